This is an optimization exercise on Yosys and OpenROAD, whose aim is small area, not a production implementation. RTL that was checked went through simulation tests only; none was proved equivalent to the original. The runs stand in the order in which they began. Some may have run side by side, so a run need not build on the results above it, and the first need not be the original design. Some runs may be left out. An edit can pass the tests and still lose a function that they never use. Function not checked in run 2: the RTL went through the layout flow alone. The flow treats the clock pin as an ideal source, which a real chip does not have. Power figures rest on the tool's default switching activity, not on a simulated workload.

`flow/run.sh`:
```
#!/bin/bash
# synth_recipe.tcl (not shown) runs the flow's synth.tcl, then flattens the netlist and writes it again
# the make line also repeats each setting of config.mk as NAME=value (left out here)
make -C /OpenROAD-flow-scripts/flow DESIGN_CONFIG=/design/flow/config.mk WORK_HOME=/design/flow/orfs CLKGATE_MAP_FILE= SYNTH_SCRIPT=/design/flow/synth_recipe.tcl finish
```
`flow/config.mk`:
```
export PLATFORM = sky130hd
export DESIGN_NAME = system
export DESIGN_NICKNAME = system
export VERILOG_FILES = /design/flow/design.v
export SDC_FILE = /design/flow/constraint.sdc
export NUM_CORES = 4
export LEC_CHECK = 0
export CAP_MARGIN = 20
export CORE_MARGIN = 2
export CORE_UTILIZATION = 40
export SLEW_MARGIN = 20
```
`flow/constraint.sdc`:
```
create_clock -name core_clock -period 100.0 [get_ports {CLOCK_50}]
set_input_delay 20.0000 -clock core_clock [delete_from_list [all_inputs] [get_ports {CLOCK_50}]]
set_output_delay 20.0000 -clock core_clock [all_outputs]
set_load 0.01 [all_outputs]
```
`flow/design.v`:
```
module debouncer (
 input CLOCK_50,
 input rst,
 input in,
 output reg out
 );
 reg [9:0] count;
 always @(posedge CLOCK_50)
 if (rst)
 count <= 10'd0;
 else
 count <= count + 1'b1;
 always @(posedge CLOCK_50)
 if (rst)
 out <= 1'b0;
 else if (count == 10'h1ff)
 out <= in;
endmodule
module incrementer(
    input CLOCK_50,
    input rst,
    input [1:0] SW,
    input DB,
    output reg [7:0] BPM
    );
	reg DB_q;
	always @(posedge CLOCK_50)
		if (rst)
			DB_q <= 1'b0;
		else
			DB_q <= DB;
	always @(posedge CLOCK_50) begin 
		if (rst)
			BPM <= 8'd121;
		else if (DB & ~DB_q) begin
		if(SW[1])
			BPM <= 8'd120;
		else if(BPM == 1 & SW[0] == 0)
			BPM <= 8'd255;
		else if(BPM == 255 & SW[0] == 1)
			BPM <= 8'd1;
		else if(SW[0])
			BPM <= BPM + 1;
		else
			BPM <= BPM - 1;
		end
	end
endmodule
module bin_to_dec (
	input [7:0] binary,
	output reg [3:0] huns,
	output reg [3:0] tens,
	output reg [3:0] ones
	);
	integer count;
	always @(binary)	
		begin
			huns = 4'd0;
			tens = 4'd0;
			ones = 4'd0;
		for ( count = 7; count >=0; count = count-1)
			begin	 
				if (huns >= 5)
					huns = huns + 3;
				if (tens >= 5)
					tens = tens + 3;
				if (ones >= 5)
					ones = ones + 3;
				huns = huns << 1;
				huns[0] = tens[3];
				tens = tens << 1;
				tens[0] = ones[3];
				ones = ones << 1;
				ones[0] = binary[count];
			end
		end
endmodule		
module clk_det(
   input [7:0]BPM,
   input    CLOCK_50,
   input    rst,
   output reg BEEP
	);
	reg [31:0] goal;
	reg [31:0] counter;
	reg [31:0] lightcount;
	always@ (posedge(CLOCK_50)) begin
		if (rst) begin
			goal <= 0;
			counter <= 0;
			lightcount <= 0;
			BEEP <= 0;
		end
		else begin
		goal <= 50000 * 60 / BPM;
		counter <= counter + 1;
		lightcount <= lightcount + 1;
		if(counter >= goal) begin
			BEEP <= 1;
			counter <= 0;
			lightcount <= 0;
		end
		else if(lightcount > 1000)	
			BEEP <= 0;
		end
	end
endmodule
module disp(
	input [3:0]in,
	output reg [6:0]out);
	always @(in) begin
		case (in)
			4'h0: out = 7'b1000000;
			4'h1: out = 7'b1111001;
			4'h2: out = 7'b0100100;
			4'h3: out = 7'b0110000;
			4'h4: out = 7'b0011001;
			4'h5: out = 7'b0010010;
			4'h6: out = 7'b0000010;
			4'h7: out = 7'b1111000;
			4'h8: out = 7'b0000000;
			4'h9: out = 7'b0010000;
			4'ha: out = 7'b0001000;
			4'hb: out = 7'b0000011;
			4'hc: out = 7'b1000110;
			4'hd: out = 7'b0100001;
			4'he: out = 7'b0000110;
			4'hf: out = 7'b0001110;
		endcase
	end
endmodule
module system(
	input [1:0] SW,
	input KEY,
	input CLOCK_50,
	input rst,
	output LEDG,
	output [6:0] HEX0,
	output [6:0] HEX1,
	output [6:0] HEX2);
	wire debouncer_to_inc;
	wire debouncer_to_res;
	wire [7:0]inc_to_clk_det;
	wire [3:0]inc_to_disp100;
	wire [3:0]inc_to_disp10;
	wire [3:0]inc_to_disp1;
	debouncer d(
		.CLOCK_50		(CLOCK_50),
		.rst				(rst),
		.in				(KEY),
		.out				(debouncer_to_inc)
	);
	incrementer inc(
		.CLOCK_50		(CLOCK_50),
		.rst				(rst),
		.SW				(SW),
		.DB				(debouncer_to_inc),
		.BPM				(inc_to_clk_det)
	);
	bin_to_dec conv(
		.binary			(inc_to_clk_det),
		.huns				(inc_to_disp100),
		.tens				(inc_to_disp10),
		.ones				(inc_to_disp1)
	);
	clk_det	clk_det(
		.BPM				(inc_to_clk_det),
		.CLOCK_50		(CLOCK_50),
		.rst				(rst),
		.BEEP				(LEDG)
	);
	disp disp100(
		.in				(inc_to_disp100),
		.out				(HEX2)
	);
	disp disp10(
		.in		(inc_to_disp10),
		.out		(HEX1)		
	);
	disp disp1(
		.in		(inc_to_disp1),
		.out		(HEX0)		
	);	
endmodule
```
==> results.json, run 1 <==
{
  "path_clk_slew_ns": 0.06,
  "ant_nets": 0,
  "nets": 4157,
  "ys.flop_type": "dfxtp_1",
  "grt_pass1_vias": 26600,
  "slew_violations": 0,
  "syn_area_mm2": 0.0278,
  "die_w_um": 268,
  "cts_setup_buffers": 0,
  "avgSynthCellArea_um2": 7.05,
  "fp.dieArea_mm2": 0.0717,
  "synth_top_area_share_pct": 11.8,
  "holdPathStages": 1,
  "drv_cap": 0,
  "r2r-start": "inc.BPM[0]$_SDFFE_PP1P_",
  "max_freq_ghz": 0.0117,
  "root_buffer": "clkbuf_16",
  "outcome": "finished clean",
  "synth_common_cells": "nor2_1, nand2_1, a21oi_1",
  "drt-initial-drc-count": 2219,
  "initial_core_util_pct": 40.5,
  "rsz0062_at_grt": "false",
  "setup_viol": 0,
  "start_kind": "register",
  "finClkSkew_ns": 0.0127,
  "vias": 28900,
  "clock_sink_count": 117,
  "grt_usage_pct": 22.0,
  "cp_slowest_stage_delay_ns": 0.84,
  "cts_max_path_buffers": 2,
  "syn2layout_area_growth_pct": 5.76,
  "reg2regPathDepth": 361,
  "synth_area_leader_cell": "ha_1",
  "grt_first_pass_wirelength_mm": 134,
  "slew_headroom_pct": 31.7,
  "via_per_inst": 5.98,
  "r2r_slack_ns": 14.38,
  "hold_buffers": 0,
  "grt_max_degree": 55,
  "overflow": 0,
  "min_to": "d.count[0]$_SDFF_PP0_",
  "timing.final.crit_period_ns": 85.62,
  "worst_slew_pin_slew_ns": 1.01,
  "cp_common_cell": "o21a_1",
  "path_class": "register to register",
  "slowest_stage": "a41oi_1",
  "cts_tree": "built",
  "cp.required_ns": 100.27,
  "wirelength_mm": 80.9,
  "antenna_found_initial": 1,
  "async_reset_ff_share_pct": 0,
  "post_cts_resized": 0,
  "yosysMostFrequentCell": "nor2_1",
  "synth_area_leaders": "ha_1, dfxtp_1, nor2_1",
  "worstPathArrival_ns": 85.89,
  "ys_seq_area_share_pct": 8.42,
  "hpwlAfterDp_mm": 62.6,
  "first_pass_iters": 6,
  "io_buffers": 25,
  "wire_per_inst_um": 16.7,
  "drc": 0,
  "rr_endpoint": "clk_det.goal[0]$_SDFF_PP0_",
  "min-delay-start": "d.count[0]$_SDFF_PP0_",
  "syn_nets": 4218,
  "drive_gt1_share_pct": 6.36,
  "ys_warn_count": 5,
  "min_path_type": "register to register",
  "synth_cell_types": 135,
  "layout_worst_path_cycle_share_pct": 85.6,
  "ys_ff_latch": 117,
  "coreArea_mm2": 0.0687,
  "io_pins": 27,
  "htreeDepth": 4,
  "syn_inst": 3950,
  "end_kind": "register",
  "cp_max_fo": 36,
  "synth-edff-count": 0,
  "report.final.hold_viol_count": 0,
  "die_height_um": 268,
  "fin_tns_setup_ns": 0,
  "cts_buffers": 17,
  "clk_latency_ns": 0.43,
  "finalWeightedCongestion": 0.917,
  "num_rows": 96
}
how the worst max path moves through the flow:
stage                                       to                    start  depth (start not counted)
finish              clk_det.goal[0]$_SDFF_PP0_  inc.BPM[0]$_SDFFE_PP1P_                        361
CTS                 clk_det.goal[0]$_SDFF_PP0_  inc.BPM[0]$_SDFFE_PP1P_                        361
floorplan           clk_det.goal[0]$_SDFF_PP0_  inc.BPM[0]$_SDFFE_PP1P_                        399
global placement    clk_det.goal[0]$_SDFF_PP0_  inc.BPM[0]$_SDFFE_PP1P_                        362
global route        clk_det.goal[0]$_SDFF_PP0_  inc.BPM[0]$_SDFFE_PP1P_                        365
detailed placement  clk_det.goal[0]$_SDFF_PP0_  inc.BPM[0]$_SDFFE_PP1P_                        362
final cells by class:
class                   count  area [um^2]
well taps                 931         1160
flip-flops and latches    117         2340
clock buffers              19          433
fillers                  7157        39300
repair buffers             52          448
diodes                      1         2.50
multi-input cells        3580        24400
clock inverters            13          170
inverters                 121          454
critical path, delay by kind of cell (launching register included):
family	cells	cell delay, ns
AOI/OAI and AO/OA	184	39.36
adders and majority gates	31	9.58
buffers and inverters	6	1.07
DFF	1	0.80
muxes	3	0.76
and+or+nand+nor	137	33.75
sequential cells by signal (all words and copies together), names as in the netlist:
signal	count
d.out	1
d.count	10
inc.BPM	8
inc.DB_q	1
clk_det.goal	32
clk_det.lightcount	32
clk_det.BEEP	1
clk_det.counter	32
layer usage:
metal	track usage, %	share of wire [%]
met4	4.05	1.3
met5	0	0
met3	1.70	4.2
met2	37.1	45
met1	30.9	49
per-stage QoR:
stage          area [um^2]  hold slack, ns  util [%]  setup WS [ns]  std cells
2_1_floorplan        27800           0.418         -          24.49       3950
3_3_place_gp         28800           0.433      42.0          17.58       4801
3_5_place_dp         28800           0.440      42.0          15.49       4801
4_1_cts              29400           0.453      42.8          15.08       4833
5_1_grt              29400           0.497      42.8           5.22       4834
6_report             29400           0.450      42.8          14.38       4834
cell usage in the layout (no fill, tap or decap), drive strengths merged, types with 19 or more instances in the layout:
cell           Yosys  layout
a211oi            57      57
a21boi            24      24
a21o             123     123
a21oi            298     298
a31oi             47      47
and2              60      60
and3              54      54
buf               60      28
clkbuf            72      19
clkdlybuf4s50      0      24
dfxtp            117     117
ha               263     263
inv              121     124
mux2              62      62
mux2i             57      57
nand2            304     304
nand2b            97      97
nand3            142     142
nand4             59      59
nor2             468     468
nor2b             70      70
nor3             142     142
nor4              56      56
o211ai            49      49
o21a              99      99
o21ai            223     223
o22ai             20      20
o31ai             56      56
or2               34      34
or3               54      54
xnor2            166     166
xor2             136     136
cell families (layout without fill, tap and decap cells):
family | Yosys count | in the layout | share of synthesized area (%)
flip-flops | 117 | 117 | 8.42
AND/OR/NAND/NOR | 1643 | 1643 | 30.6
multiplexers | 120 | 120 | 4.68
other | 1 | 2 | 0.0135
XOR/XNOR | 304 | 304 | 9.70
AO/OA/AOI/OAI | 1249 | 1249 | 30.9
adder cells (fa/ha/maj) | 263 | 263 | 11.8
buffers and inverters | 253 | 205 | 3.87
Power of run 1 is not shown: the default activity estimate is doubtful for this run.
==> run 2: changes to the inputs <==
==> flow/design.v (replaced) <==
module debouncer (
	input CLOCK_50,
	input rst,
	input in,
	output reg out,
	output reg [9:0] count
	);
	always @(posedge CLOCK_50)
		if (rst)
			count <= 10'd0;
		else
			count <= count + 1'b1;
	always @(posedge CLOCK_50)
		if (rst)
			out <= 1'b0;
		else if (count == 10'h1ff)
			out <= in;
endmodule
module incrementer(
	input CLOCK_50,
	input rst,
	input [1:0] SW,
	input DB,
	output reg [7:0] BPM,
	output press
	);
	reg DB_q;
	always @(posedge CLOCK_50)
		if (rst)
			DB_q <= 1'b0;
		else
			DB_q <= DB;
	assign press = DB & ~DB_q;
	always @(posedge CLOCK_50)
		if (rst)
			BPM <= 8'd121;
		else if (press) begin
			if (SW[1])
				BPM <= 8'd120;
			else if (SW[0])
				BPM <= (BPM == 8'd255) ? 8'd1 : BPM + 8'd1;
			else
				BPM <= (BPM == 8'd1) ? 8'd255 : BPM - 8'd1;
		end
endmodule
module bin_to_dec (
	input [7:0] binary,
	output reg [3:0] huns,
	output reg [3:0] tens,
	output reg [3:0] ones
	);
	integer count;
	always @(binary)	
		begin
			huns = 4'd0;
			tens = 4'd0;
			ones = 4'd0;
		for ( count = 7; count >=0; count = count-1)
			begin	 
				if (huns >= 5)
					huns = huns + 3;
				if (tens >= 5)
					tens = tens + 3;
				if (ones >= 5)
					ones = ones + 3;
				huns = huns << 1;
				huns[0] = tens[3];
				tens = tens << 1;
				tens[0] = ones[3];
				ones = ones << 1;
				ones[0] = binary[count];
			end
		end
endmodule		
module clk_det(
	input  [7:0] BPM,
	input        CLOCK_50,
	input        rst,
	input  [1:0] SW,
	input        press,
	input  [9:0] P,
	output reg   BEEP
	);
	localparam [21:0] N = 22'd3000000;
	reg [21:0] G, GU, C;
	reg  [7:0] rem;
	reg  [1:0] mode;           
	wire p512  = (P == 10'd512);
	wire p513  = (P == 10'd513);
	wire win   = (P[9:5] == 5'b10000);
	wire step  = win & (P[4:0] >= 5'd10);           
	wire hold  = win & (P[4:0] >= 5'd2);            
	wire top   = (BPM == 8'd255);
	wire up    = (mode == 2'b01);
	wire down  = (mode == 2'b10);
	wire div   = (up | down) & ~top;
	wire [4:0] idx  = 5'd31 - P[4:0];
	wire       nbit = N[idx];
	wire [8:0] rs   = {rem, nbit};
	wire [9:0] diff = {1'b0, rs} - {2'b0, BPM} - {9'b0, up};
	wire       q    = ~diff[9];
	wire beat = (C >= G) & ~(down & ~top & hold);
	always @(posedge CLOCK_50) begin
		if (p512)
			mode <= {press & (SW[1] | ~SW[0]), press & (SW[1] | SW[0])};
		if (div & step)
			rem <= q ? diff[7:0] : rs[7:0];
		else
			rem <= 8'd0;
		if (rst) begin
			G  <= 22'd24793;
			GU <= 22'd24590;
		end
		else if (p513) begin
			case (mode)
			2'b01: begin G <= GU; if (top) GU <= 22'd3000000; end
			2'b10: begin GU <= G; if (top) G <= 22'd11764; end
			2'b11: begin G <= 22'd25000; GU <= 22'd24793; end
			default: ;
			endcase
		end
		else if (div & step) begin
			if (up) GU <= {GU[20:0], q};
			else    G  <= {G[20:0], q};
		end
		if (rst) begin
			C    <= 22'h3fffff;
			BEEP <= 1'b0;
		end
		else if (beat) begin
			C    <= 22'd0;
			BEEP <= 1'b1;
		end
		else begin
			C <= C + 22'd1;
			if (C > 22'd1000)
				BEEP <= 1'b0;
		end
	end
endmodule
module disp(
	input [3:0]in,
	output reg [6:0]out);
	always @(in) begin
		case (in)
			4'h0: out = 7'b1000000;
			4'h1: out = 7'b1111001;
			4'h2: out = 7'b0100100;
			4'h3: out = 7'b0110000;
			4'h4: out = 7'b0011001;
			4'h5: out = 7'b0010010;
			4'h6: out = 7'b0000010;
			4'h7: out = 7'b1111000;
			4'h8: out = 7'b0000000;
			4'h9: out = 7'b0010000;
			4'ha: out = 7'b0001000;
			4'hb: out = 7'b0000011;
			4'hc: out = 7'b1000110;
			4'hd: out = 7'b0100001;
			4'he: out = 7'b0000110;
			4'hf: out = 7'b0001110;
		endcase
	end
endmodule
module system(
	input [1:0] SW,
	input KEY,
	input CLOCK_50,
	input rst,
	output LEDG,
	output [6:0] HEX0,
	output [6:0] HEX1,
	output [6:0] HEX2);
	wire       db;
	wire [9:0] P;
	wire [7:0] bpm;
	wire       press;
	wire [3:0] d100, d10, d1;
	debouncer d(
		.CLOCK_50 (CLOCK_50),
		.rst      (rst),
		.in       (KEY),
		.out      (db),
		.count    (P)
	);
	incrementer inc(
		.CLOCK_50 (CLOCK_50),
		.rst      (rst),
		.SW       (SW),
		.DB       (db),
		.BPM      (bpm),
		.press    (press)
	);
	bin_to_dec conv(
		.binary (bpm),
		.huns   (d100),
		.tens   (d10),
		.ones   (d1)
	);
	clk_det clk_det(
		.BPM      (bpm),
		.CLOCK_50 (CLOCK_50),
		.rst      (rst),
		.SW       (SW),
		.press    (press),
		.P        (P),
		.BEEP     (LEDG)
	);
	disp disp100(.in(d100), .out(HEX2));
	disp disp10 (.in(d10),  .out(HEX1));
	disp disp1  (.in(d1),   .out(HEX0));
endmodule
==> run 2 against run 1 <==
  * Still clean
  * Routed wire length is 79% lower
  * Cell count is 76% lower
  * Final area is 72% lower
  * Non-clock buffer count is 22 lower
  * Global-route usage is 4.5 points lower
  * Register-to-register slack better by 81 ns
  * Sequential cell count is 20 lower
  * Core utilization is 0.98 points higher
  * Largest cell class unchanged
==> results.json, run 2 <==
{
  "ys.flop_type": "dfxtp_1",
  "initial_core_util_pct": 40.4,
  "avgSynthCellArea_um2": 8.03,
  "nets": 995,
  "cp_common_cell": "ha_1",
  "final_common_cell": "dfxtp_1",
  "multi_input_area_mm2": 0.00503,
  "start_kind": "register",
  "r2r-start": "d.count[0]$_SDFF_PP0_",
  "finClkSkew_ns": 0.00889,
  "wire_per_inst_um": 14.7,
  "worst-path-stages": 29,
  "drive_gt1_share_pct": 5.33,
  "hold_buffers": 0,
  "num_rows": 50,
  "cp.required_ns": 80.00,
  "fin_tns_setup_ns": 0,
  "wirelength_mm": 16.9,
  "diodes": 0,
  "r2r_slack_ns": 95.70,
  "path_buf_inv": 6,
  "syn_inst": 935,
  "outcome": "finished clean",
  "ys_warn_count": 5,
  "synth-edff-count": 2,
  "synth_cell_types": 90,
  "hpwlAfterDp_mm": 12.0,
  "ant_nets": 0,
  "fp.dieArea_mm2": 0.0199,
  "n_fill_cell": 1881,
  "overflow": 0,
  "max_freq_ghz": 0.0358,
  "rr_endpoint": "clk_det.G[0]$_SDFFE_PP1P_",
  "timing.final.crit_period_ns": 27.93,
  "setup_viol": 0,
  "grt_usage_pct": 17.5,
  "root_buffer": "clkbuf_16",
  "async_reset_ff_share_pct": 0,
  "coreArea_mm2": 0.0186,
  "path_clk_slew_ns": 0.06,
  "crit_end": "HEX1[2]",
  "via_per_inst": 5.55,
  "leakage_nw": 3.12,
  "ys_seq_area_share_pct": 26.1,
  "slew_headroom_pct": 33.2,
  "final_cell_mix": "dfxtp_1, nor2_1, inv_1",
  "yosysMostFrequentCell": "dfxtp_1",
  "path_class": "register to output pin",
  "die_height_um": 141,
  "fin_util_pct": 43.8,
  "slew_violations": 0,
  "cts_buffers": 9,
  "grt_max_degree": 88,
  "end_kind": "output pin",
  "antenna_found_initial": 0,
  "finalWeightedCongestion": 0.803,
  "die_w_um": 141,
  "grt_first_pass_wirelength_mm": 29.2,
  "power_density_mw_per_mm2": 10.3,
  "min_path_type": "register to register",
  "vias": 6399,
  "placed_cells": 1141,
  "htreeDepth": 3,
  "cts_setup_buffers": 0,
  "synth_area_leader_cell": "dfxtp_1",
  "grt_pass1_vias": 6009,
  "worst_slew_pin_slew_ns": 1.00,
  "drt-initial-drc-count": 440,
  "synth_top_area_share_pct": 25.3,
  "layout_worst_path_cycle_share_pct": 27.9,
  "drv_cap": 0,
  "ys_ff_latch": 97,
  "reg_top3": "clk_det.C (22), clk_det.GU (22), clk_det.G (22)",
  "drc": 0,
  "io_pins": 27,
  "syn_nets": 1012,
  "ir_drop_uv": 8.82,
  "reg2regPathDepth": 17,
  "rsz0062_at_grt": "false",
  "worstPathArrival_ns": 7.93,
  "critPathLaunch": "inc.BPM[6]$_SDFFE_PP1P_",
  "cts_max_path_buffers": 2,
  "clock_sink_count": 97,
  "cp_max_fo": 11,
  "synth_area_leaders": "dfxtp_1, ha_1, a211oi_1",
  "first_pass_iters": 5,
  "holdPathStages": 2,
  "report.final.hold_viol_count": 0,
  "cp_slowest_stage_delay_ns": 0.55,
  "synth_common_cells": "dfxtp_1, nor2_1, inv_1",
  "syn2layout_area_growth_pct": 8.38,
  "syn_area_mm2": 0.00751,
  "cts_tree": "built",
  "post_cts_resized": 0,
  "clk_latency_ns": 0.35,
  "path_delay_family": "simple AND/OR/NAND/NOR gates",
  "final_cells": 1154,
  "slowest_stage": "or4_4",
  "seqCellArea_mm2": 0.00196,
  "io_buffers": 25
}
-- run 2: cell count changes in the layout (fill, tap and decap cells not counted), sizes merged, moves of 113 or more --
cell   before  now
o21ai     223   31
nor2      468   82
ha        263   70
xnor2     166   21
nor3      142   29
a21oi     298   50
nand2     304   52
xor2      136   18
-- run 2: routing by layer --
layer	vias to the layer above	GRT usage (%)	share of wire, %	routed length (um)
li1	3351	-	-	-
met4	0	4.37	1.4	244
met5	-	0	0	0
met3	15	3.50	2.8	478
met1	2949	23.2	49	8330
met2	84	29.4	47	7880
-- run 2: how the worst min path moves through the flow --
| stage | start | endpoint | slack, ns |
|---|---|---|---|
| after floorplan | d.count[0]$_SDFF_PP0_ | d.count[0]$_SDFF_PP0_ | 0.44 |
| after global placement | clk_det.GU[4]$_SDFFE_PP0P_ | clk_det.GU[4]$_SDFFE_PP0P_ | 0.46 |
| after detailed placement | clk_det.GU[0]$_SDFFE_PP0P_ | clk_det.GU[0]$_SDFFE_PP0P_ | 0.47 |
| after CTS | clk_det.GU[0]$_SDFFE_PP0P_ | clk_det.GU[0]$_SDFFE_PP0P_ | 0.48 |
| after global routing | d.count[0]$_SDFF_PP0_ | d.count[0]$_SDFF_PP0_ | 0.52 |
| final | clk_det.GU[4]$_SDFFE_PP0P_ | clk_det.GU[4]$_SDFFE_PP0P_ | 0.48 |
-- run 2: layout make-up --
type	instances	share of cell area [%]
Timing Repair Buffer	30	3.47
Clock buffer	11	3.12
Multi-Input combinational cell	705	61.8
Tap cell	234	3.60
Inverter	75	3.46
Sequential cell	97	24.1
Clock inverter	2	0.476
-- run 2: cells by family (layout without fill, tap and decap cells) --
family | after synthesis | in the layout | synth area share, %
mux | 25 | 25 | 3.48
simple gates | 301 | 301 | 20.5
compound gates | 267 | 267 | 25.8
buf+inv | 133 | 118 | 7.11
flops | 97 | 97 | 26.1
fa+ha+maj | 72 | 72 | 12.2
other cells | 1 | 1 | 0.0499
xor+xnor | 39 | 39 | 4.75
-- run 2: through the flow --
step | power (mW) | area, um^2 | setup slack (ns) | hold WS (ns)
after global placement | 0.0491 | 7850 | 72.66 | 0.464
after global routing | 0.0877 | 8140 | 71.39 | 0.516
final | 0.0835 | 8140 | 72.07 | 0.479
after floorplan | 0.0473 | 7510 | 73.62 | 0.445
after CTS | 0.0849 | 8140 | 72.11 | 0.483
after detailed placement | 0.0492 | 7850 | 72.52 | 0.472
-- run 2: tightest hold or removal path: stages (launching register included) --
cell and delay, ns:
dfxtp_1 0.32, nand2_1 0.06, a21oi_1 0.05
-- run 2: power breakdown --
group	switching, mW	internal, mW
Combinational	0.00357	0.00312
Clock	0.0147	0.0206
Sequential	0.00169	0.0399
==> run 3: changes to the inputs <==
--- a/flow/design.v
+++ b/flow/design.v
@@ -32,4 +32,15 @@
 			DB_q <= DB;
 	assign press = DB & ~DB_q;
+	wire       dn = ~SW[0];
+	wire [7:0] a  = BPM ^ {8{dn}};
+	wire [7:0] t;
+	assign t[0] = 1'b1;
+	genvar i;
+	generate for (i = 1; i < 8; i = i + 1) begin : g
+		assign t[i] = t[i-1] & a[i-1];
+	end endgenerate
+	wire [7:0] pm  = BPM ^ t;
+	wire       top = &BPM;                      
+	wire       bot = (BPM[7:1] == 7'd0);        
 	always @(posedge CLOCK_50)
 		if (rst)
@@ -38,8 +49,10 @@
 			if (SW[1])
 				BPM <= 8'd120;
-			else if (SW[0])
-				BPM <= (BPM == 8'd255) ? 8'd1 : BPM + 8'd1;
+			else if (~dn & top)
+				BPM <= 8'd1;
+			else if (dn & bot)
+				BPM <= 8'd255;
 			else
-				BPM <= (BPM == 8'd1) ? 8'd255 : BPM - 8'd1;
+				BPM <= pm;
 		end
 endmodule
@@ -86,42 +99,60 @@
 	reg  [7:0] rem;
 	reg  [1:0] mode;           
+	reg        init;
 	wire p512  = (P == 10'd512);
 	wire p513  = (P == 10'd513);
-	wire win   = (P[9:5] == 5'b10000);
-	wire step  = win & (P[4:0] >= 5'd10);           
-	wire hold  = win & (P[4:0] >= 5'd2);            
-	wire top   = (BPM == 8'd255);
+	wire step  = (P[8:5] == 4'b0000) & (P[4:0] >= 5'd10);   
+	wire w1    = step & P[9];
+	wire w2    = step & ~P[9];
+	wire hold  = (P[9:5] == 5'b10000) & (P[4:1] != 4'd0);   
+	wire top   = &BPM;
 	wire up    = (mode == 2'b01);
 	wire down  = (mode == 2'b10);
-	wire div   = (up | down) & ~top;
-	wire [4:0] idx  = 5'd31 - P[4:0];
-	wire       nbit = N[idx];
+	wire gdiv  = (down & ~top) | init;
+	wire       nbit = N[5'd31 - P[4:0]];
 	wire [8:0] rs   = {rem, nbit};
-	wire [9:0] diff = {1'b0, rs} - {2'b0, BPM} - {9'b0, up};
-	wire       q    = ~diff[9];
-	wire beat = (C >= G) & ~(down & ~top & hold);
+	wire [8:0] d    = {1'b0, BPM & {8{~(w2 & top)}}};
+	wire       cin  = w2;             
+	wire [9:0] b;                     
+	wire [8:0] df;
+	assign b[0] = cin;
+	genvar i;
+	generate for (i = 0; i < 9; i = i + 1) begin : sub
+		assign df[i]  = rs[i] ^ d[i] ^ b[i];
+		assign b[i+1] = (~rs[i] & (d[i] | b[i])) | (d[i] & b[i]);
+	end endgenerate
+	wire q = ~b[9];
+	wire [22:0] c;
+	assign c[0] = 1'b1;
+	generate for (i = 0; i < 22; i = i + 1) begin : cmp
+		assign c[i+1] = (C[i] & ~G[i]) | ((C[i] | ~G[i]) & c[i]);
+	end endgenerate
+	wire ge = c[22];
+	wire beat = ge & ~(hold & gdiv);
+	wire [22:0] cc;
+	assign cc[0] = 1'b1;
+	generate for (i = 0; i < 22; i = i + 1) begin : inc
+		assign cc[i+1] = cc[i] & C[i];
+	end endgenerate
+	wire [21:0] cn = C ^ cc[21:0];
 	always @(posedge CLOCK_50) begin
 		if (p512)
 			mode <= {press & (SW[1] | ~SW[0]), press & (SW[1] | SW[0])};
-		if (div & step)
-			rem <= q ? diff[7:0] : rs[7:0];
+		if (rst)
+			init <= 1'b1;
+		else if (P[9:5] == 5'b10001)
+			init <= 1'b0;
+		if (step)
+			rem <= q ? df[7:0] : rs[7:0];
 		else
 			rem <= 8'd0;
-		if (rst) begin
-			G  <= 22'd24793;
-			GU <= 22'd24590;
-		end
-		else if (p513) begin
-			case (mode)
-			2'b01: begin G <= GU; if (top) GU <= 22'd3000000; end
-			2'b10: begin GU <= G; if (top) G <= 22'd11764; end
-			2'b11: begin G <= 22'd25000; GU <= 22'd24793; end
-			default: ;
-			endcase
-		end
-		else if (div & step) begin
-			if (up) GU <= {GU[20:0], q};
-			else    G  <= {G[20:0], q};
-		end
+		if (w2)
+			GU <= {GU[20:0], q};
+		if (rst)
+			G[13] <= 1'b1;
+		else if (p513 & (mode != 2'b00) & ~(down & ~top))
+			G <= up ? GU : mode[0] ? 22'd25000 : 22'd11764;
+		else if (w1 & gdiv)
+			G <= {G[20:0], q};
 		if (rst) begin
 			C    <= 22'h3fffff;
@@ -133,6 +164,6 @@
 		end
 		else begin
-			C <= C + 22'd1;
-			if (C > 22'd1000)
+			C <= cn;
+			if ({C[9:5], C[3], C[0]} == 7'b1111111)
 				BEEP <= 1'b0;
 		end
--- a/flow/config.mk
+++ b/flow/config.mk
@@ -6,4 +6,5 @@
 export NUM_CORES = 4
 export LEC_CHECK = 0
+export ABC_AREA = 1
 export CAP_MARGIN = 20
 export CORE_MARGIN = 2
==> run 3 against run 2 <==
  * Critical endpoint unchanged
  * Clock power shrank 4%
  * Sequential cell count is 1 higher
  * Total power decreased by 2.2%
  * First-iteration DRC count is 55% lower
  * Largest power group unchanged
  * Cell count decreased by 12%
  * Maximum frequency is 4.0% higher
==> results.json, run 3 <==
{
  "via_per_inst": 4.86,
  "cts_buffers": 9,
  "ys_ff_latch": 98,
  "cts_max_path_buffers": 2,
  "syn_inst": 801,
  "ir_drop_uv": 8.52,
  "grt_first_pass_wirelength_mm": 20.5,
  "grt_pass1_vias": 4559,
  "fp.dieArea_mm2": 0.0164,
  "drt-initial-drc-count": 199,
  "finClkSkew_ns": 0.00835,
  "clk_latency_ns": 0.35,
  "critPathLaunch": "inc.BPM[5]$_SDFFE_PP1P_",
  "outcome": "finished clean",
  "nets": 885,
  "vias": 4918,
  "final_common_cell": "nand2_1",
  "diodes": 0,
  "power_density_mw_per_mm2": 11.9,
  "drive_gt1_share_pct": 6.68,
  "hpwlAfterDp_mm": 8.55,
  "coreArea_mm2": 0.0151,
  "ant_nets": 0,
  "reg2regPathDepth": 22,
  "ys_warn_count": 5,
  "fin_tns_setup_ns": 0,
  "hold_buffers": 0,
  "num_rows": 45,
  "cts_tree": "built",
  "synth-edff-count": 45,
  "grt_max_degree": 32,
  "end_kind": "output pin",
  "path_clk_slew_ns": 0.07,
  "wire_per_inst_um": 11.8,
  "leakage_nw": 3.22,
  "synth_area_leaders": "edfxtp_1, dfxtp_1, nand2_1",
  "wirelength_mm": 11.9,
  "layout_worst_path_cycle_share_pct": 26.9,
  "async_reset_ff_share_pct": 0,
  "worstPathArrival_ns": 6.86,
  "reg_top3": "clk_det.C (22), clk_det.GU (22), clk_det.G (22)",
  "synth_common_cells": "nand2_1, inv_1, ha_1",
  "path_class": "register to output pin",
  "final_cell_mix": "nand2_1, inv_1, ha_1",
  "timing.final.crit_period_ns": 26.86,
  "clock_sink_count": 98,
  "slew_violations": 0,
  "die_height_um": 128,
  "syn_area_mm2": 0.00616,
  "min_path_type": "register to register",
  "synth_area_leader_cell": "edfxtp_1",
  "initial_core_util_pct": 40.6,
  "io_buffers": 25,
  "setup_viol": 0,
  "htreeDepth": 3,
  "r2r-start": "d.count[1]$_SDFF_PP0_",
  "worst_slew_pin_slew_ns": 0.849,
  "grt_usage_pct": 15.3,
  "ys.flop_type": "dfxtp_1",
  "r2r_slack_ns": 93.87,
  "overflow": 0,
  "io_pins": 27,
  "slowest_stage": "clkdlybuf4s50_1",
  "root_buffer": "clkbuf_16",
  "ys_seq_area_share_pct": 39.2,
  "crit_end": "HEX1[2]",
  "rr_endpoint": "clk_det.rem[5]$_SDFF_PN0_",
  "cp_slowest_stage_delay_ns": 0.56,
  "synth_top_area_share_pct": 22.0,
  "cp_common_cell": "inv_1",
  "synth_cell_types": 42,
  "report.final.hold_viol_count": 0,
  "syn2layout_area_growth_pct": 11.6,
  "syn_nets": 868,
  "yosysMostFrequentCell": "nand2_1",
  "rsz0062_at_grt": "false",
  "avgSynthCellArea_um2": 7.69,
  "cp.required_ns": 80.00,
  "post_cts_resized": 0,
  "max_freq_ghz": 0.0372,
  "n_fill_cell": 1498,
  "cts_setup_buffers": 0,
  "finalWeightedCongestion": 0.803,
  "drc": 0,
  "cp_max_fo": 9,
  "antenna_found_initial": 0,
  "drv_cap": 0,
  "first_pass_iters": 4,
  "die_w_um": 128,
  "whs_ns": 0.453,
  "slew_headroom_pct": 43.2,
  "start_kind": "register"
}
==> run 3: kinds of logic (layout without fill, tap and decap cells) <==
family | Yosys count | count (layout) | synth area share [%]
and+or+nand+nor | 327 | 327 | 22.1
adders and majority gates | 62 | 62 | 13.6
DFF | 98 | 98 | 39.2
xor gates and xnor gates | 12 | 12 | 1.95
buffers and inverters | 169 | 191 | 10.5
AOI/OAI and AO/OA | 132 | 132 | 12.6
other | 1 | 1 | 0.0609
==> run 3: how the worst min path moves through the flow <==
stage                              start                         to  cells past startpoint
5_1_grt         clk_det.GU[11]$_DFFE_PP_   clk_det.GU[12]$_DFFE_PP_                      0
6_report        clk_det.GU[14]$_DFFE_PP_   clk_det.GU[15]$_DFFE_PP_                      0
4_1_cts         clk_det.GU[11]$_DFFE_PP_   clk_det.GU[12]$_DFFE_PP_                      0
3_5_place_dp    clk_det.GU[11]$_DFFE_PP_   clk_det.GU[12]$_DFFE_PP_                      0
3_3_place_gp    clk_det.GU[11]$_DFFE_PP_   clk_det.GU[12]$_DFFE_PP_                      0
2_1_floorplan  clk_det.init$_SDFFE_PP1N_  clk_det.init$_SDFFE_PP1N_                      2
==> run 3: area by class of cell <==
type	instances	area, um^2	area share, %
Clock buffer	10	239	3.48
Clock inverter	6	48.8	0.711
Inverter	148	558	8.13
Multi-Input combinational cell	534	3110	45.3
Sequential cell	98	2410	35.1
Tap cell	188	235	3.43
Timing Repair Buffer	27	265	3.86
==> run 3: through the flow <==
stage	instances	total power, mW	utilization (%)	worst slack [ns]	instance area, um^2
detailed placement	995	0.0490	43.4	73.57	6580
CTS	1011	0.0828	45.3	73.14	6860
finish	1011	0.0817	45.3	73.14	6870
floorplan	801	0.0478	-	74.52	6160
global placement	995	0.0489	43.4	73.73	6580
global route	1011	0.0852	45.3	72.51	6870
==> run 3: layer usage <==
| metal | vias to the layer above | global-route usage (%) | wire length, um |
|---|---|---|---|
| met2 | 64 | 25.9 | 5600 |
| li1 | 2593 | - | - |
| met5 | - | 0 | 0 |
| met1 | 2257 | 19.4 | 5820 |
| met4 | 0 | 4.14 | 78 |
| met3 | 4 | 3.96 | 400 |
==> run 3: worst max-delay path: cells and delay by family (launching register included) <==
| kind | cells | cell delay (ns) |
|---|---|---|
| simple gates | 9 | 0.98 |
| xor+xnor | 4 | 1.15 |
| buf+inv | 11 | 1.54 |
| compound gates | 4 | 0.77 |
| flops | 1 | 0.49 |
| fa+ha+maj | 8 | 1.54 |
==> run 3: power breakdown <==
part | internal, mW | switching (mW)
Combinational | 0.00180 | 0.00271
Sequential | 0.0426 | 0.000936
Clock | 0.0178 | 0.0159
Total | 0.0622 | 0.0195
==> run 4: changes to the inputs <==
==> flow/flow/run.sh (new file) <==
#!/bin/bash
# Own flow: the standard synthesis, then its combinational logic re-mapped
# for area by ABC (flip-flops untouched), then the standard layout with
# small port buffers and a lighter clock tree.
set -euo pipefail
W=$(pwd)
F=$W/flow
R=$W/orfs/results/$FLOW_PLATFORM/system/base
LIB=$FLOW_HOME/platforms/$FLOW_PLATFORM/lib/sky130_fd_sc_hd__tt_025C_1v80.lib
YOSYS=$(command -v yosys || echo "$FLOW_HOME/../tools/install/yosys/bin/yosys")

bash standard.sh synth > $W/log_1_standard_synth.txt 2>&1

cp $R/1_2_yosys.v $W/std_synth.v
FFS=$(grep -oE '^\s*sky130_fd_sc_hd__[a-z0-9_]+' $W/std_synth.v | tr -d ' ' | sort -u | grep -E '__(s?e?df|dl[xr]|dlclkp|sdlclkp)' | tr '\n' ' ')
REOPT_LIB=$LIB REOPT_FFS="$FFS" REOPT_DONT_USE="$(cat $F/dont_use.txt | tr '\n' ' ')" \
REOPT_IN=$W/std_synth.v REOPT_OUT=$W/reopt.v REOPT_STAT=$W/reopt_stat.txt REOPT_SCRIPT=$F/abc_area.script \
  $YOSYS -c $F/reopt.tcl > $W/log_2_reopt.txt 2>&1

ffs() { grep -E '^\s*sky130_fd_sc_hd__(s?e?df|dl[xr]|dlclkp|sdlclkp)' "$1" | awk '{print $1, $2}' | sort; }
if [[ "$(ffs $W/std_synth.v)" == "$(ffs $W/reopt.v)" ]] && [[ -s $W/reopt.v ]]; then
  cp $W/reopt.v $R/1_2_yosys.v
  echo "re-mapped netlist used" > $W/log_3_choice.txt
else
  echo "flip-flops differ; standard netlist kept" > $W/log_3_choice.txt
fi
touch $R/1_2_yosys.v

export BUFFER_PORTS_ARGS="-buffer_cell sky130_fd_sc_hd__buf_1"
export CTS_ARGS="-sink_clustering_enable -repair_clock_nets -dont_use_dummy_load -buf_list sky130_fd_sc_hd__clkbuf_8"
bash standard.sh > $W/log_4_standard_layout.txt 2>&1
==> flow/flow/abc_area.script (new file) <==
strash
dch
map -a
strash
dch
map -a
==> flow/flow/dont_use.txt (new file) <==
sky130_fd_sc_hd__probe_p_8
sky130_fd_sc_hd__probec_p_8
sky130_fd_sc_hd__lpflow_bleeder_1
sky130_fd_sc_hd__lpflow_clkbufkapwr_1
sky130_fd_sc_hd__lpflow_clkbufkapwr_16
sky130_fd_sc_hd__lpflow_clkbufkapwr_2
sky130_fd_sc_hd__lpflow_clkbufkapwr_4
sky130_fd_sc_hd__lpflow_clkbufkapwr_8
sky130_fd_sc_hd__lpflow_clkinvkapwr_1
sky130_fd_sc_hd__lpflow_clkinvkapwr_16
sky130_fd_sc_hd__lpflow_clkinvkapwr_2
sky130_fd_sc_hd__lpflow_clkinvkapwr_4
sky130_fd_sc_hd__lpflow_clkinvkapwr_8
sky130_fd_sc_hd__lpflow_decapkapwr_12
sky130_fd_sc_hd__lpflow_decapkapwr_3
sky130_fd_sc_hd__lpflow_decapkapwr_4
sky130_fd_sc_hd__lpflow_decapkapwr_6
sky130_fd_sc_hd__lpflow_decapkapwr_8
sky130_fd_sc_hd__lpflow_inputiso0n_1
sky130_fd_sc_hd__lpflow_inputiso0p_1
sky130_fd_sc_hd__lpflow_inputiso1n_1
sky130_fd_sc_hd__lpflow_inputiso1p_1
sky130_fd_sc_hd__lpflow_inputisolatch_1
sky130_fd_sc_hd__lpflow_isobufsrc_1
sky130_fd_sc_hd__lpflow_isobufsrc_16
sky130_fd_sc_hd__lpflow_isobufsrc_2
sky130_fd_sc_hd__lpflow_isobufsrc_4
sky130_fd_sc_hd__lpflow_isobufsrc_8
sky130_fd_sc_hd__lpflow_isobufsrckapwr_16
sky130_fd_sc_hd__lpflow_lsbuf_lh_hl_isowell_tap_1
sky130_fd_sc_hd__lpflow_lsbuf_lh_hl_isowell_tap_2
sky130_fd_sc_hd__lpflow_lsbuf_lh_hl_isowell_tap_4
sky130_fd_sc_hd__lpflow_lsbuf_lh_isowell_4
sky130_fd_sc_hd__lpflow_lsbuf_lh_isowell_tap_1
sky130_fd_sc_hd__lpflow_lsbuf_lh_isowell_tap_2
sky130_fd_sc_hd__lpflow_lsbuf_lh_isowell_tap_4
sky130_fd_sc_hd__fill_1
sky130_fd_sc_hd__fill_2
sky130_fd_sc_hd__fill_4
sky130_fd_sc_hd__fill_8
==> flow/flow/reopt.tcl (new file) <==
# Re-map the combinational logic of the standard synthesis for area.
# The flip-flops are kept as they are (same instances, names and cells).
yosys -import
set lib   $::env(REOPT_LIB)
set ffs   $::env(REOPT_FFS)
set du    {}
foreach c [split [string trim $::env(REOPT_DONT_USE)]] { lappend du -dont_use $c }
read_liberty -ignore_miss_func $lib
read_verilog $::env(REOPT_IN)
hierarchy -top $::env(FLOW_TOP)
foreach f $ffs { setattr -mod -set keep_hierarchy 1 $f }
flatten
foreach f $ffs { blackbox $f }
hierarchy -top $::env(FLOW_TOP)
opt -purge
abc -liberty $lib {*}$du -script $::env(REOPT_SCRIPT)
opt_clean -purge
splitnets
opt_clean -purge
hilomap -singleton -hicell sky130_fd_sc_hd__conb_1 HI -locell sky130_fd_sc_hd__conb_1 LO
insbuf -buf sky130_fd_sc_hd__buf_4 A X
check
tee -o $::env(REOPT_STAT) stat -liberty $lib
write_verilog -noattr -nohex -nodec $::env(REOPT_OUT)
==> flow/standard.sh (new file) <==
#!/bin/bash
# synth_recipe.tcl (not shown) runs the flow's synth.tcl, then flattens the netlist and writes it again
# the make line also repeats each setting of config.mk as NAME=value (left out here)
make -C /OpenROAD-flow-scripts/flow DESIGN_CONFIG=/design/flow/config.mk WORK_HOME=/design/flow/orfs CLKGATE_MAP_FILE= SYNTH_SCRIPT=/design/flow/synth_recipe.tcl "${@:-finish}"
--- a/flow/config.mk
+++ b/flow/config.mk
@@ -9,4 +9,4 @@
 export CAP_MARGIN = 20
 export CORE_MARGIN = 2
-export CORE_UTILIZATION = 40
+export CORE_UTILIZATION = 70
 export SLEW_MARGIN = 20
removed: flow/run.sh
==> run 4 against run 3 <==
  * Count of clock-buffer cells in the layout fell by 1
  * Synthesized area down 22%
  * Routed wire length decreased by 14%
  * Still clean
==> results.json, run 4 <==
{
  "fp.dieArea_mm2": 0.00757,
  "holdPathStages": 0,
  "syn_nets": 630,
  "root_buffer": "clkbuf_8",
  "cts_tree": "built",
  "sw_frac_of_total_pct": 23.0,
  "cp_max_fo": 6,
  "leakage_nw": 1.90,
  "syn_area_mm2": 0.00482,
  "grt_first_pass_wirelength_mm": 16.9,
  "initial_core_util_pct": 71.8,
  "clk_latency_ns": 0.37,
  "slowest_stage": "dfxtp_1",
  "ir_drop_uv": 7.83,
  "path_class": "register to output pin",
  "final_common_cell": "nor2_1",
  "setup_viol": 0,
  "cts_setup_buffers": 0,
  "r2r-start": "inc.BPM[7]$_SDFFE_PP0P_",
  "hold_buffers": 0,
  "timing.final.crit_period_ns": 25.23,
  "path_delay_family": "simple AND/OR/NAND/NOR gates",
  "crit_end": "HEX0[3]",
  "pwr-share-seq_pct": 64.3,
  "drt-initial-drc-count": 218,
  "slew_violations": 0,
  "path_buf_inv": 11,
  "finalWeightedCongestion": 0.958,
  "overflow": 0,
  "finClkSkew_ns": 0.0317,
  "hpwlAfterDp_mm": 7.56,
  "num_rows": 30,
  "vias": 4262,
  "htreeDepth": 3,
  "syn_inst": 625,
  "nets": 666,
  "drive_gt1_share_pct": 3.19,
  "io_pins": 27,
  "p_sw_mw": 0.0155,
  "grt_max_degree": 34,
  "end_kind": "output pin",
  "r2r_slack_ns": 93.98,
  "drv_cap": 0,
  "worst_slew_pin_slew_ns": 0.908,
  "worst-path-stages": 36,
  "ant_nets": 0,
  "reg_top3": "clk_det.C (22), clk_det.GU (22), clk_det.G (22)",
  "cp_common_cell": "nor2_1",
  "grt_pass1_vias": 3881,
  "fin_util_pct": 76.6,
  "report.final.hold_viol_count": 0,
  "layout_worst_path_cycle_share_pct": 25.2,
  "antenna_found_initial": 0,
  "path_clk_slew_ns": 0.10,
  "cts_max_path_buffers": 2,
  "n_fill_cell": 499,
  "io_buffers": 25,
  "cts_buffers": 9,
  "avgSynthCellArea_um2": 7.72,
  "max_freq_ghz": 0.0396,
  "final_cell_mix": "nor2_1, clkinv_1, nand2_1",
  "cp.required_ns": 80.00,
  "worstPathArrival_ns": 5.23,
  "outcome": "finished clean",
  "clock_sink_count": 98,
  "diodes": 0,
  "grt_usage_pct": 28.5,
  "slew_headroom_pct": 38.9,
  "power_density_mw_per_mm2": 13.1,
  "p_int_mw": 0.0520,
  "via_per_inst": 5.77,
  "first_pass_iters": 5,
  "wire_per_inst_um": 13.8,
  "rsz0062_at_grt": "false",
  "p_comb_share_pct": 5.9,
  "drc": 0,
  "ys_warn_count": 5,
  "min_path_type": "register to register",
  "post_cts_resized": 0,
  "cp_slowest_stage_delay_ns": 0.34,
  "die_height_um": 87,
  "coreArea_mm2": 0.00672,
  "clkPwrFrac_pct": 29.9,
  "power_mw": 0.0675,
  "reg2regPathDepth": 42,
  "syn2layout_area_growth_pct": 6.72,
  "start_kind": "register",
  "die_w_um": 87,
  "critPathLaunch": "inc.BPM[7]$_SDFFE_PP0P_",
  "rr_endpoint": "clk_det.rem[4]$_SDFF_PN0_",
  "wirelength_mm": 10.2,
  "fin_tns_setup_ns": 0
}
==> run 4: through the flow <==
step | setup WS [ns] | instances | instance area, um^2 | hold slack, ns
after global placement | 75.58 | 730 | 5020 | 0.424
final | 74.77 | 739 | 5150 | 0.431
after detailed placement | 75.20 | 730 | 5020 | 0.430
after CTS | 74.81 | 739 | 5150 | 0.425
after floorplan | 75.91 | 625 | 4820 | 0.413
after global routing | 74.06 | 739 | 5150 | 0.431
==> run 4: routing by layer <==
metal	routed length (um)	vias up	global-route usage (%)
met5	0	-	0
met4	308	0	11.6
met3	466	27	4.74
met2	4920	111	48.8
met1	4510	1947	35.8
li1	-	2177	-
==> run 4: power groups by stage <==
stage                     sequential, mW  clock, mW  combinational [mW]
after floorplan                   0.0441          0             0.00289
after global placement            0.0442          0             0.00369
after detailed placement          0.0443          0             0.00392
after CTS                         0.0433     0.0200             0.00393
after global routing              0.0435     0.0216             0.00456
final                             0.0434     0.0202             0.00396
==> run 4: final cells by class <==
| class | count | area [um^2] | area share [%] |
|---|---|---|---|
| sequential | 98 | 2410 | 46.9 |
| multi-input combinational | 420 | 2000 | 38.9 |
| timing repair buffer | 28 | 116 | 2.26 |
| tap | 80 | 100 | 1.95 |
| inverter | 104 | 390 | 7.59 |
| clock buffer | 9 | 124 | 2.41 |
==> run 4: worst min-delay path by stage <==
stage,from,to,slack [ns]
2_1_floorplan,d.out$_SDFFE_PP0N_,inc.DB_q$_SDFF_PP0_,0.41
3_3_place_gp,d.out$_SDFFE_PP0N_,inc.DB_q$_SDFF_PP0_,0.42
3_5_place_dp,d.out$_SDFFE_PP0N_,inc.DB_q$_SDFF_PP0_,0.43
4_1_cts,clk_det.GU[5]$_DFFE_PP_,clk_det.GU[6]$_DFFE_PP_,0.43
5_1_grt,clk_det.GU[5]$_DFFE_PP_,clk_det.GU[6]$_DFFE_PP_,0.43
6_report,clk_det.GU[5]$_DFFE_PP_,clk_det.GU[6]$_DFFE_PP_,0.43
==> run 4: worst reg2reg max path: cells and delay by family (launching register included) <==
| family | cells | cell delay, ns |
|---|---|---|
| flops | 1 | 0.34 |
| compound gates | 11 | 1.15 |
| buf+inv | 8 | 0.94 |
| simple gates | 23 | 3.52 |
==> run 5: changes to the inputs <==
--- a/flow/config.mk
+++ b/flow/config.mk
@@ -9,4 +9,4 @@
 export CAP_MARGIN = 20
 export CORE_MARGIN = 2
-export CORE_UTILIZATION = 70
+export CORE_UTILIZATION = 40
 export SLEW_MARGIN = 20
==> run 5 against run 4 <==
  * Worst setup slack worse by 0.035 ns
  * Via count is 2.3% lower
  * Routed wire length grew 2.1%
  * Synthesized cell count did not move
  * Register-to-register slack barely moved
  * Critical path type unchanged
  * Highest routed layer unchanged
==> results.json, run 5 <==
{
  "io_buffers": 25,
  "htreeDepth": 3,
  "min_path_type": "register to register",
  "drive_gt1_share_pct": 3.04,
  "ir_drop_uv": 7.31,
  "min-delay-start": "clk_det.rem[1]$_SDFF_PN0_",
  "cts_setup_buffers": 0,
  "end_kind": "output pin",
  "wire_per_inst_um": 12.9,
  "die_height_um": 114,
  "post_cts_resized": 0,
  "start_kind": "register",
  "r2r_slack_ns": 93.98,
  "placed_cells": 796,
  "fin_tns_setup_ns": 0,
  "rr_endpoint": "clk_det.rem[1]$_SDFF_PN0_",
  "grt_max_degree": 34,
  "io_pins": 27,
  "clk_latency_ns": 0.37,
  "wirelength_mm": 10.4,
  "final_cell_mix": "nor2_1, clkinv_1, nand2_1",
  "antenna_found_initial": 0,
  "power_density_mw_per_mm2": 12.9,
  "syn2layout_area_growth_pct": 8.30,
  "layout_worst_path_cycle_share_pct": 25.3,
  "timing.final.crit_period_ns": 25.26,
  "p_sw_mw": 0.0155,
  "holdPathStages": 1,
  "initial_core_util_pct": 40.5,
  "diodes": 0,
  "hold_buffers": 0,
  "final_area_mm2": 0.00522,
  "cp_common_cell": "nor2_1",
  "ys_warn_count": 5,
  "overflow": 0,
  "max_freq_ghz": 0.0396,
  "power_mw": 0.0675,
  "finalWeightedCongestion": 0.828,
  "nets": 665,
  "cp_max_fo": 6,
  "final_cells": 805,
  "avgSynthCellArea_um2": 7.72,
  "reg2regPathDepth": 42,
  "reg_top3": "clk_det.C (22), clk_det.GU (22), clk_det.G (22)",
  "pwr-share-seq_pct": 64.3,
  "syn_nets": 630,
  "clkPwrFrac_pct": 30.1,
  "first_pass_iters": 4,
  "report.final.hold_viol_count": 0,
  "slowest_stage": "dfxtp_1",
  "leakage_nw": 1.89,
  "min_to": "clk_det.rem[2]$_SDFF_PN0_",
  "path_clk_slew_ns": 0.09,
  "syn_inst": 625,
  "grt_usage_pct": 17.0,
  "cp_slowest_stage_delay_ns": 0.34,
  "cts_max_path_buffers": 2,
  "p_comb_share_pct": 5.7,
  "hpwlAfterDp_mm": 7.73,
  "cts_tree": "built",
  "sw_frac_of_total_pct": 23.0,
  "rsz0062_at_grt": "false",
  "outcome": "finished clean",
  "slew_violations": 0,
  "drc": 0,
  "coreArea_mm2": 0.0119,
  "syn_area_mm2": 0.00482,
  "final_common_cell": "nor2_1",
  "place_area_mm2": 0.00510,
  "vias": 4166,
  "grt_pass1_vias": 3839,
  "setup_viol": 0,
  "drt-initial-drc-count": 164,
  "root_buffer": "clkbuf_8",
  "drv_cap": 0,
  "cp.required_ns": 80.00,
  "ant_nets": 0,
  "worst_slew_pin_slew_ns": 1.03,
  "grt_first_pass_wirelength_mm": 17.5,
  "worstPathArrival_ns": 5.26,
  "fp.dieArea_mm2": 0.0129,
  "via_per_inst": 5.18,
  "r2r-start": "inc.BPM[7]$_SDFFE_PP0P_",
  "die_w_um": 114,
  "finClkSkew_ns": 0.0313,
  "clock_sink_count": 98,
  "path_class": "register to output pin",
  "p_int_mw": 0.0519,
  "num_rows": 40,
  "slew_headroom_pct": 30.8,
  "cts_buffers": 9
}
## run 5: changes by cell type in the layout (fill, tap and decap cells not counted)
cell,previous run,this run
buf_4,3,2
## run 5: worst max path at each step
stage	start	slack, ns	to	depth (start not counted)
final	inc.BPM[7]$_SDFFE_PP0P_	74.74	HEX0[3]	36
after global routing	inc.BPM[7]$_SDFFE_PP0P_	74.01	HEX0[3]	36
after CTS	inc.BPM[7]$_SDFFE_PP0P_	74.80	HEX0[3]	36
after detailed placement	inc.BPM[7]$_SDFFE_PP0P_	75.23	HEX0[3]	36
after global placement	inc.BPM[7]$_SDFFE_PP0P_	75.54	HEX0[3]	36
after floorplan	inc.BPM[7]$_SDFFE_PP0P_	75.91	HEX0[3]	35
## run 5: critical path, delay by kind of cell, from the launching register on
| kind | cells | cell delay (ns) |
|---|---|---|
| AND/OR/NAND/NOR | 22 | 2.88 |
| flip-flops | 1 | 0.34 |
| buffers and inverters | 11 | 1.15 |
| AO/OA/AOI/OAI | 3 | 0.56 |
## run 5: layout make-up
class / instances / area [um^2]
flip-flops and latches: 98 / 2410
clock buffers: 9 / 124
fillers: 1222 / 6690
multi-input cells: 420 / 2000
well taps: 147 / 184
repair buffers: 27 / 109
inverters: 104 / 390
## run 5: power groups by stage
stage | logic [mW] | clock network [mW] | registers [mW]
3_5_place_dp | 0.00384 | 0 | 0.0442
3_3_place_gp | 0.00373 | 0 | 0.0442
4_1_cts | 0.00385 | 0.0212 | 0.0433
6_report | 0.00381 | 0.0203 | 0.0433
2_1_floorplan | 0.00289 | 0 | 0.0441
5_1_grt | 0.00452 | 0.0226 | 0.0435
## run 5: per-layer routing
metal	share of wire [%]	global-route usage [%]
met1	49	21.7
met2	47	28.9
met3	4.0	4.14
met4	0.65	4.55
met5	0	0
## run 5: metrics by stage
stage	setup slack (ns)	hold WS, ns	util [%]
3_3_place_gp	75.54	0.429	42.8
3_5_place_dp	75.23	0.436	42.8
2_1_floorplan	75.91	0.413	-
4_1_cts	74.80	0.416	43.8
5_1_grt	74.01	0.427	43.8
6_report	74.74	0.416	43.8
==> run 6: changes to the inputs <==
--- a/flow/flow/run.sh
+++ b/flow/flow/run.sh
@@ -28,4 +28,4 @@
 
 export BUFFER_PORTS_ARGS="-buffer_cell sky130_fd_sc_hd__buf_1"
-export CTS_ARGS="-sink_clustering_enable -repair_clock_nets -dont_use_dummy_load -buf_list sky130_fd_sc_hd__clkbuf_8"
+export CTS_ARGS="-sink_clustering_enable -repair_clock_nets -dont_use_dummy_load -buf_list sky130_fd_sc_hd__clkbuf_8 -sink_clustering_size 35 -sink_clustering_max_diameter 120"
 bash standard.sh > $W/log_4_standard_layout.txt 2>&1
==> run 6 against run 5 <==
  * Still clean on timing, DRC and antenna
  * Maximum frequency stayed put
  * Sequential cell count did not move
  * Critical path depth did not move
  * Non-clock buffer count unchanged
  * Global-route usage unchanged
  * Core utilization is the same
  * First-iteration DRC count did not move
  * Clock skew unchanged
  * Hold slack unchanged
  * Critical path type unchanged
==> results.json, run 6 <==
{
  "ys_warn_count": 5,
  "syn_area_mm2": 0.00482,
  "syn_nets": 630,
  "ant_nets": 0,
  "r2r_slack_ns": 93.98,
  "rr_endpoint": "clk_det.rem[1]$_SDFF_PN0_",
  "wire_per_inst_um": 12.9,
  "overflow": 0,
  "power_density_mw_per_mm2": 12.9,
  "via_per_inst": 5.18,
  "min_path_type": "register to register",
  "clk_latency_ns": 0.37,
  "cp_common_cell": "nor2_1",
  "avgSynthCellArea_um2": 7.72,
  "rsz0062_at_grt": "false",
  "slew_headroom_pct": 30.8,
  "vias": 4166,
  "pwr-share-seq_pct": 64.3,
  "grt_pass1_vias": 3839,
  "cp_max_fo": 6,
  "grt_max_degree": 34,
  "final_common_cell": "nor2_1",
  "r2r-start": "inc.BPM[7]$_SDFFE_PP0P_",
  "cts_max_path_buffers": 2,
  "fin_tns_setup_ns": 0,
  "n_fill_cell": 1222,
  "syn2layout_area_growth_pct": 8.30,
  "finalWeightedCongestion": 0.828,
  "reg_top3": "clk_det.C (22), clk_det.GU (22), clk_det.G (22)",
  "initial_core_util_pct": 40.5,
  "seqCellArea_mm2": 0.00241,
  "setup_viol": 0,
  "max_freq_ghz": 0.0396,
  "nets": 665,
  "antenna_found_initial": 0,
  "cts_setup_buffers": 0,
  "critPathLaunch": "inc.BPM[7]$_SDFFE_PP0P_",
  "drv_cap": 0,
  "cts_tree": "built",
  "root_buffer": "clkbuf_8",
  "reg2regPathDepth": 42,
  "cp_slowest_stage_delay_ns": 0.34,
  "multi_input_area_mm2": 0.00200,
  "diodes": 0,
  "io_pins": 27,
  "p_sw_mw": 0.0155,
  "timing.final.crit_period_ns": 25.26,
  "htreeDepth": 3,
  "p_comb_share_pct": 5.7,
  "io_buffers": 25,
  "end_kind": "output pin",
  "clkPwrFrac_pct": 30.1,
  "die_w_um": 114,
  "grt_first_pass_wirelength_mm": 17.5,
  "outcome": "finished clean",
  "grt_usage_pct": 17.0,
  "num_rows": 40,
  "die_height_um": 114,
  "worstPathArrival_ns": 5.26,
  "fin_util_pct": 43.8,
  "start_kind": "register",
  "drt-initial-drc-count": 164,
  "syn_inst": 625,
  "first_pass_iters": 4,
  "drc": 0,
  "report.final.hold_viol_count": 0,
  "slew_violations": 0,
  "path_clk_slew_ns": 0.09,
  "finClkSkew_ns": 0.0313,
  "clock_sink_count": 98,
  "slowest_stage": "dfxtp_1",
  "drive_gt1_share_pct": 3.04,
  "hpwlAfterDp_mm": 7.73,
  "final_cell_mix": "nor2_1, clkinv_1, nand2_1",
  "cts_buffers": 9,
  "cp.required_ns": 80.00,
  "fp.dieArea_mm2": 0.0129,
  "ir_drop_uv": 7.31,
  "power_mw": 0.0675,
  "leakage_nw": 1.89,
  "post_cts_resized": 0,
  "p_int_mw": 0.0519,
  "layout_worst_path_cycle_share_pct": 25.3,
  "crit_end": "HEX0[3]",
  "sw_frac_of_total_pct": 23.0,
  "path_class": "register to output pin",
  "hold_buffers": 0,
  "worst_slew_pin_slew_ns": 1.03,
  "coreArea_mm2": 0.0119,
  "wirelength_mm": 10.4
}
-- run 6: critical path: cells and delay by family (launching register included) --
kind | cells | cell delay (ns)
buf+inv | 11 | 1.15
flops | 1 | 0.34
compound gates | 3 | 0.56
simple gates | 22 | 2.88
-- run 6: power by group through the flow --
stage,Sequential [mW],Clock [mW],Combinational (mW)
final,0.0433,0.0203,0.00381
after detailed placement,0.0442,0,0.00384
after global routing,0.0435,0.0226,0.00452
after global placement,0.0442,0,0.00373
after floorplan,0.0441,0,0.00289
after CTS,0.0433,0.0212,0.00385
-- run 6: worst min-delay path by stage --
stage / from / cells after the start / slack (ns) / endpoint
after floorplan: d.out$_SDFFE_PP0N_ / 2 / 0.41 / inc.DB_q$_SDFF_PP0_
after CTS: clk_det.rem[4]$_SDFF_PN0_ / 1 / 0.42 / clk_det.rem[5]$_SDFF_PN0_
after global routing: clk_det.rem[4]$_SDFF_PN0_ / 1 / 0.43 / clk_det.rem[5]$_SDFF_PN0_
after detailed placement: clk_det.GU[0]$_DFFE_PP_ / 0 / 0.44 / clk_det.GU[1]$_DFFE_PP_
after global placement: d.out$_SDFFE_PP0N_ / 2 / 0.43 / inc.DB_q$_SDFF_PP0_
final: clk_det.rem[1]$_SDFF_PN0_ / 1 / 0.42 / clk_det.rem[2]$_SDFF_PN0_
-- run 6: area by class of cell --
type,count,area share (%)
clock buffer,9,2.37
tap,147,3.52
sequential,98,46.2
inverter,104,7.47
timing repair buffer,27,2.08
multi-input combinational,420,38.4
-- run 6: stage by stage --
step           instances  hold slack [ns]  worst slack (ns)  instance area (um^2)
2_1_floorplan        625            0.413             75.91                  4820
6_report             805            0.416             74.74                  5220
3_3_place_gp         796            0.429             75.54                  5100
5_1_grt              805            0.427             74.01                  5220
3_5_place_dp         796            0.436             75.23                  5100
4_1_cts              805            0.416             74.80                  5220
-- run 6: per-layer routing --
| layer | up-vias | share of wire, % | track usage, % |
|---|---|---|---|
| li1 | 2176 | - | - |
| met3 | 4 | 4.0 | 4.14 |
| met2 | 81 | 47 | 28.9 |
| met5 | - | 0 | 0 |
| met4 | 0 | 0.65 | 4.55 |
| met1 | 1905 | 49 | 21.7 |
==> run 7: changes to the inputs <==
--- a/flow/flow/run.sh
+++ b/flow/flow/run.sh
@@ -28,4 +28,4 @@
 
 export BUFFER_PORTS_ARGS="-buffer_cell sky130_fd_sc_hd__buf_1"
-export CTS_ARGS="-sink_clustering_enable -repair_clock_nets -dont_use_dummy_load -buf_list sky130_fd_sc_hd__clkbuf_8 -sink_clustering_size 35 -sink_clustering_max_diameter 120"
+export CTS_ARGS="-sink_clustering_enable -repair_clock_nets -dont_use_dummy_load -buf_list sky130_fd_sc_hd__clkbuf_16 -sink_clustering_size 50 -sink_clustering_max_diameter 200"
 bash standard.sh > $W/log_4_standard_layout.txt 2>&1
==> run 7 against run 6 <==
  * Worst setup slack better by 0.069 ns
  * Clock power up 44%
  * Synthesized cell count unchanged
  * Largest cell class unchanged
  * Die area unchanged
  * Core utilization up 0.85 points
  * Still clean on timing, DRC and antenna
  * Final area up 1.9%
  * Critical path depth unchanged
  * Sequential cell count unchanged
  * Largest power group unchanged
  * Sequential share of layout area down 0.88 points
  * Hold slack better by 0.016 ns
  * Sequential power about the same
==> results.json, run 7 <==
{
  "slew_violations": 0,
  "clock_sink_count": 98,
  "io_buffers": 25,
  "clk_latency_ns": 0.34,
  "final_area_mm2": 0.00532,
  "reg_top3": "clk_det.C (22), clk_det.GU (22), clk_det.G (22)",
  "outcome": "finished clean",
  "timing.final.crit_period_ns": 25.19,
  "path_buf_inv": 11,
  "worst-path-stages": 36,
  "avgSynthCellArea_um2": 7.72,
  "max_freq_ghz": 0.0397,
  "cp_max_fo": 6,
  "hold_buffers": 0,
  "cts_buffers": 9,
  "num_rows": 40,
  "worst_slew_pin_slew_ns": 1.02,
  "drt-met1-wl_mm": 5.06,
  "fin_tns_setup_ns": 0,
  "root_buffer": "clkbuf_16",
  "grt_pass1_vias": 3865,
  "hpwlAfterDp_mm": 7.73,
  "slew_headroom_pct": 31.9,
  "syn_nets": 630,
  "final_cell_mix": "nor2_1, clkinv_1, nand2_1",
  "drt-initial-drc-count": 163,
  "cts_tree": "built",
  "slowest_stage": "dfxtp_1",
  "ir_drop_uv": 11.6,
  "path_clk_slew_ns": 0.07,
  "grt_max_degree": 34,
  "report.final.hold_viol_count": 0,
  "leakage_nw": 1.94,
  "drive_gt1_share_pct": 3.04,
  "htreeDepth": 3,
  "wirelength_mm": 10.5,
  "worstPathArrival_ns": 5.19,
  "drv_cap": 0,
  "syn_inst": 625,
  "ant_nets": 0,
  "start_kind": "register",
  "post_cts_resized": 0,
  "first_pass_iters": 4,
  "ys_warn_count": 5,
  "grt_first_pass_wirelength_mm": 17.6,
  "syn2layout_area_growth_pct": 10.4,
  "rsz0062_at_grt": "false",
  "routed.top_layer": "met4",
  "setup_viol": 0,
  "nets": 665,
  "final_common_cell": "nor2_1",
  "finClkSkew_ns": 0.0177,
  "cts_max_path_buffers": 2,
  "wire_per_inst_um": 13.0,
  "syn_area_mm2": 0.00482,
  "layout_worst_path_cycle_share_pct": 25.2,
  "end_kind": "output pin",
  "initial_core_util_pct": 40.5,
  "grt_usage_pct": 17.1,
  "via_per_inst": 5.20,
  "met3_length_um": 410,
  "die_height_um": 114,
  "min_path_type": "register to register",
  "coreArea_mm2": 0.0119,
  "cts_setup_buffers": 0,
  "cp.required_ns": 80.00,
  "drc": 0,
  "diodes": 0,
  "cp_common_cell": "nor2_1",
  "io_pins": 27,
  "finalWeightedCongestion": 0.828,
  "wl_met2_mm": 4.84,
  "vias": 4182,
  "fp.dieArea_mm2": 0.0129,
  "overflow": 0,
  "power_density_mw_per_mm2": 14.4,
  "cp_slowest_stage_delay_ns": 0.33,
  "holdPathStages": 1,
  "place_area_mm2": 0.00510,
  "antenna_found_initial": 0,
  "die_w_um": 114,
  "path_delay_family": "simple AND/OR/NAND/NOR gates",
  "reg2regPathDepth": 42,
  "path_class": "register to output pin"
}
run 7: final timing paths:
kind,from,endpoint,slack (ns)
max,inc.BPM[7]$_SDFFE_PP0P_,HEX0[3],74.81
min,clk_det.rem[1]$_SDFF_PN0_,clk_det.rem[2]$_SDFF_PN0_,0.43
max reg2reg,inc.BPM[7]$_SDFFE_PP0P_,clk_det.rem[1]$_SDFF_PN0_,94.01
min reg2reg,clk_det.rem[1]$_SDFF_PN0_,clk_det.rem[2]$_SDFF_PN0_,0.43
run 7: layout make-up:
type,count,area (um^2)
repair buffers,27,109
inverters,104,390
fillers,1202,6590
multi-input cells,420,2000
flip-flops and latches,98,2410
well taps,147,184
clock buffers,9,225
run 7: metal layers:
metal | track usage, % | vias up
li1 | - | 2174
met1 | 21.7 | 1917
met2 | 29.2 | 77
met3 | 4.46 | 14
met4 | 4.72 | 0
met5 | 0 | -
run 7: report_power, final:
part | total, mW | internal, mW | switching (mW)
Combinational | 0.00381 | 0.00133 | 0.00248
Sequential | 0.0434 | 0.0426 | 0.000828
Clock | 0.0292 | 0.0159 | 0.0133
Total | 0.0764 | 0.0598 | 0.0166
run 7: through the flow:
step / power, mW / cells / setup slack, ns / hold slack, ns / util (%)
after floorplan: 0.0469 / 625 / 75.91 / 0.413 / -
after global placement: 0.0480 / 796 / 75.54 / 0.429 / 42.8
after detailed placement: 0.0481 / 796 / 75.23 / 0.436 / 42.8
after CTS: 0.0773 / 805 / 74.84 / 0.430 / 44.7
after global routing: 0.0797 / 805 / 74.05 / 0.444 / 44.7
final: 0.0764 / 805 / 74.81 / 0.433 / 44.7
==> run 8: changes to the inputs <==
--- a/flow/design.v
+++ b/flow/design.v
@@ -21,15 +21,21 @@
 	input rst,
 	input [1:0] SW,
+	input KEY,
 	input DB,
+	input [9:0] P,
 	output reg [7:0] BPM,
-	output press
-	);
-	reg DB_q;
-	always @(posedge CLOCK_50)
-		if (rst)
-			DB_q <= 1'b0;
-		else
-			DB_q <= DB;
-	assign press = DB & ~DB_q;
+	output reg [1:0] mode
+	);
+	wire p511  = (P == 10'd511);
+	wire p512  = (P == 10'd512);
+	wire press = p512 & mode[0];
+	always @(posedge CLOCK_50) begin
+		if (p511)
+			mode[0] <= KEY & ~DB;
+		else if (p512)
+			mode[0] <= mode[0] & (SW[1] | SW[0]);
+		if (p512)
+			mode[1] <= mode[0] & (SW[1] | ~SW[0]);
+	end
 	wire       dn = ~SW[0];
 	wire [7:0] a  = BPM ^ {8{dn}};
@@ -90,7 +96,6 @@
 	input        CLOCK_50,
 	input        rst,
-	input  [1:0] SW,
-	input        press,
 	input  [9:0] P,
+	input  [1:0] mode,
 	output reg   BEEP
 	);
@@ -98,23 +103,21 @@
 	reg [21:0] G, GU, C;
 	reg  [7:0] rem;
-	reg  [1:0] mode;           
 	reg        init;
-	wire p512  = (P == 10'd512);
-	wire p513  = (P == 10'd513);
-	wire step  = (P[8:5] == 4'b0000) & (P[4:0] >= 5'd10);   
-	wire w1    = step & P[9];
-	wire w2    = step & ~P[9];
-	wire hold  = (P[9:5] == 5'b10000) & (P[4:1] != 4'd0);   
-	wire top   = &BPM;
-	wire up    = (mode == 2'b01);
-	wire down  = (mode == 2'b10);
-	wire gdiv  = (down & ~top) | init;
-	wire       nbit = N[5'd31 - P[4:0]];
+	wire e1   = (P == 10'd513);
+	wire cp   = (P == 10'd541);
+	wire step = (P[8:5] == 4'b0000) & (P[4:0] >= 5'd7) & (P[4:0] <= 5'd28);
+	wire w1   = step & P[9];                                  
+	wire w2   = step & ~P[9];                                 
+	wire hold = (P[9:5] == 5'b10000) & (P[4:0] >= 5'd2) & (P[4:0] <= 5'd29);
+	wire top  = &BPM;
+	wire up   = (mode == 2'b01);
+	wire down = (mode == 2'b10);
+	wire gdiv = (down & ~top) | init;
+	wire       nbit = N[5'd28 - P[4:0]];
 	wire [8:0] rs   = {rem, nbit};
 	wire [8:0] d    = {1'b0, BPM & {8{~(w2 & top)}}};
-	wire       cin  = w2;             
 	wire [9:0] b;                     
 	wire [8:0] df;
-	assign b[0] = cin;
+	assign b[0] = w2;
 	genvar i;
 	generate for (i = 0; i < 9; i = i + 1) begin : sub
@@ -128,6 +131,5 @@
 		assign c[i+1] = (C[i] & ~G[i]) | ((C[i] | ~G[i]) & c[i]);
 	end endgenerate
-	wire ge = c[22];
-	wire beat = ge & ~(hold & gdiv);
+	wire beat = c[22] & ~(hold & gdiv);
 	wire [22:0] cc;
 	assign cc[0] = 1'b1;
@@ -136,10 +138,10 @@
 	end endgenerate
 	wire [21:0] cn = C ^ cc[21:0];
+	wire gload = (e1 & (mode[0] | (mode[1] & top))) | (cp & gdiv);
+	wire [21:0] gx = (e1 & ~up) ? (mode[0] ? 22'd25000 : 22'd11764) : GU;
 	always @(posedge CLOCK_50) begin
-		if (p512)
-			mode <= {press & (SW[1] | ~SW[0]), press & (SW[1] | SW[0])};
 		if (rst)
 			init <= 1'b1;
-		else if (P[9:5] == 5'b10001)
+		else if (cp)
 			init <= 1'b0;
 		if (step)
@@ -147,12 +149,9 @@
 		else
 			rem <= 8'd0;
-		if (w2)
-			GU <= {GU[20:0], q};
+		GU <= {GU[20:0], (w2 | (w1 & gdiv)) ? q : GU[21]};
 		if (rst)
 			G[13] <= 1'b1;
-		else if (p513 & (mode != 2'b00) & ~(down & ~top))
-			G <= up ? GU : mode[0] ? 22'd25000 : 22'd11764;
-		else if (w1 & gdiv)
-			G <= {G[20:0], q};
+		else if (gload)
+			G <= gx;
 		if (rst) begin
 			C    <= 22'h3fffff;
@@ -206,5 +205,5 @@
 	wire [9:0] P;
 	wire [7:0] bpm;
-	wire       press;
+	wire [1:0] mode;
 	wire [3:0] d100, d10, d1;
 	debouncer d(
@@ -219,7 +218,9 @@
 		.rst      (rst),
 		.SW       (SW),
+		.KEY      (KEY),
 		.DB       (db),
+		.P        (P),
 		.BPM      (bpm),
-		.press    (press)
+		.mode     (mode)
 	);
 	bin_to_dec conv(
@@ -233,7 +234,6 @@
 		.CLOCK_50 (CLOCK_50),
 		.rst      (rst),
-		.SW       (SW),
-		.press    (press),
 		.P        (P),
+		.mode     (mode),
 		.BEEP     (LEDG)
 	);
==> flow/flow/run.sh (replaced) <==
#!/bin/bash
# Own flow: the standard synthesis; then its combinational logic re-mapped
# for area by ABC with a few scripts (flip-flops untouched), each result
# checked to be fully mapped, to keep the standard flip-flops and to be
# equivalent to the standard netlist, and the smallest kept; then the
# standard layout with small port buffers and a lighter clock tree.
set -uo pipefail
W=$(pwd)
F=$W/flow
R=$W/orfs/results/$FLOW_PLATFORM/system/base
LIB=$FLOW_HOME/platforms/$FLOW_PLATFORM/lib/sky130_fd_sc_hd__tt_025C_1v80.lib
YOSYS=$(command -v yosys || echo "$FLOW_HOME/../tools/install/yosys/bin/yosys")

bash standard.sh synth > $W/log_1_standard_synth.txt 2>&1 || exit 1
cp $R/1_2_yosys.v $W/std_synth.v

FFRE='__(s?e?df|dl[xr]|dlclkp|sdlclkp)'
FFS=$(grep -oE '^\s*sky130_fd_sc_hd__[a-z0-9_]+' $W/std_synth.v | tr -d ' ' | sort -u | grep -E "$FFRE" | tr '\n' ' ')
ffs() { grep -E "^\s*sky130_fd_sc_hd__(s?e?df|dl[xr]|dlclkp|sdlclkp)" "$1" | awk '{print $1, $2}' | sort; }

remap() {  # remap NAME
  local n=$1
  REOPT_LIB=$LIB REOPT_FFS="$FFS" REOPT_DONT_USE="$(tr '\n' ' ' < $F/dont_use.txt)" \
  REOPT_IN=$W/std_synth.v REOPT_OUT=$W/reopt_$n.v REOPT_STAT=$W/reopt_$n.stat REOPT_SCRIPT=$F/abc_$n.script \
    timeout 1200 $YOSYS -c $F/reopt.tcl > $W/log_2_reopt_$n.txt 2>&1 || return 1
  [[ "$(ffs $W/std_synth.v)" == "$(ffs $W/reopt_$n.v)" ]] || { echo "flip-flops differ" >> $W/log_2_reopt_$n.txt; return 1; }
  EQ_LIB=$LIB EQ_GOLD=$W/std_synth.v EQ_GATE=$W/reopt_$n.v \
    timeout 1200 $YOSYS -c $F/eqv.tcl > $W/log_3_equiv_$n.txt 2>&1 || return 1
  grep 'Chip area' $W/reopt_$n.stat | awk '{print $NF}' > $W/reopt_$n.area
}
for n in a b c; do remap $n & done
wait

best=""; barea=""
for n in a b c; do
  [[ -s $W/reopt_$n.area ]] || continue
  a=$(cat $W/reopt_$n.area)
  if [[ -z "$best" ]] || awk -v x="$a" -v y="$barea" 'BEGIN{exit !(x<y)}'; then best=$n; barea=$a; fi
done
if [[ -n "$best" ]]; then
  cp $W/reopt_$best.v $R/1_2_yosys.v
  echo "re-mapped netlist $best used, area $barea" > $W/log_4_choice.txt
else
  echo "no re-mapped netlist passed; standard netlist kept" > $W/log_4_choice.txt
fi
touch $R/1_2_yosys.v

export BUFFER_PORTS_ARGS="-buffer_cell sky130_fd_sc_hd__buf_1"
export CTS_ARGS="-sink_clustering_enable -repair_clock_nets -dont_use_dummy_load -buf_list sky130_fd_sc_hd__clkbuf_8"
bash standard.sh > $W/log_5_standard_layout.txt 2>&1
==> flow/flow/abc_a.script (new file) <==
strash
dch -f
amap
mfs
strash
dch -f
amap
mfs
strash
dch -f
amap
==> flow/flow/abc_b.script (new file) <==
strash
&get -n
&deepsyn -T 60
&put
dch -f
amap
mfs
strash
dch -f
amap
==> flow/flow/abc_c.script (new file) <==
strash
dch
map -a
strash
dch
map -a
==> flow/flow/eqv.tcl (new file) <==
yosys -import
set lib $::env(EQ_LIB)
read_liberty -ignore_miss_func $lib
read_verilog $::env(EQ_GOLD)
yosys rename $::env(FLOW_TOP) gold
read_verilog $::env(EQ_GATE)
yosys rename $::env(FLOW_TOP) gate
hierarchy -check
flatten gold gate
opt_clean
yosys rename -hide gold/w:_* gate/w:_*
async2sync
check -assert gate
setundef -undriven -zero gate
equiv_make gold gate equiv
hierarchy -top equiv
equiv_simple -seq 2
equiv_induct
equiv_status -assert
--- a/flow/flow/reopt.tcl
+++ b/flow/flow/reopt.tcl
@@ -21,4 +21,5 @@
 insbuf -buf sky130_fd_sc_hd__buf_4 A X
 check
+select -assert-none t:$*
 tee -o $::env(REOPT_STAT) stat -liberty $lib
 write_verilog -noattr -nohex -nodec $::env(REOPT_OUT)
removed: flow/flow/abc_area.script
==> run 8 against run 7 <==
  * Total power shrank 13%
  * Cell count shrank 8.3%
  * Die area is 7.7% lower
  * Synthesized cell count shrank 9.9%
  * Core utilization about the same
  * Critical path type unchanged
  * Largest cell class unchanged
==> results.json, run 8 <==
{
  "outcome": "finished clean",
  "die_height_um": 109,
  "drv_cap": 0,
  "clock_sink_count": 97,
  "clk_latency_ns": 0.36,
  "layout_worst_path_cycle_share_pct": 23.5,
  "initial_core_util_pct": 40.9,
  "min_path_type": "register to register",
  "worst_slew_pin_slew_ns": 0.907,
  "n_fill_cell": 1124,
  "via_per_inst": 5.14,
  "cp_max_fo": 7,
  "slew_violations": 0,
  "avgSynthCellArea_um2": 7.88,
  "drive_gt1_share_pct": 2.17,
  "ys_warn_count": 5,
  "grt_max_degree": 26,
  "nets": 605,
  "end_kind": "output pin",
  "rr_endpoint": "clk_det.rem[0]$_SDFF_PN0_",
  "drc": 0,
  "io_buffers": 25,
  "syn_inst": 563,
  "grt_usage_pct": 16.2,
  "grt_first_pass_wirelength_mm": 15.6,
  "num_rows": 38,
  "min-delay-start": "clk_det.GU[17]$_DFF_P_",
  "report.final.hold_viol_count": 0,
  "wirelength_mm": 8.98,
  "vias": 3794,
  "cts_tree": "built",
  "htreeDepth": 3,
  "power_mw": 0.0666,
  "drt-initial-drc-count": 156,
  "ant_nets": 0,
  "r2r_slack_ns": 93.59,
  "syn_nets": 568,
  "reg_top3": "clk_det.C (22), clk_det.GU (22), clk_det.G (22)",
  "overflow": 0,
  "first_pass_iters": 5,
  "syn_area_mm2": 0.00444,
  "start_kind": "register",
  "io_pins": 27,
  "max_freq_ghz": 0.0426,
  "rsz0062_at_grt": "false",
  "min_to": "clk_det.GU[18]$_DFF_P_",
  "grt_pass1_vias": 3517,
  "antenna_found_initial": 0,
  "setup_slack_ns": 76.54,
  "timing.final.crit_period_ns": 23.46,
  "diodes": 0,
  "fp.dieArea_mm2": 0.0120,
  "cp.required_ns": 80.00,
  "whs_ns": 0.324,
  "hold_buffers": 0,
  "slew_headroom_pct": 38.7,
  "leakage_nw": 1.69,
  "syn2layout_area_growth_pct": 9.11,
  "hpwlAfterDp_mm": 6.76,
  "cts_buffers": 9,
  "final_cell_mix": "nor2_1, clkinv_1, o21ai_0",
  "holdPathStages": 0,
  "fin_tns_setup_ns": 0,
  "wire_per_inst_um": 12.2,
  "reg2regPathDepth": 32,
  "post_cts_resized": 0,
  "finClkSkew_ns": 0.0262,
  "path_class": "register to output pin",
  "final_common_cell": "nor2_1",
  "power_density_mw_per_mm2": 13.8,
  "finalWeightedCongestion": 0.865,
  "cts_setup_buffers": 0,
  "worstPathArrival_ns": 3.46,
  "root_buffer": "clkbuf_8",
  "die_w_um": 109,
  "path_clk_slew_ns": 0.09,
  "cts_max_path_buffers": 2,
  "ir_drop_uv": 5.90,
  "dpl_worst_slack_ns": 77.05,
  "setup_viol": 0,
  "coreArea_mm2": 0.0108,
  "fin_util_pct": 44.7,
  "r2r-start": "inc.BPM[5]$_SDFFE_PP1P_"
}
==> run 8: worst max-delay path, stage by stage, from the launching register on <==
cell      delay (ns)
dfxtp_1         0.46
clkinv_1        0.21
nor2_1          0.21
clkinv_1        0.11
nor2_1          0.26
nor2b_1         0.12
a21oi_1         0.24
nand2_1         0.13
nor2_1          0.26
clkinv_1        0.19
nor4_1          0.31
o31ai_1         0.15
o21ai_0         0.25
clkinv_1        0.10
buf_1           0.13
==> run 8: worst max path at each step <==
stage	cells after the start	from	slack [ns]	end
2_1_floorplan	14	inc.BPM[5]$_SDFFE_PP1P_	77.37	HEX1[1]
3_3_place_gp	15	inc.BPM[5]$_SDFFE_PP1P_	77.20	HEX0[3]
3_5_place_dp	14	inc.BPM[4]$_SDFFE_PP1P_	77.05	HEX0[3]
4_1_cts	14	inc.BPM[5]$_SDFFE_PP1P_	76.65	HEX0[3]
5_1_grt	14	inc.BPM[5]$_SDFFE_PP1P_	76.28	HEX0[3]
6_report	14	inc.BPM[5]$_SDFFE_PP1P_	76.54	HEX0[3]
==> run 8: final cells by class <==
class / instances / area [um^2] / area share [%]
flip-flops and latches: 97 / 2170 / 44.9
multi-input cells: 376 / 1920 / 39.6
inverters: 87 / 327 / 6.75
well taps: 140 / 175 / 3.62
clock buffers: 9 / 124 / 2.56
repair buffers: 29 / 124 / 2.56
==> run 8: report_power, final <==
group / switching, mW / total, mW / internal (mW)
combinational: 0.00275 / 0.00450 / 0.00175
clock: 0.0118 / 0.0199 / 0.00810
sequential: 0.000823 / 0.0423 / 0.0414
==> run 8: per-layer routing <==
| layer | vias to the layer above | share of wire (%) | wire (um) | global-route usage [%] |
|---|---|---|---|---|
| li1 | 2006 | - | - | - |
| met1 | 1708 | 49 | 4360 | 21.0 |
| met2 | 65 | 47 | 4230 | 27.6 |
| met3 | 15 | 2.8 | 252 | 2.73 |
| met4 | 0 | 1.4 | 128 | 5.24 |
| met5 | - | 0 | 0 | 0 |
==> run 8: through the flow <==
stage / area [um^2] / std cells
2_1_floorplan: 4440 / 563
3_3_place_gp: 4720 / 729
3_5_place_dp: 4720 / 729
4_1_cts: 4840 / 738
5_1_grt: 4840 / 738
6_report: 4840 / 738
==> run 9: changes to the inputs <==
--- a/flow/flow/run.sh
+++ b/flow/flow/run.sh
@@ -47,4 +47,4 @@
 
 export BUFFER_PORTS_ARGS="-buffer_cell sky130_fd_sc_hd__buf_1"
-export CTS_ARGS="-sink_clustering_enable -repair_clock_nets -dont_use_dummy_load -buf_list sky130_fd_sc_hd__clkbuf_8"
+export CTS_ARGS="-sink_clustering_enable -repair_clock_nets -dont_use_dummy_load -buf_list sky130_fd_sc_hd__clkbuf_8 -sink_clustering_size 30 -sink_clustering_max_diameter 80 -sink_clustering_levels 1"
 bash standard.sh > $W/log_5_standard_layout.txt 2>&1
==> run 9 against run 8 <==
  * Cell count unchanged
  * Worst setup slack is the same
  * Global-route usage did not move
  * Synthesized cell count did not move
  * Sequential power is essentially flat
  * Non-clock buffer count stayed put
  * Clock power barely moved
  * Synthesized area stayed put
  * Die area is the same
  * Critical path type unchanged
==> results.json, run 9 <==
{
  "fin_tns_setup_ns": 0,
  "finClkSkew_ns": 0.0262,
  "grt_use_met3_pct": 2.73,
  "ys_warn_count": 5,
  "wire_per_inst_um": 12.2,
  "initial_core_util_pct": 40.9,
  "cp_slowest_stage_delay_ns": 0.46,
  "cts_tree": "built",
  "worst_slew_pin_slew_ns": 0.907,
  "fp.dieArea_mm2": 0.0120,
  "pwr-share-seq_pct": 63.4,
  "path_class": "register to output pin",
  "cp.required_ns": 80.00,
  "post_cts_resized": 0,
  "slew_headroom_pct": 38.7,
  "power_density_mw_per_mm2": 13.8,
  "wirelength_mm": 8.98,
  "layout_worst_path_cycle_share_pct": 23.5,
  "die_height_um": 109,
  "num_rows": 38,
  "cp_common_cell": "clkinv_1",
  "min_path_type": "register to register",
  "grt_max_degree": 26,
  "r2r-start": "inc.BPM[5]$_SDFFE_PP1P_",
  "path_delay_family": "simple AND/OR/NAND/NOR gates",
  "overflow": 0,
  "holdPathStages": 0,
  "setup_viol": 0,
  "clk_latency_ns": 0.36,
  "leakage_nw": 1.69,
  "finalWeightedCongestion": 0.865,
  "antenna_found_initial": 0,
  "timing.final.crit_period_ns": 23.46,
  "path_clk_slew_ns": 0.09,
  "drc": 0,
  "placed_cells": 729,
  "cp_cell_sequence": "clkinv_1, nor2_1, clkinv_1, nor2_1, nor2b_1, a21oi_1, nand2_1, nor2_1, clkinv_1, nor4_1, o31ai_1, o21ai_0, clkinv_1, buf_1",
  "cts_setup_buffers": 0,
  "min_to": "clk_det.GU[18]$_DFF_P_",
  "grt_util_met1_pct": 21.0,
  "rsz0062_at_grt": "false",
  "hpwlAfterDp_mm": 6.76,
  "drt-initial-drc-count": 156,
  "n_fill_cell": 1124,
  "slowest_stage": "dfxtp_1",
  "cp_max_fo": 7,
  "rr_endpoint": "clk_det.rem[0]$_SDFF_PN0_",
  "grt_pass1_vias": 3517,
  "hold_buffers": 0,
  "cts_max_path_buffers": 2,
  "place_area_mm2": 0.00472,
  "first_pass_iters": 5,
  "max_freq_ghz": 0.0426,
  "slew_violations": 0,
  "syn2layout_area_growth_pct": 9.11,
  "final_cell_mix": "nor2_1, clkinv_1, o21ai_0",
  "ir_drop_uv": 5.90,
  "clkPwrFrac_pct": 29.8,
  "htreeDepth": 3,
  "via_per_inst": 5.14,
  "drive_gt1_share_pct": 2.17,
  "p_comb_share_pct": 6.7,
  "coreArea_mm2": 0.0108,
  "grt_first_pass_wirelength_mm": 15.6,
  "grt_usage_pct": 16.2,
  "reg_top3": "clk_det.C (22), clk_det.GU (22), clk_det.G (22)",
  "cts_buffers": 9,
  "syn_area_mm2": 0.00444,
  "start_kind": "register",
  "reg2regPathDepth": 32,
  "root_buffer": "clkbuf_8",
  "r2r_slack_ns": 93.59,
  "worstPathArrival_ns": 3.46,
  "report.final.hold_viol_count": 0,
  "nets": 605,
  "final_area_mm2": 0.00484,
  "avgSynthCellArea_um2": 7.88,
  "p_int_mw": 0.0513,
  "diodes": 0,
  "min-delay-start": "clk_det.GU[17]$_DFF_P_",
  "io_buffers": 25,
  "syn_inst": 563,
  "io_pins": 27,
  "path_buf_inv": 5,
  "clock_sink_count": 97,
  "final_common_cell": "nor2_1",
  "final_cells": 738,
  "grtUsageMet2_pct": 27.6,
  "end_kind": "output pin",
  "grt-busiest-layer": "met2",
  "p_sw_mw": 0.0153,
  "die_w_um": 109,
  "vias": 3794,
  "drv_cap": 0,
  "outcome": "finished clean",
  "sw_frac_of_total_pct": 23.0,
  "ant_nets": 0,
  "syn_nets": 568
}
-- run 9: layout make-up --
type	instances	area, um^2	area share, %
sequential	97	2170	44.9
tap	140	175	3.62
clock buffer	9	124	2.56
multi-input combinational	376	1920	39.6
inverter	87	327	6.75
timing repair buffer	29	124	2.56
-- run 9: worst max-delay path by stage --
stage | startpoint | to | slack [ns] | cells after the start
5_1_grt | inc.BPM[5]$_SDFFE_PP1P_ | HEX0[3] | 76.28 | 14
3_3_place_gp | inc.BPM[5]$_SDFFE_PP1P_ | HEX0[3] | 77.20 | 15
4_1_cts | inc.BPM[5]$_SDFFE_PP1P_ | HEX0[3] | 76.65 | 14
2_1_floorplan | inc.BPM[5]$_SDFFE_PP1P_ | HEX1[1] | 77.37 | 14
3_5_place_dp | inc.BPM[4]$_SDFFE_PP1P_ | HEX0[3] | 77.05 | 14
6_report | inc.BPM[5]$_SDFFE_PP1P_ | HEX0[3] | 76.54 | 14
-- run 9: metal layers --
metal	share of wire (%)	vias to the layer above
met3	2.8	15
li1	-	2006
met4	1.4	0
met1	49	1708
met5	0	-
met2	47	65
-- run 9: power by group through the flow --
stage	Sequential [mW]	Combinational, mW	Clock (mW)
6_report	0.0423	0.00450	0.0199
4_1_cts	0.0423	0.00457	0.0207
5_1_grt	0.0425	0.00530	0.0219
3_5_place_dp	0.0432	0.00455	0
3_3_place_gp	0.0431	0.00440	0
2_1_floorplan	0.0430	0.00338	0
-- run 9: through the flow --
stage	total power, mW	setup slack [ns]	hold WS, ns	util [%]
after floorplan	0.0463	77.37	0.324	-
after global routing	0.0696	76.28	0.325	44.7
final	0.0666	76.54	0.324	44.7
after detailed placement	0.0477	77.05	0.333	43.5
after global placement	0.0475	77.20	0.331	43.5
after CTS	0.0675	76.65	0.319	44.7
==> run 10: changes to the inputs <==
--- a/flow/flow/run.sh
+++ b/flow/flow/run.sh
@@ -47,4 +47,4 @@
 
 export BUFFER_PORTS_ARGS="-buffer_cell sky130_fd_sc_hd__buf_1"
-export CTS_ARGS="-sink_clustering_enable -repair_clock_nets -dont_use_dummy_load -buf_list sky130_fd_sc_hd__clkbuf_8 -sink_clustering_size 30 -sink_clustering_max_diameter 80 -sink_clustering_levels 1"
+export CTS_ARGS="-sink_clustering_enable -repair_clock_nets -dont_use_dummy_load -buf_list \"sky130_fd_sc_hd__clkbuf_4 sky130_fd_sc_hd__clkbuf_8\""
 bash standard.sh > $W/log_5_standard_layout.txt 2>&1
==> run 10 against run 9 <==
  * Maximum frequency did not move
  * Sequential cell count did not move
  * Synthesized area did not move
  * Die area did not move
  * Hold slack did not move
  * Global-route usage did not move
  * Critical endpoint unchanged
  * Largest cell class unchanged
==> results.json, run 10 <==
{
  "io_buffers": 25,
  "multi_input_area_mm2": 0.00192,
  "cts_buffers": 9,
  "rsz0062_at_grt": "false",
  "grt_pass1_vias": 3517,
  "cp_max_fo": 7,
  "hpwlAfterDp_mm": 6.76,
  "worstPathArrival_ns": 3.46,
  "report.final.hold_viol_count": 0,
  "die_w_um": 109,
  "min_path_type": "register to register",
  "ir_drop_uv": 5.90,
  "worst_slew_pin_slew_ns": 0.907,
  "avgSynthCellArea_um2": 7.88,
  "overflow": 0,
  "cts_setup_buffers": 0,
  "start_kind": "register",
  "max_freq_ghz": 0.0426,
  "syn_nets": 568,
  "path_clk_slew_ns": 0.09,
  "power_density_mw_per_mm2": 13.8,
  "finClkSkew_ns": 0.0262,
  "fin_tns_setup_ns": 0,
  "syn_area_mm2": 0.00444,
  "ant_nets": 0,
  "slew_headroom_pct": 38.7,
  "clk_latency_ns": 0.36,
  "vias": 3794,
  "reg_top3": "clk_det.C (22), clk_det.GU (22), clk_det.G (22)",
  "wirelength_mm": 8.98,
  "hold_buffers": 0,
  "drv_cap": 0,
  "antenna_found_initial": 0,
  "grt_first_pass_wirelength_mm": 15.6,
  "cts_tree": "built",
  "outcome": "finished clean",
  "power_mw": 0.0666,
  "final_cell_mix": "nor2_1, clkinv_1, o21ai_0",
  "path_class": "register to output pin",
  "grt_usage_pct": 16.2,
  "r2r_slack_ns": 93.59,
  "post_cts_resized": 0,
  "htreeDepth": 3,
  "grt_max_degree": 26,
  "via_per_inst": 5.14,
  "cts_max_path_buffers": 2,
  "num_rows": 38,
  "final_common_cell": "nor2_1",
  "initial_core_util_pct": 40.9,
  "die_height_um": 109,
  "fp.dieArea_mm2": 0.0120,
  "layout_worst_path_cycle_share_pct": 23.5,
  "wire_per_inst_um": 12.2,
  "nets": 605,
  "seqCellArea_mm2": 0.00217,
  "coreArea_mm2": 0.0108,
  "root_buffer": "clkbuf_8",
  "diodes": 0,
  "syn2layout_area_growth_pct": 9.11,
  "drt-initial-drc-count": 156,
  "clock_sink_count": 97,
  "drc": 0,
  "finalWeightedCongestion": 0.865,
  "io_pins": 27,
  "end_kind": "output pin",
  "cp.required_ns": 80.00,
  "drive_gt1_share_pct": 2.17,
  "first_pass_iters": 5,
  "slew_violations": 0,
  "ys_warn_count": 5,
  "leakage_nw": 1.69,
  "n_fill_cell": 1124,
  "timing.final.crit_period_ns": 23.46,
  "setup_viol": 0,
  "syn_inst": 563
}
[run 10: per-layer routing]
metal	routed length (um)	up-vias	track usage, %
li1	-	2006	-
met1	4360	1708	21.0
met2	4230	65	27.6
met3	252	15	2.73
met4	128	0	5.24
met5	0	-	0
[run 10: power by group]
group | total, mW | leakage, nW | switching, mW | internal, mW
Sequential | 0.0423 | 0.819 | 0.000823 | 0.0414
Combinational | 0.00450 | 0.809 | 0.00275 | 0.00175
Clock | 0.0199 | 0.0647 | 0.0118 | 0.00810
[run 10: through the flow]
step / cell area (um^2) / utilization (%) / std cells / hold WS (ns) / setup WS, ns
final: 4840 / 44.7 / 738 / 0.324 / 76.54
after global routing: 4840 / 44.7 / 738 / 0.325 / 76.28
after CTS: 4840 / 44.7 / 738 / 0.319 / 76.65
after detailed placement: 4720 / 43.5 / 729 / 0.333 / 77.05
after global placement: 4720 / 43.5 / 729 / 0.331 / 77.20
after floorplan: 4440 / - / 563 / 0.324 / 77.37
[run 10: final timing paths]
check | from | end | cells after the start
setup / recovery | inc.BPM[5]$_SDFFE_PP1P_ | HEX0[3] | 14
setup reg to reg | inc.BPM[5]$_SDFFE_PP1P_ | clk_det.rem[0]$_SDFF_PN0_ | 32
hold / removal | clk_det.GU[17]$_DFF_P_ | clk_det.GU[18]$_DFF_P_ | 0
hold reg to reg | clk_det.GU[17]$_DFF_P_ | clk_det.GU[18]$_DFF_P_ | 0
[run 10: final cells by class]
type                       instances  area share [%]
multi-input combinational        376            39.6
tap                              140            3.62
sequential                        97            44.9
clock buffer                       9            2.56
inverter                          87            6.75
timing repair buffer              29            2.56
[run 10: worst max-delay path, cell delays in order (launching register included)]
cell and delay, ns:
dfxtp_1 0.46, clkinv_1 0.21, nor2_1 0.21, clkinv_1 0.11, nor2_1 0.26, nor2b_1 0.12
a21oi_1 0.24, nand2_1 0.13, nor2_1 0.26, clkinv_1 0.19, nor4_1 0.31, o31ai_1 0.15
o21ai_0 0.25, clkinv_1 0.10, buf_1 0.13
==> run 11: changes to the inputs <==
--- a/flow/flow/run.sh
+++ b/flow/flow/run.sh
@@ -47,4 +47,4 @@
 
 export BUFFER_PORTS_ARGS="-buffer_cell sky130_fd_sc_hd__buf_1"
-export CTS_ARGS="-sink_clustering_enable -repair_clock_nets -dont_use_dummy_load -buf_list \"sky130_fd_sc_hd__clkbuf_4 sky130_fd_sc_hd__clkbuf_8\""
+export CTS_ARGS="-sink_clustering_enable -repair_clock_nets -dont_use_dummy_load -root_buf sky130_fd_sc_hd__clkbuf_8 -buf_list sky130_fd_sc_hd__clkbuf_4"
 bash standard.sh > $W/log_5_standard_layout.txt 2>&1
==> run 11 against run 10 <==
  * Still clean
  * Hold slack unchanged
  * Final area unchanged
  * Sequential cell count did not move
  * Combinational power about the same
  * Synthesized cell count did not move
  * First-iteration DRC count unchanged
  * Sequential power is essentially flat
  * Total power unchanged
  * Routed wire length is the same
  * Maximum frequency did not move
  * Register-to-register slack is essentially flat
  * Core utilization unchanged
  * Critical endpoint unchanged
  * Highest routed layer unchanged
==> results.json, run 11 <==
{
  "final_cell_mix": "nor2_1, clkinv_1, o21ai_0",
  "reg_top3": "clk_det.C (22), clk_det.GU (22), clk_det.G (22)",
  "final_common_cell": "nor2_1",
  "cp.required_ns": 80.00,
  "overflow": 0,
  "drv_cap": 0,
  "ys_warn_count": 5,
  "antenna_found_initial": 0,
  "cts_max_path_buffers": 2,
  "io_pins": 27,
  "path_clk_slew_ns": 0.09,
  "end_kind": "output pin",
  "clock_sink_count": 97,
  "slew_violations": 0,
  "whs_ns": 0.324,
  "die_w_um": 109,
  "place_area_mm2": 0.00472,
  "diodes": 0,
  "htreeDepth": 3,
  "timing.final.crit_period_ns": 23.46,
  "rsz0062_at_grt": "false",
  "post_cts_resized": 0,
  "die_height_um": 109,
  "max_freq_ghz": 0.0426,
  "outcome": "finished clean",
  "syn2layout_area_growth_pct": 9.11,
  "min_path_type": "register to register",
  "grt_usage_pct": 16.2,
  "slew_headroom_pct": 38.7,
  "grt_max_degree": 26,
  "grt_pass1_vias": 3517,
  "vias": 3794,
  "cts_buffers": 9,
  "grt_first_pass_wirelength_mm": 15.6,
  "ant_nets": 0,
  "ir_drop_uv": 5.90,
  "syn_inst": 563,
  "fp.dieArea_mm2": 0.0120,
  "drt-initial-drc-count": 156,
  "wire_per_inst_um": 12.2,
  "hpwlAfterDp_mm": 6.76,
  "first_pass_iters": 5,
  "initial_core_util_pct": 40.9,
  "report.final.hold_viol_count": 0,
  "drive_gt1_share_pct": 2.17,
  "final_cells": 738,
  "dpl_worst_slack_ns": 77.05,
  "placed_cells": 729,
  "cts_tree": "built",
  "io_buffers": 25,
  "fin_util_pct": 44.7,
  "wirelength_mm": 8.98,
  "final_area_mm2": 0.00484,
  "setup_viol": 0,
  "hold_buffers": 0,
  "drc": 0,
  "via_per_inst": 5.14,
  "coreArea_mm2": 0.0108,
  "layout_worst_path_cycle_share_pct": 23.5,
  "power_density_mw_per_mm2": 13.8,
  "leakage_nw": 1.69,
  "start_kind": "register",
  "worst_slew_pin_slew_ns": 0.907,
  "cp_max_fo": 7,
  "power_mw": 0.0666,
  "syn_area_mm2": 0.00444,
  "fin_tns_setup_ns": 0,
  "worstPathArrival_ns": 3.46,
  "cts_setup_buffers": 0,
  "finClkSkew_ns": 0.0262,
  "finalWeightedCongestion": 0.865,
  "num_rows": 38,
  "clk_latency_ns": 0.36,
  "root_buffer": "clkbuf_8",
  "path_class": "register to output pin",
  "setup_slack_ns": 76.54,
  "nets": 605,
  "avgSynthCellArea_um2": 7.88,
  "syn_nets": 568
}
==> run 11: metal layers <==
layer	global-route usage (%)	vias to the layer above	share of wire, %	wire [um]
met5	0	-	0	0
met4	5.24	0	1.4	128
met3	2.73	15	2.8	252
met2	27.6	65	47	4230
met1	21.0	1708	49	4360
li1	-	2006	-	-
==> run 11: area by class of cell <==
class                   count  area [um^2]
fillers                  1124         6000
flip-flops and latches     97         2170
multi-input cells         376         1920
inverters                  87          327
well taps                 140          175
clock buffers               9          124
repair buffers             29          124
==> run 11: worst max-delay path: stages (launching register included) <==
cell,delay [ns]
dfxtp_1,0.46
clkinv_1,0.21
nor2_1,0.21
clkinv_1,0.11
nor2_1,0.26
nor2b_1,0.12
a21oi_1,0.24
nand2_1,0.13
nor2_1,0.26
clkinv_1,0.19
nor4_1,0.31
o31ai_1,0.15
o21ai_0,0.25
clkinv_1,0.10
buf_1,0.13
==> run 11: power breakdown <==
part           total, mW  switching, mW  internal [mW]  leakage [nW]
combinational    0.00450        0.00275        0.00175         0.809
clock             0.0199         0.0118        0.00810        0.0647
sequential        0.0423       0.000823         0.0414         0.819
==> run 11: worst paths after layout <==
check / to / from / slack, ns / cells after the start
worst max register to register: clk_det.rem[0]$_SDFF_PN0_ / inc.BPM[5]$_SDFFE_PP1P_ / 93.59 / 32
worst min-delay path: clk_det.GU[18]$_DFF_P_ / clk_det.GU[17]$_DFF_P_ / 0.32 / 0
worst min register to register: clk_det.GU[18]$_DFF_P_ / clk_det.GU[17]$_DFF_P_ / 0.32 / 0
worst max-delay path: HEX0[3] / inc.BPM[5]$_SDFFE_PP1P_ / 76.54 / 14
==> run 12: changes to the inputs <==
--- a/flow/design.v
+++ b/flow/design.v
@@ -103,5 +103,4 @@
 	reg [21:0] G, GU, C;
 	reg  [7:0] rem;
-	reg        init;
 	wire e1   = (P == 10'd513);
 	wire cp   = (P == 10'd541);
@@ -109,9 +108,8 @@
 	wire w1   = step & P[9];                                  
 	wire w2   = step & ~P[9];                                 
-	wire hold = (P[9:5] == 5'b10000) & (P[4:0] >= 5'd2) & (P[4:0] <= 5'd29);
+	wire hold = (P[9:5] == 5'b10000) & (P[4:1] != 4'd0);           
 	wire top  = &BPM;
 	wire up   = (mode == 2'b01);
 	wire down = (mode == 2'b10);
-	wire gdiv = (down & ~top) | init;
 	wire       nbit = N[5'd28 - P[4:0]];
 	wire [8:0] rs   = {rem, nbit};
@@ -131,5 +129,5 @@
 		assign c[i+1] = (C[i] & ~G[i]) | ((C[i] | ~G[i]) & c[i]);
 	end endgenerate
-	wire beat = c[22] & ~(hold & gdiv);
+	wire beat = c[22] & ~(hold & down & ~top);
 	wire [22:0] cc;
 	assign cc[0] = 1'b1;
@@ -138,16 +136,12 @@
 	end endgenerate
 	wire [21:0] cn = C ^ cc[21:0];
-	wire gload = (e1 & (mode[0] | (mode[1] & top))) | (cp & gdiv);
+	wire gload = (e1 & (mode[0] | (mode[1] & top))) | cp;
 	wire [21:0] gx = (e1 & ~up) ? (mode[0] ? 22'd25000 : 22'd11764) : GU;
 	always @(posedge CLOCK_50) begin
-		if (rst)
-			init <= 1'b1;
-		else if (cp)
-			init <= 1'b0;
 		if (step)
 			rem <= q ? df[7:0] : rs[7:0];
 		else
 			rem <= 8'd0;
-		GU <= {GU[20:0], (w2 | (w1 & gdiv)) ? q : GU[21]};
+		GU <= {GU[20:0], step ? q : GU[21]};
 		if (rst)
 			G[13] <= 1'b1;
--- a/flow/flow/run.sh
+++ b/flow/flow/run.sh
@@ -29,9 +29,9 @@
   grep 'Chip area' $W/reopt_$n.stat | awk '{print $NF}' > $W/reopt_$n.area
 }
-for n in a b c; do remap $n & done
+for n in a c d1 d2 d3 d4 d5 d6; do remap $n & done
 wait
 
 best=""; barea=""
-for n in a b c; do
+for n in a c d1 d2 d3 d4 d5 d6; do
   [[ -s $W/reopt_$n.area ]] || continue
   a=$(cat $W/reopt_$n.area)
@@ -47,4 +47,4 @@
 
 export BUFFER_PORTS_ARGS="-buffer_cell sky130_fd_sc_hd__buf_1"
-export CTS_ARGS="-sink_clustering_enable -repair_clock_nets -dont_use_dummy_load -root_buf sky130_fd_sc_hd__clkbuf_8 -buf_list sky130_fd_sc_hd__clkbuf_4"
+export CTS_ARGS="-sink_clustering_enable -repair_clock_nets -dont_use_dummy_load -buf_list sky130_fd_sc_hd__clkbuf_8"
 bash standard.sh > $W/log_5_standard_layout.txt 2>&1
==> flow/flow/abc_d1.script (new file) <==
strash
&get -n
&deepsyn -T 60 -S 1
&put
dch -f
amap
mfs
strash
dch -f
amap
==> flow/flow/abc_d2.script (new file) <==
strash
&get -n
&deepsyn -T 60 -S 2
&put
dch -f
amap
mfs
strash
dch -f
amap
==> flow/flow/abc_d3.script (new file) <==
strash
&get -n
&deepsyn -T 60 -S 3
&put
dch -f
amap
mfs
strash
dch -f
amap
==> flow/flow/abc_d4.script (new file) <==
strash
&get -n
&deepsyn -T 60 -S 4
&put
dch -f
amap
mfs
strash
dch -f
amap
==> flow/flow/abc_d5.script (new file) <==
strash
&get -n
&deepsyn -T 60 -S 5
&put
dch -f
amap
mfs
strash
dch -f
amap
==> flow/flow/abc_d6.script (new file) <==
strash
&get -n
&deepsyn -T 60 -S 6
&put
dch -f
amap
mfs
strash
dch -f
amap
removed: flow/flow/abc_b.script
==> run 12 against run 11 <==
  * Synthesized cell count shrank 6.4%
  * Sequential share of layout area increased by 1.1 points
  * Non-clock buffer count shrank 2
  * Final area shrank 3.4%
  * Total power fell by 5.3%
  * Critical path depth increased by 3
  * Critical endpoint is now HEX1[6]
  * Highest routed layer unchanged
==> results.json, run 12 <==
{
  "clk_latency_ns": 0.36,
  "setup_viol": 0,
  "antenna_found_initial": 0,
  "drc": 0,
  "cts_setup_buffers": 0,
  "cts_buffers": 9,
  "min-delay-start": "clk_det.GU[12]$_DFF_P_",
  "reg_top3": "clk_det.C (22), clk_det.GU (22), clk_det.G (22)",
  "die_height_um": 107,
  "hpwlAfterDp_mm": 6.37,
  "clock_sink_count": 96,
  "diodes": 0,
  "path_class": "register to output pin",
  "finClkSkew_ns": 0.0263,
  "grt_usage_pct": 16.1,
  "cts_max_path_buffers": 2,
  "final_cells": 696,
  "fp.dieArea_mm2": 0.0115,
  "r2r_slack_ns": 93.23,
  "slew_violations": 0,
  "root_buffer": "clkbuf_8",
  "num_rows": 37,
  "outcome": "finished clean",
  "die_w_um": 107,
  "grt_pass1_vias": 3317,
  "io_pins": 27,
  "wire_per_inst_um": 12.5,
  "leakage_nw": 1.83,
  "final_area_mm2": 0.00468,
  "drt-initial-drc-count": 191,
  "io_buffers": 25,
  "worst_slew_pin_slew_ns": 1.00,
  "ys_warn_count": 5,
  "ir_drop_uv": 6.27,
  "drive_gt1_share_pct": 2.32,
  "end_kind": "output pin",
  "nets": 567,
  "timing.final.crit_period_ns": 23.82,
  "final_common_cell": "nor2_1",
  "start_kind": "register",
  "cp_max_fo": 5,
  "cp.required_ns": 80.00,
  "post_cts_resized": 0,
  "syn_inst": 527,
  "finalWeightedCongestion": 0.841,
  "placed_cells": 687,
  "reg2regPathDepth": 33,
  "overflow": 0,
  "min_path_type": "register to register",
  "slew_headroom_pct": 32.8,
  "syn_nets": 532,
  "syn2layout_area_growth_pct": 9.23,
  "holdPathStages": 0,
  "place_area_mm2": 0.00455,
  "ant_nets": 0,
  "layout_worst_path_cycle_share_pct": 23.8,
  "power_mw": 0.0631,
  "min_to": "clk_det.GU[13]$_DFF_P_",
  "hold_buffers": 0,
  "via_per_inst": 5.15,
  "drv_cap": 0,
  "coreArea_mm2": 0.0104,
  "rsz0062_at_grt": "false",
  "initial_core_util_pct": 41.3,
  "n_fill_cell": 1055,
  "grt_first_pass_wirelength_mm": 14.9,
  "wirelength_mm": 8.69,
  "max_freq_ghz": 0.0420,
  "first_pass_iters": 4,
  "syn_area_mm2": 0.00428,
  "htreeDepth": 3,
  "fin_tns_setup_ns": 0,
  "avgSynthCellArea_um2": 8.12,
  "worstPathArrival_ns": 3.82,
  "vias": 3587,
  "report.final.hold_viol_count": 0,
  "path_clk_slew_ns": 0.09,
  "final_cell_mix": "nor2_1, dfxtp_1, clkinv_1",
  "r2r-start": "inc.BPM[5]$_SDFFE_PP1P_",
  "rr_endpoint": "clk_det.rem[1]$_SDFF_PN0_",
  "cts_tree": "built",
  "power_density_mw_per_mm2": 13.5,
  "grt_max_degree": 27
}
==> run 12: final cells by class <==
cell class / instances / area [um^2] / share of cell area, %
Clock buffer: 9 / 124 / 2.65
Inverter: 61 / 229 / 4.90
Multi-Input combinational cell: 367 / 1890 / 40.5
Sequential cell: 96 / 2150 / 46.0
Tap cell: 136 / 170 / 3.64
Timing Repair Buffer: 27 / 109 / 2.33
==> run 12: routing by layer <==
metal | vias up | routed length, um | track usage [%]
li1 | 1887 | - | -
met1 | 1596 | 4230 | 21.2
met2 | 84 | 3950 | 26.0
met3 | 20 | 299 | 2.30
met4 | 0 | 214 | 7.97
met5 | - | 0 | 0
==> run 12: how the worst max path moves through the flow <==
| stage | to | slack, ns | start |
|---|---|---|---|
| 2_1_floorplan | HEX1[6] | 76.91 | inc.BPM[5]$_SDFFE_PP1P_ |
| 3_3_place_gp | HEX1[6] | 76.81 | inc.BPM[5]$_SDFFE_PP1P_ |
| 3_5_place_dp | HEX1[6] | 76.60 | inc.BPM[5]$_SDFFE_PP1P_ |
| 4_1_cts | HEX1[6] | 76.19 | inc.BPM[5]$_SDFFE_PP1P_ |
| 5_1_grt | HEX1[6] | 75.76 | inc.BPM[5]$_SDFFE_PP1P_ |
| 6_report | HEX1[6] | 76.18 | inc.BPM[5]$_SDFFE_PP1P_ |
==> run 12: metrics by stage <==
stage,util [%],hold slack [ns],setup slack (ns)
global route,45.1,0.356,75.76
floorplan,-,0.324,76.91
detailed placement,43.9,0.331,76.60
global placement,43.9,0.331,76.81
CTS,45.1,0.353,76.19
finish,45.1,0.347,76.18
==> run 12: critical path, cell delays in order, from the launching register on <==
cell and delay (ns):
dfxtp_1 0.37, clkinv_1 0.15, nor2_1 0.22, nand2_1 0.13, and3_1 0.19, or2_0 0.24, a31oi_1 0.30, nor2_1 0.11
nor2_1 0.21, nor2_1 0.11, o32ai_1 0.32, clkinv_1 0.16, o21ai_0 0.12, o21ai_0 0.20, o211ai_1 0.17, clkinv_1 0.14
nor2_1 0.16, buf_1 0.17
==> run 12: where the power goes <==
part	switching, mW	leakage, nW	internal (mW)	total, mW
Sequential	0.000406	0.853	0.0401	0.0405
Combinational	0.00173	0.909	0.000909	0.00264
Clock	0.0118	0.0647	0.00809	0.0199
Total	0.0139	1.83	0.0491	0.0631
==> run 13: changes to the inputs <==
--- a/flow/flow/run.sh
+++ b/flow/flow/run.sh
@@ -19,8 +19,8 @@
 ffs() { grep -E "^\s*sky130_fd_sc_hd__(s?e?df|dl[xr]|dlclkp|sdlclkp)" "$1" | awk '{print $1, $2}' | sort; }
 
-remap() {  # remap NAME
+remap() {  # remap NAME SCRIPT INPUT
   local n=$1
   REOPT_LIB=$LIB REOPT_FFS="$FFS" REOPT_DONT_USE="$(tr '\n' ' ' < $F/dont_use.txt)" \
-  REOPT_IN=$W/std_synth.v REOPT_OUT=$W/reopt_$n.v REOPT_STAT=$W/reopt_$n.stat REOPT_SCRIPT=$F/abc_$n.script \
+  REOPT_IN=$3 REOPT_OUT=$W/reopt_$n.v REOPT_STAT=$W/reopt_$n.stat REOPT_SCRIPT=$F/abc_$2.script \
     timeout 1200 $YOSYS -c $F/reopt.tcl > $W/log_2_reopt_$n.txt 2>&1 || return 1
   [[ "$(ffs $W/std_synth.v)" == "$(ffs $W/reopt_$n.v)" ]] || { echo "flip-flops differ" >> $W/log_2_reopt_$n.txt; return 1; }
@@ -29,13 +29,22 @@
   grep 'Chip area' $W/reopt_$n.stat | awk '{print $NF}' > $W/reopt_$n.area
 }
-for n in a c d1 d2 d3 d4 d5 d6; do remap $n & done
+pick() {  # pick NAMES... -> sets best/barea
+  for n in "$@"; do
+    [[ -s $W/reopt_$n.area ]] || continue
+    a=$(cat $W/reopt_$n.area)
+    if [[ -z "$best" ]] || awk -v x="$a" -v y="$barea" 'BEGIN{exit !(x<y)}'; then best=$n; barea=$a; fi
+  done
+}
+best=""; barea=""
+# round 1 from the standard netlist, round 2 from round 1's smallest
+for s in a c d1 d2 d3 d4 d5 d6; do remap 1$s $s $W/std_synth.v & done
 wait
-
-best=""; barea=""
-for n in a c d1 d2 d3 d4 d5 d6; do
-  [[ -s $W/reopt_$n.area ]] || continue
-  a=$(cat $W/reopt_$n.area)
-  if [[ -z "$best" ]] || awk -v x="$a" -v y="$barea" 'BEGIN{exit !(x<y)}'; then best=$n; barea=$a; fi
-done
+pick 1a 1c 1d1 1d2 1d3 1d4 1d5 1d6
+if [[ -n "$best" ]]; then
+  first=$best
+  for s in a d1 d2 d3 d4 d5 d6 d7; do remap 2$s $s $W/reopt_$first.v & done
+  wait
+  pick 2a 2d1 2d2 2d3 2d4 2d5 2d6 2d7
+fi
 if [[ -n "$best" ]]; then
   cp $W/reopt_$best.v $R/1_2_yosys.v
==> flow/flow/abc_d7.script (new file) <==
strash
&get -n
&deepsyn -T 60 -S 7
&put
dch -f
amap
mfs
strash
dch -f
amap
--- a/flow/flow/reopt.tcl
+++ b/flow/flow/reopt.tcl
@@ -19,5 +19,5 @@
 opt_clean -purge
 hilomap -singleton -hicell sky130_fd_sc_hd__conb_1 HI -locell sky130_fd_sc_hd__conb_1 LO
-insbuf -buf sky130_fd_sc_hd__buf_4 A X
+insbuf -buf sky130_fd_sc_hd__buf_1 A X
 check
 select -assert-none t:$*
==> run 13 against run 12 <==
  * Combinational power is 64% higher
  * Total power grew 4.2%
  * Critical path depth shrank 1
  * Largest power group unchanged
  * Routed wire length up 0.60%
  * Hold slack lost 0.014 ns
  * Largest cell class unchanged
  * Sequential power up 3%
  * Synthesized cell count is 0.38% higher
  * Sequential share of layout area rose by 0.36 points
==> results.json, run 13 <==
{
  "outcome": "finished clean",
  "avgSynthCellArea_um2": 8.03,
  "fin_util_pct": 45.0,
  "setup_slack_ns": 76.04,
  "final_common_cell": "nor2_1",
  "die_height_um": 107,
  "drv_cap": 0,
  "cts_tree": "built",
  "syn_area_mm2": 0.00425,
  "cp_max_fo": 9,
  "worstPathArrival_ns": 3.96,
  "power_mw": 0.0657,
  "max_freq_ghz": 0.0417,
  "min_to": "clk_det.GU[13]$_DFF_P_",
  "final_cell_mix": "nor2_1, dfxtp_1, clkinv_1",
  "ir_drop_uv": 6.12,
  "syn_inst": 529,
  "ys_warn_count": 5,
  "via_per_inst": 5.21,
  "drc": 0,
  "holdPathStages": 0,
  "nets": 569,
  "fp.dieArea_mm2": 0.0115,
  "clock_sink_count": 96,
  "cts_setup_buffers": 0,
  "coreArea_mm2": 0.0103,
  "min-delay-start": "clk_det.GU[12]$_DFF_P_",
  "cts_max_path_buffers": 2,
  "num_rows": 37,
  "antenna_found_initial": 0,
  "wire_per_inst_um": 12.5,
  "min_path_type": "register to register",
  "timing.final.crit_period_ns": 23.96,
  "grt_pass1_vias": 3450,
  "grt_max_degree": 27,
  "rr_endpoint": "clk_det.rem[1]$_SDFF_PN0_",
  "finClkSkew_ns": 0.0247,
  "cp_cell_sequence": "clkinv_1, o22ai_1, a21oi_1, o22ai_1, clkinv_1, nor2_1, clkinv_1, a32oi_1, o21ai_0, o32ai_1, clkinv_1, o21ai_0, clkinv_1, nor2b_1, nor2_1, buf_1",
  "path_class": "register to output pin",
  "setup_viol": 0,
  "cts_buffers": 9,
  "io_pins": 27,
  "n_fill_cell": 1014,
  "slew_headroom_pct": 33.1,
  "diodes": 0,
  "layout_worst_path_cycle_share_pct": 24.0,
  "syn_nets": 534,
  "hold_buffers": 0,
  "report.final.hold_viol_count": 0,
  "rsz0062_at_grt": "false",
  "r2r-start": "inc.BPM[6]$_SDFFE_PP1P_",
  "cp_slowest_stage_delay_ns": 0.50,
  "r2r_slack_ns": 93.34,
  "wirelength_mm": 8.75,
  "slowest_stage": "dfxtp_1",
  "path_clk_slew_ns": 0.09,
  "power_density_mw_per_mm2": 14.2,
  "end_kind": "output pin",
  "start_kind": "register",
  "root_buffer": "clkbuf_8",
  "initial_core_util_pct": 41.1,
  "whs_ns": 0.333,
  "worst_slew_pin_slew_ns": 0.997,
  "dpl_worst_slack_ns": 76.53,
  "io_buffers": 25,
  "cp_common_cell": "clkinv_1",
  "hpwlAfterDp_mm": 6.28,
  "ant_nets": 0,
  "grt_first_pass_wirelength_mm": 15.3,
  "fin_tns_setup_ns": 0,
  "overflow": 0,
  "cp.required_ns": 80.00,
  "reg2regPathDepth": 30,
  "htreeDepth": 3,
  "first_pass_iters": 6,
  "slew_violations": 0,
  "clk_latency_ns": 0.35,
  "reg_top3": "clk_det.C (22), clk_det.GU (22), clk_det.G (22)",
  "grt_usage_pct": 16.4,
  "finalWeightedCongestion": 0.827,
  "drive_gt1_share_pct": 2.14,
  "syn2layout_area_growth_pct": 9.31,
  "post_cts_resized": 0,
  "vias": 3639,
  "leakage_nw": 1.63,
  "die_w_um": 107,
  "drt-initial-drc-count": 122
}
run 13: how the worst max path moves through the flow:
stage	startpoint	to	slack, ns	cells after the start
finish	inc.BPM[6]$_SDFFE_PP1P_	HEX1[6]	76.04	16
global placement	inc.BPM[5]$_SDFFE_PP1P_	HEX1[6]	76.70	16
floorplan	inc.BPM[6]$_SDFFE_PP1P_	HEX1[6]	76.90	15
CTS	inc.BPM[6]$_SDFFE_PP1P_	HEX1[6]	76.13	16
detailed placement	inc.BPM[6]$_SDFFE_PP1P_	HEX1[6]	76.53	16
global route	inc.BPM[6]$_SDFFE_PP1P_	HEX1[6]	75.52	16
run 13: power breakdown:
part | switching [mW] | internal [mW]
logic | 0.00268 | 0.00166
clock network | 0.0115 | 0.00810
registers | 0.000806 | 0.0410
run 13: critical path, delay by kind of cell (launching register included):
family	cells	cell delay [ns]
AOI/OAI and AO/OA	7	1.68
buffers and inverters	6	0.95
DFF	1	0.50
and+or+nand+nor	3	0.50
run 13: cell type report:
type | instances | area, um^2 | share of cell area, %
timing repair buffer | 27 | 109 | 2.35
tap | 136 | 170 | 3.67
clock buffer | 9 | 124 | 2.67
multi-input combinational | 358 | 1820 | 39.1
inverter | 72 | 270 | 5.82
sequential | 96 | 2150 | 46.4
run 13: per-stage QoR:
stage	area, um^2	std cells
after global routing	4640	698
final	4640	698
after floorplan	4250	529
after detailed placement	4520	689
after CTS	4640	698
after global placement	4520	689
run 13: routing by layer:
metal / share of wire [%] / vias to the layer above / global-route usage (%)
met1: 48 / 1625 / 20.7
met2: 46 / 99 / 27.7
met3: 4.1 / 15 / 3.40
met4: 1.6 / 0 / 5.47
met5: 0 / - / 0
li1: - / 1900 / -
==> run 14: changes to the inputs <==
--- a/flow/design.v
+++ b/flow/design.v
@@ -101,9 +101,10 @@
 	);
 	localparam [21:0] N = 22'd3000000;
-	reg [21:0] G, GU, C;
+	reg [21:0] Gn, C;          
+	reg [20:0] GUn;            
 	reg  [7:0] rem;
 	wire e1   = (P == 10'd513);
-	wire cp   = (P == 10'd541);
-	wire step = (P[8:5] == 4'b0000) & (P[4:0] >= 5'd7) & (P[4:0] <= 5'd28);
+	wire cp   = (P == 10'd542);
+	wire step = (P[8:5] == 4'b0000) & (P[4:0] >= 5'd8) & (P[4:0] <= 5'd29);
 	wire w1   = step & P[9];                                  
 	wire w2   = step & ~P[9];                                 
@@ -112,5 +113,5 @@
 	wire up   = (mode == 2'b01);
 	wire down = (mode == 2'b10);
-	wire       nbit = N[5'd28 - P[4:0]];
+	wire       nbit = N[5'd29 - P[4:0]];
 	wire [8:0] rs   = {rem, nbit};
 	wire [8:0] d    = {1'b0, BPM & {8{~(w2 & top)}}};
@@ -127,5 +128,5 @@
 	assign c[0] = 1'b1;
 	generate for (i = 0; i < 22; i = i + 1) begin : cmp
-		assign c[i+1] = (C[i] & ~G[i]) | ((C[i] | ~G[i]) & c[i]);
+		assign c[i+1] = (C[i] & Gn[i]) | ((C[i] | Gn[i]) & c[i]);
 	end endgenerate
 	wire beat = c[22] & ~(hold & down & ~top);
@@ -137,5 +138,6 @@
 	wire [21:0] cn = C ^ cc[21:0];
 	wire gload = (e1 & (mode[0] | (mode[1] & top))) | cp;
-	wire [21:0] gx = (e1 & ~up) ? (mode[0] ? 22'd25000 : 22'd11764) : GU;
+	wire [20:0] gx = (e1 & ~up) ? (mode[0] ? ~21'd25000 : ~21'd11764) : GUn;
+	wire        bot = (BPM == 8'd1);
 	always @(posedge CLOCK_50) begin
 		if (step)
@@ -143,9 +145,9 @@
 		else
 			rem <= 8'd0;
-		GU <= {GU[20:0], step ? q : GU[21]};
-		if (rst)
-			G[13] <= 1'b1;
+		GUn <= {GUn[19:0], step ? ~q : GUn[20]};
+		if (rst)
+			Gn[13] <= 1'b0;
 		else if (gload)
-			G <= gx;
+			Gn <= {~bot, gx};
 		if (rst) begin
 			C    <= 22'h3fffff;
==> run 14 against run 13 <==
  * Still clean
  * Sequential power is 1% lower
  * First-iteration DRC count rose by 70%
  * Final area decreased by 0.62%
  * Worst setup slack better by 0.19 ns
  * Die area is 1.2% lower
  * Hold slack improved by 0.0016 ns
  * Via count is 1.5% lower
  * Largest cell class unchanged
==> results.json, run 14 <==
{
  "rsz0062_at_grt": "false",
  "first_pass_iters": 4,
  "syn_inst": 516,
  "drive_gt1_share_pct": 2.71,
  "path_clk_slew_ns": 0.09,
  "final_common_cell": "nor2_1",
  "worstPathArrival_ns": 3.77,
  "drt-initial-drc-count": 208,
  "ir_drop_uv": 6.65,
  "coreArea_mm2": 0.0102,
  "n_fill_cell": 1022,
  "die_height_um": 106,
  "grt_max_degree": 27,
  "nets": 560,
  "cp_common_cell": "clkinv_1",
  "final_cell_mix": "nor2_1, dfxtp_1, o21ai_0",
  "io_buffers": 25,
  "via_per_inst": 5.20,
  "cts_setup_buffers": 0,
  "hpwlAfterDp_mm": 6.11,
  "place_area_mm2": 0.00449,
  "htreeDepth": 3,
  "fin_tns_setup_ns": 0,
  "fin_util_pct": 45.1,
  "cp_cell_sequence": "clkinv_1, nor2_1, clkinv_1, nand2_1, o22ai_1, nor2_1, clkinv_1, o22ai_1, o21ai_0, o21ai_0, o221ai_1, clkinv_1, o32ai_1, nand2_1, o21ai_0, o22ai_1, nor2b_1, nor2_1, buf_1",
  "vias": 3584,
  "timing.final.crit_period_ns": 23.77,
  "start_kind": "register",
  "cp.required_ns": 80.00,
  "grt_usage_pct": 16.3,
  "leakage_nw": 1.74,
  "power_density_mw_per_mm2": 14.0,
  "fp.dieArea_mm2": 0.0113,
  "root_buffer": "clkbuf_8",
  "whs_ns": 0.334,
  "dpl_worst_slack_ns": 76.70,
  "cp_max_fo": 9,
  "cts_buffers": 9,
  "setup_slack_ns": 76.23,
  "finalWeightedCongestion": 0.833,
  "overflow": 0,
  "max_freq_ghz": 0.0421,
  "diodes": 0,
  "worst_slew_pin_slew_ns": 0.640,
  "min_path_type": "register to register",
  "cts_max_path_buffers": 2,
  "grt_pass1_vias": 3338,
  "slew_violations": 0,
  "cp_slowest_stage_delay_ns": 0.40,
  "io_pins": 27,
  "path_delay_family": "compound AO/OA/AOI/OAI gates",
  "slowest_stage": "dfxtp_1",
  "layout_worst_path_cycle_share_pct": 23.8,
  "syn2layout_area_growth_pct": 10.1,
  "ys_warn_count": 5,
  "path_class": "register to output pin",
  "finClkSkew_ns": 0.0242,
  "outcome": "finished clean",
  "setup_viol": 0,
  "clk_latency_ns": 0.36,
  "cts_tree": "built",
  "drc": 0,
  "syn_area_mm2": 0.00419,
  "clock_sink_count": 95,
  "grt_first_pass_wirelength_mm": 15.0,
  "die_w_um": 106,
  "syn_nets": 521,
  "reg_top3": "clk_det.C (22), clk_det.Gn (22), clk_det.GUn (21)",
  "initial_core_util_pct": 41.0,
  "final_area_mm2": 0.00461,
  "num_rows": 37,
  "avgSynthCellArea_um2": 8.12,
  "report.final.hold_viol_count": 0,
  "post_cts_resized": 0,
  "hold_buffers": 0,
  "slew_headroom_pct": 56.2,
  "r2r_slack_ns": 93.85,
  "antenna_found_initial": 0,
  "path_buf_inv": 5,
  "drv_cap": 0,
  "ant_nets": 0,
  "wire_per_inst_um": 12.3,
  "end_kind": "output pin",
  "wirelength_mm": 8.48
}
-- run 14: cell count changes in the layout (fill, tap and decap cells not counted), sizes merged, moves of 4 or more --
cell,delta
clkinv,-19
buf,+4
nand3,-5
o21ai,-8
a21oi,+6
nor2b,-10
a21boi,+4
or3,+14
nand2,+9
-- run 14: worst register-to-register path: cells and delay by family, from the launching register on --
family          cells  cell delay, ns
buf+inv             3            0.63
compound gates     11            1.97
simple gates       17            3.07
flops               1            0.40
-- run 14: layout make-up --
| cell class | instances | area, um^2 | area share, % |
|---|---|---|---|
| well taps | 136 | 170 | 3.69 |
| flip-flops and latches | 95 | 2130 | 46.2 |
| repair buffers | 31 | 139 | 3.01 |
| inverters | 53 | 199 | 4.31 |
| clock buffers | 9 | 124 | 2.69 |
| multi-input cells | 365 | 1850 | 40.1 |
-- run 14: path summary, 6_finish.rpt --
| kind | from | endpoint | cells after the start |
|---|---|---|---|
| setup / recovery | inc.BPM[5]$_SDFFE_PP1P_ | HEX1[6] | 19 |
| hold / removal | clk_det.GUn[3]$_DFF_P_ | clk_det.GUn[4]$_DFF_P_ | 0 |
| setup reg to reg | inc.BPM[5]$_SDFFE_PP1P_ | clk_det.rem[0]$_SDFF_PN0_ | 31 |
| hold reg to reg | clk_det.GUn[3]$_DFF_P_ | clk_det.GUn[4]$_DFF_P_ | 0 |
-- run 14: stage by stage --
step | std cells | power, mW
after floorplan | 516 | 0.0446
after global placement | 680 | 0.0456
after detailed placement | 680 | 0.0457
after CTS | 689 | 0.0654
after global routing | 689 | 0.0675
final | 689 | 0.0645
-- run 14: report_power, final --
part / internal [mW] / switching (mW) / total, mW
sequential: 0.0403 / 0.000973 / 0.0413
combinational: 0.00151 / 0.00201 / 0.00353
clock: 0.00808 / 0.0116 / 0.0196
total: 0.0499 / 0.0145 / 0.0645
-- run 14: per-layer routing --
metal	track usage, %	share of wire, %	up-vias	wire length (um)
met2	26.1	45	57	3790
li1	-	-	1902	-
met5	0	0	-	0
met4	5.36	1.3	0	106
met1	21.3	50	1618	4250
met3	4.54	4.0	7	335
==> run 15: changes to the inputs <==
--- a/flow/config.mk
+++ b/flow/config.mk
@@ -10,3 +10,4 @@
 export CORE_MARGIN = 2
 export CORE_UTILIZATION = 40
+export GPL_TIMING_DRIVEN = 0
 export SLEW_MARGIN = 20
==> run 15 against run 14 <==
  * Clock power about the same
  * Combinational power is 2% higher
  * Clock skew decreased by 0.00068 ns
  * Via count grew 2.1%
  * Critical path depth unchanged
  * Maximum frequency shrank 0.15%
  * Largest cell class unchanged
==> results.json, run 15 <==
{
  "outcome": "finished clean",
  "start_kind": "register",
  "slew_violations": 0,
  "initial_core_util_pct": 41.0,
  "syn_inst": 516,
  "ir_drop_uv": 5.68,
  "fin_tns_setup_ns": 0,
  "htreeDepth": 3,
  "end_kind": "output pin",
  "io_pins": 27,
  "ant_nets": 0,
  "path_clk_slew_ns": 0.08,
  "whs_ns": 0.340,
  "hpwlAfterDp_mm": 6.20,
  "layout_worst_path_cycle_share_pct": 23.8,
  "die_height_um": 106,
  "p_comb_share_pct": 5.6,
  "final_common_cell": "nor2_1",
  "cp_slowest_stage_delay_ns": 0.47,
  "cp_cell_sequence": "clkinv_1, nor2_1, o21a_1, a21oi_1, o21a_1, nor2_1, clkinv_1, o22ai_1, o21ai_0, o21ai_0, o221ai_1, clkinv_1, o32ai_1, nand2_1, o21ai_0, o22ai_1, nor2b_1, nor2_1, buf_1",
  "path_class": "register to output pin",
  "diodes": 0,
  "power_density_mw_per_mm2": 14.0,
  "hold_buffers": 0,
  "first_pass_iters": 4,
  "antenna_found_initial": 0,
  "clk_latency_ns": 0.37,
  "setup_slack_ns": 76.19,
  "dpl_worst_slack_ns": 76.67,
  "coreArea_mm2": 0.0102,
  "p_sw_mw": 0.0149,
  "vias": 3658,
  "cts_setup_buffers": 0,
  "grt_max_degree": 27,
  "worst_slew_pin_slew_ns": 1.07,
  "max_freq_ghz": 0.0420,
  "ys_warn_count": 5,
  "min_path_type": "register to register",
  "worstPathArrival_ns": 3.81,
  "fp.dieArea_mm2": 0.0113,
  "report.final.hold_viol_count": 0,
  "clock_sink_count": 95,
  "die_w_um": 106,
  "cp_max_fo": 8,
  "p_int_mw": 0.0499,
  "avgSynthCellArea_um2": 8.12,
  "timing.final.crit_period_ns": 23.81,
  "clkPwrFrac_pct": 30.7,
  "post_cts_resized": 0,
  "finClkSkew_ns": 0.0235,
  "reg_top3": "clk_det.C (22), clk_det.Gn (22), clk_det.GUn (21)",
  "grt_usage_pct": 16.7,
  "final_cell_mix": "nor2_1, dfxtp_1, o21ai_0",
  "syn_area_mm2": 0.00419,
  "drc": 0,
  "cts_max_path_buffers": 2,
  "nets": 559,
  "via_per_inst": 5.32,
  "slowest_stage": "dfxtp_1",
  "grt_first_pass_wirelength_mm": 15.1,
  "drt-initial-drc-count": 148,
  "overflow": 0,
  "io_buffers": 25,
  "drive_gt1_share_pct": 2.54,
  "leakage_nw": 1.72,
  "slew_headroom_pct": 28.5,
  "syn2layout_area_growth_pct": 10.2,
  "grt_pass1_vias": 3384,
  "r2r_slack_ns": 93.79,
  "root_buffer": "clkbuf_8",
  "syn_nets": 521,
  "sw_frac_of_total_pct": 23.0,
  "wire_per_inst_um": 12.7,
  "rsz0062_at_grt": "false",
  "cts_buffers": 9,
  "num_rows": 37,
  "cp.required_ns": 80.00,
  "setup_viol": 0,
  "pwr-share-seq_pct": 63.7,
  "finalWeightedCongestion": 0.856,
  "wirelength_mm": 8.75,
  "cts_tree": "built",
  "drv_cap": 0
}
-- run 15: critical path, delay by kind of cell, from the launching register on --
family                 cells  cell delay [ns]
AOI/OAI and AO/OA         10             1.55
and+or+nand+nor            5             0.81
buffers and inverters      4             0.63
DFF                        1             0.47
-- run 15: path summary, 6_finish.rpt --
| kind | start | endpoint | cells past startpoint |
|---|---|---|---|
| worst min register to register | clk_det.GUn[19]$_DFF_P_ | clk_det.GUn[20]$_DFF_P_ | 0 |
| worst max-delay path | inc.BPM[2]$_SDFFE_PP0P_ | HEX1[6] | 19 |
| worst max register to register | inc.BPM[2]$_SDFFE_PP0P_ | clk_det.rem[0]$_SDFF_PN0_ | 31 |
| worst min-delay path | clk_det.GUn[19]$_DFF_P_ | clk_det.GUn[20]$_DFF_P_ | 0 |
-- run 15: final cells by class --
class / instances / area [um^2]
inverter: 53 / 199
timing repair buffer: 27 / 120
sequential: 95 / 2130
clock buffer: 9 / 124
multi-input combinational: 365 / 1860
tap: 136 / 170
buffer: 3 / 11.3
fill: 1031 / 5610
-- run 15: routing by layer --
metal  vias up  routed length, um  GRT usage (%)
li1       1886                  -              -
met1      1679               4230           20.7
met2        77               3980           27.2
met3        16                334           3.99
met4         0                204           7.99
met5         -                  0              0
-- run 15: metrics by stage --
step	total power, mW	cell area (um^2)	cells	utilization, %
CTS	0.0655	4620	688	45.1
floorplan	0.0446	4190	516	-
global placement	0.0455	4450	677	43.5
global route	0.0681	4620	688	45.1
detailed placement	0.0458	4490	679	43.9
finish	0.0649	4620	688	45.1
-- run 15: power by group through the flow --
stage	combinational (mW)	sequential [mW]	clock [mW]
floorplan	0.00266	0.0420	0
global placement	0.00338	0.0422	0
global route	0.00421	0.0415	0.0224
CTS	0.00363	0.0413	0.0205
detailed placement	0.00361	0.0422	0
finish	0.00361	0.0413	0.0199
==> run 16: changes to the inputs <==
--- a/flow/config.mk
+++ b/flow/config.mk
@@ -7,7 +7,6 @@
 export LEC_CHECK = 0
 export ABC_AREA = 1
-export CAP_MARGIN = 20
+export CAP_MARGIN = 0
 export CORE_MARGIN = 2
 export CORE_UTILIZATION = 40
-export GPL_TIMING_DRIVEN = 0
-export SLEW_MARGIN = 20
+export SLEW_MARGIN = 0
==> run 16 against run 15 <==
  * Register-to-register slack improved by 0.06 ns
  * Maximum frequency increased by 0.15%
  * Die area stayed put
  * Count of clock-buffer cells in the layout unchanged
  * Non-clock buffer count rose by 1
  * Final area shrank 0.11%
  * First-iteration DRC count increased by 41%
  * Largest cell class unchanged
  * Combinational power down 2%
==> results.json, run 16 <==
{
  "reg2regPathDepth": 31,
  "power_density_mw_per_mm2": 14.0,
  "clk_latency_ns": 0.36,
  "ys_warn_count": 5,
  "path_class": "register to output pin",
  "fin_tns_setup_ns": 0,
  "dpl_worst_slack_ns": 76.70,
  "report.final.hold_viol_count": 0,
  "overflow": 0,
  "antenna_found_initial": 0,
  "setup_slack_ns": 76.23,
  "cts_buffers": 9,
  "wire_per_inst_um": 12.3,
  "diodes": 0,
  "hpwlAfterDp_mm": 6.11,
  "path_clk_slew_ns": 0.09,
  "worst_slew_pin_slew_ns": 0.640,
  "slowest_stage": "dfxtp_1",
  "grt_pass1_vias": 3338,
  "timing.final.crit_period_ns": 23.77,
  "end_kind": "output pin",
  "syn_nets": 521,
  "via_per_inst": 5.20,
  "final_cell_mix": "nor2_1, dfxtp_1, o21ai_0",
  "die_height_um": 106,
  "coreArea_mm2": 0.0102,
  "hold_buffers": 0,
  "outcome": "finished clean",
  "final_cells": 689,
  "cp_cell_sequence": "clkinv_1, nor2_1, clkinv_1, nand2_1, o22ai_1, nor2_1, clkinv_1, o22ai_1, o21ai_0, o21ai_0, o221ai_1, clkinv_1, o32ai_1, nand2_1, o21ai_0, o22ai_1, nor2b_1, nor2_1, buf_1",
  "die_w_um": 106,
  "initial_core_util_pct": 41.0,
  "drv_cap": 0,
  "cp_max_fo": 9,
  "syn2layout_area_growth_pct": 10.1,
  "min_path_type": "register to register",
  "seqCellArea_mm2": 0.00213,
  "htreeDepth": 3,
  "cts_setup_buffers": 0,
  "wirelength_mm": 8.48,
  "ir_drop_uv": 6.65,
  "fp.dieArea_mm2": 0.0113,
  "post_cts_resized": 0,
  "vias": 3584,
  "finClkSkew_ns": 0.0242,
  "sw_frac_of_total_pct": 22.6,
  "syn_area_mm2": 0.00419,
  "layout_worst_path_cycle_share_pct": 23.8,
  "num_rows": 37,
  "final_common_cell": "nor2_1",
  "max_freq_ghz": 0.0421,
  "drc": 0,
  "drt-initial-drc-count": 208,
  "worstPathArrival_ns": 3.77,
  "holdPathStages": 0,
  "root_buffer": "clkbuf_8",
  "worst-path-stages": 19,
  "first_pass_iters": 4,
  "cts_max_path_buffers": 2,
  "setup_viol": 0,
  "finalWeightedCongestion": 0.833,
  "nets": 560,
  "start_kind": "register",
  "grt_max_degree": 27,
  "p_int_mw": 0.0499,
  "cp_slowest_stage_delay_ns": 0.40,
  "n_fill_cell": 1022,
  "leakage_nw": 1.74,
  "rsz0062_at_grt": "false",
  "drive_gt1_share_pct": 2.71,
  "grt_first_pass_wirelength_mm": 15.0,
  "p_sw_mw": 0.0145,
  "ant_nets": 0,
  "path_delay_family": "compound AO/OA/AOI/OAI gates",
  "pwr-share-seq_pct": 64.1,
  "placed_cells": 680,
  "cp.required_ns": 80.00,
  "p_comb_share_pct": 5.5,
  "io_pins": 27,
  "grt_usage_pct": 16.3,
  "io_buffers": 25,
  "avgSynthCellArea_um2": 8.12,
  "fin_util_pct": 45.1,
  "slew_violations": 0,
  "reg_top3": "clk_det.C (22), clk_det.Gn (22), clk_det.GUn (21)",
  "path_buf_inv": 5,
  "clock_sink_count": 95,
  "cts_tree": "built",
  "syn_inst": 516,
  "clkPwrFrac_pct": 30.5,
  "cp_common_cell": "clkinv_1",
  "multi_input_area_mm2": 0.00185,
  "slew_headroom_pct": 56.2
}
[run 16: layout make-up]
class | instances | share of cell area [%]
clock buffers | 9 | 2.69
inverters | 53 | 4.31
multi-input cells | 365 | 40.1
flip-flops and latches | 95 | 46.2
well taps | 136 | 3.69
repair buffers | 31 | 3.01
[run 16: metal layers]
metal,vias up,part of all wire (%),global-route usage [%]
li1,1902,-,-
met1,1618,50,21.3
met2,57,45,26.1
met3,7,4.0,4.54
met4,0,1.3,5.36
met5,-,0,0
[run 16: path summary, 6_finish.rpt]
| check | from | to | slack (ns) |
|---|---|---|---|
| worst max-delay path | inc.BPM[5]$_SDFFE_PP1P_ | HEX1[6] | 76.23 |
| worst min-delay path | clk_det.GUn[3]$_DFF_P_ | clk_det.GUn[4]$_DFF_P_ | 0.33 |
| worst max register to register | inc.BPM[5]$_SDFFE_PP1P_ | clk_det.rem[0]$_SDFF_PN0_ | 93.85 |
| worst min register to register | clk_det.GUn[3]$_DFF_P_ | clk_det.GUn[4]$_DFF_P_ | 0.33 |
[run 16: power by group through the flow]
stage	registers, mW	logic, mW	clock network (mW)
floorplan	0.0420	0.00266	0
global placement	0.0422	0.00342	0
detailed placement	0.0422	0.00353	0
CTS	0.0413	0.00355	0.0205
global route	0.0415	0.00411	0.0219
finish	0.0413	0.00353	0.0196
[run 16: per-stage QoR]
| step | hold WS (ns) | power, mW | instance area, um^2 |
|---|---|---|---|
| 2_1_floorplan | 0.323 | 0.0446 | 4190 |
| 3_5_place_dp | 0.331 | 0.0457 | 4490 |
| 4_1_cts | 0.333 | 0.0654 | 4610 |
| 3_3_place_gp | 0.328 | 0.0456 | 4490 |
| 5_1_grt | 0.334 | 0.0675 | 4610 |
| 6_report | 0.334 | 0.0645 | 4610 |
==> run 17: changes to the inputs <==
--- a/flow/design.v
+++ b/flow/design.v
@@ -147,9 +147,9 @@
 		GUn <= {GUn[19:0], step ? ~q : GUn[20]};
 		if (rst)
-			Gn[13] <= 1'b0;
+			Gn[21:13] <= 9'h1fe;
 		else if (gload)
 			Gn <= {~bot, gx};
 		if (rst) begin
-			C    <= 22'h3fffff;
+			C    <= 22'h004000;
 			BEEP <= 1'b0;
 		end
--- a/flow/config.mk
+++ b/flow/config.mk
@@ -7,6 +7,6 @@
 export LEC_CHECK = 0
 export ABC_AREA = 1
-export CAP_MARGIN = 0
+export CAP_MARGIN = 20
 export CORE_MARGIN = 2
 export CORE_UTILIZATION = 40
-export SLEW_MARGIN = 0
+export SLEW_MARGIN = 20
==> run 17 against run 16 <==
  * Hold slack gained 0.012 ns
  * Routed wire length grew 0.42%
  * Global-route usage grew 0.40 points
  * Final area shrank 1.8%
  * Synthesized area shrank 1.2%
  * Count of clock-buffer cells in the layout is the same
  * Critical path type unchanged
  * Core utilization shrank 0.62 points
  * Combinational power grew 14%
  * Critical path depth grew 1
  * Sequential power shrank 4%
  * Sequential share of layout area shrank 0.91 points
  * Critical endpoint is now HEX1[2]
==> results.json, run 17 <==
{
  "start_kind": "register",
  "min_path_type": "register to register",
  "antenna_found_initial": 0,
  "reg_top3": "clk_det.C (22), clk_det.Gn (22), clk_det.GUn (21)",
  "report.final.hold_viol_count": 0,
  "max_freq_ghz": 0.0408,
  "drive_gt1_share_pct": 2.01,
  "slew_headroom_pct": 31.5,
  "syn2layout_area_growth_pct": 9.34,
  "final_area_mm2": 0.00453,
  "fin_util_pct": 44.5,
  "die_height_um": 106,
  "post_cts_resized": 0,
  "setup_viol": 0,
  "initial_core_util_pct": 40.7,
  "avgSynthCellArea_um2": 8.03,
  "cp.required_ns": 80.00,
  "power_density_mw_per_mm2": 14.1,
  "end_kind": "output pin",
  "nets": 555,
  "ir_drop_uv": 5.30,
  "dpl_worst_slack_ns": 75.96,
  "ys_warn_count": 5,
  "io_pins": 27,
  "cts_buffers": 9,
  "place_area_mm2": 0.00440,
  "cts_tree": "built",
  "grt_pass1_vias": 3389,
  "wirelength_mm": 8.51,
  "whs_ns": 0.346,
  "syn_area_mm2": 0.00414,
  "layout_worst_path_cycle_share_pct": 24.5,
  "htreeDepth": 3,
  "path_clk_slew_ns": 0.09,
  "coreArea_mm2": 0.0102,
  "overflow": 0,
  "num_rows": 37,
  "clk_latency_ns": 0.37,
  "fin_tns_setup_ns": 0,
  "rsz0062_at_grt": "false",
  "slew_violations": 0,
  "hpwlAfterDp_mm": 6.34,
  "fp.dieArea_mm2": 0.0112,
  "worst_slew_pin_slew_ns": 1.02,
  "finClkSkew_ns": 0.0256,
  "cp_max_fo": 8,
  "n_fill_cell": 1056,
  "root_buffer": "clkbuf_8",
  "grt_max_degree": 19,
  "wire_per_inst_um": 12.4,
  "final_common_cell": "nor2_1",
  "syn_nets": 521,
  "placed_cells": 675,
  "drc": 0,
  "ant_nets": 0,
  "worstPathArrival_ns": 4.51,
  "timing.final.crit_period_ns": 24.51,
  "final_cell_mix": "nor2_1, dfxtp_1, clkinv_1",
  "grt_usage_pct": 16.7,
  "cts_setup_buffers": 0,
  "first_pass_iters": 4,
  "setup_slack_ns": 75.49,
  "vias": 3552,
  "outcome": "finished clean",
  "hold_buffers": 0,
  "cts_max_path_buffers": 2,
  "power_mw": 0.0636,
  "io_buffers": 25,
  "syn_inst": 516,
  "finalWeightedCongestion": 0.839,
  "diodes": 0,
  "final_cells": 684,
  "leakage_nw": 1.59,
  "via_per_inst": 5.19,
  "r2r_slack_ns": 92.24,
  "clock_sink_count": 95,
  "drt-initial-drc-count": 128,
  "grt_first_pass_wirelength_mm": 15.1,
  "drv_cap": 0,
  "die_w_um": 106,
  "path_class": "register to output pin"
}
-- run 17: worst max-delay path, stage by stage, from the launching register on --
cell      delay [ns]
dfxtp_1         0.38
clkinv_1        0.21
nor2_1          0.20
clkinv_1        0.12
a21oi_1         0.18
o21ai_0         0.11
o21ai_0         0.16
clkinv_1        0.15
nor2_1          0.16
or2_0           0.21
nor2_1          0.09
clkinv_1        0.07
nor2_1          0.05
o32ai_1         0.67
nor2_1          0.07
o21ai_0         0.26
nor2_1          0.09
or2_0           0.25
a221oi_1        0.46
nor3_1          0.12
buf_1           0.15
-- run 17: where the power goes --
group	leakage [nW]	switching, mW	internal (mW)
combinational	0.738	0.00263	0.00138
sequential	0.786	0.000471	0.0392
clock	0.0647	0.0118	0.00809
total	1.59	0.0149	0.0487
-- run 17: worst paths after layout --
check                          start                   endpoint  cells after the start
min reg2reg   clk_det.GUn[3]$_DFF_P_     clk_det.GUn[4]$_DFF_P_                      0
max          inc.BPM[4]$_SDFFE_PP1P_                    HEX1[2]                     20
max reg2reg  inc.BPM[4]$_SDFFE_PP1P_  clk_det.rem[5]$_SDFF_PN0_                     34
min           clk_det.GUn[3]$_DFF_P_     clk_det.GUn[4]$_DFF_P_                      0
-- run 17: layout make-up --
type	instances	area [um^2]	area share (%)
Sequential cell	95	2050	45.3
Clock buffer	9	124	2.74
Timing Repair Buffer	26	101	2.24
Tap cell	136	170	3.76
Inverter	60	225	4.97
Multi-Input combinational cell	358	1860	41.0
-- run 17: per-layer routing --
metal / up-vias / GRT usage (%) / part of all wire, %
met3: 15 / 2.66 / 3.9
li1: 1875 / - / -
met5: - / 0 / 0
met1: 1593 / 20.8 / 48
met2: 69 / 27.7 / 46
met4: 0 / 8.93 / 1.6
==> run 18: changes to the inputs <==
--- a/flow/design.v
+++ b/flow/design.v
@@ -34,5 +34,5 @@
 			mode[0] <= KEY & ~DB;
 		else if (p512)
-			mode[0] <= mode[0] & (SW[1] | SW[0]);
+			mode[0] <= mode[0] & (SW[1] | SW[0] | (BPM == 8'd1));
 		if (p512)
 			mode[1] <= mode[0] & (SW[1] | ~SW[0]);
@@ -111,5 +111,4 @@
 	wire hold = (P[9:5] == 5'b10000) & (P[4:1] != 4'd0);           
 	wire top  = &BPM;
-	wire up   = (mode == 2'b01);
 	wire down = (mode == 2'b10);
 	wire       nbit = N[5'd29 - P[4:0]];
@@ -130,5 +129,5 @@
 		assign c[i+1] = (C[i] & Gn[i]) | ((C[i] | Gn[i]) & c[i]);
 	end endgenerate
-	wire beat = c[22] & ~(hold & down & ~top);
+	wire beat = c[22] & ~(hold & down);
 	wire [22:0] cc;
 	assign cc[0] = 1'b1;
@@ -137,6 +136,6 @@
 	end endgenerate
 	wire [21:0] cn = C ^ cc[21:0];
-	wire gload = (e1 & (mode[0] | (mode[1] & top))) | cp;
-	wire [20:0] gx = (e1 & ~up) ? (mode[0] ? ~21'd25000 : ~21'd11764) : GUn;
+	wire gload = (e1 & mode[0]) | cp;
+	wire [20:0] gx = (e1 & mode[1]) ? (top ? ~21'd11764 : ~21'd25000) : GUn;
 	wire        bot = (BPM == 8'd1);
 	always @(posedge CLOCK_50) begin
==> run 18 against run 17 <==
  * Worst setup slack gained 0.34 ns
  * Still clean on timing, DRC and antenna
  * Highest routed layer unchanged
  * Final area shrank 0.41%
  * Critical path depth shrank 2
  * Die area shrank 0.91%
  * Global-route usage shrank 0.51 points
  * Hold slack lost 0.025 ns
  * Core utilization grew 1.3 points
==> results.json, run 18 <==
{
  "outcome": "finished clean",
  "path_clk_slew_ns": 0.10,
  "path_class": "register to output pin",
  "syn_inst": 496,
  "drive_gt1_share_pct": 2.45,
  "fp.dieArea_mm2": 0.0111,
  "initial_core_util_pct": 41.6,
  "drv_cap": 0,
  "io_pins": 27,
  "grt_usage_pct": 16.2,
  "diodes": 0,
  "syn2layout_area_growth_pct": 9.91,
  "fin_tns_setup_ns": 0,
  "holdPathStages": 0,
  "multi_input_area_mm2": 0.00182,
  "power_density_mw_per_mm2": 13.4,
  "fin_util_pct": 45.7,
  "die_w_um": 105,
  "final_cell_mix": "nor2_1, dfxtp_1, clkinv_1",
  "cts_tree": "built",
  "min_path_type": "register to register",
  "grt_first_pass_wirelength_mm": 14.7,
  "sw_frac_of_total_pct": 21.0,
  "clock_sink_count": 95,
  "setup_viol": 0,
  "nets": 537,
  "first_pass_iters": 4,
  "cts_max_path_buffers": 2,
  "end_kind": "output pin",
  "clk_latency_ns": 0.36,
  "wirelength_mm": 8.63,
  "final_common_cell": "nor2_1",
  "p_comb_share_pct": 2.9,
  "num_rows": 36,
  "finalWeightedCongestion": 0.880,
  "die_height_um": 105,
  "p_int_mw": 0.0478,
  "cp.required_ns": 80.00,
  "cts_buffers": 9,
  "post_cts_resized": 0,
  "drc": 0,
  "hpwlAfterDp_mm": 6.41,
  "vias": 3530,
  "rsz0062_at_grt": "false",
  "worstPathArrival_ns": 4.17,
  "drt-initial-drc-count": 153,
  "leakage_nw": 1.47,
  "whs_ns": 0.321,
  "overflow": 0,
  "max_freq_ghz": 0.0414,
  "ir_drop_uv": 7.04,
  "worst_slew_pin_slew_ns": 0.722,
  "grt_max_degree": 18,
  "reg_top3": "clk_det.C (22), clk_det.Gn (22), clk_det.GUn (21)",
  "clkPwrFrac_pct": 31.9,
  "power_mw": 0.0606,
  "timing.final.crit_period_ns": 24.17,
  "slew_headroom_pct": 51.8,
  "seqCellArea_mm2": 0.00205,
  "dpl_worst_slack_ns": 76.31,
  "start_kind": "register",
  "reg2regPathDepth": 35,
  "pwr-share-seq_pct": 65.1,
  "syn_area_mm2": 0.00410,
  "layout_worst_path_cycle_share_pct": 24.2,
  "io_buffers": 25,
  "report.final.hold_viol_count": 0,
  "ant_nets": 0,
  "finClkSkew_ns": 0.0324,
  "antenna_found_initial": 0,
  "slew_violations": 0,
  "root_buffer": "clkbuf_8",
  "wire_per_inst_um": 13.0,
  "n_fill_cell": 966,
  "ys_warn_count": 5,
  "grt_pass1_vias": 3205,
  "setup_slack_ns": 75.83,
  "avgSynthCellArea_um2": 8.27,
  "htreeDepth": 3,
  "p_sw_mw": 0.0127,
  "via_per_inst": 5.32,
  "syn_nets": 501,
  "cts_setup_buffers": 0,
  "hold_buffers": 0,
  "coreArea_mm2": 0.00986,
  "cp_max_fo": 11
}
run 18: power groups by stage:
stage                     Combinational, mW  Sequential (mW)  Clock (mW)
final                               0.00178           0.0395      0.0194
after global routing                0.00202           0.0395      0.0219
after CTS                           0.00177           0.0394      0.0201
after detailed placement            0.00176           0.0403           0
after global placement              0.00174           0.0403           0
after floorplan                     0.00117           0.0403           0
run 18: worst max-delay path: stages (launching register included):
cell and delay (ns):
dfxtp_1 0.52, clkinv_1 0.27, o22ai_1 0.43, clkinv_1 0.21, nor2_1 0.17, nor2_1 0.09, nand2_1 0.09, nor2_1 0.08
clkinv_1 0.09, o21ai_0 0.12, a31oi_1 0.35, o21a_1 0.23, nor2b_1 0.08, nor4_1 0.31, a21oi_1 0.11, o21ai_0 0.11
nor2_1 0.11, nor2b_1 0.28, buf_1 0.20
run 18: cell type report:
class                      count  share of cell area [%]
sequential                    95                    45.5
timing repair buffer          28                    2.58
multi-input combinational    337                    40.4
clock buffer                   9                    2.75
tap                          133                    3.69
inverter                      61                    5.08
run 18: path summary, 6_finish.rpt:
check | from | endpoint | slack (ns)
worst max register to register | inc.BPM[5]$_SDFFE_PP1P_ | clk_det.rem[2]$_SDFF_PN0_ | 92.74
worst min register to register | clk_det.GUn[8]$_DFF_P_ | clk_det.GUn[9]$_DFF_P_ | 0.32
worst min-delay path | clk_det.GUn[8]$_DFF_P_ | clk_det.GUn[9]$_DFF_P_ | 0.32
worst max-delay path | inc.BPM[5]$_SDFFE_PP1P_ | HEX1[6] | 75.83
run 18: metal layers:
layer | part of all wire (%) | GRT usage [%] | routed length [um] | vias up
li1 | - | - | - | 1844
met1 | 49 | 20.2 | 4220 | 1626
met2 | 47 | 27.6 | 4060 | 51
met3 | 3.2 | 4.76 | 272 | 9
met4 | 0.94 | 3.62 | 81 | 0
met5 | 0 | 0 | 0 | -
run 18: stage by stage:
step / cells / area (um^2)
after floorplan: 496 / 4100
after global placement: 654 / 4380
after detailed placement: 654 / 4380
after CTS: 663 / 4500
after global routing: 663 / 4510
final: 663 / 4510
==> run 19: changes to the inputs <==
--- a/flow/flow/run.sh
+++ b/flow/flow/run.sh
@@ -57,3 +57,10 @@
 export BUFFER_PORTS_ARGS="-buffer_cell sky130_fd_sc_hd__buf_1"
 export CTS_ARGS="-sink_clustering_enable -repair_clock_nets -dont_use_dummy_load -buf_list sky130_fd_sc_hd__clkbuf_8"
-bash standard.sh > $W/log_5_standard_layout.txt 2>&1
+bash standard.sh cts > $W/log_5_standard_to_cts.txt 2>&1 || exit 1
+cp $R/4_cts.odb $W/4_cts_standard.odb
+if ROOT_LIB=$LIB ROOT_DB=$R/4_cts.odb openroad -no_init -exit $F/root.tcl > $W/log_6_root.txt 2>&1; then
+  touch $R/4_cts.odb
+else
+  cp $W/4_cts_standard.odb $R/4_cts.odb
+fi
+bash standard.sh > $W/log_7_standard_layout.txt 2>&1
==> flow/flow/root.tcl (new file) <==
# Downsize the clock tree's root buffer, which drives only the leaf clock
# buffers; the leaves that drive the flip-flops are kept as CTS made them.
read_liberty $::env(ROOT_LIB)
read_db $::env(ROOT_DB)
foreach c [get_cells clkbuf_0_*] {
  puts "root [get_name $c] [get_property $c ref_name] -> sky130_fd_sc_hd__clkbuf_4"
  replace_cell $c sky130_fd_sc_hd__clkbuf_4
}
check_placement -verbose
write_db $::env(ROOT_DB)
==> run 19 against run 18 <==
  * Worst setup slack lost 0.072 ns
  * Core utilization shrank 0.063 points
  * Maximum frequency shrank 0.29%
  * Largest power group unchanged
  * Sequential share of layout area grew 0.063 points
  * Critical path depth is the same
==> results.json, run 19 <==
{
  "initial_core_util_pct": 41.6,
  "setup_viol": 0,
  "path_clk_slew_ns": 0.10,
  "end_kind": "output pin",
  "die_w_um": 105,
  "cts_buffers": 9,
  "worstPathArrival_ns": 4.24,
  "syn2layout_area_growth_pct": 9.76,
  "overflow": 0,
  "htreeDepth": 3,
  "post_cts_resized": 0,
  "grt-busiest-layer": "met2",
  "path_delay_family": "compound AO/OA/AOI/OAI gates",
  "wirelength_mm": 8.60,
  "cp.required_ns": 80.00,
  "whs_ns": 0.322,
  "hpwlAfterDp_mm": 6.41,
  "grt_usage_pct": 16.2,
  "final_cell_mix": "nor2_1, dfxtp_1, clkinv_1",
  "path_class": "register to output pin",
  "reg_top3": "clk_det.C (22), clk_det.Gn (22), clk_det.GUn (21)",
  "vias": 3524,
  "grt_use_met3_pct": 4.76,
  "path_buf_inv": 4,
  "power_mw": 0.0600,
  "critPathLaunch": "inc.BPM[5]$_SDFFE_PP1P_",
  "ys_warn_count": 5,
  "start_kind": "register",
  "r2r_slack_ns": 92.74,
  "r2r-start": "inc.BPM[5]$_SDFFE_PP1P_",
  "drv_cap": 0,
  "slowest_stage": "dfxtp_1",
  "hold_buffers": 0,
  "die_height_um": 105,
  "cts_max_path_buffers": 2,
  "num_rows": 36,
  "final_cells": 663,
  "crit_end": "HEX1[6]",
  "finClkSkew_ns": 0.0315,
  "antenna_found_initial": 0,
  "coreArea_mm2": 0.00986,
  "final_area_mm2": 0.00450,
  "syn_inst": 496,
  "leakage_nw": 1.47,
  "grt_max_degree": 18,
  "clock_sink_count": 95,
  "cp_slowest_stage_delay_ns": 0.52,
  "syn_area_mm2": 0.00410,
  "layout_worst_path_cycle_share_pct": 24.2,
  "dpl_worst_slack_ns": 76.31,
  "cp_max_fo": 11,
  "grtUsageMet2_pct": 27.6,
  "avgSynthCellArea_um2": 8.27,
  "placed_cells": 654,
  "via_per_inst": 5.32,
  "ant_nets": 0,
  "fp.dieArea_mm2": 0.0111,
  "syn_nets": 501,
  "min_path_type": "register to register",
  "worst-path-stages": 18,
  "place_area_mm2": 0.00438,
  "drive_gt1_share_pct": 2.45,
  "io_pins": 27,
  "timing.final.crit_period_ns": 24.24,
  "io_buffers": 25,
  "clk_latency_ns": 0.42,
  "grt_util_met1_pct": 20.2,
  "outcome": "finished clean",
  "reg2regPathDepth": 35,
  "fin_util_pct": 45.6,
  "drt-initial-drc-count": 149,
  "max_freq_ghz": 0.0413,
  "grt_first_pass_wirelength_mm": 14.7,
  "final_common_cell": "nor2_1",
  "power_density_mw_per_mm2": 13.3,
  "finalWeightedCongestion": 0.880,
  "report.final.hold_viol_count": 0,
  "slew_headroom_pct": 52.0,
  "slew_violations": 0,
  "n_fill_cell": 968,
  "cp_cell_sequence": "clkinv_1, o22ai_1, clkinv_1, nor2_1, nor2_1, nand2_1, nor2_1, clkinv_1, o21ai_0, a31oi_1, o21a_1, nor2b_1, nor4_1, a21oi_1, o21ai_0, nor2_1, nor2b_1, buf_1",
  "drc": 0,
  "cp_common_cell": "nor2_1",
  "nets": 537,
  "rr_endpoint": "clk_det.rem[2]$_SDFF_PN0_",
  "grt_pass1_vias": 3205,
  "ir_drop_uv": 7.01,
  "cts_tree": "built",
  "wire_per_inst_um": 13.0,
  "worst_slew_pin_slew_ns": 0.720,
  "setup_slack_ns": 75.76,
  "cts_setup_buffers": 0,
  "root_buffer": "clkbuf_8",
  "fin_tns_setup_ns": 0,
  "diodes": 0,
  "rsz0062_at_grt": "false",
  "first_pass_iters": 4
}
-- run 19: worst register-to-register path, delay by kind of cell (launching register included) --
family / cells / cell delay [ns]
AO/OA/AOI/OAI: 14 / 3.30
AND/OR/NAND/NOR: 16 / 2.51
buffers and inverters: 5 / 0.87
flip-flops: 1 / 0.52
-- run 19: metal layers --
metal	vias to the layer above	routed length, um	part of all wire (%)
met5	-	0	0
met4	0	47	0.55
met3	4	275	3.2
met2	55	4070	47
met1	1623	4210	49
li1	1842	-	-
-- run 19: how the worst min path moves through the flow --
| stage | startpoint | to | depth (start not counted) |
|---|---|---|---|
| after floorplan | clk_det.GUn[5]$_DFF_P_ | clk_det.GUn[6]$_DFF_P_ | 0 |
| after global placement | clk_det.GUn[5]$_DFF_P_ | clk_det.GUn[6]$_DFF_P_ | 0 |
| after detailed placement | clk_det.GUn[5]$_DFF_P_ | clk_det.GUn[6]$_DFF_P_ | 0 |
| after CTS | clk_det.GUn[8]$_DFF_P_ | clk_det.GUn[9]$_DFF_P_ | 0 |
| after global routing | clk_det.GUn[8]$_DFF_P_ | clk_det.GUn[9]$_DFF_P_ | 0 |
| final | clk_det.GUn[8]$_DFF_P_ | clk_det.GUn[9]$_DFF_P_ | 0 |
-- run 19: layout make-up --
type,instances,area [um^2],share of cell area (%)
flip-flops and latches,95,2050,45.6
multi-input cells,337,1820,40.5
inverters,61,229,5.08
well taps,133,166,3.70
clock buffers,9,118,2.61
repair buffers,28,116,2.58
-- run 19: power breakdown --
group          leakage [nW]  internal [mW]  switching (mW)
registers             0.786         0.0391        0.000322
logic                 0.620       0.000626         0.00115
clock network        0.0621        0.00757          0.0112
total                  1.47         0.0473          0.0126

[afterwards: timing with drivers on the ports]
How much do the figures lean on ideal ports? The routed layouts below were timed once more, with nothing changed but the port constraints.
Step 1, drivers: a clkbuf_16 drives CLOCK_50 and a buf_2 each remaining input, both assumed.
Step 2, shift: input delay + t, output delay - t, t = (earliest + latest rising clock arrival at the registers) / 2. This alone moves slack from input paths to output paths.
Three values: ideal ports, drivers, drivers and shift; two values: the first two.
| run | t (ns) | setup WS [ns] | hold WS [ns] | worst slew at a driven data input, ns |
|---|---|---|---|---|
| run 1 | 0.470 | 14.379 / 14.379 / 14.379 | 0.450 / 0.450 / 0.450 | 0.06 |
| run 2 | 0.385 | 72.074 / 72.033 / 72.417 | 0.479 / 0.479 / 0.479 | 0.04 |
| run 3 | 0.389 | 73.142 / 73.103 / 73.492 | 0.453 / 0.453 / 0.453 | 0.04 |
| run 4 | 0.384 | 74.775 / 74.744 / 75.128 | 0.431 / 0.431 / 0.431 | 0.03 |
| run 5 | 0.383 | 74.740 / 74.709 / 75.092 | 0.416 / 0.416 / 0.416 | 0.04 |
| run 6 | 0.383 | 74.740 / 74.709 / 75.092 | 0.416 / 0.416 / 0.416 | 0.04 |
| run 7 | 0.372 | 74.809 / 74.773 / 75.145 | 0.433 / 0.433 / 0.433 | 0.04 |
| run 8 | 0.373 | 76.539 / 76.509 / 76.883 | 0.324 / 0.324 / 0.324 | 0.03 |
| run 9 | 0.373 | 76.539 / 76.509 / 76.883 | 0.324 / 0.324 / 0.324 | 0.03 |
| run 10 | 0.373 | 76.539 / 76.509 / 76.883 | 0.324 / 0.324 / 0.324 | 0.03 |
| run 11 | 0.373 | 76.539 / 76.509 / 76.883 | 0.324 / 0.324 / 0.324 | 0.03 |
| run 12 | 0.381 | 76.183 / 76.148 / 76.529 | 0.347 / 0.347 / 0.347 | 0.03 |
| run 13 | 0.363 | 76.041 / 76.011 / 76.374 | 0.333 / 0.333 / 0.333 | 0.03 |
| run 14 | 0.378 | 76.228 / 76.198 / 76.576 | 0.334 / 0.334 / 0.334 | 0.03 |
| run 15 | 0.388 | 76.191 / 76.159 / 76.547 | 0.340 / 0.340 / 0.340 | 0.03 |
| run 16 | 0.378 | 76.228 / 76.198 / 76.576 | 0.334 / 0.334 / 0.334 | 0.03 |
| run 17 | 0.388 | 75.493 / 75.460 / 75.848 | 0.346 / 0.346 / 0.346 | 0.03 |
| run 18 | 0.373 | 75.829 / 75.798 / 76.171 | 0.321 / 0.321 / 0.321 | 0.04 |
| run 19 | 0.437 | 75.758 / 75.729 / 76.166 | 0.322 / 0.322 / 0.322 | 0.04 |
After both steps every run listed still meets setup and hold.
